This is an optimization exercise on Yosys and OpenROAD, whose aim is small area, a short achievable clock period and few clock cycles, not a production implementation. RTL that was checked went through simulation tests only; none was proved equivalent to the original. Order is by start time. A run may have started before the one above it ended, and the first run may already hold edits. Not every run is shown, and edits may drop behaviour that the tests do not exercise. The RTL of runs 3 to 7, 9 and 11 was laid out without a check of its function. Power is estimated from default activity; no workload was simulated.

==> flow/config.mk <==
export PLATFORM = sky130hd
export DESIGN_NAME = data_mem_subsystem
export DESIGN_NICKNAME = data_mem_subsystem
export VERILOG_FILES = /design/flow/design.v
export SDC_FILE = /design/flow/constraint.sdc
export NUM_CORES = 4
export LEC_CHECK = 0
export CAP_MARGIN = 20
export CORE_MARGIN = 2
export CORE_UTILIZATION = 40
export SLEW_MARGIN = 20
export SYNTH_MEMORY_MAX_BITS = 8192
==> flow/constraint.sdc <==
create_clock -name core_clock -period 10.0 [get_ports {clk}]
set_input_delay 2.0000 -clock core_clock [delete_from_list [all_inputs] [get_ports {clk}]]
set_output_delay 2.0000 -clock core_clock [all_outputs]
set_load 0.01 [all_outputs]
==> flow/design.v <==
`timescale 1ns / 1ps
module data_mem_subsystem(
    input flush,
    input clk,
    input wr_en,
    input [15:0] addr,
    input [7:0] rdata,
    output [7:0] wdata,
    output stall,
    output cache_hit,
    output [15:0] mem_addr,
    output mem_wr_en,
    output [7:0] mem_wdata,
    input [7:0] mem_rdata
    );
wire [6:0] tag   = addr[15:9];
wire [5:0] index = addr[8:3];
reg [6:0] tag_field [0:63];
reg [63:0] valid;
reg [15:0] rd_addr;
reg        rd_valid;
wire lookup   = valid[index] & (tag_field[index] == tag);
wire rd_done  = rd_valid & (rd_addr == addr);    
wire complete = ~wr_en & rd_done;
assign stall     = ~wr_en & ~rd_done;
assign cache_hit = lookup | ~wr_en;
assign wdata     = mem_rdata;
assign mem_wr_en = wr_en;
assign mem_wdata = rdata;
assign mem_addr  = complete ? addr + 16'd1 : addr;
always @(posedge clk) begin
    rd_addr  <= mem_addr;
    rd_valid <= ~wr_en & ~flush;
    if (complete & ~flush)
        tag_field[index] <= tag;
    if (flush)
        valid <= 64'd0;
    else if (complete)
        valid[index] <= 1'b1;
end
endmodule
==> flow/run.sh <==
#!/bin/bash
# synth_recipe.tcl (not shown) runs the flow's synth.tcl, then flattens the netlist and writes it again
# the make line also repeats each setting of config.mk as NAME=value (left out here)
make -C /OpenROAD-flow-scripts/flow DESIGN_CONFIG=/design/flow/config.mk WORK_HOME=/design/flow/orfs CLKGATE_MAP_FILE= SYNTH_SCRIPT=/design/flow/synth_recipe.tcl finish
==> run summary, run 1 <==
* Die height at ~240 um
* Post-synthesis register bit count at about 530
* RSZ-0062 raised after global routing: no
* Synth area leaders: edfxtp_1 63%, dfxtp_1 7.6%, mux4_2 6.9%
* Simple-Gate Fraction of Synth Area at 7.65%
* Final WS setup at 1470 ps
* Max Cap Violations at 0
* Remaining global-route overflow at 0
* Post-Syn Nets at 1437
* First-pass GRT wire length at a little under 90000 um
* I/O Pins at 70
* Largest net degree at the start of global routing at 71
* Port buffer count at 37
* CP max FO at 64
* Routed wire per std cell at approximately 28 um
* Initial antenna violation count at 0
* Data required time of the critical path at 8000 ps
* Type of the worst min-delay path: reg2reg
* Post-synthesis adder-cell area fraction at 0.291%
* Detailed Place HPWL at 39600 um
* Die Wd at 236 um
* Fin cells at 2160
* Synth Flop Type: edfxtp_1
* Area leader, netlist: edfxtp_1
* Num CTS Buffers at 53
* Critical Path Source Type: input pin
* Synth Area in Compound Gates at 8.07%
* # fillers at ~4600
* Pwr/cell area at 190 nW/um^2
* Synth top cells by count: 448 x edfxtp_1, 135 x nor2_1, 81 x dfxtp_1, 66 x mux4_2, 59 x a21oi_1
* Setup violators final at 0
* Global Route Usage Sum at a little over a fifth
* Tcrit/Tclk final at 85.3%
* Area fraction of the dominant cell type after synthesis at a little over three fifths
* Later-pin clock latency in the skew report at 620 ps
* Final WL at about 60000 um
* GP Congestion at around 0.93
* CTS Hold Buffers Added at 0
* Main combinational cell family by area after synthesis: multiplexers
* Die area at 55600 sq um
* Setup TNS at 0 ps
* Pre-CTS WS at approximately 1700 ps
* Worst-path clk slew at 60 ps
* Worst clock skew at 35.5 ps
* Max rail drop VDD at 118 uV
* Post-synthesis mux area share at 9.07%
* Clock root cell: clkbuf_16
* Most frequent cell after synthesis: edfxtp_1
* Final layout net count at 1467
* PostCTS Resize Cnt at 0
* Initial DRC Count at 1495
* H-tree levels at 2
* Layout cell share with drive strength beyond 1 at 14.4%
* Clk sinks at 529
* TritonRoute pass-1 iters at 5
* Synth cell types at 72
* Slew @ Worst Pin at 1130 ps
* # DRC at 0
* CTS tree: built
* Total number of vias at approximately 13000
* Post-synthesis xor/xnor area fraction at 1.51%
* Rel. slew slack at between 20 and 25%
* Row count at 84
* Register area share after synthesis at a little over two thirds
* Lkg Pwr at 7.67 nW
* Register area at 15100 sq um
* Share of flip-flops with an asynchronous set or reset at 0%
* Max Slew Vio Count at 0
* Fin util at between 40 and 50%
* Vias in the first global route at 12673
* Post-CTS Setup Inserts at 0
* Area of the multi-input gates at 5730 sq um
* Tot Pwr at 4.57 mW
* Core ar. at 52900 sq um
* CP Class: in2out
* Synth Area per Inst at ~15 sq um
* Period minus WS final at 8530 ps
* Worst-case clock buffer depth at 3
* Fmax at 117 MHz
* Area grow syn2layout at 12.2%
* Area of the mapped netlist at about 21000 sq um
* Starting Density at about two fifths
* Placed instance count at 2060
* Via-to-Cell Ratio at roughly 6
* Yosys synthesis warning count at 1
* Post-DRT Antenna Nets at 0
* Crit end category: primary output
* Antenna diodes at 0
* Mapped Cells at 1397
* WP data arrival at 6530 ps
* Status: finished clean
* Endpoints failing hold at 0
* EDFF count, synth at 448
## flip-flops by register name, summed over array words and instances, names as in the netlist
signal / flops
rd_addr: 16
tag_field: 448
rd_valid: 1
valid: 64
## report_power, final
| part | total, mW | leakage [nW] | switching, mW | internal [mW] |
|---|---|---|---|---|
| Sequential | 2.39 | 4.68 | 0.00141 | 2.39 |
| Combinational | 0.271 | 2.16 | 0.186 | 0.0850 |
| Clock | 1.91 | 0.823 | 0.834 | 1.08 |
| Total | 4.57 | 7.67 | 1.02 | 3.55 |
## through the flow
step | area (sq um) | hold WS (ps)
after detailed placement | 22400 | 458
after floorplan | 21500 | 428
after CTS | 24100 | 473
final | 24100 | 473
after global placement | 22400 | 443
after global routing | 24100 | 495
## area by class of cell
type	count	share of cell area [%]
Timing Repair Buffer	74	2.59
Sequential cell	529	62.6
Tap cell	688	3.57
Inverter	41	0.639
Clock buffer	66	6.01
Clock inverter	34	0.877
Multi-Input combinational cell	728	23.8
## placed cells by master (no fill, tap or decap), drive strengths merged, types with 26 or more instances in the layout
cell type / n
clkbuf: 67
a21oi: 59
mux2i: 37
mux4: 66
edfxtp: 448
o22ai: 36
buf: 47
a22oi: 47
nor2: 135
nand3: 26
dfxtp: 81
clkdlybuf4s50: 26
clkinv: 32
inv: 40
nand2: 58
## critical path: stages
cell and delay, ps:
buf_6 460, and3b_1 630, o2bb2ai_1 280, a2111oi_0 810
nor4_1 200, or4b_1 510, a22oi_1 200, nand4_1 160
o41ai_2 560, clkdlybuf4s50_1 640
## path summary, 6_finish.rpt
check | startpoint | slack [ps] | end | cells after the start
max | addr[5] | 1470 | cache_hit | 10
min | valid[14] | 470 | valid[14] | 2
max reg2reg | rd_addr[1] | 6510 | tag_field[5][3] | 9
min reg2reg | valid[14] | 470 | valid[14] | 2
## kinds of logic after synthesis
| logic type | count (synthesis) |
|---|---|
| adder cells (fa/ha/maj) | 5 |
| multiplexers | 111 |
| AND/OR/NAND/NOR | 326 |
| buffers and inverters | 140 |
| XOR/XNOR | 37 |
| flip-flops | 529 |
| AO/OA/AOI/OAI | 249 |
## metal layers
layer | GRT usage, % | up-vias | wire length, um
li1 | - | 5522 | -
met1 | 29.6 | 6564 | 24900
met2 | 33.6 | 688 | 27700
met3 | 5.73 | 133 | 5760
met4 | 7.62 | 0 | 2130
met5 | 0 | - | 0
Testbench counts, summed over its fixed seeds: cycles 47,714.
==> run 2: changes to the inputs <==
--- a/flow/config.mk
+++ b/flow/config.mk
@@ -8,5 +8,6 @@
 export CAP_MARGIN = 20
 export CORE_MARGIN = 2
 export CORE_UTILIZATION = 40
+export SETUP_SLACK_MARGIN = 4
 export SLEW_MARGIN = 20
 export SYNTH_MEMORY_MAX_BITS = 8192
==> run summary, run 2 <==
* Area of the mapped netlist at 21500 sq um (unchanged)
* Routed wire per std cell at 29.6 um (+5.7%)
* Yosys synthesis warning count at 1 (unchanged)
* Clk sinks at 529 (unchanged)
* Initial DRC Count at 1855 (+24%)
* CP peak stage delay at 550 ps (-260 ps)
* Vias in the first global route at 13192 (+4.1%)
* Critical Path Source Type: input pin
* Endpoints failing hold at 0 (unchanged)
* Synth cell types at 72 (unchanged)
* Largest net degree at the start of global routing at 68 (-4.2%)
* Post-Syn Nets at 1437 (unchanged)
* Reg power frac at 50.9% (-1.4 points)
* Num CTS Buffers at 53 (unchanged)
* Final layout net count at 1557 (+6.1%)
* Synth Area in Compound Gates at 8.07% (unchanged)
* Data required time of the critical path at 8000 ps (about the same)
* Synth Flop Type: edfxtp_1
* Tcrit/Tclk final at 68.9% (-16 points)
* Crit path cell chain: clkbuf_16 -> and3b_2 -> buf_6 -> buf_4 -> o2bb2ai_1 -> a2111oi_2 -> nor4_2 -> or4b_1 -> a22oi_2 -> nand4_1 -> o41ai_4 -> buf_2
* Max Cap Violations at 0 (unchanged)
* Post-synthesis xor/xnor area fraction at 1.51% (unchanged)
* Worst Setup SP: addr[3]
* Remaining global-route overflow at 0 (unchanged)
* RSZ-0062 raised after global routing: yes
* Synth top cells by count: 448 x edfxtp_1, 135 x nor2_1, 81 x dfxtp_1, 66 x mux4_2, 59 x a21oi_1
* Via-to-Cell Ratio at 6.06 (+1.4%)
* Most frequent cells in the layout: 448 x edfxtp_1, 129 x nor2_1, 82 x buf_4, 81 x dfxtp_1, 66 x mux4_2
* Area leader, netlist: edfxtp_1
* Hold Path Stages at 2 (unchanged)
* CTS tree: built
* Most frequent cell after synthesis: edfxtp_1
* EDFF count, synth at 448 (unchanged)
* Status: finished clean
* Largest regs: tag_field: 448 flops, valid: 64 flops, rd_addr: 16 flops
* Post-synthesis mux area share at 9.07% (unchanged)
* Mapped Cells at 1397 (unchanged)
* Fin cells at 2248 (+4.1%)
* Die height at 236 um (unchanged)
* Die Wd at 236 um (unchanged)
* P_sw at 1.05 mW (+2.8%)
* Hold Startpoint: valid[5]
* Share of flip-flops with an asynchronous set or reset at 0% (unchanged)
* Area grow syn2layout at 19.9%
* Area fraction of the dominant cell type after synthesis at 62.6% (unchanged)
* Setup TNS at 0 ps (unchanged)
* Clk pwr share at 41.7% (about the same)
* H-tree levels at 2 (unchanged)
* Core ar. at 52900 sq um (unchanged)
* Post-synthesis adder-cell area fraction at 0.291% (unchanged)
* Period minus WS final at 6890 ps (-1640 ps)
* Combinational Power Share at 7.3% (+1.4 points)
* CP Class: in2out
* Reg-to-reg startpoint: rd_addr[1]
* Cell depth of the worst flop-to-flop path at 10 (+1)
* Layout cell share with drive strength beyond 1 at 24.4% (+10 points)
* Main combinational cell family by area after synthesis: multiplexers
* Clock root cell: clkbuf_16
* TritonRoute pass-1 iters at 5 (unchanged)
* Fin util at 48.7% (+3.1 points)
* Simple-Gate Fraction of Synth Area at 7.65% (unchanged)
* I/O Pins at 70 (unchanged)
* Sw Share at 22.3% (about the same)
* Synth Area per Inst at 15.4 sq um (unchanged)
* Worst-path clk slew at 60 ps (about the same)
* Rel. slew slack at 19.7% (-4.8 points)
* Setup violators final at 0 (unchanged)
* Global Route Usage Sum at 23.3% (+1.6 points)
* Synth area leaders: edfxtp_1 63%, dfxtp_1 7.6%, mux4_2 6.9%
* Max Slew Vio Count at 0 (unchanged)
* Initial antenna violation count at 2 (+2)
* Worst path slowest cell: or4b_1
* Int Pwr at 3.65 mW (+2.8%)
* Worst clock skew at 17.9 ps (-17.6 ps)
* # fillers at 4434 (-2.9%)
* Lkg Pwr at 8.53 nW (+11%)
* # DRC at 0 (unchanged)
* Max FFs per register at 448 (unchanged)
* Die area at 55600 sq um (unchanged)
* Register area at 15100 sq um (unchanged)
* GP Congestion at 0.931 (about the same)
* Post-synthesis register bit count at 529 (unchanged)
* Reg with most FFs: tag_field
* Crit end category: primary output
* Row count at 84 (unchanged)
* Fmax at 145 MHz (+24%)
* WP data arrival at 4890 ps (-1640 ps)
* Commonest non-fill, non-tap cell in the layout: edfxtp_1
* Area of the multi-input gates at 6130 sq um (+7.1%)
* Post-DRT Antenna Nets at 0 (unchanged)
* Antenna diodes at 0 (unchanged)
* Placed instance count at 2062 (+0.097%)
* Port buffer count at 37 (unchanged)
* Slew @ Worst Pin at 1200 ps (+68.1 ps)
* CP max FO at 6 (-91%)
* Total number of vias at 13620 (+5.5%)
* Type of the worst min-delay path: reg2reg
* Register area share after synthesis at 70.2% (unchanged)
* Final WL at 66500 um (+10%)
* Starting Density at 40.6% (unchanged)
* Max rail drop VDD at 128 uV (+8.2%)
* First-pass GRT wire length at 94000 um (+6.2%)
* Detailed Place HPWL at 38800 um (-1.9%)
* Pwr/cell area at 182 nW/um^2 (-3.9%)
* Worst-case clock buffer depth at 3 (unchanged)
* Later-pin clock latency in the skew report at 610 ps (about the same)
==> run 2: cell counts after synthesis <==
No cell type changed its count.
==> run 2: cell families (layout without fill, tap and decap cells) <==
logic type                 Yosys count  count (layout)
AOI/OAI and AO/OA                  249             249
xor gates and xnor gates            37              37
adders and majority gates            5               5
buffers and inverters              140             303
DFF                                529             529
muxes                              111             111
and+or+nand+nor                    326             326
==> run 2: power by group through the flow <==
stage	combinational, mW	sequential [mW]	clock, mW
floorplan	0.153	2.44	0
global placement	0.268	2.44	0
detailed placement	0.269	2.44	0
CTS	0.315	2.39	1.98
global route	0.356	2.39	2.06
finish	0.345	2.39	1.96
==> run 2: final timing paths <==
path,to,slack (ps)
setup / recovery,cache_hit,3110
hold / removal,valid[5],470
setup reg to reg,tag_field[26][3],6000
hold reg to reg,valid[5],470
==> run 2: critical path, delay by kind of cell <==
family                 cells  cell delay, ps
and+or+nand+nor            4            1030
buffers and inverters      4             640
AOI/OAI and AO/OA          4            1200
==> run 2: per-layer routing <==
metal / vias up / GRT usage [%] / share of wire, %
met4: 2 / 8.69 / 4.2
li1: 5723 / - / -
met1: 6883 / 32.7 / 40
met3: 176 / 5.77 / 11
met2: 836 / 35.2 / 45
met5: - / 0 / 0.020
==> run 2: area by class of cell <==
cell class	count	area share, %
clock buffers	63	5.46
inverters	41	0.632
well taps	688	3.34
repair buffers	164	7.08
flip-flops and latches	529	58.5
clock inverters	35	1.15
multi-input cells	728	23.8
==> run 2: what timing repair did <==
action	CTS	global route
hold endpoints to repair	0	0
hold buffers	0	0
pin swaps	23	33
resized for setup	176	59
setup buffers	47	24
setup endpoints to repair	18	18
gates cloned	12	5
==> run 2: metrics by stage <==
stage / power (mW) / hold WS (ps) / setup WS [ps] / instance area, sq um
3_3_place_gp: 2.71 / 452 / 1750 / 22500
5_1_grt: 4.81 / 493 / 3100 / 25800
3_5_place_dp: 2.71 / 452 / 1720 / 22500
6_report: 4.70 / 469 / 3110 / 25800
2_1_floorplan: 2.59 / 428 / 3790 / 21600
4_1_cts: 4.68 / 469 / 3090 / 25200
==> run 3: changes to the inputs <==
--- a/flow/design.v
+++ b/flow/design.v
@@ -19,7 +19,21 @@
 reg [63:0] valid;
 reg [15:0] rd_addr;
 reg        rd_valid;
-wire lookup   = valid[index] & (tag_field[index] == tag);
+wire [7:0] ent [0:63];
+genvar gi;
+generate for (gi = 0; gi < 64; gi = gi + 1) begin : g_ent
+    assign ent[gi] = {valid[gi], tag_field[gi]};
+end endgenerate
+wire [7:0] m1 [0:15];
+wire [7:0] m2 [0:3];
+generate for (gi = 0; gi < 16; gi = gi + 1) begin : g_m1
+    assign m1[gi] = ent[4*gi + addr[4:3]];
+end
+for (gi = 0; gi < 4; gi = gi + 1) begin : g_m2
+    assign m2[gi] = m1[4*gi + addr[6:5]];
+end endgenerate
+wire [7:0] sel = m2[addr[8:7]];
+wire lookup = sel[7] & (sel[6:0] == tag);
 wire rd_done  = rd_valid & (rd_addr == addr);    
 wire complete = ~wr_en & rd_done;
 assign stall     = ~wr_en & ~rd_done;
--- a/flow/config.mk
+++ b/flow/config.mk
@@ -8,6 +8,6 @@
 export CAP_MARGIN = 20
 export CORE_MARGIN = 2
 export CORE_UTILIZATION = 40
-export SETUP_SLACK_MARGIN = 4
+export SETUP_SLACK_MARGIN = 5
 export SLEW_MARGIN = 20
 export SYNTH_MEMORY_MAX_BITS = 8192
==> run summary, run 3 <==
* Most frequent cells in the layout: 448 x edfxtp_1, 173 x a22oi_1, 81 x dfxtp_1, 74 x buf_4, 70 x nand3_1
* Synth Flop Type: edfxtp_1
* Later-pin clock latency in the skew report at 610 ps (about the same)
* Tcrit/Tclk final at 71.2% (+2.3 points)
* CTS Hold Buffers Added at 0 (unchanged)
* Routed wire per std cell at 27.7 um (-6.4%)
* Remaining global-route overflow at 0 (unchanged)
* WP data arrival at 5120 ps (+230 ps)
* Synth area leaders: edfxtp_1 64%, dfxtp_1 7.7%, a22oi_1 6.2%
* Synth top cells by count: 448 x edfxtp_1, 174 x a22oi_1, 127 x nor2_1, 81 x dfxtp_1, 74 x nand3_1
* # fillers at 4391 (-0.97%)
* EDFF count, synth at 448 (unchanged)
* Int Pwr at 3.59 mW (-1.6%)
* I/O Pins at 70 (unchanged)
* Share of flip-flops with an asynchronous set or reset at 0% (unchanged)
* Post-synthesis register bit count at 529 (unchanged)
* Final WL at 63700 um (-4.3%)
* Reg with most FFs: tag_field
* P_sw at 1.07 mW (+2.1%)
* Synth cell types at 66 (-8.3%)
* Starting Density at 40.7% (about the same)
* Combinational Power Share at 7.7% (+0.4 points)
* TritonRoute pass-1 iters at 5 (unchanged)
* Final layout net count at 1618 (+3.9%)
* Area grow syn2layout at 21.3%
* CP max FO at 7 (+1)
* Mapped Cells at 1483 (+6.2%)
* CP Class: in2out
* Largest net degree at the start of global routing at 70 (+2.9%)
* Pwr/cell area at 184 nW/um^2 (+0.58%)
* Final WS setup at 2880 ps (-232 ps)
* Max rail drop VDD at 124 uV (-2.9%)
* Die Wd at 233 um (-1.2%)
* Rel. slew slack at 29.9% (+10 points)
* Clock root cell: clkbuf_16
* CTS tree: built
* Setup TNS at 0 ps (unchanged)
* Total number of vias at 14018 (+2.9%)
* Num CTS Buffers at 54 (+1.9%)
* R2r setup slk at 6300 ps (+300 ps)
* H-tree levels at 2 (unchanged)
* Most frequent cell after synthesis: edfxtp_1
* Worst-case clock buffer depth at 3 (unchanged)
* Worst clock skew at 17.0 ps (-0.968 ps)
* Post-DRT Antenna Nets at 0 (unchanged)
* Most Frequent Cell on Critical Path: buf_12
* Critical Path Source Type: input pin
* Worst-path clk slew at 60 ps (about the same)
* Sw Share at 23.0% (+0.66 points)
* Data required time of the critical path at 8000 ps (about the same)
* First-pass GRT wire length at 93300 um (-0.80%)
* Setup violators final at 0 (unchanged)
* Type of the worst min-delay path: reg2reg
* Area of the mapped netlist at 20900 sq um (-2.5%)
* Largest regs: tag_field: 448 flops, valid: 64 flops, rd_addr: 16 flops
* Max FFs per register at 448 (unchanged)
* Row count at 83 (-1.2%)
* Clk sinks at 529 (unchanged)
* Max Cap Violations at 0 (unchanged)
* Port buffer count at 37 (unchanged)
* Initial antenna violation count at 1 (-1)
* Die height at 233 um (-1.2%)
* Via-to-Cell Ratio at 6.10 (+0.68%)
* Worst path slowest cell: or4_4
* Detailed Place HPWL at 35300 um (-9.1%)
* Period minus WS final at 7120 ps (+232 ps)
* Status: finished clean
* Fmax at 140 MHz (-3.3%)
* Crit end category: primary output
* Slew @ Worst Pin at 1050 ps (-153 ps)
* Die area at 54200 sq um (-2.4%)
* Clk pwr share at 41.0% (-0.7 points)
* # DRC at 0 (unchanged)
* Reg power frac at 51.3% (+0.4 points)
* Endpoints failing hold at 0 (unchanged)
* CP peak stage delay at 530 ps (-20 ps)
* Commonest non-fill, non-tap cell in the layout: edfxtp_1
* Lkg Pwr at 8.18 nW (-4.1%)
* Area leader, netlist: edfxtp_1
* Crit path cell chain: buf_12 -> buf_12 -> ha_4 -> buf_12 -> buf_4 -> or4_4 -> o21ai_1 -> a2111oi_0 -> a222oi_1 -> nand3b_1 -> or4b_4 -> o41ai_4 -> buf_2
* Post-Syn Nets at 1525 (+6.1%)
* Synth Area per Inst at 14.1 sq um (-8.1%)
* Yosys synthesis warning count at 1 (unchanged)
* Vias in the first global route at 13860 (+5.1%)
* Area fraction of the dominant cell type after synthesis at 64.2% (+1.6 points)
* Core ar. at 51500 sq um (-2.6%)
* Register area share after synthesis at 72.0% (+1.8 points)
* Global Route Usage Sum at 23.5% (+0.18 points)
* RSZ-0062 raised after global routing: yes
* Pre-CTS WS at 1260 ps (-458 ps)
* Layout cell share with drive strength beyond 1 at 23.3% (-1.1 points)
* Initial DRC Count at 1946 (+4.9%)
* Max Slew Vio Count at 0 (unchanged)
* GP Congestion at 0.874 (-6.1%)
[run 3: kinds of logic (layout without fill, tap and decap cells)]
group / count (synthesis) / in the layout / synth area share [%]
xor+xnor: 39 / 39 / 1.63
flops: 529 / 529 / 72.0
mux: 5 / 5 / 0.424
compound gates: 388 / 388 / 13.8
fa+ha+maj: 7 / 7 / 0.418
simple gates: 357 / 358 / 8.07
buf+inv: 158 / 291 / 3.63
other cells: 0 / 1 / 0
[run 3: final cells by class]
cell class	instances	area (sq um)	area share (%)
Antenna cell	1	2.50	0.00985
Clock buffer	72	1460	5.75
Clock inverter	25	185	0.729
Inverter	37	148	0.581
Multi-Input combinational cell	797	5860	23.0
Sequential cell	529	15100	59.3
Tap cell	680	851	3.35
Timing Repair Buffer	157	1830	7.20
[run 3: routing by layer]
layer	wire length (um)	global-route usage, %	vias up
met4	2420	9.38	0
met1	25600	31.8	7076
met5	0	0	-
met3	5880	4.72	149
met2	29800	37.2	761
li1	-	-	6032
[run 3: worst max-delay path, delay by kind of cell]
family / cells / cell delay [ps]
and+or+nand+nor: 3 / 1160
buffers and inverters: 5 / 740
AOI/OAI and AO/OA: 4 / 1020
adders and majority gates: 1 / 190
[run 3: path summary, 6_finish.rpt]
| kind | to | start | depth (start not counted) |
|---|---|---|---|
| setup / recovery | cache_hit | addr[4] | 13 |
| hold / removal | valid[12] | valid[12] | 2 |
| setup reg to reg | tag_field[61][1] | rd_addr[7] | 9 |
| hold reg to reg | valid[12] | valid[12] | 2 |
[run 3: what timing repair did]
item | CTS | global route
setup endpoints to repair | 470 | 459
pin swaps | 28 | 13
buffers inserted | 63 | 15
gates cloned | 8 | 0
resized for setup | 279 | 51
[run 3: per-stage QoR]
step                      util (%)  instances  power [mW]  cell area (sq um)  hold slack, ps
after global routing          49.3       2297        4.78              25400             501
final                         49.3       2298        4.66              25400             474
after floorplan                  -       1483        2.60              21200             436
after global placement        42.6       2114        2.72              22000             447
after detailed placement      42.6       2114        2.72              22000             460
after CTS                     48.6       2282        4.67              25100             474
[run 3: power by group through the flow]
stage / registers [mW] / logic [mW] / clock network, mW
2_1_floorplan: 2.44 / 0.164 / 0
3_3_place_gp: 2.44 / 0.280 / 0
3_5_place_dp: 2.44 / 0.283 / 0
4_1_cts: 2.39 / 0.348 / 1.93
5_1_grt: 2.39 / 0.376 / 2.01
6_report: 2.39 / 0.358 / 1.91
==> run 4: changes to the inputs <==
--- a/flow/design.v
+++ b/flow/design.v
@@ -19,21 +19,16 @@
 reg [63:0] valid;
 reg [15:0] rd_addr;
 reg        rd_valid;
-wire [7:0] ent [0:63];
-genvar gi;
-generate for (gi = 0; gi < 64; gi = gi + 1) begin : g_ent
-    assign ent[gi] = {valid[gi], tag_field[gi]};
-end endgenerate
-wire [7:0] m1 [0:15];
-wire [7:0] m2 [0:3];
-generate for (gi = 0; gi < 16; gi = gi + 1) begin : g_m1
-    assign m1[gi] = ent[4*gi + addr[4:3]];
+reg [7:0] m;
+reg [7:0] cand;
+integer gj;
+always @* begin
+    for (gj = 0; gj < 8; gj = gj + 1) begin
+        cand = {valid[8*gj + addr[5:3]], tag_field[8*gj + addr[5:3]]};
+        m[gj] = cand[7] & (cand[6:0] == tag);
+    end
 end
-for (gi = 0; gi < 4; gi = gi + 1) begin : g_m2
-    assign m2[gi] = m1[4*gi + addr[6:5]];
-end endgenerate
-wire [7:0] sel = m2[addr[8:7]];
-wire lookup = sel[7] & (sel[6:0] == tag);
+wire lookup = m[addr[8:6]];
 wire rd_done  = rd_valid & (rd_addr == addr);    
 wire complete = ~wr_en & rd_done;
 assign stall     = ~wr_en & ~rd_done;
==> run summary, run 4 <==
* Status: finished clean
* Area fraction of the dominant cell type after synthesis at 62.1% (-2.2 points)
* Global Route Usage Sum at 20.6% (-2.8 points)
* Routed wire per std cell at 26.4 um (-4.6%)
* Remaining global-route overflow at 0 (unchanged)
* Max rail drop VDD at 119 uV (-4.6%)
* Max Cap Violations at 0 (unchanged)
* Largest delay contributor family on the critical path: compound AO/OA/AOI/OAI gates
* Crit path cell chain: buf_16 -> buf_16 -> mux2_4 -> a222oi_1 -> o21ai_1 -> xor2_1 -> nor4_2 -> nand4_1 -> o2111ai_2 -> a32o_2 -> buf_6
* Area grow syn2layout at 17.7%
* Layout cell share with drive strength beyond 1 at 25.0% (+1.7 points)
* Main combinational cell family by area after synthesis: multiplexers
* Crit end category: primary output
* Reg with most FFs: tag_field
* Core ar. at 53700 sq um (+4.3%)
* Detailed Place HPWL at 33100 um (-6.4%)
* Most frequent cells in the layout: 448 x edfxtp_1, 81 x dfxtp_1, 73 x mux2i_1, 71 x nor2_1, 70 x mux4_2
* Data required time of the critical path at 8000 ps (about the same)
* Area leader, netlist: edfxtp_1
* Pre-CTS WS at 1970 ps (+714 ps)
* Area of the mapped netlist at 21700 sq um (+3.5%)
* Total number of vias at 12565 (-10%)
* Post-synthesis register bit count at 529 (unchanged)
* WHS at 470 ps (-4.94 ps)
* Mapped Cells at 1375 (-7.3%)
* Worst-path clk slew at 60 ps (about the same)
* Cell depth of the worst flop-to-flop path at 8 (-1)
* Lkg Pwr at 8.28 nW (+1.2%)
* Post-Syn Nets at 1415 (-7.2%)
* R2r setup slk at 6340 ps (+40 ps)
* Register area share after synthesis at 69.6% (-2.4 points)
* First-pass GRT wire length at 84900 um (-9.0%)
* Setup TNS at 0 ps (unchanged)
* Rel. slew slack at 39.0% (+9.0 points)
* Synth Area per Inst at 15.8 sq um (+12%)
* DP Area at 22700 sq um (+3.5%)
* H-tree levels at 2 (unchanged)
* I/O Pins at 70 (unchanged)
* Worst r2r dst: tag_field[21][4]
* Worst path slowest cell: a222oi_1
* Num CTS Buffers at 55 (+1.9%)
* Slew @ Worst Pin at 912 ps (-135 ps)
* Final WL at 57600 um (-9.6%)
* TritonRoute pass-1 iters at 8 (+3)
* Max FFs per register at 448 (unchanged)
* # DRC at 0 (unchanged)
* Initial DRC Count at 1414 (-27%)
* WP buf/inv at 3 (-2)
* Clk sinks at 529 (unchanged)
* Die height at 237 um (+1.7%)
* EDFF count, synth at 448 (unchanged)
* Pwr/cell area at 180 nW/um^2 (-2.1%)
* Tot Pwr at 4.58 mW (-1.8%)
* Tcrit/Tclk final at 66.1% (-5.2 points)
* Synth cell types at 61 (-7.6%)
* CTS tree: built
* Critical Path Source Type: input pin
* Clock root cell: clkbuf_16
* Vias in the first global route at 12697 (-8.4%)
* Final layout net count at 1478 (-8.7%)
* Simple-Gate Fraction of Synth Area at 5.52% (-2.5 points)
* Antenna diodes at 0 (-1)
* Most frequent cell after synthesis: edfxtp_1
* Fmax at 151 MHz (+7.8%)
* Hold Path Stages at 2 (unchanged)
* CP max FO at 5 (-2)
* Worst-case clock buffer depth at 3 (unchanged)
* Setup violators final at 0 (unchanged)
* Synth Area in Compound Gates at 6.19% (-7.7 points)
* Synth area leaders: edfxtp_1 62%, dfxtp_1 7.5%, mux4_2 7.3%
* Share of flip-flops with an asynchronous set or reset at 0% (unchanged)
* WP data arrival at 4610 ps (-510 ps)
* Largest regs: tag_field: 448 flops, valid: 64 flops, rd_addr: 16 flops
* Die area at 56100 sq um (+3.4%)
* Reg-to-reg startpoint: rd_addr[0]
* GP Congestion at 0.830 (-5.1%)
* Post-synthesis adder-cell area fraction at 0.289% (-0.13 points)
* Type of the worst min-delay path: reg2reg
* Commonest non-fill, non-tap cell in the layout: edfxtp_1
* Starting Density at 40.4% (-0.30 points)
* Row count at 85 (+2.4%)
* CP peak stage delay at 420 ps (-110 ps)
* Post-DRT Antenna Nets at 0 (unchanged)
* Die Wd at 237 um (+1.7%)
* CP Class: in2out
* Synth Flop Type: edfxtp_1
* Hold Startpoint: valid[17]
* Endpoints failing hold at 0 (unchanged)
* Initial antenna violation count at 1 (unchanged)
* RSZ-0062 raised after global routing: yes
* Most Frequent Cell on Critical Path: buf_16
* Period minus WS final at 6610 ps (-516 ps)
* Final instance area at 25500 sq um (+0.36%)
* Final WS setup at 3390 ps (+516 ps)
* Worst clock skew at 31.6 ps (+14.6 ps)
* Later-pin clock latency in the skew report at 610 ps (about the same)
* Port buffer count at 37 (unchanged)
* Largest net degree at the start of global routing at 76 (+8.6%)
* Yosys synthesis warning count at 1 (unchanged)
* Via-to-Cell Ratio at 5.77 (-5.3%)
* Max Slew Vio Count at 0 (unchanged)
* Post-synthesis mux area share at 11.8% (+11 points)
* Synth top cells by count: 448 x edfxtp_1, 137 x nor2_1, 81 x dfxtp_1, 73 x mux2i_1, 70 x mux4_2
* Hold Path End: valid[17]
* Post-synthesis xor/xnor area fraction at 3.56% (+1.9 points)
[run 4: power breakdown]
group	internal (mW)	total (mW)	switching (mW)
Combinational	0.128	0.324	0.196
Clock	1.03	1.86	0.832
Sequential	2.39	2.39	0.00200
[run 4: layout make-up]
cell class              instances  area [sq um]
well taps                     696           871
multi-input cells             715          6550
flip-flops and latches        529         15100
clock buffers                  72          1470
inverters                      35           133
fillers                      4473         28200
clock inverters                27           139
repair buffers                102          1260
[run 4: metal layers]
metal	up-vias	GRT usage, %	share of wire, %
li1	5462	-	-
met1	6445	29.6	43
met2	553	31.8	46
met4	0	6.48	2.8
met3	105	4.13	8.1
met5	-	0	0
[run 4: worst max path at each step]
stage	to	start	cells past startpoint
floorplan	mem_addr[14]	addr[11]	8
CTS	cache_hit	addr[3]	11
global placement	cache_hit	addr[3]	11
detailed placement	cache_hit	addr[3]	11
finish	cache_hit	addr[3]	11
global route	cache_hit	addr[3]	11
[run 4: worst min-delay path, cell delays in order, from the launching register on]
cell,delay (ps)
dfxtp_1,330
a21oi_1,40
nor2_1,70
[run 4: through the flow]
step / utilization, % / instances
after floorplan: - / 1375
after global placement: 42.3 / 2043
after detailed placement: 42.3 / 2043
after CTS: 47.1 / 2175
after global routing: 47.5 / 2176
final: 47.5 / 2176
[run 4: kinds of logic (layout without fill, tap and decap cells)]
kind of cell,after synthesis,after routing
compound gates,198,198
buf+inv,131,236
mux,165,165
fa+ha+maj,5,5
simple gates,259,259
flops,529,529
xor+xnor,88,88
[run 4: what timing repair did]
item	CTS	global route
buffers inserted	22	1
gates resized for setup	170	51
gates cloned	11	0
pin swaps	17	11
hold buffers	0	0
setup endpoints to repair	467	344
==> run 5: changes to the inputs <==
==> flow/design.v (replaced) <==
`timescale 1ns / 1ps
module data_mem_subsystem(
    input flush,
    input clk,
    input wr_en,
    input [15:0] addr,
    input [7:0] rdata,
    output [7:0] wdata,
    output stall,
    output cache_hit,
    output [15:0] mem_addr,
    output mem_wr_en,
    output [7:0] mem_wdata,
    input [7:0] mem_rdata
    );
wire [6:0] tag   = addr[15:9];
wire [5:0] index = addr[8:3];
reg [6:0] tag_field [0:63];
reg [63:0] valid;
reg       second;      
reg       hit_q;       
assign stall     = ~second;
assign cache_hit = hit_q;
assign wdata     = mem_rdata;
assign mem_wr_en = wr_en;
assign mem_wdata = rdata;
assign mem_addr  = addr;
always @(posedge clk) begin
    second <= ~second & ~flush;
    hit_q  <= ~wr_en | (valid[index] & (tag_field[index] == tag));
    if (second & ~wr_en & ~flush)
        tag_field[index] <= tag;
    if (flush)
        valid <= 64'd0;
    else if (second & ~wr_en)
        valid[index] <= 1'b1;
end
endmodule
==> run summary, run 5 <==
* Initial antenna violation count at 3 (+2)
* Row count at 83 (-2.4%)
* Rel. slew slack at 25.0% (-14 points)
* Total number of vias at 12782 (+1.7%)
* CP max FO at 52 (+47)
* Post-Syn Nets at 1390 (-1.8%)
* Routed wire per std cell at 29.9 um (+13%)
* Synth cell types at 68 (+11%)
* Fin util at 46.1% (-1.4 points)
* EDFF count, synth at 448 (unchanged)
* Synth Flop Type: edfxtp_1
* Final instance area at 23700 sq um (-7.2%)
* Setup TNS at 0 ps (unchanged)
* Synth top cells by count: 448 x edfxtp_1, 151 x nor2_1, 80 x a21oi_1, 66 x dfxtp_1, 63 x a22oi_1
* Worst Setup SP: addr[4]
* Core ar. at 51300 sq um (-4.5%)
* Die area at 53700 sq um (-4.1%)
* Max FFs per register at 448 (unchanged)
* GP Congestion at 0.941 (+13%)
* Remaining global-route overflow at 0 (unchanged)
* Register area share after synthesis at 71.2% (+1.6 points)
* Type of the worst min-delay path: reg2reg
* Area of the mapped netlist at 20800 sq um (-4.2%)
* Largest net degree at the start of global routing at 68 (-11%)
* Post-synthesis register bit count at 514 (-2.8%)
* Slew @ Worst Pin at 1130 ps (+213 ps)
* Num CTS Buffers at 52 (-5.5%)
* Reg with most FFs: tag_field
* I/O Pins at 70 (unchanged)
* Area grow syn2layout at 13.9%
* Layout cell share with drive strength beyond 1 at 14.7% (-10 points)
* Max rail drop VDD at 143 uV (+20%)
* Max Slew Vio Count at 0 (unchanged)
* WHS at 412 ps (-57.7 ps)
* Endpoints failing hold at 0 (unchanged)
* Area leader, netlist: edfxtp_1
* Data required time of the critical path at 8000 ps (about the same)
* Worst-path clk slew at 60 ps (about the same)
* Max Cap Violations at 0 (unchanged)
* RSZ-0062 raised after global routing: yes
* Starting Density at 40.5% (+0.11 points)
* Mapped Cells at 1351 (-1.7%)
* CTS tree: built
* Worst clock skew at 22.0 ps (-9.63 ps)
* Post-DRT Antenna Nets at 0 (unchanged)
* Lkg Pwr at 7.68 nW (-7.3%)
* Period minus WS final at 5060 ps (-1550 ps)
* Via-to-Cell Ratio at 6.16 (+6.7%)
* Most frequent cell after synthesis: edfxtp_1
* Cell depth of the worst flop-to-flop path at 4 (-4)
* Die Wd at 232 um (-2.1%)
* Final WL at 62100 um (+7.9%)
* Later-pin clock latency in the skew report at 610 ps (about the same)
* R2r setup slk at 6850 ps (+510 ps)
* # fillers at 4474 (+0.022%)
* Area fraction of the dominant cell type after synthesis at 64.8% (+2.7 points)
* Share of flip-flops with an asynchronous set or reset at 0% (unchanged)
* Critical Path Source Type: input pin
* CP Class: in2out
* Fmax at 198 MHz (+31%)
* Pwr/cell area at 189 nW/um^2 (+5.3%)
* TritonRoute pass-1 iters at 8 (unchanged)
* Initial DRC Count at 1754 (+24%)
* Crit end category: primary output
* WP data arrival at 3060 ps (-1550 ps)
* DP Area at 21400 sq um (-5.8%)
* Yosys synthesis warning count at 1 (unchanged)
* Setup violators final at 0 (unchanged)
* Port buffer count at 31 (-16%)
* Reg-to-reg startpoint: second
* Global Route Usage Sum at 22.9% (+2.2 points)
* Detailed Place HPWL at 34500 um (+4.4%)
* Antenna diodes at 0 (unchanged)
* Synth area leaders: edfxtp_1 65%, dfxtp_1 6.4%, mux4_2 4.2%
* Most frequent cells in the layout: 448 x edfxtp_1, 151 x nor2_1, 80 x a21oi_1, 66 x dfxtp_1, 63 x a22oi_1
* Largest regs: tag_field: 448 flops, valid: 64 flops
* Worst r2r dst: tag_field[59][2]
* Tot Pwr at 4.48 mW (-2.3%)
* Final layout net count at 1394 (-5.7%)
* H-tree levels at 2 (unchanged)
* # DRC at 0 (unchanged)
* Die height at 232 um (-2.1%)
* Setup crit end: mem_addr[4]
* First-pass GRT wire length at 88500 um (+4.3%)
* Worst-case clock buffer depth at 3 (unchanged)
* Status: finished clean
* Clock root cell: clkbuf_16
* Tcrit/Tclk final at 50.6% (-15 points)
* Vias in the first global route at 12366 (-2.6%)
* Synth Area per Inst at 15.4 sq um (-2.5%)
* Clk sinks at 514 (-2.8%)
* Commonest non-fill, non-tap cell in the layout: edfxtp_1
## run 5: cell types whose count changed after synthesis, sizes merged, moves of 15 or more
cell / delta
a221oi: -23
a22oi: +42
xor2: -28
xnor2: -55
a21oi: +35
mux4: -31
clkbuf: +16
inv: -24
o22ai: -36
dfxtp: -15
## run 5: kinds of logic after synthesis
family	after synthesis	share of synthesized area, %
xor+xnor	5	0.211
flops	514	71.2
fa+ha+maj	4	0.241
buf+inv	129	3.36
mux	123	8.42
simple gates	321	8.01
compound gates	255	8.59
## run 5: area by class of cell
cell class              instances  area [sq um]  area share (%)
repair buffers                 70          1080            4.56
clock inverters                32           262            1.11
multi-input cells             708          5320            22.5
flip-flops and latches        514         14800            62.5
inverters                       9          33.8           0.143
clock buffers                  62          1340            5.66
well taps                     680           851            3.60
## run 5: per-layer routing
| layer | vias up | part of all wire (%) | global-route usage [%] |
|---|---|---|---|
| li1 | 5331 | - | - |
| met1 | 6486 | 41 | 31.4 |
| met2 | 814 | 45 | 35.3 |
| met3 | 149 | 9.9 | 5.30 |
| met4 | 2 | 4.0 | 9.01 |
| met5 | - | 0.021 | 0 |
## run 5: how the worst min path moves through the flow
stage                     startpoint     end  slack (ps)  depth (start not counted)
after detailed placement      second  second         400                          1
after global placement        second  second         400                          1
after floorplan               second  second         390                          1
after CTS                     second  second         410                          1
after global routing          second  second         440                          1
final                         second  second         410                          1
## run 5: timing repair
item / in CTS / in global routing
gates cloned: 12 / 4
hold buffers: 0 / 0
resized for setup: 51 / 4
setup buffers: 0 / 1
setup endpoints to repair: 118 / 5
## run 5: worst max-delay path: stages
cell and delay [ps]:
buf_16 230, buf_16 250, clkdlybuf4s50_1 570
## run 5: per-stage QoR
stage               std cells  setup slack [ps]
global route             2075              4900
detailed placement       1964              3880
floorplan                1351              5650
finish                   2075              4940
CTS                      2070              4900
global placement         1964              3860
## run 5: power by group
group | internal [mW] | total [mW] | switching [mW]
Clock | 1.03 | 1.86 | 0.826
Sequential | 2.33 | 2.33 | 0.00145
Combinational | 0.0999 | 0.283 | 0.183
==> run 6: changes to the inputs <==
--- a/flow/config.mk
+++ b/flow/config.mk
@@ -7,7 +7,9 @@
 export LEC_CHECK = 0
 export CAP_MARGIN = 20
 export CORE_MARGIN = 2
-export CORE_UTILIZATION = 40
+export CORE_UTILIZATION = 60
+export CTS_BUF_LIST = sky130_fd_sc_hd__clkbuf_4 sky130_fd_sc_hd__clkbuf_8
+export CTS_CLUSTER_SIZE = 30
 export SETUP_SLACK_MARGIN = 5
 export SLEW_MARGIN = 20
 export SYNTH_MEMORY_MAX_BITS = 8192
==> run summary, run 6 <==
* Final layout net count at 1411 (+1.2%)
* Global Route Usage Sum at 31.9% (+9.0 points)
* Setup TNS at 0 ps (unchanged)
* First-pass GRT wire length at 82200 um (-7.2%)
* Slew @ Worst Pin at 1020 ps (-103 ps)
* Largest regs: tag_field: 448 flops, valid: 64 flops
* WP data arrival at 5300 ps (+2240 ps)
* Simple-Gate Fraction of Synth Area at 8.01% (unchanged)
* # DRC at 0 (unchanged)
* Area fraction of the dominant cell type after synthesis at 64.8% (unchanged)
* Reg with most FFs: tag_field
* Starting Density at 60.5% (+20 points)
* Clk pwr share at 40.8% (-0.8 points)
* Yosys synthesis warning count at 1 (unchanged)
* DP Area at 21200 sq um (-1.2%)
* Area grow syn2layout at 9.94%
* Tcrit/Tclk final at 50.3% (-0.26 points)
* Type of the worst min-delay path: reg2reg
* H-tree levels at 3 (+1)
* Core ar. at 34300 sq um (-33%)
* Layout cell share with drive strength beyond 1 at 17.2% (+2.5 points)
* Post-synthesis register bit count at 514 (unchanged)
* TritonRoute pass-1 iters at 5 (-3)
* Worst Setup SP: addr[4]
* Die height at 190 um (-18%)
* Lkg Pwr at 7.45 nW (-2.9%)
* Most frequent cells in the layout: 448 x edfxtp_1, 151 x nor2_1, 84 x clkbuf_8, 80 x a21oi_1, 66 x dfxtp_1
* Initial antenna violation count at 0 (-3)
* Hold Path Stages at 1 (unchanged)
* I/O Pins at 70 (unchanged)
* Final instance area at 22800 sq um (-3.5%)
* Post-synthesis mux area share at 8.42% (unchanged)
* Later-pin clock latency in the skew report at 650 ps (+40 ps)
* Reg power frac at 53.7% (+1.6 points)
* CP Class: in2reg
* Detailed Place HPWL at 33700 um (-2.4%)
* Hold Startpoint: second
* Post-synthesis xor/xnor area fraction at 0.211% (unchanged)
* Period minus WS final at 5030 ps (-26.3 ps)
* Synth Flop Type: edfxtp_1
* R2r setup slk at 6970 ps (+120 ps)
* Vias in the first global route at 11963 (-3.3%)
* Worst r2r dst: tag_field[0][1]
* Post-CTS Setup Inserts at 0 (unchanged)
* Mapped Cells at 1351 (unchanged)
* Synth top cells by count: 448 x edfxtp_1, 151 x nor2_1, 80 x a21oi_1, 66 x dfxtp_1, 63 x a22oi_1
* Sw Share at 22.6% (about the same)
* Critical Path Source Type: input pin
* Worst-path clk slew at 60 ps (about the same)
* Share of flip-flops with an asynchronous set or reset at 0% (unchanged)
* Most frequent cell after synthesis: edfxtp_1
* Max FFs per register at 448 (unchanged)
* Antenna diodes at 0 (unchanged)
* Combinational Power Share at 5.5% (-0.8 points)
* Main combinational cell family by area after synthesis: compound AO/OA/AOI/OAI gates
* Area leader, netlist: edfxtp_1
* Row count at 68 (-18%)
* Reg-to-reg startpoint: second
* Crit end category: flop
* Synth cell types at 68 (unchanged)
* Initial DRC Count at 1475 (-16%)
* Worst clock skew at 29.8 ps (+7.81 ps)
* Commonest non-fill, non-tap cell in the layout: edfxtp_1
* Port buffer count at 31 (unchanged)
* Pwr/cell area at 190 nW/um^2 (+0.65%)
* CTS tree: built
* Post-DRT Antenna Nets at 0 (unchanged)
* Status: finished clean
* Max Cap Violations at 0 (unchanged)
* CTS Hold Buffers Added at 0 (unchanged)
* RSZ-0062 raised after global routing: no
* Die Wd at 190 um (-18%)
* Max rail drop VDD at 143 uV (about the same)
* EDFF count, synth at 448 (unchanged)
* Remaining global-route overflow at 0 (unchanged)
* Hold Path End: second
* Post-Syn Nets at 1390 (unchanged)
* Post-synthesis adder-cell area fraction at 0.241% (unchanged)
* GP Congestion at 0.886 (-5.8%)
* Routed wire per std cell at 30.2 um (+0.85%)
* Endpoints failing hold at 0 (unchanged)
* Die area at 36100 sq um (-33%)
* Area of the mapped netlist at 20800 sq um (unchanged)
* Num CTS Buffers at 81 (+56%)
* Synth area leaders: edfxtp_1 65%, dfxtp_1 6.4%, mux4_2 4.2%
* Largest net degree at the start of global routing at 70 (+2.9%)
* Final WL at 57100 um (-8.0%)
* Max Slew Vio Count at 0 (unchanged)
* Clock root cell: clkbuf_8
* Worst-case clock buffer depth at 3 (unchanged)
* Total number of vias at 12675 (-0.84%)
* CP max FO at 64 (+23%)
* # fillers at 2426 (-46%)
* Rel. slew slack at 31.3% (+6.4 points)
* Register area share after synthesis at 71.2% (unchanged)
* Fmax at 199 MHz (+0.52%)
* Int Pwr at 3.36 mW (-2.9%)
* Cell depth of the worst flop-to-flop path at 4 (unchanged)
* Synth Area in Compound Gates at 8.59% (unchanged)
* Clk sinks at 514 (unchanged)
* P_sw at 0.982 mW (-2.8%)
* Data required time of the critical path at 10270 ps (+2270 ps)
* Synth Area per Inst at 15.4 sq um (unchanged)
* Setup violators final at 0 (unchanged)
* Via-to-Cell Ratio at 6.70 (+8.8%)
==> run 6: critical path, stage by stage <==
cell     delay (ps)
buf_12          310
buf_4           530
and3b_1         890
nand2_1         750
nor2_1          720
==> run 6: kinds of logic after synthesis <==
kind of cell	count (synthesis)
DFF	514
and+or+nand+nor	321
AOI/OAI and AO/OA	255
buffers and inverters	129
muxes	123
xor gates and xnor gates	5
adders and majority gates	4
==> run 6: stage by stage <==
stage / hold slack, ps / setup slack, ps / utilization [%] / power, mW / cells
after detailed placement: 411 / 3970 / 61.7 / 2.61 / 1743
after CTS: 419 / 4780 / 66.5 / 4.36 / 1891
after global routing: 422 / 5000 / 66.6 / 4.47 / 1892
after floorplan: 393 / 5650 / - / 2.52 / 1351
final: 423 / 4970 / 66.6 / 4.35 / 1892
after global placement: 404 / 4020 / 61.7 / 2.61 / 1743
==> run 6: worst max-delay path by stage <==
stage | end | slack [ps] | depth (start not counted)
after floorplan | hit_q | 5650 | 11
after global placement | hit_q | 4020 | 9
after detailed placement | hit_q | 3970 | 9
after CTS | mem_addr[6] | 4780 | 2
after global routing | mem_addr[7] | 5000 | 3
final | tag_field[62][3] | 4970 | 5
==> run 6: timing repair <==
action	in CTS	in global routing
setup endpoints to repair	64	3
gates resized for setup	16	4
cloned	0	1
==> run 6: metal layers <==
layer / up-vias / part of all wire (%) / GRT usage, %
met5: - / 0 / 0
met4: 0 / 3.6 / 12.0
met3: 121 / 9.3 / 7.18
met2: 737 / 46 / 47.6
met1: 6460 / 41 / 46.3
li1: 5357 / - / -
==> run 6: layout make-up <==
cell class	instances	area, sq um	share of cell area (%)
clock buffers	117	1400	6.15
multi-input cells	708	5320	23.3
repair buffers	58	522	2.29
clock inverters	31	199	0.872
well taps	455	569	2.49
inverters	9	33.8	0.148
flip-flops and latches	514	14800	64.7
==> run 6: power groups by stage <==
stage	sequential [mW]	combinational, mW	clock, mW
after floorplan	2.38	0.142	0
after CTS	2.33	0.236	1.79
after detailed placement	2.38	0.234	0
after global placement	2.38	0.232	0
after global routing	2.33	0.253	1.88
final	2.33	0.241	1.77
==> run 7: changes to the inputs <==
==> flow/flow/run.sh (new file) <==
#!/bin/bash
set -euo pipefail
export SETUP_SLACK_MARGIN=6
export BUFFER_PORTS_ARGS="-buffer_cell sky130_fd_sc_hd__buf_4"
bash standard.sh > orfs_make.log 2>&1
==> flow/standard.sh (new file) <==
#!/bin/bash
# synth_recipe.tcl (not shown) runs the flow's synth.tcl, then flattens the netlist and writes it again
# the make line also repeats each setting of config.mk as NAME=value (left out here)
make -C /OpenROAD-flow-scripts/flow DESIGN_CONFIG=/design/flow/config.mk WORK_HOME=/design/flow/orfs CLKGATE_MAP_FILE= SYNTH_SCRIPT=/design/flow/synth_recipe.tcl "${@:-finish}"
==> flow/config.mk (replaced) <==
export PLATFORM = sky130hd
export DESIGN_NAME = data_mem_subsystem
export DESIGN_NICKNAME = data_mem_subsystem
export VERILOG_FILES = /design/flow/design.v
export SDC_FILE = /design/flow/constraint.sdc
export NUM_CORES = 4
export LEC_CHECK = 0
export CAP_MARGIN = 20
export CORE_MARGIN = 2
export CORE_UTILIZATION = 50
export SLEW_MARGIN = 20
export SYNTH_MEMORY_MAX_BITS = 8192
removed: flow/run.sh
==> run summary, run 7 <==
* Most frequent cells in the layout: 448 x edfxtp_1, 88 x nor2_1, 80 x a21oi_1, 66 x dfxtp_1, 63 x a22oi_1
* Data required time of the critical path at 10550 ps (+280 ps)
* Die area at 43200 sq um (+20%)
* GR Util met2 at 45.9% (-1.7 points)
* CP Class: in2reg
* CTS tree: built
* Worst-path clk slew at 60 ps (about the same)
* Vias in the first global route at 12598 (+5.3%)
* Pwr/cell area at 184 nW/um^2 (-3.5%)
* Int Pwr at 3.48 mW (+3.5%)
* R2r setup slk at 7110 ps (+140 ps)
* H-tree levels at 2 (-1)
* Largest delay contributor family on the critical path: simple AND/OR/NAND/NOR gates
* Detailed Place HPWL at 34500 um (+2.3%)
* Row count at 74 (+8.8%)
* Most frequent cell after synthesis: edfxtp_1
* Critical Path Source Type: input pin
* Max rail drop VDD at 140 uV (-1.8%)
* Fin cells at 1966 (+3.9%)
* Final instance area at 24400 sq um (+7.1%)
* Remaining global-route overflow at 0 (unchanged)
* Commonest non-fill, non-tap cell in the layout: edfxtp_1
* Num CTS Buffers at 52 (-36%)
* Synth Area per Inst at 15.4 sq um (unchanged)
* CP peak stage delay at 650 ps (-240 ps)
* Synth area leaders: edfxtp_1 65%, dfxtp_1 6.4%, mux4_2 4.2%
* Tcrit/Tclk final at 43.0% (-7.4 points)
* Max FFs per register at 448 (unchanged)
* Core ar. at 40900 sq um (+19%)
* Starting Density at 50.7% (-9.8 points)
* Synth cell types at 68 (unchanged)
* Later-pin clock latency in the skew report at 600 ps (-50 ps)
* Most Frequent Cell on Critical Path: buf_4
* Post-DRT Antenna Nets at 0 (unchanged)
* Endpoints failing hold at 0 (unchanged)
* Crit path depth at 10 (+5)
* TritonRoute pass-1 iters at 8 (+3)
* Period minus WS final at 4300 ps (-736 ps)
* Worst Setup SP: addr[5]
* Crit path cell chain: bufbuf_16 -> buf_4 -> and3b_1 -> buf_4 -> a22oi_1 -> a41oi_1 -> or4_4 -> or3_1 -> a211oi_2 -> a41o_1
* Lkg Pwr at 8.10 nW (+8.7%)
* Post-Syn Nets at 1390 (unchanged)
* CP max FO at 13 (-80%)
* Setup TNS at 0 ps (unchanged)
* Crit end category: flop
* Setup violators final at 0 (unchanged)
* Reg with most FFs: tag_field
* Mapped Cells at 1351 (unchanged)
* EDFF count, synth at 448 (unchanged)
* Type of the worst min-delay path: reg2reg
* Initial DRC Count at 1876 (+27%)
* Largest net degree at the start of global routing at 67 (-4.3%)
* Hold Startpoint: second
* Grt peak-use layer: met2
* Worst path slowest cell: or4_4
* Die height at 208 um (+9.3%)
* Final WL at 64900 um (+14%)
* First-pass GRT wire length at 92700 um (+13%)
* WP buf/inv at 3 (+1)
* Rel. slew slack at 25.2% (-6.1 points)
* RSZ-0062 raised after global routing: yes
* WP data arrival at 4850 ps (-450 ps)
* # DRC at 0 (unchanged)
* Area of the mapped netlist at 20800 sq um (unchanged)
* Reg-to-reg startpoint: second
* Fin util at 59.7% (-6.9 points)
* CTS Hold Buffers Added at 0 (unchanged)
* Final WS setup at 5700 ps (+736 ps)
* Fmax at 233 MHz (+17%)
* P_sw at 1.00 mW (+2.3%)
* Post-synthesis register bit count at 514 (unchanged)
* Area fraction of the dominant cell type after synthesis at 64.8% (unchanged)
* Worst clock skew at 25.9 ps (-3.88 ps)
* GP Congestion at 0.892 (+0.68%)
* Status: finished clean
* Die Wd at 208 um (+9.3%)
* Combinational Power Share at 7.2% (+1.7 points)
* Share of flip-flops with an asynchronous set or reset at 0% (unchanged)
* Largest regs: tag_field: 448 flops, valid: 64 flops
* Routed wire per std cell at 33.0 um (+9.4%)
* Layout cell share with drive strength beyond 1 at 23.8% (+6.6 points)
* Slew @ Worst Pin at 1120 ps (+96.4 ps)
* Register area share after synthesis at 71.2% (unchanged)
* Worst r2r dst: tag_field[41][6]
* Antenna diodes at 0 (unchanged)
* I/O Pins at 70 (unchanged)
* Synth Flop Type: edfxtp_1
* Via-to-Cell Ratio at 6.66 (-0.54%)
* Area grow syn2layout at 17.7%
* Max Slew Vio Count at 0 (unchanged)
* Pre-CTS WS at 4240 ps (+268 ps)
* Clk sinks at 514 (unchanged)
* # fillers at 3117 (+28%)
* Yosys synthesis warning count at 1 (unchanged)
* Final layout net count at 1433 (+1.6%)
* Sw Share at 22.4% (-0.21 points)
* M3 GR Usage at 6.97% (-0.20 points)
* Reg power frac at 52.0% (-1.7 points)
* DP Area at 21300 sq um (+0.46%)
* Total number of vias at 13100 (+3.4%)
* Clk pwr share at 40.8% (about the same)
* Placed instance count at 1808 (+3.7%)
* Global Route Usage Sum at 30.0% (-1.8 points)
* Synth top cells by count: 448 x edfxtp_1, 151 x nor2_1, 80 x a21oi_1, 66 x dfxtp_1, 63 x a22oi_1
* Setup crit end: hit_q
* Clock root cell: clkbuf_16
* Initial antenna violation count at 0 (unchanged)
* Cell depth of the worst flop-to-flop path at 4 (unchanged)
* Port buffer count at 31 (unchanged)
* Area leader, netlist: edfxtp_1
* Max Cap Violations at 0 (unchanged)
* Worst-case clock buffer depth at 3 (unchanged)
* Met1 Resource Use GR at 41.4% (-4.9 points)
run 7: worst min path at each step:
stage	endpoint	cells after the start
3_5_place_dp	second	1
3_3_place_gp	second	1
2_1_floorplan	second	1
4_1_cts	second	1
6_report	second	1
5_1_grt	second	1
run 7: through the flow:
stage               power [mW]  hold slack (ps)
floorplan                 2.53              393
global placement          2.61              401
detailed placement        2.61              405
finish                    4.49              410
global route              4.59              427
CTS                       4.49              413
run 7: layout make-up:
type                            count  area [sq um]  area share, %
Sequential cell                   514         14800           60.5
Multi-Input combinational cell    708          5610           23.0
Timing Repair Buffer              109          1780           7.29
Clock buffer                       66          1380           5.63
Tap cell                          532           666           2.72
Clock inverter                     28           189          0.773
Inverter                            9          37.5          0.154
run 7: timing repair:
| action | 4_1_cts | 5_1_grt |
|---|---|---|
| gates resized for setup | 116 | 15 |
| setup buffers | 33 | 5 |
| gates cloned | 26 | 0 |
| pin swaps | 0 | 1 |
| endpoints found under the setup margin | 527 | 297 |
run 7: cell families (layout without fill, tap and decap cells):
family | after synthesis | count (layout) | synth area share, %
AO/OA/AOI/OAI | 255 | 255 | 8.59
XOR/XNOR | 5 | 5 | 0.211
adder cells (fa/ha/maj) | 4 | 4 | 0.241
buffers and inverters | 129 | 212 | 3.36
flip-flops | 514 | 514 | 71.2
multiplexers | 123 | 123 | 8.42
AND/OR/NAND/NOR | 321 | 321 | 8.01
run 7: per-layer routing:
metal	wire, um	vias up
li1	-	5408
met5	0	-
met1	25900	6669
met3	6300	183
met4	3120	0
met2	29600	840
run 7: power groups by stage:
stage / Clock (mW) / Sequential [mW] / Combinational [mW]
2_1_floorplan: 0 / 2.38 / 0.151
3_3_place_gp: 0 / 2.38 / 0.233
3_5_place_dp: 0 / 2.38 / 0.235
4_1_cts: 1.85 / 2.33 / 0.314
5_1_grt: 1.93 / 2.33 / 0.333
6_report: 1.83 / 2.33 / 0.325
==> run 8: changes to the inputs <==
--- a/flow/design.v
+++ b/flow/design.v
@@ -18,21 +18,27 @@
 reg [6:0] tag_field [0:63];
 reg [63:0] valid;
 reg       second;      
-reg       hit_q;       
+reg       rd_q;        
+reg [5:0] index_q;     
+reg [6:0] tag_q;
+reg [7:0] entry_q;     
 assign stall     = ~second;
-assign cache_hit = hit_q;
+assign cache_hit = rd_q | (entry_q[7] & (entry_q[6:0] == tag_q));
 assign wdata     = mem_rdata;
 assign mem_wr_en = wr_en;
 assign mem_wdata = rdata;
 assign mem_addr  = addr;
 always @(posedge clk) begin
-    second <= ~second & ~flush;
-    hit_q  <= ~wr_en | (valid[index] & (tag_field[index] == tag));
-    if (second & ~wr_en & ~flush)
-        tag_field[index] <= tag;
+    second  <= ~second & ~flush;
+    rd_q    <= ~wr_en;
+    index_q <= index;
+    tag_q   <= tag;
+    entry_q <= {valid[index], tag_field[index]};
+    if (second & rd_q)
+        tag_field[index_q] <= tag_q;
     if (flush)
         valid <= 64'd0;
-    else if (second & ~wr_en)
-        valid[index] <= 1'b1;
+    else if (second & rd_q)
+        valid[index_q] <= 1'b1;
 end
 endmodule
==> flow/flow/run.sh (replaced) <==
#!/bin/bash
set -euo pipefail
export SETUP_SLACK_MARGIN=5.8
export BUFFER_PORTS_ARGS="-buffer_cell sky130_fd_sc_hd__buf_4"
bash standard.sh > orfs_make.log 2>&1
==> run summary, run 8 <==
* Area grow syn2layout at 13.1%
* # DRC at 0 (unchanged)
* Worst r2r dst: tag_field[5][3]
* Most frequent cell after synthesis: edfxtp_1
* Detailed Place HPWL at 28200 um (-18%)
* Synth area leaders: edfxtp_1 64%, mux4_2 14%, dfxtp_1 8.3%
* Fmax at 237 MHz (+1.8%)
* RSZ-0062 raised after global routing: yes
* Mapped Cells at 1156 (-14%)
* Worst-case clock buffer depth at 3 (unchanged)
* Remaining global-route overflow at 0 (unchanged)
* # fillers at 3170 (+1.7%)
* Hold Path Stages at 1 (unchanged)
* Post-synthesis register bit count at 535 (+4.1%)
* Critical Path Source Type: input pin
* Type of the worst min-delay path: reg2reg
* Global Route Usage Sum at 23.4% (-6.7 points)
* Status: finished clean
* DP Area at 21500 sq um (+0.97%)
* Slew @ Worst Pin at 1100 ps (-19.8 ps)
* Crit end category: primary output
* Max FFs per register at 448 (unchanged)
* CP max FO at 3 (-10)
* Starting Density at 50.3% (-0.38 points)
* Area of the mapped netlist at 21000 sq um (+1.0%)
* Layout cell share with drive strength beyond 1 at 24.1% (+0.28 points)
* CTS tree: built
* Synth top cells by count: 448 x edfxtp_1, 142 x nor2_1, 135 x mux4_2, 87 x dfxtp_1, 55 x a21oi_1
* Vias in the first global route at 10688 (-15%)
* Worst path slowest cell: buf_16
* Antenna diodes at 0 (unchanged)
* Worst-path clk slew at 60 ps (about the same)
* Worst clock skew at 27.6 ps (+1.72 ps)
* Die area at 43600 sq um (+1.0%)
* Data required time of the critical path at 8000 ps (-2550 ps)
* Rel. slew slack at 26.5% (+1.3 points)
* Final WL at 49600 um (-24%)
* Max Cap Violations at 0 (unchanged)
* CP Class: in2out
* Pre-CTS WS at 4690 ps (+448 ps)
* Clock root cell: clkbuf_16
* R2r setup slk at 6980 ps (-130 ps)
* Period minus WS final at 4220 ps (-76.3 ps)
* Die height at 209 um (+0.51%)
* Routed wire per std cell at 28.2 um (-15%)
* Largest net degree at the start of global routing at 66 (-1.5%)
* Reg-to-reg startpoint: rd_q
* Port buffer count at 31 (unchanged)
* Tot Pwr at 4.68 mW (+4.3%)
* Synth cell types at 52 (-24%)
* Largest delay contributor family on the critical path: buffers and inverters
* Via-to-Cell Ratio at 6.12 (-8.1%)
* EDFF count, synth at 448 (unchanged)
* Share of flip-flops with an asynchronous set or reset at 0% (unchanged)
* Most frequent cells in the layout: 448 x edfxtp_1, 142 x nor2_1, 135 x mux4_2, 80 x dfxtp_1, 57 x clkbuf_16
* First-pass GRT wire length at 73400 um (-21%)
* Final layout net count at 1217 (-15%)
* Synth Flop Type: edfxtp_1
* Area leader, netlist: edfxtp_1
* Row count at 75 (+1.4%)
* Crit path cell chain: buf_16 -> buf_6
* Area fraction of the dominant cell type after synthesis at 64.1% (-0.67 points)
* Reg with most FFs: tag_field
* Final instance area at 23700 sq um (-2.9%)
* Setup violators final at 0 (unchanged)
* Post-DRT Antenna Nets at 0 (unchanged)
* Post-Syn Nets at 1195 (-14%)
* Lkg Pwr at 7.65 nW (-5.6%)
* Num CTS Buffers at 54 (+3.8%)
* Max Slew Vio Count at 0 (unchanged)
* WP data arrival at 2220 ps (-2630 ps)
* TritonRoute pass-1 iters at 5 (-3)
* Initial antenna violation count at 0 (unchanged)
* Core ar. at 41700 sq um (+1.8%)
* Endpoints failing hold at 0 (unchanged)
* CP peak stage delay at 110 ps (-540 ps)
* Later-pin clock latency in the skew report at 610 ps (about the same)
* I/O Pins at 70 (unchanged)
* Hold Path End: second
* Max rail drop VDD at 119 uV (-15%)
* CTS Hold Buffers Added at 0 (unchanged)
* Total number of vias at 10779 (-18%)
* Synth Area per Inst at 18.1 sq um (+18%)
* WP buf/inv at 2 (-1)
* Final WS setup at 5780 ps (+76.3 ps)
* H-tree levels at 2 (unchanged)
* Yosys synthesis warning count at 1 (unchanged)
* Pwr/cell area at 197 nW/um^2 (+7.4%)
* Initial DRC Count at 1185 (-37%)
* Setup TNS at 0 ps (unchanged)
* Clk sinks at 535 (+4.1%)
* Hold Startpoint: second
* Cell depth of the worst flop-to-flop path at 4 (unchanged)
* Die Wd at 209 um (+0.51%)
* Commonest non-fill, non-tap cell in the layout: edfxtp_1
* GP Congestion at 0.807 (-9.5%)
* Tcrit/Tclk final at 42.2% (-0.76 points)
* Largest regs: tag_field: 448 flops, valid: 64 flops, entry_q: 8 flops
* Register area share after synthesis at 72.4% (+1.3 points)
==> run 8: worst max-delay path by stage <==
stage / start / endpoint / depth (start not counted)
after floorplan: addr[0] / mem_addr[0] / 1
after global placement: addr[3] / entry_q[0] / 7
after detailed placement: addr[3] / entry_q[0] / 7
after CTS: addr[3] / mem_addr[3] / 2
after global routing: addr[4] / mem_addr[4] / 2
final: addr[4] / mem_addr[4] / 2
==> run 8: repair_timing <==
action,4_1_cts,5_1_grt
gates cloned,6,0
gates resized for setup,49,4
buffers inserted,10,2
endpoints found under the setup margin,23,21
==> run 8: through the flow <==
stage	hold WS [ps]	utilization, %	cells
after floorplan	413	-	1156
after detailed placement	443	51.5	1643
after CTS	457	56.9	1759
after global routing	483	56.9	1761
final	454	56.9	1761
after global placement	423	51.5	1643
==> run 8: kinds of logic (layout without fill, tap and decap cells) <==
kind of cell / after synthesis / after routing / synth area share (%)
compound gates: 136 / 136 / 4.15
xor+xnor: 9 / 9 / 0.376
mux: 160 / 160 / 15.7
flops: 535 / 535 / 72.4
simple gates: 208 / 208 / 4.37
buf+inv: 104 / 170 / 2.72
fa+ha+maj: 4 / 4 / 0.239
==> run 8: final cells by class <==
class                           count  area (sq um)  share of cell area (%)
Clock buffer                       77          1530                    6.45
Clock inverter                     23           225                   0.949
Inverter                            8          30.0                   0.127
Multi-Input combinational cell    517          5210                    22.0
Sequential cell                   535         15200                    64.1
Tap cell                          539           674                    2.84
Timing Repair Buffer               62           848                    3.58
==> run 8: routing by layer <==
| layer | global-route usage [%] | up-vias | wire (um) |
|---|---|---|---|
| met1 | 34.3 | 5645 | 21300 |
| li1 | - | 4633 | - |
| met3 | 3.26 | 84 | 3180 |
| met5 | 0 | - | 0 |
| met2 | 36.2 | 417 | 23600 |
| met4 | 8.55 | 0 | 1550 |
==> run 8: where the power goes <==
| part | internal (mW) | switching, mW |
|---|---|---|
| sequential | 2.42 | 0.0110 |
| combinational | 0.101 | 0.146 |
| clock | 1.17 | 0.831 |
| total | 3.69 | 0.988 |
Testbench counts for the RTL of run 8, summed over its fixed seeds: cycles 64,000.
==> run 9: changes to the inputs <==
==> flow/design.v (replaced) <==
`timescale 1ns / 1ps
module dmc_nor2(input a, input b, output y);
assign y = ~(a | b);
endmodule
module dmc_aoi222(input a0, input b0, input a1, input b1, input a2, input b2, output y);
assign y = ~((a0 & b0) | (a1 & b1) | (a2 & b2));
endmodule
module data_mem_subsystem(
    input flush,
    input clk,
    input wr_en,
    input [15:0] addr,
    input [7:0] rdata,
    output [7:0] wdata,
    output stall,
    output cache_hit,
    output [15:0] mem_addr,
    output mem_wr_en,
    output [7:0] mem_wdata,
    input [7:0] mem_rdata
    );
wire [6:0] tag   = addr[15:9];
wire [5:0] index = addr[8:3];
reg [6:0] tag_field [0:63];
reg [63:0] valid;
reg       second;      
reg       rd_q;        
reg       valid_q;     
reg [6:0] diff_q;      
assign stall     = ~second;
assign cache_hit = rd_q | (valid_q & ~|diff_q);
assign wdata     = mem_rdata;
assign mem_wr_en = wr_en;
assign mem_wdata = rdata;
assign mem_addr  = addr;
wire [7:0] lo_n = ~(8'd1 << index[2:0]);
wire [7:0] hi_n = ~(8'd1 << index[5:3]);
wire alloc = second & rd_q;                  
wire [7:0] hi_wn = hi_n | {8{~alloc}};
wire [63:0] line;      
wire [63:0] line_we;   
genvar g, b, t;
generate
    for (g = 0; g < 64; g = g + 1) begin : g_dec
        dmc_nor2 u_sel (.a(hi_n[g/8]),  .b(lo_n[g%8]), .y(line[g]));
        dmc_nor2 u_we  (.a(hi_wn[g/8]), .b(lo_n[g%8]), .y(line_we[g]));
    end
endgenerate
wire [7:0] ent [0:63];
wire [21:0] part_n [0:7];
wire [7:0] entry;
generate
    for (g = 0; g < 64; g = g + 1) begin : g_ent
        assign ent[g] = {valid[g], tag_field[g]};
    end
    for (b = 0; b < 8; b = b + 1) begin : g_bit
        for (t = 0; t < 21; t = t + 1) begin : g_term
            dmc_aoi222 u (.a0(line[3*t]),   .b0(ent[3*t][b]),
                          .a1(line[3*t+1]), .b1(ent[3*t+1][b]),
                          .a2(line[3*t+2]), .b2(ent[3*t+2][b]),
                          .y(part_n[b][t]));
        end
        assign part_n[b][21] = ~(line[63] & ent[63][b]);
        assign entry[b] = ~&part_n[b];
    end
endgenerate
integer i;
always @(posedge clk) begin
    second  <= ~second & ~flush;
    rd_q    <= ~wr_en;
    valid_q <= entry[7];
    diff_q  <= entry[6:0] ^ tag;
    for (i = 0; i < 64; i = i + 1) begin
        if (line_we[i])
            tag_field[i] <= tag;
        valid[i] <= ~flush & (valid[i] | line_we[i]);
    end
end
endmodule
--- a/flow/config.mk
+++ b/flow/config.mk
@@ -9,4 +9,6 @@
 export CORE_MARGIN = 2
 export CORE_UTILIZATION = 50
 export SLEW_MARGIN = 20
+export SYNTH_HIERARCHICAL = 1
 export SYNTH_MEMORY_MAX_BITS = 8192
+export SYNTH_MINIMUM_KEEP_SIZE = 0
==> run summary, run 9 <==
* Status: finished clean
* Detailed Place HPWL at 28500 um (+0.92%)
* CTS Hold Buffers Added at 0 (unchanged)
* P_sw at 0.904 mW (-8.6%)
* Largest delay contributor family on the critical path: buffers and inverters
* Worst-case clock buffer depth at 3 (unchanged)
* Post-Syn Nets at 1131 (-5.4%)
* Max Slew Vio Count at 0 (unchanged)
* WP data arrival at 2250 ps (+30 ps)
* I/O Pins at 70 (unchanged)
* Clk pwr share at 43.3% (+0.6 points)
* H-tree levels at 2 (unchanged)
* Tcrit/Tclk final at 42.5% (+0.30 points)
* Crit end category: primary output
* Global Route Usage Sum at 25.6% (+2.3 points)
* CP Class: in2out
* Reg power frac at 52.9% (+0.9 points)
* Largest net degree at the start of global routing at 66 (unchanged)
* Fin cells at 1695 (-3.7%)
* EDFF count, synth at 448 (unchanged)
* RSZ-0062 raised after global routing: yes
* Clk sinks at 522 (-2.4%)
* Antenna diodes at 0 (unchanged)
* Via-to-Cell Ratio at 6.56 (+7.1%)
* Final layout net count at 1218 (+0.082%)
* Setup TNS at 0 ps (unchanged)
* Remaining global-route overflow at 0 (unchanged)
* # fillers at 2703 (-15%)
* Area fraction of the dominant cell type after synthesis at 72.5% (+8.3 points)
* Lkg Pwr at 7.03 nW (-8.1%)
* Post-DRT Antenna Nets at 0 (unchanged)
* Starting Density at 50.7% (+0.35 points)
* Num CTS Buffers at 52 (-3.7%)
* Die height at 197 um (-5.8%)
* Synth top cells by count: 448 x edfxtp_1, 260 x nor2_1, 168 x a222oi_1, 74 x dfxtp_1, 33 x buf_4
* Largest regs: tag_field: 448 flops, valid: 64 flops, diff_q: 7 flops
* Vias in the first global route at 10714 (+0.24%)
* Final WL at 49600 um (-0.10%)
* Area leader, netlist: edfxtp_1
* Rel. slew slack at 35.4% (+9.0 points)
* Row count at 70 (-6.7%)
* Int Pwr at 3.59 mW (-2.8%)
* Data required time of the critical path at 8000 ps (about the same)
* Core ar. at 36600 sq um (-12%)
* Share of flip-flops with an asynchronous set or reset at 0% (unchanged)
* CTS tree: built
* Area of the mapped netlist at 18600 sq um (-12%)
* Pwr/cell area at 206 nW/um^2 (+4.4%)
* # DRC at 0 (unchanged)
* Initial antenna violation count at 0 (unchanged)
* Slew @ Worst Pin at 965 ps (-134 ps)
* Type of the worst min-delay path: reg2reg
* Endpoints failing hold at 0 (unchanged)
* Routed wire per std cell at 29.3 um (+3.8%)
* Max Cap Violations at 0 (unchanged)
* Reg with most FFs: tag_field
* Register area share after synthesis at 80.5% (+8.0 points)
* Synth cell types at 24 (-54%)
* Commonest non-fill, non-tap cell in the layout: edfxtp_1
* WP buf/inv at 2 (unchanged)
* GP Congestion at 0.884 (+9.6%)
* Period minus WS final at 4250 ps (+30.2 ps)
* Mapped Cells at 1096 (-5.2%)
* Sw Share at 20.1% (-1.0 points)
* Max FFs per register at 448 (unchanged)
* Synth Area per Inst at 16.9 sq um (-6.7%)
* Synth area leaders: edfxtp_1 72%, a222oi_1 9.1%, dfxtp_1 8.0%
* Post-synthesis register bit count at 522 (-2.4%)
* Placed instance count at 1563 (-4.9%)
* Most frequent cell after synthesis: edfxtp_1
* Crit path cell chain: buf_16 -> buf_6
* Layout cell share with drive strength beyond 1 at 14.9% (-9.1 points)
* Port buffer count at 31 (unchanged)
* Later-pin clock latency in the skew report at 610 ps (about the same)
* Area grow syn2layout at 17.6%
* Synth Flop Type: edfxtp_1
* Yosys synthesis warning count at 9 (+8)
* Die area at 38700 sq um (-11%)
* Max rail drop VDD at 168 uV (+41%)
* First-pass GRT wire length at 71300 um (-2.8%)
* Worst-path clk slew at 60 ps (about the same)
* Fin util at 59.6% (+2.7 points)
* Fmax at 235 MHz (-0.71%)
* Initial DRC Count at 1736 (+46%)
* Combinational Power Share at 3.8% (-1.5 points)
* CP peak stage delay at 120 ps (about the same)
* Critical Path Source Type: input pin
* R2r setup slk at 7410 ps (+430 ps)
* Worst path slowest cell: buf_16
* Total number of vias at 11116 (+3.1%)
* TritonRoute pass-1 iters at 8 (+3)
* Clock root cell: clkbuf_16
* CP max FO at 2 (-1)
* Die Wd at 197 um (-5.8%)
* Most frequent cells in the layout: 448 x edfxtp_1, 250 x nor2_1, 168 x a222oi_1, 74 x dfxtp_1, 57 x clkbuf_16
* Worst clock skew at 24.9 ps (-2.74 ps)
* Setup violators final at 0 (unchanged)
## run 9: changes by cell type in the layout (fill, tap and decap cells not counted), sizes merged, moves of 23 or more
cell | before | now
nor2 | 142 | 260
a222oi | 0 | 168
nand4 | 0 | 32
a21oi | 55 | 0
mux2i | 23 | 0
mux4 | 135 | 0
## run 9: per-layer routing
layer  global-route usage, %  share of wire, %
met5                       0             0.085
met4                    10.7               4.1
met3                    4.33               9.2
met2                    41.6                48
met1                    34.8                39
## run 9: timing repair
action	4_1_cts	5_1_grt
setup endpoints to repair	22	21
gates resized for setup	68	27
setup buffers	16	6
pin swaps	14	21
gates cloned	8	4
## run 9: kinds of logic after synthesis
kind of cell	Yosys count	synth area share (%)
buffers and inverters	43	1.54
xor gates and xnor gates	7	0.330
AOI/OAI and AO/OA	177	9.71
DFF	522	80.5
and+or+nand+nor	347	7.96
## run 9: cell type report
| class | instances | area, sq um | area share (%) |
|---|---|---|---|
| Sequential cell | 522 | 14900 | 68.4 |
| Multi-Input combinational cell | 531 | 3450 | 15.8 |
| Clock buffer | 77 | 1520 | 6.95 |
| Timing Repair Buffer | 74 | 1120 | 5.13 |
| Tap cell | 468 | 586 | 2.68 |
| Clock inverter | 21 | 210 | 0.963 |
| Inverter | 2 | 7.51 | 0.0344 |
## run 9: final timing paths
| kind | startpoint | endpoint | depth (start not counted) |
|---|---|---|---|
| worst min register to register | valid[7] | valid[7] | 2 |
| worst max register to register | tag_field[18][3] | diff_q[3] | 5 |
| worst min-delay path | valid[7] | valid[7] | 2 |
| worst max-delay path | addr[12] | mem_addr[12] | 2 |
## run 9: modules after synthesis, one instance, submodules excluded
module / times used / area (sq um) / flip-flops and latches / cells inside
dmc_nor2: 128 / 3.75 / 0 / 1
data_mem_subsystem: 1 / 16400 / 522 / 800
dmc_aoi222: 168 / 10.0 / 0 / 1
## run 9: stage by stage
step | hold WS, ps | instance area, sq um | total power [mW] | setup WS [ps]
final | 466 | 21800 | 4.50 | 5750
after global routing | 480 | 21800 | 4.61 | 5710
after CTS | 468 | 21600 | 4.51 | 5750
after detailed placement | 453 | 19200 | 2.55 | 4560
after global placement | 444 | 19200 | 2.55 | 4590
after floorplan | 422 | 18600 | 2.48 | 5820
## run 9: power groups by stage
| stage | registers [mW] | clock network [mW] | logic [mW] |
|---|---|---|---|
| detailed placement | 2.42 | 0 | 0.126 |
| global route | 2.38 | 2.06 | 0.179 |
| floorplan | 2.42 | 0 | 0.0611 |
| finish | 2.38 | 1.95 | 0.172 |
| CTS | 2.38 | 1.98 | 0.159 |
| global placement | 2.42 | 0 | 0.124 |
==> run 10: changes to the inputs <==
==> flow/design.v (replaced) <==
`timescale 1ns / 1ps
module data_mem_subsystem(
    input flush,
    input clk,
    input wr_en,
    input [15:0] addr,
    input [7:0] rdata,
    output [7:0] wdata,
    output stall,
    output cache_hit,
    output [15:0] mem_addr,
    output mem_wr_en,
    output [7:0] mem_wdata,
    input [7:0] mem_rdata
    );
wire [6:0] tag   = addr[15:9];
wire [5:0] index = addr[8:3];
reg [6:0] tag_field [0:63];
reg [63:0] valid;
reg       second;      
reg       rd_q;        
reg [5:0] index_q;     
reg [6:0] tag_q;
reg [7:0] entry_q;     
assign stall     = ~second;
assign cache_hit = rd_q | (entry_q[7] & (entry_q[6:0] == tag_q));
assign wdata     = mem_rdata;
assign mem_wr_en = wr_en;
assign mem_wdata = rdata;
assign mem_addr  = addr;
always @(posedge clk) begin
    second  <= ~second & ~flush;
    rd_q    <= ~wr_en;
    index_q <= index;
    tag_q   <= tag;
    entry_q <= {valid[index], tag_field[index]};
    if (second & rd_q)
        tag_field[index_q] <= tag_q;
    if (flush)
        valid <= 64'd0;
    else if (second & rd_q)
        valid[index_q] <= 1'b1;
end
endmodule
--- a/flow/config.mk
+++ b/flow/config.mk
@@ -8,7 +8,8 @@
 export CAP_MARGIN = 20
 export CORE_MARGIN = 2
 export CORE_UTILIZATION = 50
+export CTS_BUF_LIST = sky130_fd_sc_hd__clkbuf_8 sky130_fd_sc_hd__clkbuf_16
+export CTS_CLUSTER_DIAMETER = 60
+export CTS_CLUSTER_SIZE = 20
 export SLEW_MARGIN = 20
-export SYNTH_HIERARCHICAL = 1
 export SYNTH_MEMORY_MAX_BITS = 8192
-export SYNTH_MINIMUM_KEEP_SIZE = 0
==> run summary, run 10 <==
* Status: finished clean
* Metal3 WL at 2980 um (-35%)
* Sw Share at 21.7% (+1.6 points)
* # DRC at 0 (unchanged)
* Tcrit/Tclk final at 42.2% (-0.31 points)
* Area fraction of the dominant cell type after synthesis at 64.1% (-8.3 points)
* EDFF count, synth at 448 (unchanged)
* Pwr/cell area at 181 nW/um^2 (-12%)
* CTS Hold Buffers Added at 0 (unchanged)
* Placed instance count at 1643 (+5.1%)
* Largest delay contributor family on the critical path: buffers and inverters
* WP buf/inv at 2 (unchanged)
* Commonest non-fill, non-tap cell in the layout: edfxtp_1
* Vias in the first global route at 10498 (-2.0%)
* Max FFs per register at 448 (unchanged)
* Synth Flop Type: edfxtp_1
* Area of the mapped netlist at 21000 sq um (+13%)
* CP peak stage delay at 110 ps (about the same)
* Fmax at 237 MHz (+0.74%)
* Core ar. at 41700 sq um (+14%)
* Antenna diodes at 0 (unchanged)
* Rel. slew slack at 28.3% (-7.1 points)
* Combinational Power Share at 5.9% (+2.1 points)
* Worst-case clock buffer depth at 3 (unchanged)
* Starting Density at 50.3% (-0.35 points)
* Critical Path Source Type: input pin
* First-pass GRT wire length at 72000 um (+1.0%)
* Clock root cell: clkbuf_16
* M1 WL at 21200 um (+11%)
* Crit end category: primary output
* Most frequent cells in the layout: 448 x edfxtp_1, 142 x nor2_1, 135 x mux4_2, 80 x dfxtp_1, 55 x a21oi_1
* Final instance area at 23200 sq um (+6.1%)
* Die Wd at 209 um (+6.2%)
* Synth top cells by count: 448 x edfxtp_1, 142 x nor2_1, 135 x mux4_2, 87 x dfxtp_1, 55 x a21oi_1
* CTS tree: built
* Post-DRT Antenna Nets at 0 (unchanged)
* Global Route Usage Sum at 22.9% (-2.7 points)
* Fin cells at 1728 (+1.9%)
* Wire length on met2 at 23000 um (-3.3%)
* Die area at 43600 sq um (+13%)
* Initial DRC Count at 1280 (-26%)
* Reg with most FFs: tag_field
* Lkg Pwr at 7.40 nW (+5.2%)
* Total number of vias at 10620 (-4.5%)
* CP max FO at 3 (+1)
* Layout cell share with drive strength beyond 1 at 23.0% (+8.0 points)
* Synth area leaders: edfxtp_1 64%, mux4_2 14%, dfxtp_1 8.3%
* Type of the worst min-delay path: reg2reg
* Num CTS Buffers at 37 (-29%)
* Post-synthesis register bit count at 535 (+2.5%)
* TritonRoute pass-1 iters at 5 (-3)
* Later-pin clock latency in the skew report at 570 ps (-40 ps)
* Period minus WS final at 4220 ps (-31.4 ps)
* Tot Pwr at 4.19 mW (-6.8%)
* Int Pwr at 3.28 mW (-8.8%)
* Die height at 209 um (+6.2%)
* Endpoints failing hold at 0 (unchanged)
* Post-Syn Nets at 1195 (+5.7%)
* Mapped Cells at 1156 (+5.5%)
* P_sw at 0.911 mW (+0.79%)
* I/O Pins at 70 (unchanged)
* Data required time of the critical path at 8000 ps (about the same)
* Synth Area per Inst at 18.1 sq um (+7.2%)
* CP Class: in2out
* RSZ-0062 raised after global routing: yes
* Largest regs: tag_field: 448 flops, valid: 64 flops, entry_q: 8 flops
* Area leader, netlist: edfxtp_1
* Clk pwr share at 36.0% (-7.3 points)
* Final layout net count at 1201 (-1.4%)
* Clk sinks at 535 (+2.5%)
* H-tree levels at 2 (unchanged)
* Reg power frac at 58.1% (+5.2 points)
* WP data arrival at 2220 ps (-30 ps)
* Via-to-Cell Ratio at 6.15 (-6.3%)
* Row count at 75 (+7.1%)
* DR top layer: met5
* Remaining global-route overflow at 0 (unchanged)
* Worst clock skew at 19.8 ps (-5.09 ps)
* Register area share after synthesis at 72.4% (-8.0 points)
* Port buffer count at 31 (unchanged)
* Slew @ Worst Pin at 1070 ps (+101 ps)
* Yosys synthesis warning count at 1 (-8)
* Setup violators final at 0 (unchanged)
* GP Congestion at 0.807 (-8.8%)
* Largest net degree at the start of global routing at 66 (unchanged)
* Worst path slowest cell: buf_16
* Routed wire per std cell at 28.2 um (-3.5%)
* Max Cap Violations at 0 (unchanged)
* Worst-path clk slew at 70 ps (about the same)
* Final WL at 48800 um (-1.6%)
* Setup TNS at 0 ps (unchanged)
* Area grow syn2layout at 10.4%
* Initial antenna violation count at 1 (+1)
* Synth cell types at 52 (+120%)
* Max rail drop VDD at 103 uV (-39%)
* Share of flip-flops with an asynchronous set or reset at 0% (unchanged)
* Detailed Place HPWL at 28200 um (-0.91%)
* Most frequent cell after synthesis: edfxtp_1
* Max Slew Vio Count at 0 (unchanged)
* Crit path cell chain: buf_16 -> buf_6
* DP Area at 21500 sq um (+12%)
[run 10: cell types whose count changed in the layout (fill, tap and decap cells not counted), moves of 14 or more]
cell,before,now
a222oi_1,168,0
mux4_2,0,135
nor2_1,250,142
a21oi_1,0,55
nand4_1,32,0
mux2i_1,0,23
a31oi_1,0,18
clkbuf_16,57,39
clkbuf_1,14,0
o21ai_0,0,14
[run 10: cell type report]
class	instances	area (sq um)
flip-flops and latches	535	15200
fillers	3211	18500
clock inverters	26	185
clock buffers	40	990
well taps	539	674
repair buffers	63	856
inverters	8	30.0
multi-input cells	517	5210
[run 10: per-layer routing]
metal | vias up | GRT usage, %
met3 | 87 | 3.14
met4 | 2 | 7.96
met5 | - | 0
li1 | 4591 | -
met1 | 5581 | 33.9
met2 | 359 | 35.4
[run 10: worst paths after layout]
check / endpoint / slack, ps / from / cells past startpoint
max: mem_addr[4] / 5780 / addr[4] / 2
min: second / 460 / second / 1
max reg2reg: tag_field[5][5] / 6920 / rd_q / 4
min reg2reg: second / 460 / second / 1
[run 10: timing repair]
item / in CTS / in global routing
endpoints found under the setup margin: 23 / 23
gates cloned: 6 / 0
setup buffers: 10 / 3
gates resized for setup: 49 / 4
[run 10: kinds of logic (layout without fill, tap and decap cells)]
| logic type | count (synthesis) | count (layout) | synth area share [%] |
|---|---|---|---|
| mux | 160 | 160 | 15.7 |
| compound gates | 136 | 136 | 4.15 |
| buf+inv | 104 | 137 | 2.72 |
| simple gates | 208 | 208 | 4.37 |
| fa+ha+maj | 4 | 4 | 0.239 |
| xor+xnor | 9 | 9 | 0.376 |
| flops | 535 | 535 | 72.4 |
[run 10: power groups by stage]
stage / sequential, mW / combinational (mW) / clock [mW]
after floorplan: 2.49 / 0.145 / 0
after global placement: 2.48 / 0.223 / 0
after detailed placement: 2.48 / 0.224 / 0
after CTS: 2.43 / 0.248 / 1.54
after global routing: 2.43 / 0.264 / 1.62
final: 2.43 / 0.247 / 1.51
[run 10: through the flow]
step	util [%]	hold WS, ps	worst slack (ps)
floorplan	-	413	5880
global placement	51.5	423	4670
detailed placement	51.5	443	4690
CTS	55.5	459	5780
global route	55.6	485	5780
finish	55.6	455	5780
Testbench counts for the RTL of run 10, summed over its fixed seeds: cycles 64,000.
==> run 11: changes to the inputs <==
==> flow/design.v (replaced) <==
`timescale 1ns / 1ps
module dmc_nor2(input a, input b, output y);
assign y = ~(a | b);
endmodule
module dmc_aoi222(input a0, input b0, input a1, input b1, input a2, input b2, output y);
assign y = ~((a0 & b0) | (a1 & b1) | (a2 & b2));
endmodule
module data_mem_subsystem(
    input flush,
    input clk,
    input wr_en,
    input [15:0] addr,
    input [7:0] rdata,
    output [7:0] wdata,
    output stall,
    output cache_hit,
    output [15:0] mem_addr,
    output mem_wr_en,
    output [7:0] mem_wdata,
    input [7:0] mem_rdata
    );
wire [6:0] tag   = addr[15:9];
wire [5:0] index = addr[8:3];
reg [6:0] tag_field [0:63];
reg [63:0] valid;
reg       second;      
reg       rd_q;        
reg       valid_q;     
reg [6:0] diff_q;      
assign stall     = ~second;
assign cache_hit = rd_q | (valid_q & ~|diff_q);
assign wdata     = mem_rdata;
assign mem_wr_en = wr_en;
assign mem_wdata = rdata;
assign mem_addr  = addr;
wire [7:0] lo_n = ~(8'd1 << index[2:0]);
wire [7:0] hi_n = ~(8'd1 << index[5:3]);
wire alloc = second & rd_q;                  
wire [7:0] hi_wn = hi_n | {8{~alloc}};
wire [63:0] line;      
wire [63:0] line_we;   
genvar g, b, t;
generate
    for (g = 0; g < 64; g = g + 1) begin : g_dec
        dmc_nor2 u_sel (.a(hi_n[g/8]),  .b(lo_n[g%8]), .y(line[g]));
        dmc_nor2 u_we  (.a(hi_wn[g/8]), .b(lo_n[g%8]), .y(line_we[g]));
    end
endgenerate
wire [7:0] ent [0:63];
wire [21:0] part_n [0:7];
wire [7:0] entry;
generate
    for (g = 0; g < 64; g = g + 1) begin : g_ent
        assign ent[g] = {valid[g], tag_field[g]};
    end
    for (b = 0; b < 8; b = b + 1) begin : g_bit
        for (t = 0; t < 21; t = t + 1) begin : g_term
            dmc_aoi222 u (.a0(line[3*t]),   .b0(ent[3*t][b]),
                          .a1(line[3*t+1]), .b1(ent[3*t+1][b]),
                          .a2(line[3*t+2]), .b2(ent[3*t+2][b]),
                          .y(part_n[b][t]));
        end
        assign part_n[b][21] = ~(line[63] & ent[63][b]);
        assign entry[b] = ~&part_n[b];
    end
endgenerate
integer i;
always @(posedge clk) begin
    second  <= ~second & ~flush;
    rd_q    <= ~wr_en;
    valid_q <= entry[7];
    diff_q  <= entry[6:0] ^ tag;
    for (i = 0; i < 64; i = i + 1) begin
        if (line_we[i])
            tag_field[i] <= tag;
        valid[i] <= ~flush & (valid[i] | line_we[i]);
    end
end
endmodule
--- a/flow/config.mk
+++ b/flow/config.mk
@@ -12,4 +12,6 @@
 export CTS_CLUSTER_DIAMETER = 60
 export CTS_CLUSTER_SIZE = 20
 export SLEW_MARGIN = 20
+export SYNTH_HIERARCHICAL = 1
 export SYNTH_MEMORY_MAX_BITS = 8192
+export SYNTH_MINIMUM_KEEP_SIZE = 0
==> run summary, run 11 <==
* Status: finished clean
* Yosys synthesis warning count at 9 (+8)
* Reg with most FFs: tag_field
* Pwr/cell area at 189 nW/um^2 (+4.3%)
* Area grow syn2layout at 15.4%
* Total number of vias at 11096 (+4.5%)
* R2r setup slk at 7480 ps (+560 ps)
* Remaining global-route overflow at 0 (unchanged)
* P_sw at 0.809 mW (-11%)
* Pre-CTS WS at 4560 ps (-126 ps)
* Tcrit/Tclk final at 42.5% (+0.34 points)
* Slew @ Worst Pin at 1230 ps (+163 ps)
* Critical Path Source Type: input pin
* Largest delay contributor family on the critical path: simple AND/OR/NAND/NOR gates
* Max FFs per register at 448 (unchanged)
* Crit path cell chain: bufbuf_16 -> nor2_1 -> nand2_2 -> buf_4 -> nor2_2 -> a222oi_1 -> nand4_1 -> or4_4 -> a2111oi_4 -> xnor2_1
* WP buf/inv at 2 (unchanged)
* Share of flip-flops with an asynchronous set or reset at 0% (unchanged)
* Die height at 197 um (-5.8%)
* Period minus WS final at 4250 ps (+34.3 ps)
* Final WS setup at 5750 ps (-34.3 ps)
* Synth Area per Inst at 16.9 sq um (-6.7%)
* Layout cell share with drive strength beyond 1 at 14.7% (-8.3 points)
* Num CTS Buffers at 34 (-8.1%)
* Synth Flop Type: edfxtp_1
* Most frequent cells in the layout: 448 x edfxtp_1, 238 x nor2_1, 168 x a222oi_1, 74 x dfxtp_1, 39 x clkbuf_16
* Worst-path clk slew at 70 ps (about the same)
* Clk pwr share at 36.8% (+0.8 points)
* Rel. slew slack at 17.8% (-11 points)
* Largest regs: tag_field: 448 flops, valid: 64 flops, diff_q: 7 flops
* Register area share after synthesis at 80.5% (+8.0 points)
* Synth area leaders: edfxtp_1 72%, a222oi_1 9.1%, dfxtp_1 8.0%
* Max Cap Violations at 0 (unchanged)
* Placed instance count at 1563 (-4.9%)
* Later-pin clock latency in the skew report at 540 ps (-30 ps)
* CP max FO at 8 (+5)
* Commonest non-fill, non-tap cell in the layout: edfxtp_1
* Post-synthesis register bit count at 522 (-2.4%)
* CTS Hold Buffers Added at 0 (unchanged)
* Via-to-Cell Ratio at 6.66 (+8.4%)
* Post-Syn Nets at 1131 (-5.4%)
* Final layout net count at 1206 (+0.42%)
* Max rail drop VDD at 187 uV (+82%)
* EDFF count, synth at 448 (unchanged)
* Fin util at 58.5% (+2.9 points)
* Die Wd at 197 um (-5.8%)
* Clock root cell: clkbuf_16
* Max Slew Vio Count at 0 (unchanged)
* Reg power frac at 58.7% (+0.6 points)
* Initial antenna violation count at 2 (+1)
* Area leader, netlist: edfxtp_1
* Worst path slowest cell: a222oi_1
* H-tree levels at 2 (unchanged)
* Detailed Place HPWL at 28500 um (+0.92%)
* Die area at 38700 sq um (-11%)
* Worst clock skew at 13.1 ps (-6.74 ps)
* Combinational Power Share at 4.5% (-1.4 points)
* Int Pwr at 3.23 mW (-1.5%)
* Area of the mapped netlist at 18600 sq um (-12%)
* Worst-case clock buffer depth at 3 (unchanged)
* Area fraction of the dominant cell type after synthesis at 72.5% (+8.3 points)
* GP Congestion at 0.884 (+9.6%)
* Lkg Pwr at 6.85 nW (-7.4%)
* CP Class: in2reg
* Type of the worst min-delay path: reg2reg
* Synth cell types at 24 (-54%)
* Global Route Usage Sum at 25.4% (+2.5 points)
* RSZ-0062 raised after global routing: yes
* CP peak stage delay at 620 ps (+510 ps)
* # DRC at 0 (unchanged)
* DP Area at 19200 sq um (-11%)
* Clk sinks at 522 (-2.4%)
* Starting Density at 50.7% (+0.35 points)
* Most frequent cell after synthesis: edfxtp_1
* TritonRoute pass-1 iters at 10 (+5)
* Sw Share at 20.0% (-1.7 points)
* Setup TNS at 0 ps (unchanged)
* First-pass GRT wire length at 71100 um (-1.3%)
* Synth top cells by count: 448 x edfxtp_1, 260 x nor2_1, 168 x a222oi_1, 74 x dfxtp_1, 33 x buf_4
* Fin cells at 1665 (-3.6%)
* Core ar. at 36600 sq um (-12%)
* Routed wire per std cell at 29.6 um (+4.9%)
* Mapped Cells at 1096 (-5.2%)
* Tot Pwr at 4.04 mW (-3.6%)
* Fmax at 235 MHz (-0.81%)
* Row count at 70 (-6.7%)
* CTS tree: built
* Port buffer count at 31 (unchanged)
* Vias in the first global route at 10516 (+0.17%)
* Final WL at 49300 um (+1.1%)
* WP data arrival at 4650 ps (+2430 ps)
* Antenna diodes at 0 (unchanged)
* Data required time of the critical path at 10400 ps (+2400 ps)
* Endpoints failing hold at 0 (unchanged)
* WHS at 472 ps (+16.4 ps)
* Largest net degree at the start of global routing at 66 (unchanged)
* Setup violators final at 0 (unchanged)
* Initial DRC Count at 1727 (+35%)
* Post-DRT Antenna Nets at 0 (unchanged)
* Final instance area at 21400 sq um (-7.5%)
* I/O Pins at 70 (unchanged)
* Crit end category: flop
[run 11: routing by layer]
| layer | GRT usage (%) | routed length, um |
|---|---|---|
| met3 | 4.24 | 4220 |
| met5 | 0 | 0 |
| met1 | 35.3 | 19500 |
| met4 | 8.97 | 1750 |
| met2 | 41.1 | 23900 |
[run 11: worst paths after layout]
check / start / endpoint / cells past startpoint
setup reg to reg: tag_field[18][2] / diff_q[2] / 5
hold / removal: valid[4] / valid[4] / 2
hold reg to reg: valid[4] / valid[4] / 2
setup / recovery: addr[8] / diff_q[5] / 10
[run 11: what timing repair did]
item                       4_1_cts  5_1_grt
gates resized for setup         75       42
setup buffers                   16       12
gates cloned                    10        2
pin swaps                       14       33
setup endpoints to repair       22       21
[run 11: area by class of cell]
type / count / area, sq um
flip-flops and latches: 522 / 14900
inverters: 2 / 7.51
multi-input cells: 531 / 3530
clock buffers: 38 / 940
repair buffers: 80 / 1190
fillers: 2728 / 15200
well taps: 468 / 586
clock inverters: 24 / 215
[run 11: kinds of logic after synthesis]
logic type,count (synthesis),share of synthesized area (%)
xor gates and xnor gates,7,0.330
DFF,522,80.5
buffers and inverters,43,1.54
AOI/OAI and AO/OA,177,9.71
and+or+nand+nor,347,7.96
[run 11: worst min-delay path: stages (launching register included)]
cell and delay [ps]:
dfxtp_1 310, nor2_1 80, nor2_1 40
[run 11: power groups by stage]
stage	clock network [mW]	registers (mW)	logic (mW)
finish	1.48	2.37	0.182
global route	1.58	2.37	0.190
global placement	0	2.42	0.124
CTS	1.51	2.37	0.163
detailed placement	0	2.42	0.126
floorplan	0	2.42	0.0611
[run 11: per-module statistics from Yosys (local to each module, per instance)]
module	area [sq um]	times used
data_mem_subsystem	16400	1
dmc_aoi222	10.0	168
dmc_nor2	3.75	128
==> run 12: changes to the inputs <==
--- a/flow/design.v
+++ b/flow/design.v
@@ -4,6 +4,15 @@
 endmodule
 module dmc_aoi222(input a0, input b0, input a1, input b1, input a2, input b2, output y);
 assign y = ~((a0 & b0) | (a1 & b1) | (a2 & b2));
+endmodule
+module dmc_nand4(input a, input b, input c, input d, output y);
+assign y = ~(a & b & c & d);
+endmodule
+module dmc_nand2(input a, input b, output y);
+assign y = ~(a & b);
+endmodule
+module dmc_nor3(input a, input b, input c, output y);
+assign y = ~(a | b | c);
 endmodule
 module data_mem_subsystem(
     input flush,
@@ -60,8 +69,17 @@
                           .a2(line[3*t+2]), .b2(ent[3*t+2][b]),
                           .y(part_n[b][t]));
         end
-        assign part_n[b][21] = ~(line[63] & ent[63][b]);
-        assign entry[b] = ~&part_n[b];
+        dmc_nand2 u_last (.a(line[63]), .b(ent[63][b]), .y(part_n[b][21]));
+        wire [5:0] grp;
+        wire [1:0] grp_n;
+        for (t = 0; t < 5; t = t + 1) begin : g_grp
+            dmc_nand4 u (.a(part_n[b][4*t]), .b(part_n[b][4*t+1]),
+                         .c(part_n[b][4*t+2]), .d(part_n[b][4*t+3]), .y(grp[t]));
+        end
+        dmc_nand2 u_g5 (.a(part_n[b][20]), .b(part_n[b][21]), .y(grp[5]));
+        dmc_nor3 u_n0 (.a(grp[0]), .b(grp[1]), .c(grp[2]), .y(grp_n[0]));
+        dmc_nor3 u_n1 (.a(grp[3]), .b(grp[4]), .c(grp[5]), .y(grp_n[1]));
+        dmc_nand2 u_out (.a(grp_n[0]), .b(grp_n[1]), .y(entry[b]));
     end
 endgenerate
 integer i;
==> flow/flow/run.sh (replaced) <==
#!/bin/bash
set -euo pipefail
export SETUP_SLACK_MARGIN=5.75
export BUFFER_PORTS_ARGS="-buffer_cell sky130_fd_sc_hd__buf_4"
bash standard.sh > orfs_make.log 2>&1
==> run summary, run 12 <==
* Tcrit/Tclk final at 42.5% (-0.058 points)
* Period minus WS final at 4250 ps (-5.81 ps)
* Reg power frac at 58.7% (about the same)
* Layout cell share with drive strength beyond 1 at 10.7% (-4.0 points)
* CTS tree: built
* First-pass GRT wire length at 68200 um (-4.1%)
* Port buffer count at 31 (unchanged)
* Rel. slew slack at 37.2% (+19 points)
* Max Slew Vio Count at 0 (unchanged)
* Num CTS Buffers at 35 (+2.9%)
* Mapped Cells at 1111 (+1.4%)
* Detailed Place HPWL at 26800 um (-5.8%)
* Largest delay contributor family on the critical path: buffers and inverters
* Worst-case clock buffer depth at 3 (unchanged)
* WP buf/inv at 2 (unchanged)
* Die height at 197 um (+0.21%)
* Post-Syn Nets at 1146 (+1.3%)
* Initial antenna violation count at 0 (-2)
* Starting Density at 50.8% (+0.094 points)
* Type of the worst min-delay path: reg2reg
* Setup violators final at 0 (unchanged)
* EDFF count, synth at 448 (unchanged)
* I/O Pins at 70 (unchanged)
* Area leader, netlist: edfxtp_1
* Area grow syn2layout at 12.9%
* Pwr/cell area at 192 nW/um^2 (+1.8%)
* Final layout net count at 1200 (-0.50%)
* CP peak stage delay at 120 ps (-500 ps)
* Share of flip-flops with an asynchronous set or reset at 0% (unchanged)
* Row count at 70 (unchanged)
* Reg with most FFs: tag_field
* CP Class: in2out
* Tot Pwr at 4.04 mW (about the same)
* Synth top cells by count: 448 x edfxtp_1, 259 x nor2_1, 168 x a222oi_1, 74 x dfxtp_1, 41 x nand4_1
* Fmax at 236 MHz (+0.14%)
* Post-DRT Antenna Nets at 0 (unchanged)
* P_sw at 0.815 mW (+0.70%)
* Clk pwr share at 37.6% (+0.8 points)
* CP max FO at 2 (-6)
* Commonest non-fill, non-tap cell in the layout: edfxtp_1
* Synth area leaders: edfxtp_1 72%, a222oi_1 9.0%, dfxtp_1 7.9%
* Endpoints failing hold at 0 (unchanged)
* Largest regs: tag_field: 448 flops, valid: 64 flops, diff_q: 7 flops
* Sw Share at 20.2% (+0.12 points)
* Clock root cell: clkbuf_16
* Fin util at 57.3% (-1.2 points)
* Most frequent cells in the layout: 448 x edfxtp_1, 259 x nor2_1, 168 x a222oi_1, 74 x dfxtp_1, 41 x nand4_1
* Vias in the first global route at 10386 (-1.2%)
* CTS Hold Buffers Added at 0 (unchanged)
* Clk sinks at 522 (unchanged)
* Core ar. at 36700 sq um (+0.24%)
* Combinational Power Share at 3.7% (-0.8 points)
* Max FFs per register at 448 (unchanged)
* Data required time of the critical path at 8000 ps (-2400 ps)
* Max Cap Violations at 0 (unchanged)
* Routed wire per std cell at 27.8 um (-6.0%)
* Max rail drop VDD at 158 uV (-15%)
* Global Route Usage Sum at 24.1% (-1.4 points)
* Most frequent cell after synthesis: edfxtp_1
* Worst path slowest cell: buf_12
* H-tree levels at 2 (unchanged)
* Worst clock skew at 18.5 ps (+5.46 ps)
* # DRC at 0 (unchanged)
* Post-synthesis register bit count at 522 (unchanged)
* Lkg Pwr at 6.72 nW (-1.8%)
* Synth Flop Type: edfxtp_1
* Register area share after synthesis at 80.1% (-0.34 points)
* Initial DRC Count at 1698 (-1.7%)
* Final WL at 46200 um (-6.3%)
* Setup TNS at 0 ps (unchanged)
* Worst-path clk slew at 80 ps (about the same)
* Synth Area per Inst at 16.8 sq um (-0.93%)
* Die Wd at 197 um (+0.21%)
* Crit path cell chain: buf_12 -> buf_6
* Crit end category: primary output
* Largest net degree at the start of global routing at 66 (unchanged)
* Antenna diodes at 0 (unchanged)
* Area fraction of the dominant cell type after synthesis at 72.2% (-0.31 points)
* Remaining global-route overflow at 0 (unchanged)
* Slew @ Worst Pin at 939 ps (-289 ps)
* Critical Path Source Type: input pin
* TritonRoute pass-1 iters at 9 (-1)
* Area of the mapped netlist at 18600 sq um (+0.42%)
* Synth cell types at 23 (-4.2%)
* Via-to-Cell Ratio at 6.51 (-2.3%)
* Die area at 38800 sq um (+0.42%)
* WP data arrival at 2250 ps (-2400 ps)
* Int Pwr at 3.23 mW (about the same)
* GP Congestion at 0.839 (-5.1%)
* Yosys synthesis warning count at 9 (unchanged)
* Status: finished clean
* Total number of vias at 10803 (-2.6%)
* RSZ-0062 raised after global routing: yes
* WHS at 471 ps (-0.116 ps)
* Later-pin clock latency in the skew report at 540 ps (about the same)
run 12: power groups by stage:
stage | sequential (mW) | combinational, mW | clock, mW
finish | 2.37 | 0.151 | 1.52
global route | 2.37 | 0.160 | 1.62
CTS | 2.37 | 0.149 | 1.55
detailed placement | 2.42 | 0.117 | 0
global placement | 2.42 | 0.114 | 0
floorplan | 2.42 | 0.0591 | 0
run 12: cell families after synthesis:
kind of cell	after synthesis	share of synthesized area, %
buffers and inverters	43	1.64
XOR/XNOR	7	0.329
flip-flops	522	80.1
AO/OA/AOI/OAI	169	9.06
AND/OR/NAND/NOR	370	8.83
run 12: layout make-up:
type                       instances  area (sq um)
multi-input combinational        546          3400
clock buffer                      44          1040
timing repair buffer              57           903
tap                              468           586
inverter                           3          11.3
sequential                       522         14900
fill                            2777         15700
clock inverter                    19           164
run 12: per-module statistics from Yosys (local to each module, per instance):
module              area [sq um]  flops+latches
dmc_nand2                   3.75              0
dmc_nand4                   6.26              0
data_mem_subsystem         16000            522
dmc_nor2                    3.75              0
dmc_aoi222                  10.0              0
dmc_nor3                    10.0              0
run 12: worst paths after layout:
kind | startpoint | to | slack, ps | cells after the start
worst min-delay path | valid[30] | valid[30] | 470 | 2
worst max register to register | second | tag_field[39][6] | 7910 | 3
worst max-delay path | addr[9] | mem_addr[9] | 5750 | 2
worst min register to register | valid[30] | valid[30] | 470 | 2
run 12: through the flow:
stage / setup WS, ps / instances / area [sq um]
2_1_floorplan: 5880 / 1111 / 18600
3_3_place_gp: 5170 / 1576 / 19200
3_5_place_dp: 5160 / 1576 / 19200
4_1_cts: 5720 / 1653 / 21000
5_1_grt: 5720 / 1659 / 21000
6_report: 5750 / 1659 / 21000
run 12: routing by layer:
layer / GRT usage, % / share of wire, %
met5: 0 / 0
met3: 5.17 / 9.5
met4: 6.52 / 2.1
met1: 34.5 / 41
met2: 37.8 / 47
run 12: repair_timing:
item	CTS	global route
pin swaps	0	2
gates resized for setup	45	2
setup buffers	4	6
endpoints found under the setup margin	16	8
gates cloned	10	0
Testbench counts for the RTL of run 12, summed over its fixed seeds: cycles 64,000.
==> run 13: changes to the inputs <==
--- a/flow/design.v
+++ b/flow/design.v
@@ -4,6 +4,9 @@
 endmodule
 module dmc_aoi222(input a0, input b0, input a1, input b1, input a2, input b2, output y);
 assign y = ~((a0 & b0) | (a1 & b1) | (a2 & b2));
+endmodule
+module dmc_dec3n(input [2:0] a, output [7:0] y_n);
+assign y_n = ~(8'd1 << a);
 endmodule
 module dmc_nand4(input a, input b, input c, input d, output y);
 assign y = ~(a & b & c & d);
@@ -42,17 +45,19 @@
 assign mem_wr_en = wr_en;
 assign mem_wdata = rdata;
 assign mem_addr  = addr;
-wire [7:0] lo_n = ~(8'd1 << index[2:0]);
-wire [7:0] hi_n = ~(8'd1 << index[5:3]);
+wire [7:0] lo_n, hi_n;
+dmc_dec3n u_lo (.a(index[2:0]), .y_n(lo_n));
+dmc_dec3n u_hi (.a(index[5:3]), .y_n(hi_n));
 wire alloc = second & rd_q;                  
-wire [7:0] hi_wn = hi_n | {8{~alloc}};
+wire [7:0] lo_wn = ~(8'd1 << index[2:0]);
+wire [7:0] hi_wn = ~((8'd1 << index[5:3]) & {8{alloc}});
 wire [63:0] line;      
 wire [63:0] line_we;   
 genvar g, b, t;
 generate
     for (g = 0; g < 64; g = g + 1) begin : g_dec
         dmc_nor2 u_sel (.a(hi_n[g/8]),  .b(lo_n[g%8]), .y(line[g]));
-        dmc_nor2 u_we  (.a(hi_wn[g/8]), .b(lo_n[g%8]), .y(line_we[g]));
+        dmc_nor2 u_we  (.a(hi_wn[g/8]), .b(lo_wn[g%8]), .y(line_we[g]));
     end
 endgenerate
 wire [7:0] ent [0:63];
--- a/flow/config.mk
+++ b/flow/config.mk
@@ -7,7 +7,7 @@
 export LEC_CHECK = 0
 export CAP_MARGIN = 20
 export CORE_MARGIN = 2
-export CORE_UTILIZATION = 50
+export CORE_UTILIZATION = 65
 export CTS_BUF_LIST = sky130_fd_sc_hd__clkbuf_8 sky130_fd_sc_hd__clkbuf_16
 export CTS_CLUSTER_DIAMETER = 60
 export CTS_CLUSTER_SIZE = 20
==> run summary, run 13 <==
* Max FFs per register at 448 (unchanged)
* Commonest non-fill, non-tap cell in the layout: edfxtp_1
* Synth Area per Inst at 16.8 sq um (-0.15%)
* Post-synthesis register bit count at 522 (unchanged)
* TritonRoute pass-1 iters at 8 (-1)
* Data required time of the critical path at 8000 ps (about the same)
* Tcrit/Tclk final at 42.5% (+0.051 points)
* Simple-Gate Fraction of Synth Area at 9.21% (+0.37 points)
* H-tree levels at 2 (unchanged)
* WHS at 456 ps (-15.8 ps)
* Combinational Power Share at 3.8% (about the same)
* Vias in the first global route at 10473 (+0.84%)
* Synth cell types at 21 (-8.7%)
* Main combinational cell family by area after synthesis: simple AND/OR/NAND/NOR gates
* Die Wd at 174 um (-12%)
* Via-to-Cell Ratio at 7.00 (+7.4%)
* Endpoints failing hold at 0 (unchanged)
* Synth Flop Type: edfxtp_1
* Worst clock skew at 19.5 ps (+0.937 ps)
* Total number of vias at 11011 (+1.9%)
* Mapped Cells at 1117 (+0.54%)
* Clock root cell: clkbuf_16
* Max Slew Vio Count at 0 (unchanged)
* Detailed Place HPWL at 27000 um (+0.51%)
* Layout cell share with drive strength beyond 1 at 10.3% (-0.41 points)
* Core ar. at 28500 sq um (-22%)
* Area fraction of the dominant cell type after synthesis at 71.9% (-0.28 points)
* Area of the mapped netlist at 18700 sq um (+0.39%)
* Post-Syn Nets at 1152 (+0.52%)
* Antenna diodes at 0 (unchanged)
* Sw Share at 20.3% (+0.19 points)
* WP data arrival at 2250 ps (about the same)
* Num CTS Buffers at 37 (+5.7%)
* Slew @ Worst Pin at 951 ps (+12.1 ps)
* Synth top cells by count: 448 x edfxtp_1, 259 x nor2_1, 168 x a222oi_1, 74 x dfxtp_1, 40 x nand4_1
* Fmax at 235 MHz (-0.12%)
* Setup violators final at 0 (unchanged)
* CP peak stage delay at 120 ps (about the same)
* RSZ-0062 raised after global routing: no
* Final WL at 45600 um (-1.3%)
* Starting Density at 65.5% (+15 points)
* CP Class: in2out
* Crit path cell chain: buf_8 -> buf_6
* Largest regs: tag_field: 448 flops, valid: 64 flops, diff_q: 7 flops
* First-pass GRT wire length at 66800 um (-2.0%)
* Most frequent cells in the layout: 448 x edfxtp_1, 259 x nor2_1, 168 x a222oi_1, 74 x dfxtp_1, 40 x nand4_1
* Type of the worst min-delay path: reg2reg
* Area grow syn2layout at 12.1%
* # fillers at 1821 (-34%)
* Global Route Usage Sum at 30.4% (+6.3 points)
* Reg with most FFs: tag_field
* Lkg Pwr at 6.67 nW (-0.83%)
* Die area at 30200 sq um (-22%)
* Post-synthesis adder-cell area fraction at 0% (unchanged)
* Worst path slowest cell: buf_8
* Initial DRC Count at 1886 (+11%)
* Post-synthesis xor/xnor area fraction at 0.328% (-0.0013 points)
* Crit end category: primary output
* Pwr/cell area at 193 nW/um^2 (+0.37%)
* Int Pwr at 3.22 mW (-0.17%)
* Critical Path Source Type: input pin
* Routed wire per std cell at 29.0 um (+4.1%)
* GP Congestion at 0.833 (-0.69%)
* # DRC at 0 (unchanged)
* Fin util at 73.5% (+16 points)
* Max Cap Violations at 0 (unchanged)
* Synth area leaders: edfxtp_1 72%, a222oi_1 9.0%, dfxtp_1 7.9%
* Synth Area in Compound Gates at 9.03% (-0.035 points)
* Initial antenna violation count at 1 (+1)
* Yosys synthesis warning count at 9 (unchanged)
* Setup TNS at 0 ps (unchanged)
* EDFF count, synth at 448 (unchanged)
* I/O Pins at 70 (unchanged)
* Status: finished clean
* Worst-case clock buffer depth at 3 (unchanged)
* CP max FO at 2 (unchanged)
* Clk pwr share at 37.5% (about the same)
* Largest delay contributor family on the critical path: buffers and inverters
* CTS tree: built
* Port buffer count at 31 (unchanged)
* WP buf/inv at 2 (unchanged)
* Reg power frac at 58.7% (about the same)
* Most frequent cell after synthesis: edfxtp_1
* Die height at 174 um (-12%)
* Area leader, netlist: edfxtp_1
* Remaining global-route overflow at 0 (unchanged)
* Row count at 62 (-11%)
* Final layout net count at 1200 (unchanged)
* Share of flip-flops with an asynchronous set or reset at 0% (unchanged)
* Post-DRT Antenna Nets at 0 (unchanged)
* Largest net degree at the start of global routing at 66 (unchanged)
* Max rail drop VDD at 161 uV (+1.8%)
* P_sw at 0.823 mW (+0.98%)
* Worst-path clk slew at 70 ps (about the same)
* Later-pin clock latency in the skew report at 540 ps (about the same)
* Period minus WS final at 4250 ps (+5.08 ps)
* Rel. slew slack at 36.3% (-0.89 points)
* Post-synthesis mux area share at 0% (unchanged)
* Clk sinks at 522 (unchanged)
* Register area share after synthesis at 79.8% (-0.31 points)
run 13: per-stage QoR:
stage	area, sq um	cells	setup slack (ps)	power, mW
after global routing	21000	1574	5750	4.15
after CTS	20900	1574	5750	4.06
after global placement	19100	1494	5230	2.54
final	21000	1574	5750	4.04
after floorplan	18700	1117	5880	2.48
after detailed placement	19100	1494	5200	2.54
run 13: cells by family after synthesis:
| logic type | count (synthesis) |
|---|---|
| AOI/OAI and AO/OA | 169 |
| buffers and inverters | 42 |
| xor gates and xnor gates | 7 |
| and+or+nand+nor | 377 |
| DFF | 522 |
run 13: cell type report:
class | count | area, sq um | share of cell area, %
clock buffer | 40 | 978 | 4.66
clock inverter | 24 | 231 | 1.10
inverter | 2 | 7.51 | 0.0358
multi-input combinational | 553 | 3470 | 16.6
sequential | 522 | 14900 | 71.2
tap | 384 | 480 | 2.29
timing repair buffer | 49 | 870 | 4.15
run 13: modules after synthesis (local to each module, per instance):
module | cell area, sq um | flip-flops and latches | times used | cells inside
data_mem_subsystem | 15900 | 522 | 1 | 725
dmc_nand4 | 6.26 | 0 | 40 | 1
dmc_nor3 | 10.0 | 0 | 16 | 1
dmc_nand2 | 3.75 | 0 | 24 | 1
dmc_nor2 | 3.75 | 0 | 128 | 1
dmc_aoi222 | 10.0 | 0 | 168 | 1
dmc_dec3n | 60.1 | 0 | 2 | 8
run 13: timing repair:
| item | 4_1_cts | 5_1_grt |
|---|---|---|
| setup buffers | 6 | 0 |
| hold buffers | 0 | 0 |
| gates cloned | 10 | 0 |
| gates resized for setup | 50 | 8 |
| setup endpoints to repair | 14 | 5 |
run 13: worst paths after layout:
check | slack, ps | endpoint | startpoint | cells past startpoint
min reg2reg | 460 | second | second | 1
max | 5750 | mem_addr[12] | addr[12] | 2
min | 460 | second | second | 1
max reg2reg | 7950 | tag_field[34][3] | rd_q | 3
run 13: power by group through the flow:
stage	sequential [mW]	clock (mW)	combinational, mW
after detailed placement	2.42	0	0.118
after global placement	2.42	0	0.115
after CTS	2.37	1.53	0.149
after floorplan	2.42	0	0.0599
final	2.37	1.52	0.154
after global routing	2.37	1.61	0.161
run 13: routing by layer:
layer / share of wire (%) / GRT usage, % / up-vias
met5: 0 / 0 / -
met3: 11 / 5.29 / 110
li1: - / - / 4719
met4: 3.3 / 10.6 / 0
met1: 39 / 44.1 / 5454
met2: 47 / 47.7 / 728
Testbench counts for the RTL of run 13, summed over its fixed seeds: cycles 64,000.
==> run 14: changes to the inputs <==
--- a/flow/config.mk
+++ b/flow/config.mk
@@ -7,7 +7,7 @@
 export LEC_CHECK = 0
 export CAP_MARGIN = 20
 export CORE_MARGIN = 2
-export CORE_UTILIZATION = 65
+export CORE_UTILIZATION = 75
 export CTS_BUF_LIST = sky130_fd_sc_hd__clkbuf_8 sky130_fd_sc_hd__clkbuf_16
 export CTS_CLUSTER_DIAMETER = 60
 export CTS_CLUSTER_SIZE = 20
==> run summary, run 14 <==
* Status: finished clean
* Period minus WS final at 4250 ps (-4.71 ps)
* Reg-to-reg startpoint: rd_q
* Reg with most FFs: tag_field
* Setup crit end: mem_addr[4]
* Synth top cells by count: 448 x edfxtp_1, 259 x nor2_1, 168 x a222oi_1, 74 x dfxtp_1, 40 x nand4_1
* EDFF count, synth at 448 (unchanged)
* Post-Syn Nets at 1152 (unchanged)
* GP Congestion at 0.872 (+4.7%)
* Largest delay contributor family on the critical path: buffers and inverters
* Largest regs: tag_field: 448 flops, valid: 64 flops, diff_q: 7 flops
* Worst-case clock buffer depth at 3 (unchanged)
* Final WL at 51300 um (+12%)
* Setup violators final at 0 (unchanged)
* Clk sinks at 522 (unchanged)
* First-pass GRT wire length at 74500 um (+11%)
* Slew @ Worst Pin at 1040 ps (+89.2 ps)
* Post-synthesis xor/xnor area fraction at 0.328% (unchanged)
* Post-DRT Antenna Nets at 0 (unchanged)
* Die area at 26200 sq um (-13%)
* Area fraction of the dominant cell type after synthesis at 71.9% (unchanged)
* CP Class: in2out
* Synth area leaders: edfxtp_1 72%, a222oi_1 9.0%, dfxtp_1 7.9%
* Layout cell share with drive strength beyond 1 at 11.0% (+0.71 points)
* Final layout net count at 1213 (+1.1%)
* Initial antenna violation count at 0 (-1)
* Most frequent cell after synthesis: edfxtp_1
* Max rail drop VDD at 220 uV (+36%)
* CP peak stage delay at 120 ps (about the same)
* Crit end category: primary output
* CTS Hold Buffers Added at 0 (unchanged)
* Type of the worst min-delay path: reg2reg
* Lkg Pwr at 6.80 nW (+2.0%)
* # fillers at 1023 (-44%)
* Area of the mapped netlist at 18700 sq um (unchanged)
* Total number of vias at 12048 (+9.4%)
* Area grow syn2layout at 12.7%
* Worst r2r dst: tag_field[59][6]
* Yosys synthesis warning count at 9 (unchanged)
* Vias in the first global route at 11510 (+9.9%)
* Worst Setup SP: addr[4]
* WP buf/inv at 2 (unchanged)
* Max Slew Vio Count at 0 (unchanged)
* Data required time of the critical path at 8000 ps (about the same)
* Synth cell types at 21 (unchanged)
* H-tree levels at 2 (unchanged)
* Core ar. at 24400 sq um (-15%)
* Worst clock skew at 16.2 ps (-3.22 ps)
* Mapped Cells at 1117 (unchanged)
* Critical Path Source Type: input pin
* CTS tree: built
* Register area share after synthesis at 79.8% (unchanged)
* Main combinational cell family by area after synthesis: simple AND/OR/NAND/NOR gates
* Worst path slowest cell: buf_12
* Setup TNS at 0 ps (unchanged)
* Post-synthesis register bit count at 522 (unchanged)
* Share of flip-flops with an asynchronous set or reset at 0% (unchanged)
* Synth Flop Type: edfxtp_1
* Global Route Usage Sum at 39.7% (+9.3 points)
* Largest net degree at the start of global routing at 66 (unchanged)
* Synth Area in Compound Gates at 9.03% (unchanged)
* Rel. slew slack at 30.4% (-6.0 points)
* Initial DRC Count at 2888 (+53%)
* Post-synthesis mux area share at 0% (unchanged)
* Later-pin clock latency in the skew report at 540 ps (about the same)
* Via-to-Cell Ratio at 7.88 (+13%)
* Commonest non-fill, non-tap cell in the layout: edfxtp_1
* Worst-path clk slew at 70 ps (about the same)
* Pwr/cell area at 192 nW/um^2 (-0.56%)
* Endpoints failing hold at 0 (unchanged)
* Simple-Gate Fraction of Synth Area at 9.21% (unchanged)
* I/O Pins at 70 (unchanged)
* Max FFs per register at 448 (unchanged)
* Starting Density at 76.7% (+11 points)
* TritonRoute pass-1 iters at 10 (+2)
* Die Wd at 162 um (-6.7%)
* CP max FO at 9 (+7)
* Routed wire per std cell at 33.6 um (+16%)
* RSZ-0062 raised after global routing: no
* WP data arrival at 2250 ps (about the same)
* Most frequent cells in the layout: 448 x edfxtp_1, 259 x nor2_1, 168 x a222oi_1, 74 x dfxtp_1, 40 x nand4_1
* Final WS setup at 5750 ps (+4.71 ps)
* Tot Pwr at 4.04 mW (about the same)
* Antenna diodes at 0 (unchanged)
* Clock root cell: clkbuf_16
* Synth Area per Inst at 16.8 sq um (unchanged)
* Crit path depth at 2 (unchanged)
* # DRC at 0 (unchanged)
* Tcrit/Tclk final at 42.5% (-0.047 points)
* Port buffer count at 31 (unchanged)
* Pre-CTS WS at 5180 ps (-16.3 ps)
* R2r setup slk at 7830 ps (-120 ps)
* Cell depth of the worst flop-to-flop path at 3 (unchanged)
* Fmax at 235 MHz (+0.11%)
* Post-synthesis adder-cell area fraction at 0% (unchanged)
* Remaining global-route overflow at 0 (unchanged)
* Max Cap Violations at 0 (unchanged)
* Crit path cell chain: buf_12 -> buf_8
* Num CTS Buffers at 37 (unchanged)
* Die height at 162 um (-6.7%)
* Row count at 57 (-8.1%)
* Detailed Place HPWL at 26700 um (-0.78%)
* Area leader, netlist: edfxtp_1
==> run 14: cell counts after synthesis <==
Identical to the previous run, type by type.
==> run 14: modules after synthesis, one instance, submodules excluded <==
module              cells inside  copies in the design
dmc_nand4                      1                    40
dmc_dec3n                      8                     2
dmc_nor3                       1                    16
data_mem_subsystem           725                     1
dmc_nor2                       1                   128
dmc_aoi222                     1                   168
dmc_nand2                      1                    24
==> run 14: how the worst min path moves through the flow <==
stage	from	endpoint	slack, ps	cells after the start
final	valid[4]	valid[4]	470	2
after floorplan	second	second	420	1
after global routing	valid[63]	valid[63]	490	2
after detailed placement	valid[2]	valid[2]	450	2
after global placement	second	second	430	1
after CTS	valid[23]	valid[23]	470	2
==> run 14: per-stage QoR <==
| step | instances | cell area [sq um] | utilization [%] | hold slack, ps |
|---|---|---|---|---|
| finish | 1528 | 21100 | 86.5 | 473 |
| global route | 1528 | 21100 | 86.5 | 488 |
| CTS | 1518 | 21000 | 86.1 | 473 |
| detailed placement | 1432 | 19100 | 78.1 | 454 |
| global placement | 1432 | 19100 | 78.1 | 430 |
| floorplan | 1117 | 18700 | - | 417 |
==> run 14: report_power, final <==
group          switching [mW]  leakage (nW)  internal, mW
combinational           0.106          1.58        0.0656
clock                   0.744         0.597         0.755
sequential            0.00503          4.63          2.37
total                   0.855          6.80          3.19
==> run 14: kinds of logic (layout without fill, tap and decap cells) <==
logic type             count (synthesis)  in the layout
flip-flops                           522            522
AND/OR/NAND/NOR                      377            377
AO/OA/AOI/OAI                        169            169
buffers and inverters                 42            129
XOR/XNOR                               7              7
==> run 14: timing repair <==
action                                 in CTS  in global routing
gates resized for setup                    60                  2
gates cloned                               14                  0
endpoints found under the hold margin       0                  0
setup endpoints to repair                  13                  6
setup buffers                               7                 10
==> run 14: layer usage <==
layer	global-route usage, %	wire length [um]
met5	0	0
met4	17.5	2660
met3	9.24	7700
met2	63.2	24500
met1	53.7	16500
==> run 14: layout make-up <==
| cell class | instances | area [sq um] | area share (%) |
|---|---|---|---|
| flip-flops and latches | 522 | 14900 | 70.8 |
| multi-input cells | 553 | 3470 | 16.5 |
| repair buffers | 62 | 1090 | 5.17 |
| clock buffers | 38 | 940 | 4.46 |
| well taps | 324 | 405 | 1.92 |
| clock inverters | 27 | 235 | 1.12 |
| inverters | 2 | 7.51 | 0.0356 |
==> run 15: changes to the inputs <==
--- a/flow/config.mk
+++ b/flow/config.mk
@@ -7,10 +7,10 @@
 export LEC_CHECK = 0
 export CAP_MARGIN = 20
 export CORE_MARGIN = 2
-export CORE_UTILIZATION = 75
-export CTS_BUF_LIST = sky130_fd_sc_hd__clkbuf_8 sky130_fd_sc_hd__clkbuf_16
-export CTS_CLUSTER_DIAMETER = 60
-export CTS_CLUSTER_SIZE = 20
+export CORE_UTILIZATION = 65
+export CTS_BUF_LIST = sky130_fd_sc_hd__clkbuf_8
+export CTS_CLUSTER_DIAMETER = 50
+export CTS_CLUSTER_SIZE = 16
 export SLEW_MARGIN = 20
 export SYNTH_HIERARCHICAL = 1
 export SYNTH_MEMORY_MAX_BITS = 8192
==> run summary, run 15 <==
* Status: finished clean
* Rel. slew slack at 40.7% (+10 points)
* Post-DRT Antenna Nets at 0 (unchanged)
* Post-Syn Nets at 1152 (unchanged)
* Synth Area per Inst at 16.8 sq um (unchanged)
* Synth area leaders: edfxtp_1 72%, a222oi_1 9.0%, dfxtp_1 7.9%
* Yosys synthesis warning count at 9 (unchanged)
* Area grow syn2layout at 10.5%
* Layout cell share with drive strength beyond 1 at 10.5% (-0.56 points)
* Core ar. at 28500 sq um (+17%)
* Most frequent cell after synthesis: edfxtp_1
* DP Area at 19100 sq um (+0.47%)
* Crit path cell chain: buf_8 -> buf_6
* Data required time of the critical path at 8000 ps (about the same)
* Die height at 174 um (+7.2%)
* Worst-case clock buffer depth at 3 (unchanged)
* Fin cells at 1585 (+3.7%)
* Row count at 62 (+8.8%)
* Tcrit/Tclk final at 42.5% (+0.082 points)
* Setup TNS at 0 ps (unchanged)
* Placed instance count at 1494 (+4.3%)
* CTS tree: built
* Area leader, netlist: edfxtp_1
* Largest delay contributor family on the critical path: buffers and inverters
* Vias in the first global route at 10354 (-10%)
* First-pass GRT wire length at 66200 um (-11%)
* Post-synthesis register bit count at 522 (unchanged)
* CP max FO at 17 (+8)
* Area of the mapped netlist at 18700 sq um (unchanged)
* H-tree levels at 2 (unchanged)
* Synth top cells by count: 448 x edfxtp_1, 259 x nor2_1, 168 x a222oi_1, 74 x dfxtp_1, 40 x nand4_1
* Fin util at 72.4% (-14 points)
* # fillers at 1865 (+82%)
* Setup violators final at 0 (unchanged)
* Clock root cell: clkbuf_8
* Share of flip-flops with an asynchronous set or reset at 0% (unchanged)
* RSZ-0062 raised after global routing: yes
* Worst path slowest cell: buf_8
* Pwr/cell area at 182 nW/um^2 (-5.2%)
* CTS Hold Buffers Added at 0 (unchanged)
* Num CTS Buffers at 42 (+14%)
* Final layout net count at 1205 (-0.66%)
* Tot Pwr at 3.76 mW (-7.1%)
* GP Congestion at 0.833 (-4.5%)
* CP peak stage delay at 130 ps (about the same)
* Final instance area at 20700 sq um (-2.0%)
* Register area share after synthesis at 79.8% (unchanged)
* Remaining global-route overflow at 0 (unchanged)
* Commonest non-fill, non-tap cell in the layout: edfxtp_1
* Max Slew Vio Count at 0 (unchanged)
* Pre-CTS WS at 5200 ps (+16.3 ps)
* Period minus WS final at 4250 ps (+8.25 ps)
* Worst-path clk slew at 90 ps (+20 ps)
* Lkg Pwr at 6.58 nW (-3.3%)
* Final WS setup at 5750 ps (-8.25 ps)
* Later-pin clock latency in the skew report at 590 ps (+50 ps)
* Max FFs per register at 448 (unchanged)
* WP buf/inv at 2 (unchanged)
* Largest regs: tag_field: 448 flops, valid: 64 flops, diff_q: 7 flops
* Clk sinks at 522 (unchanged)
* Global Route Usage Sum at 30.0% (-9.6 points)
* EDFF count, synth at 448 (unchanged)
* Reg with most FFs: tag_field
* TritonRoute pass-1 iters at 8 (-2)
* WHS at 458 ps (-14.4 ps)
* Final WL at 45000 um (-12%)
* Initial antenna violation count at 1 (+1)
* Initial DRC Count at 1967 (-32%)
* Worst clock skew at 31.6 ps (+15.4 ps)
* Endpoints failing hold at 0 (unchanged)
* Routed wire per std cell at 28.4 um (-15%)
* Via-to-Cell Ratio at 6.89 (-13%)
* Synth Flop Type: edfxtp_1
* WP data arrival at 2250 ps (about the same)
* Mapped Cells at 1117 (unchanged)
* Type of the worst min-delay path: reg2reg
* Die area at 30200 sq um (+15%)
* Port buffer count at 31 (unchanged)
* Starting Density at 65.5% (-11 points)
* Detailed Place HPWL at 27000 um (+0.79%)
* Most frequent cells in the layout: 448 x edfxtp_1, 259 x nor2_1, 168 x a222oi_1, 74 x dfxtp_1, 46 x clkbuf_8
* Synth cell types at 21 (unchanged)
* Slew @ Worst Pin at 886 ps (-155 ps)
* Largest net degree at the start of global routing at 66 (unchanged)
* Antenna diodes at 0 (unchanged)
* Max Cap Violations at 0 (unchanged)
* CP Class: in2out
* Max rail drop VDD at 148 uV (-33%)
* Crit end category: primary output
* Fmax at 235 MHz (-0.19%)
* Total number of vias at 10914 (-9.4%)
* Critical Path Source Type: input pin
* # DRC at 0 (unchanged)
* Area fraction of the dominant cell type after synthesis at 71.9% (unchanged)
* I/O Pins at 70 (unchanged)
* Die Wd at 174 um (+7.2%)
## run 15: cell counts after synthesis
Identical to the previous run, type by type.
## run 15: area by class of cell
cell class	count	area, sq um	share of cell area, %
Sequential cell	522	14900	72.2
Multi-Input combinational cell	553	3470	16.8
Timing Repair Buffer	49	870	4.21
Clock buffer	46	633	3.06
Tap cell	384	480	2.32
Clock inverter	29	274	1.33
Inverter	2	7.51	0.0363
## run 15: report_power, final
group	switching [mW]	internal [mW]	total [mW]
Combinational	0.0959	0.0560	0.152
Sequential	0.00393	2.37	2.37
Clock	0.671	0.563	1.23
Total	0.771	2.99	3.76
## run 15: final timing paths
check,startpoint,to,slack (ps),cells after the start
setup / recovery,addr[5],mem_addr[5],5750,2
hold / removal,second,second,460,1
setup reg to reg,second,tag_field[57][5],7950,3
hold reg to reg,second,second,460,1
## run 15: cell families after synthesis
group	Yosys count	synth area share, %
buffers and inverters	42	1.62
AND/OR/NAND/NOR	377	9.21
AO/OA/AOI/OAI	169	9.03
XOR/XNOR	7	0.328
flip-flops	522	79.8
## run 15: Yosys stat by module (local to each module, per instance)
module              copies in the design  cells inside
dmc_aoi222                           168             1
dmc_nor2                             128             1
dmc_nand2                             24             1
dmc_nor3                              16             1
data_mem_subsystem                     1           725
dmc_dec3n                              2             8
dmc_nand4                             40             1
## run 15: per-layer routing
metal	wire length [um]	up-vias	GRT usage, %
met5	13	-	0
met3	5010	100	5.70
li1	-	4732	-
met4	1340	2	9.66
met2	21200	673	47.7
met1	17400	5407	43.0
## run 15: timing repair
item	in CTS	in global routing
endpoints found under the setup margin	14	7
endpoints found under the hold margin	0	0
gates resized for setup	50	8
setup buffers	5	1
cloned	10	0
==> run 16: changes to the inputs <==
--- a/flow/design.v
+++ b/flow/design.v
@@ -4,9 +4,6 @@
 endmodule
 module dmc_aoi222(input a0, input b0, input a1, input b1, input a2, input b2, output y);
 assign y = ~((a0 & b0) | (a1 & b1) | (a2 & b2));
-endmodule
-module dmc_dec3n(input [2:0] a, output [7:0] y_n);
-assign y_n = ~(8'd1 << a);
 endmodule
 module dmc_nand4(input a, input b, input c, input d, output y);
 assign y = ~(a & b & c & d);
@@ -45,19 +42,17 @@
 assign mem_wr_en = wr_en;
 assign mem_wdata = rdata;
 assign mem_addr  = addr;
-wire [7:0] lo_n, hi_n;
-dmc_dec3n u_lo (.a(index[2:0]), .y_n(lo_n));
-dmc_dec3n u_hi (.a(index[5:3]), .y_n(hi_n));
+wire [7:0] lo_n = ~(8'd1 << index[2:0]);
+wire [7:0] hi_n = ~(8'd1 << index[5:3]);
 wire alloc = second & rd_q;                  
-wire [7:0] lo_wn = ~(8'd1 << index[2:0]);
-wire [7:0] hi_wn = ~((8'd1 << index[5:3]) & {8{alloc}});
+wire [7:0] hi_wn = hi_n | {8{~alloc}};
 wire [63:0] line;      
 wire [63:0] line_we;   
 genvar g, b, t;
 generate
     for (g = 0; g < 64; g = g + 1) begin : g_dec
         dmc_nor2 u_sel (.a(hi_n[g/8]),  .b(lo_n[g%8]), .y(line[g]));
-        dmc_nor2 u_we  (.a(hi_wn[g/8]), .b(lo_wn[g%8]), .y(line_we[g]));
+        dmc_nor2 u_we  (.a(hi_wn[g/8]), .b(lo_n[g%8]), .y(line_we[g]));
     end
 endgenerate
 wire [7:0] ent [0:63];
--- a/flow/config.mk
+++ b/flow/config.mk
@@ -8,9 +8,9 @@
 export CAP_MARGIN = 20
 export CORE_MARGIN = 2
 export CORE_UTILIZATION = 65
-export CTS_BUF_LIST = sky130_fd_sc_hd__clkbuf_8
-export CTS_CLUSTER_DIAMETER = 50
-export CTS_CLUSTER_SIZE = 16
+export CTS_BUF_LIST = sky130_fd_sc_hd__clkbuf_8 sky130_fd_sc_hd__clkbuf_16
+export CTS_CLUSTER_DIAMETER = 60
+export CTS_CLUSTER_SIZE = 20
 export SLEW_MARGIN = 20
 export SYNTH_HIERARCHICAL = 1
 export SYNTH_MEMORY_MAX_BITS = 8192
==> run summary, run 16 <==
* Port buffer count at 31 (unchanged)
* Synth Flop Type: edfxtp_1
* Starting Density at 66.5% (+1.0 points)
* Final WS setup at 5750 ps (+7.61 ps)
* Endpoints failing hold at 0 (unchanged)
* Main combinational cell family by area after synthesis: compound AO/OA/AOI/OAI gates
* Worst-case clock buffer depth at 3 (unchanged)
* Commonest non-fill, non-tap cell in the layout: edfxtp_1
* Post-synthesis xor/xnor area fraction at 0.329% (+0.0013 points)
* Synth top cells by count: 448 x edfxtp_1, 259 x nor2_1, 168 x a222oi_1, 74 x dfxtp_1, 41 x nand4_1
* EDFF count, synth at 448 (unchanged)
* Register area share after synthesis at 80.1% (+0.31 points)
* M1 WL at 17900 um (+2.9%)
* Simple-Gate Fraction of Synth Area at 8.83% (-0.37 points)
* Synth area leaders: edfxtp_1 72%, a222oi_1 9.0%, dfxtp_1 7.9%
* Antenna diodes at 0 (unchanged)
* Clk sinks at 522 (unchanged)
* GP Congestion at 0.859 (+3.1%)
* Worst clock skew at 17.9 ps (-13.7 ps)
* Crit end category: primary output
* CP Class: in2out
* Total number of vias at 11045 (+1.2%)
* Tcrit/Tclk final at 42.5% (-0.076 points)
* Synth cell types at 23 (+9.5%)
* Synth Area in Compound Gates at 9.06% (+0.035 points)
* Die Wd at 173 um (-0.19%)
* Slew @ Worst Pin at 900 ps (+14.1 ps)
* Critical Path Source Type: input pin
* Crit path cell chain: buf_6 -> buf_6
* Layout cell share with drive strength beyond 1 at 11.0% (+0.49 points)
* CTS Hold Buffers Added at 0 (unchanged)
* Max Slew Vio Count at 0 (unchanged)
* Num CTS Buffers at 36 (-14%)
* Final instance area at 20900 sq um (+1.1%)
* DP Area at 19100 sq um (-0.18%)
* Reg with most FFs: tag_field
* Remaining global-route overflow at 0 (unchanged)
* Fmax at 235 MHz (+0.18%)
* Most Frequent Cell on Critical Path: buf_6
* Setup TNS at 0 ps (unchanged)
* Most frequent cell after synthesis: edfxtp_1
* Area grow syn2layout at 12.2%
* CP peak stage delay at 120 ps (about the same)
* Later-pin clock latency in the skew report at 530 ps (-60 ps)
* Largest net degree at the start of global routing at 66 (unchanged)
* RSZ-0062 raised after global routing: no
* Pwr/cell area at 190 nW/um^2 (+4.8%)
* Row count at 61 (-1.6%)
* Yosys synthesis warning count at 9 (unchanged)
* Post-synthesis register bit count at 522 (unchanged)
* Metal3 WL at 5580 um (+11%)
* Mapped Cells at 1111 (-0.54%)
* Max Cap Violations at 0 (unchanged)
* Fin util at 74.6% (+2.2 points)
* Worst-path clk slew at 80 ps (about the same)
* Via-to-Cell Ratio at 7.03 (+2.1%)
* Worst path slowest cell: buf_6
* Vias in the first global route at 10450 (+0.93%)
* Post-synthesis adder-cell area fraction at 0% (unchanged)
* Largest delay contributor family on the critical path: buffers and inverters
* # DRC at 0 (unchanged)
* WP buf/inv at 2 (unchanged)
* CTS tree: built
* H-tree levels at 2 (unchanged)
* Global Route Usage Sum at 30.4% (+0.34 points)
* I/O Pins at 70 (unchanged)
* Wire length on met2 at 20700 um (-2.5%)
* CP max FO at 8 (-9)
* TritonRoute pass-1 iters at 9 (+1)
* Clock root cell: clkbuf_16
* Post-synthesis mux area share at 0% (unchanged)
* Detailed Place HPWL at 26200 um (-2.8%)
* Core ar. at 28000 sq um (-1.9%)
* First-pass GRT wire length at 66700 um (+0.80%)
* Most frequent cells in the layout: 448 x edfxtp_1, 259 x nor2_1, 168 x a222oi_1, 74 x dfxtp_1, 41 x nand4_1
* Synth Area per Inst at 16.8 sq um (+0.15%)
* Largest regs: tag_field: 448 flops, valid: 64 flops, diff_q: 7 flops
* Status: finished clean
* DR top layer: met5
* Period minus WS final at 4250 ps (-7.61 ps)
* Max rail drop VDD at 165 uV (+11%)
* Area of the mapped netlist at 18600 sq um (-0.39%)
* Initial DRC Count at 1916 (-2.6%)
* Setup violators final at 0 (unchanged)
* Post-Syn Nets at 1146 (-0.52%)
* Data required time of the critical path at 8000 ps (about the same)
* WP data arrival at 2250 ps (about the same)
* Area leader, netlist: edfxtp_1
* Die area at 30000 sq um (-0.38%)
* Max FFs per register at 448 (unchanged)
* Routed wire per std cell at 29.0 um (+2.3%)
* Post-DRT Antenna Nets at 0 (unchanged)
* Initial antenna violation count at 3 (+2)
* Rel. slew slack at 39.8% (-0.94 points)
* Share of flip-flops with an asynchronous set or reset at 0% (unchanged)
* Pre-CTS WS at 5140 ps (-56.3 ps)
* Type of the worst min-delay path: reg2reg
* Lkg Pwr at 6.72 nW (+2.1%)
* Die height at 173 um (-0.19%)
* Area fraction of the dominant cell type after synthesis at 72.2% (+0.28 points)
* Final layout net count at 1202 (-0.25%)
* Final WL at 45600 um (+1.4%)
[run 16: routing by layer]
| layer | global-route usage (%) | vias up |
|---|---|---|
| li1 | - | 4715 |
| met1 | 44.4 | 5501 |
| met2 | 46.1 | 725 |
| met3 | 7.41 | 102 |
| met4 | 9.46 | 2 |
| met5 | 0 | - |
[run 16: timing repair]
action                     in CTS  in global routing
pin swaps                       0                  0
hold endpoints to repair        0                  0
setup buffers                   7                  0
gates resized for setup        46                  1
setup endpoints to repair      13                  3
gates cloned                   12                  0
[run 16: kinds of logic (layout without fill, tap and decap cells)]
kind of cell	count (synthesis)	after routing
buffers and inverters	43	125
DFF	522	522
and+or+nand+nor	370	370
AOI/OAI and AO/OA	169	169
xor gates and xnor gates	7	7
[run 16: final cells by class]
| cell class | instances | area, sq um |
|---|---|---|
| fill | 1761 | 7100 |
| clock inverter | 24 | 174 |
| multi-input combinational | 546 | 3400 |
| clock buffer | 40 | 978 |
| inverter | 3 | 11.3 |
| tap | 378 | 473 |
| sequential | 522 | 14900 |
| timing repair buffer | 58 | 940 |
[run 16: final timing paths]
kind	start	endpoint	slack, ps	depth (start not counted)
hold reg to reg	valid[55]	valid[55]	470	2
setup reg to reg	second	tag_field[31][0]	7950	3
setup / recovery	addr[7]	mem_addr[7]	5750	2
hold / removal	valid[55]	valid[55]	470	2
[run 16: per-module statistics from Yosys (local to each module, per instance)]
module,times used,flops+latches
dmc_nor2,128,0
dmc_aoi222,168,0
dmc_nor3,16,0
dmc_nand4,40,0
data_mem_subsystem,1,522
dmc_nand2,24,0
[run 16: report_power, final]
| part | internal [mW] | total (mW) | switching (mW) | leakage [nW] |
|---|---|---|---|---|
| Clock | 0.745 | 1.46 | 0.710 | 0.594 |
| Combinational | 0.0573 | 0.154 | 0.0967 | 1.50 |
| Sequential | 2.37 | 2.37 | 0.00455 | 4.63 |
| Total | 3.17 | 3.98 | 0.812 | 6.72 |
[run 16: per-stage QoR]
step                std cells  hold slack (ps)  power, mW
floorplan                1111              429       2.48
detailed placement       1488              453       2.54
global placement         1488              444       2.54
global route             1571              488       4.09
finish                   1571              469       3.98
CTS                      1571              472       4.00
Testbench counts for the RTL of run 16, summed over its fixed seeds: cycles 64,000.
==> run 17: changes to the inputs <==
--- a/flow/design.v
+++ b/flow/design.v
@@ -4,6 +4,9 @@
 endmodule
 module dmc_aoi222(input a0, input b0, input a1, input b1, input a2, input b2, output y);
 assign y = ~((a0 & b0) | (a1 & b1) | (a2 & b2));
+endmodule
+module dmc_dec3n(input [2:0] a, output [7:0] y_n);
+assign y_n = ~(8'd1 << a);
 endmodule
 module dmc_nand4(input a, input b, input c, input d, output y);
 assign y = ~(a & b & c & d);
@@ -42,17 +45,19 @@
 assign mem_wr_en = wr_en;
 assign mem_wdata = rdata;
 assign mem_addr  = addr;
-wire [7:0] lo_n = ~(8'd1 << index[2:0]);
-wire [7:0] hi_n = ~(8'd1 << index[5:3]);
+wire [7:0] lo_n, hi_n;
+dmc_dec3n u_lo (.a(index[2:0]), .y_n(lo_n));
+dmc_dec3n u_hi (.a(index[5:3]), .y_n(hi_n));
 wire alloc = second & rd_q;                  
-wire [7:0] hi_wn = hi_n | {8{~alloc}};
+wire [7:0] lo_wn = ~(8'd1 << index[2:0]);
+wire [7:0] hi_wn = ~((8'd1 << index[5:3]) & {8{alloc}});
 wire [63:0] line;      
 wire [63:0] line_we;   
 genvar g, b, t;
 generate
     for (g = 0; g < 64; g = g + 1) begin : g_dec
         dmc_nor2 u_sel (.a(hi_n[g/8]),  .b(lo_n[g%8]), .y(line[g]));
-        dmc_nor2 u_we  (.a(hi_wn[g/8]), .b(lo_n[g%8]), .y(line_we[g]));
+        dmc_nor2 u_we  (.a(hi_wn[g/8]), .b(lo_wn[g%8]), .y(line_we[g]));
     end
 endgenerate
 wire [7:0] ent [0:63];
==> flow/flow/run.sh (replaced) <==
#!/bin/bash
set -euo pipefail
export SETUP_SLACK_MARGIN=5.75
export BUFFER_PORTS_ARGS="-buffer_cell sky130_fd_sc_hd__buf_4"
res=orfs/results/sky130hd/data_mem_subsystem/base
bash standard.sh "$PWD/$res/3_3_place_gp.odb" > orfs_make_place.log 2>&1
openroad -no_init -exit flow/port_feed.tcl > port_feed.log 2>&1
bash standard.sh > orfs_make.log 2>&1
==> flow/flow/port_feed.tcl (new file) <==
# Feed each output port's buffer straight from the input port when it is
# driven through that input port's buffer.
set odb orfs/results/sky130hd/data_mem_subsystem/base/3_3_place_gp.odb
read_db $odb
set block [ord::get_db_block]
set n 0
foreach bterm [$block getBTerms] {
  if {[$bterm getIoType] ne "OUTPUT"} { continue }
  set onet [$bterm getNet]
  set obuf ""
  foreach it [$onet getITerms] {
    if {[$it isOutputSignal]} { set obuf [$it getInst] }
  }
  if {$obuf eq "" || ![string match output* [$obuf getName]]} { continue }
  set a [$obuf findITerm A]
  set mnet [$a getNet]
  set ibuf ""
  foreach it [$mnet getITerms] {
    if {[$it isOutputSignal]} { set ibuf [$it getInst] }
  }
  if {$ibuf eq "" || ![string match input* [$ibuf getName]]} { continue }
  set pnet [[$ibuf findITerm A] getNet]
  set isport 0
  foreach bt [$pnet getBTerms] {
    if {[$bt getIoType] eq "INPUT"} { set isport 1 }
  }
  if {!$isport} { continue }
  $a disconnect
  $a connect $pnet
  puts "fed [$obuf getName] ([$bterm getName]) from port net [$pnet getName]"
  incr n
}
puts "reconnected $n output buffers"
write_db $odb
==> run summary, run 17 <==
* Max Slew Vio Count at 0 (unchanged)
* Post-Syn Nets at 1152 (+0.52%)
* CP Class: in2out
* Rel. slew slack at 38.7% (-1.1 points)
* Status: finished clean
* Detailed Place HPWL at 27600 um (+5.2%)
* # DRC at 0 (unchanged)
* PostCTS Resize Cnt at 0 (-100%)
* Vias in the first global route at 9936 (-4.9%)
* Remaining global-route overflow at 0 (unchanged)
* Hold Path Stages at 1 (-1)
* Data required time of the critical path at 8000 ps (about the same)
* Pwr/cell area at 196 nW/um^2 (+2.9%)
* TritonRoute pass-1 iters at 6 (-3)
* Setup violators final at 0 (unchanged)
* Synth cell types at 21 (-8.7%)
* Worst r2r dst: tag_field[35][2]
* Tcrit/Tclk final at 41.3% (-1.2 points)
* Area grow syn2layout at 8.68%
* Synth Flop Type: edfxtp_1
* Worst-path clk slew at 70 ps (about the same)
* R2r setup slk at 8000 ps (+50 ps)
* Later-pin clock latency in the skew report at 530 ps (about the same)
* Crit path cell chain: buf_4
* Clk sinks at 522 (unchanged)
* Max Cap Violations at 0 (unchanged)
* Area fraction of the dominant cell type after synthesis at 71.9% (-0.28 points)
* Register area share after synthesis at 79.8% (-0.31 points)
* EDFF count, synth at 448 (unchanged)
* Num CTS Buffers at 37 (+2.8%)
* Type of the worst min-delay path: reg2reg
* WP data arrival at 2130 ps (-120 ps)
* Largest regs: tag_field: 448 flops, valid: 64 flops, diff_q: 7 flops
* Row count at 62 (+1.6%)
* Starting Density at 65.5% (-1.0 points)
* Area of the mapped netlist at 18700 sq um (+0.39%)
* Mapped Cells at 1117 (+0.54%)
* Final layout net count at 1184 (-1.5%)
* Synth top cells by count: 448 x edfxtp_1, 259 x nor2_1, 168 x a222oi_1, 74 x dfxtp_1, 40 x nand4_1
* I/O Pins at 70 (unchanged)
* Hold Path End: second
* First-pass GRT wire length at 63200 um (-5.3%)
* Worst-case clock buffer depth at 3 (unchanged)
* Tot Pwr at 3.98 mW (about the same)
* Routed wire per std cell at 27.5 um (-5.1%)
* Area leader, netlist: edfxtp_1
* Initial DRC Count at 1909 (-0.37%)
* Core ar. at 28500 sq um (+1.9%)
* Clock root cell: clkbuf_16
* Synth Area per Inst at 16.8 sq um (-0.15%)
* Critical Path Source Type: input pin
* RSZ-0062 raised after global routing: no
* Die Wd at 174 um (+0.19%)
* H-tree levels at 2 (unchanged)
* Reg-to-reg startpoint: second
* Cell depth of the worst flop-to-flop path at 3 (unchanged)
* CTS tree: built
* Post-CTS Setup Inserts at 0 (-7)
* Via-to-Cell Ratio at 6.87 (-2.2%)
* Most frequent cells in the layout: 448 x edfxtp_1, 259 x nor2_1, 168 x a222oi_1, 74 x dfxtp_1, 40 x nand4_1
* Fin cells at 1558 (-0.83%)
* Fin util at 71.2% (-3.4 points)
* Layout cell share with drive strength beyond 1 at 9.20% (-1.8 points)
* Port buffer count at 31 (unchanged)
* WP buf/inv at 1 (-1)
* Most frequent cell after synthesis: edfxtp_1
* Initial antenna violation count at 3 (unchanged)
* Largest net degree at the start of global routing at 66 (unchanged)
* Worst clock skew at 17.0 ps (-0.912 ps)
* Placed instance count at 1494 (+0.40%)
* Slew @ Worst Pin at 916 ps (+16.5 ps)
* Post-synthesis register bit count at 522 (unchanged)
* Yosys synthesis warning count at 9 (unchanged)
* GP Congestion at 0.833 (-3.0%)
* Max FFs per register at 448 (unchanged)
* Lkg Pwr at 6.35 nW (-5.5%)
* Hold Startpoint: second
* Endpoints failing hold at 0 (unchanged)
* Reg with most FFs: tag_field
* Post-DRT Antenna Nets at 0 (unchanged)
* Setup TNS at 0 ps (unchanged)
* Period minus WS final at 4130 ps (-117 ps)
* WHS at 451 ps (-18.5 ps)
* Final WL at 42900 um (-5.9%)
* Antenna diodes at 0 (unchanged)
* Largest delay contributor family on the critical path: buffers and inverters
* Fmax at 242 MHz (+2.8%)
* Die area at 30200 sq um (+0.38%)
* Max rail drop VDD at 155 uV (-6.0%)
* Worst path slowest cell: buf_4
* CTS Hold Buffers Added at 0 (unchanged)
* Die height at 174 um (+0.19%)
* Commonest non-fill, non-tap cell in the layout: edfxtp_1
* CP peak stage delay at 120 ps (about the same)
* Global Route Usage Sum at 28.5% (-1.9 points)
* Crit end category: primary output
* CP max FO at 2 (-6)
* Synth area leaders: edfxtp_1 72%, a222oi_1 9.0%, dfxtp_1 7.9%
* Share of flip-flops with an asynchronous set or reset at 0% (unchanged)
* Total number of vias at 10709 (-3.0%)
[run 17: layout make-up]
class / instances / area, sq um
Tap cell: 384 / 480
Timing Repair Buffer: 33 / 248
Multi-Input combinational cell: 553 / 3470
Clock inverter: 26 / 240
Inverter: 2 / 7.51
Fill cell: 1895 / 8210
Sequential cell: 522 / 14900
Clock buffer: 38 / 951
[run 17: layer usage]
layer	GRT usage, %	up-vias	wire, um
li1	-	4683	-
met1	42.4	5356	17300
met2	44.9	586	20300
met3	4.87	80	4270
met4	7.42	4	989
met5	0	-	27
[run 17: per-module statistics from Yosys (local to each module, per instance)]
module / times used / cells inside / area, sq um / flip-flops and latches
dmc_nor3: 16 / 1 / 10.0 / 0
dmc_dec3n: 2 / 8 / 60.1 / 0
dmc_nand4: 40 / 1 / 6.26 / 0
dmc_nand2: 24 / 1 / 3.75 / 0
dmc_nor2: 128 / 1 / 3.75 / 0
dmc_aoi222: 168 / 1 / 10.0 / 0
data_mem_subsystem: 1 / 725 / 15900 / 522
[run 17: worst max-delay path by stage]
| stage | cells after the start | slack (ps) | startpoint | endpoint |
|---|---|---|---|---|
| 2_1_floorplan | 1 | 5880 | addr[0] | mem_addr[0] |
| 3_3_place_gp | 2 | 5230 | addr[13] | mem_addr[13] |
| 3_5_place_dp | 8 | 5430 | addr[4] | diff_q[3] |
| 4_1_cts | 1 | 5870 | addr[9] | mem_addr[9] |
| 5_1_grt | 8 | 5780 | addr[4] | diff_q[1] |
| 6_report | 1 | 5870 | addr[12] | mem_addr[12] |
[run 17: power by group]
part / internal (mW) / switching, mW / leakage [nW] / total [mW]
Combinational: 0.0286 / 0.0890 / 1.13 / 0.118
Sequential: 2.37 / 0.00379 / 4.63 / 2.37
Clock: 0.783 / 0.711 / 0.588 / 1.49
Total: 3.18 / 0.804 / 6.35 / 3.98
[run 17: logic make-up (layout without fill, tap and decap cells)]
kind of cell              after synthesis  count (layout)  synth area share (%)
buffers and inverters                  42              99                  1.62
and+or+nand+nor                       377             377                  9.21
DFF                                   522             522                  79.8
xor gates and xnor gates                7               7                 0.328
AOI/OAI and AO/OA                     169             169                  9.03
[run 17: through the flow]
step	cell area [sq um]	worst slack, ps
floorplan	18700	5880
global placement	19100	5230
detailed placement	19100	5430
CTS	20300	5870
global route	20300	5780
finish	20300	5870
Testbench counts for the RTL of run 17, summed over its fixed seeds: cycles 64,000.
==> run 18: changes to the inputs <==
==> flow/flow/run.sh (replaced) <==
#!/bin/bash
set -euo pipefail
export SETUP_SLACK_MARGIN=5.75
export BUFFER_PORTS_ARGS="-buffer_cell sky130_fd_sc_hd__buf_4"
export CTS_ARGS="-sink_clustering_enable -repair_clock_nets -sink_clustering_size 16 -sink_clustering_max_diameter 50 -buf_list sky130_fd_sc_hd__clkbuf_8 -dont_use_dummy_load"
bash standard.sh > orfs_make.log 2>&1
--- a/flow/config.mk
+++ b/flow/config.mk
@@ -8,9 +8,9 @@
 export CAP_MARGIN = 20
 export CORE_MARGIN = 2
 export CORE_UTILIZATION = 65
-export CTS_BUF_LIST = sky130_fd_sc_hd__clkbuf_8 sky130_fd_sc_hd__clkbuf_16
-export CTS_CLUSTER_DIAMETER = 60
-export CTS_CLUSTER_SIZE = 20
+export CTS_BUF_LIST = sky130_fd_sc_hd__clkbuf_8
+export CTS_CLUSTER_DIAMETER = 50
+export CTS_CLUSTER_SIZE = 16
 export SLEW_MARGIN = 20
 export SYNTH_HIERARCHICAL = 1
 export SYNTH_MEMORY_MAX_BITS = 8192
removed: flow/flow/port_feed.tcl
==> run summary, run 18 <==
* Reg with most FFs: tag_field
* Starting Density at 65.5% (unchanged)
* First-pass GRT wire length at 66100 um (+4.7%)
* Port buffer count at 31 (unchanged)
* Lkg Pwr at 6.38 nW (+0.50%)
* Slew @ Worst Pin at 930 ps (+13.9 ps)
* Num CTS Buffers at 42 (+14%)
* Post-synthesis register bit count at 522 (unchanged)
* Area leader, netlist: edfxtp_1
* Most frequent cells in the layout: 448 x edfxtp_1, 259 x nor2_1, 168 x a222oi_1, 74 x dfxtp_1, 42 x clkbuf_8
* Setup violators final at 0 (unchanged)
* Initial DRC Count at 2043 (+7.0%)
* TritonRoute pass-1 iters at 6 (unchanged)
* # fillers at 1886 (-0.47%)
* Pre-CTS WS at 5200 ps (-230 ps)
* Initial antenna violation count at 1 (-2)
* Max rail drop VDD at 127 uV (-18%)
* R2r setup slk at 7950 ps (-50 ps)
* I/O Pins at 70 (unchanged)
* Critical Path Source Type: input pin
* Max Cap Violations at 0 (unchanged)
* Worst-case clock buffer depth at 3 (unchanged)
* Area of the mapped netlist at 18700 sq um (unchanged)
* Final instance area at 20400 sq um (about the same)
* Routed wire per std cell at 29.1 um (+5.6%)
* Synth Area per Inst at 16.8 sq um (unchanged)
* Synth cell types at 21 (unchanged)
* Via-to-Cell Ratio at 7.05 (+2.6%)
* Global Route Usage Sum at 30.1% (+1.6 points)
* Register area share after synthesis at 79.8% (unchanged)
* CP Class: in2out
* Yosys synthesis warning count at 9 (unchanged)
* CTS Hold Buffers Added at 0 (unchanged)
* Share of flip-flops with an asynchronous set or reset at 0% (unchanged)
* Max Slew Vio Count at 0 (unchanged)
* Fin util at 71.3% (about the same)
* CTS tree: built
* Area fraction of the dominant cell type after synthesis at 71.9% (unchanged)
* Mapped Cells at 1117 (unchanged)
* Largest regs: tag_field: 448 flops, valid: 64 flops, diff_q: 7 flops
* Pwr/cell area at 173 nW/um^2 (-12%)
* DP Area at 19100 sq um (unchanged)
* Vias in the first global route at 10276 (+3.4%)
* Largest delay contributor family on the critical path: buffers and inverters
* Worst-path clk slew at 80 ps (about the same)
* Remaining global-route overflow at 0 (unchanged)
* Final WL at 45200 um (+5.3%)
* Largest net degree at the start of global routing at 66 (unchanged)
* CP max FO at 2 (unchanged)
* Setup TNS at 0 ps (unchanged)
* # DRC at 0 (unchanged)
* Die height at 174 um (unchanged)
* Layout cell share with drive strength beyond 1 at 9.16% (-0.038 points)
* CP peak stage delay at 120 ps (about the same)
* Area grow syn2layout at 8.77% (about the same)
* Clk sinks at 522 (unchanged)
* Total number of vias at 10951 (+2.3%)
* Post-DRT Antenna Nets at 0 (unchanged)
* Post-Syn Nets at 1152 (unchanged)
* Final layout net count at 1205 (+1.8%)
* Data required time of the critical path at 8000 ps (about the same)
* Detailed Place HPWL at 27000 um (-2.2%)
* WP buf/inv at 2 (+1)
* Period minus WS final at 4250 ps (+116 ps)
* Synth top cells by count: 448 x edfxtp_1, 259 x nor2_1, 168 x a222oi_1, 74 x dfxtp_1, 40 x nand4_1
* GP Congestion at 0.833 (unchanged)
* Worst path slowest cell: buf_12
* EDFF count, synth at 448 (unchanged)
* Crit end category: primary output
* WP data arrival at 2250 ps (+120 ps)
* Row count at 62 (unchanged)
* Final WS setup at 5750 ps (-116 ps)
* Clock root cell: clkbuf_8
* Endpoints failing hold at 0 (unchanged)
* Crit path cell chain: buf_12 -> buf_6
* Later-pin clock latency in the skew report at 590 ps (+60 ps)
* Die area at 30200 sq um (unchanged)
* Status: finished clean
* Synth area leaders: edfxtp_1 72%, a222oi_1 9.0%, dfxtp_1 7.9%
* Max FFs per register at 448 (unchanged)
* RSZ-0062 raised after global routing: no
* Rel. slew slack at 37.8% (-0.93 points)
* Core ar. at 28500 sq um (unchanged)
* Commonest non-fill, non-tap cell in the layout: edfxtp_1
* Fmax at 235 MHz (-2.7%)
* Die Wd at 174 um (unchanged)
* Most frequent cell after synthesis: edfxtp_1
* Tot Pwr at 3.52 mW (-12%)
* Synth Flop Type: edfxtp_1
* Tcrit/Tclk final at 42.5% (+1.2 points)
* H-tree levels at 2 (unchanged)
* Worst clock skew at 41.4 ps (+24.4 ps)
* Type of the worst min-delay path: reg2reg
## run 18: metal layers
metal,GRT usage [%],up-vias,wire [um]
met1,43.5,5421,17200
met2,47.2,736,21300
met4,9.03,0,1240
met5,0,-,0
li1,-,4695,-
met3,6.47,99,5410
## run 18: timing repair
item | in CTS | in global routing
setup endpoints to repair | 14 | 6
gates resized for setup | 50 | 9
buffers inserted | 6 | 0
gates cloned | 10 | 0
pin swaps | 0 | 0
## run 18: Yosys stat by module (local to each module, per instance)
module              cells inside  cell area [sq um]  flip-flops and latches  copies in the design
dmc_aoi222                     1               10.0                       0                   168
dmc_nor3                       1               10.0                       0                    16
dmc_nand4                      1               6.26                       0                    40
dmc_nor2                       1               3.75                       0                   128
data_mem_subsystem           725              15900                     522                     1
dmc_nand2                      1               3.75                       0                    24
dmc_dec3n                      8               60.1                       0                     2
## run 18: worst paths after layout
check | start | endpoint | cells past startpoint
hold / removal | second | second | 1
setup reg to reg | second | tag_field[40][2] | 3
setup / recovery | addr[12] | mem_addr[12] | 2
hold reg to reg | second | second | 1
## run 18: logic make-up after synthesis
family                    after synthesis  share of synthesized area (%)
and+or+nand+nor                       377                           9.21
xor gates and xnor gates                7                          0.328
AOI/OAI and AO/OA                     169                           9.03
buffers and inverters                  42                           1.62
DFF                                   522                           79.8
## run 18: metrics by stage
step,instances,hold slack [ps]
6_report,1553,454
5_1_grt,1552,487
4_1_cts,1552,457
3_5_place_dp,1494,439
3_3_place_gp,1494,432
2_1_floorplan,1117,417
## run 18: cell type report
cell class	instances	area [sq um]	area share, %
antenna	1	2.50	0.0123
multi-input combinational	553	3470	17.1
timing repair buffer	49	875	4.30
tap	384	480	2.36
sequential	522	14900	73.4
clock buffer	42	578	2.84
inverter	2	7.51	0.0369
## run 18: report_power, final
| part | internal [mW] | total (mW) | switching (mW) |
|---|---|---|---|
| clock network | 0.377 | 0.992 | 0.615 |
| registers | 2.37 | 2.37 | 0.00387 |
| logic | 0.0562 | 0.153 | 0.0968 |
==> run 19: changes to the inputs <==
==> flow/flow/run.sh (replaced) <==
#!/bin/bash
set -euo pipefail
export SETUP_SLACK_MARGIN=5.9
export BUFFER_PORTS_ARGS="-buffer_cell sky130_fd_sc_hd__buf_4"
res=orfs/results/sky130hd/data_mem_subsystem/base
bash standard.sh "$PWD/$res/3_3_place_gp.odb" > orfs_make_place.log 2>&1
openroad -no_init -exit flow/port_feed.tcl > port_feed.log 2>&1
bash standard.sh > orfs_make.log 2>&1
==> flow/flow/port_feed.tcl (new file) <==
# Feed each output port's buffer straight from the input port when it is
# driven through that input port's buffer.
set odb orfs/results/sky130hd/data_mem_subsystem/base/3_3_place_gp.odb
read_db $odb
set block [ord::get_db_block]
set n 0
foreach bterm [$block getBTerms] {
  if {[$bterm getIoType] ne "OUTPUT"} { continue }
  set onet [$bterm getNet]
  set obuf ""
  foreach it [$onet getITerms] {
    if {[$it isOutputSignal]} { set obuf [$it getInst] }
  }
  if {$obuf eq "" || ![string match output* [$obuf getName]]} { continue }
  set a [$obuf findITerm A]
  set mnet [$a getNet]
  set ibuf ""
  foreach it [$mnet getITerms] {
    if {[$it isOutputSignal]} { set ibuf [$it getInst] }
  }
  if {$ibuf eq "" || ![string match input* [$ibuf getName]]} { continue }
  set pnet [[$ibuf findITerm A] getNet]
  set isport 0
  foreach bt [$pnet getBTerms] {
    if {[$bt getIoType] eq "INPUT"} { set isport 1 }
  }
  if {!$isport} { continue }
  $a disconnect
  $a connect $pnet
  puts "fed [$obuf getName] ([$bterm getName]) from port net [$pnet getName]"
  incr n
}
puts "reconnected $n output buffers"
write_db $odb
==> run summary, run 19 <==
* Crit path depth at 1 (-1)
* Largest delay contributor family on the critical path: buffers and inverters
* Combinational Power Share at 3.2% (-1.2 points)
* Sw Share at 21.0% (+0.63 points)
* Num CTS Buffers at 43 (+2.4%)
* Worst-path clk slew at 80 ps (about the same)
* RSZ-0062 raised after global routing: yes
* Setup violators final at 0 (unchanged)
* Antenna diodes at 0 (-1)
* WP buf/inv at 1 (-1)
* Int Pwr at 2.92 mW (+4.2%)
* Max Slew Vio Count at 0 (unchanged)
* TritonRoute pass-1 iters at 8 (+2)
* Final WL at 42700 um (-5.5%)
* Initial DRC Count at 1777 (-13%)
* Starting Density at 65.5% (unchanged)
* Register area share after synthesis at 79.8% (unchanged)
* Fin cells at 1570 (+1.1%)
* Fin util at 70.3% (-0.99 points)
* Final layout net count at 1188 (-1.4%)
* Most frequent cells in the layout: 448 x edfxtp_1, 259 x nor2_1, 168 x a222oi_1, 74 x dfxtp_1, 46 x clkbuf_8
* Core ar. at 28500 sq um (unchanged)
* Final WS setup at 5890 ps (+134 ps)
* CP max FO at 2 (unchanged)
* Placed instance count at 1492 (-0.13%)
* Synth area leaders: edfxtp_1 72%, a222oi_1 9.0%, dfxtp_1 7.9%
* Worst clock skew at 19.9 ps (-21.5 ps)
* EDFF count, synth at 448 (unchanged)
* Clock root cell: clkbuf_8
* Die Wd at 174 um (unchanged)
* Period minus WS final at 4110 ps (-134 ps)
* Yosys synthesis warning count at 9 (unchanged)
* Post-Syn Nets at 1152 (unchanged)
* Detailed Place HPWL at 27400 um (+1.7%)
* Reg with most FFs: tag_field
* Setup crit end: mem_addr[7]
* Total number of vias at 10708 (-2.2%)
* Lkg Pwr at 6.28 nW (-1.5%)
* Fmax at 243 MHz (+3.3%)
* Vias in the first global route at 10383 (+1.0%)
* Synth cell types at 21 (unchanged)
* Reg power frac at 64.2% (-3.2 points)
* Area grow syn2layout at 7.25%
* First-pass GRT wire length at 63700 um (-3.7%)
* Pre-CTS WS at 5460 ps (+265 ps)
* GP Congestion at 0.894 (+7.4%)
* Tcrit/Tclk final at 41.1% (-1.3 points)
* Setup TNS at 0 ps (unchanged)
* Endpoints failing hold at 0 (unchanged)
* WP data arrival at 2110 ps (-140 ps)
* Worst r2r dst: tag_field[46][6]
* Largest regs: tag_field: 448 flops, valid: 64 flops, diff_q: 7 flops
* Die area at 30200 sq um (unchanged)
* Layout cell share with drive strength beyond 1 at 9.11% (-0.055 points)
* Crit path cell chain: buf_8
* Clk pwr share at 32.6% (+4.4 points)
* Post-synthesis register bit count at 522 (unchanged)
* Share of flip-flops with an asynchronous set or reset at 0% (unchanged)
* Final instance area at 20100 sq um (-1.4%)
* R2r setup slk at 7920 ps (-30 ps)
* # fillers at 1954 (+3.6%)
* Synth Area per Inst at 16.8 sq um (unchanged)
* Area of the mapped netlist at 18700 sq um (unchanged)
* Rel. slew slack at 37.0% (-0.73 points)
* CP peak stage delay at 110 ps (about the same)
* Max FFs per register at 448 (unchanged)
* Tot Pwr at 3.69 mW (+5.0%)
* Max Cap Violations at 0 (unchanged)
* Pwr/cell area at 184 nW/um^2 (+6.5%)
* Later-pin clock latency in the skew report at 580 ps (about the same)
* Row count at 62 (unchanged)
* DP Area at 19100 sq um (about the same)
* Die height at 174 um (unchanged)
* Clk sinks at 522 (unchanged)
* Max rail drop VDD at 163 uV (+28%)
* I/O Pins at 70 (unchanged)
* Synth top cells by count: 448 x edfxtp_1, 259 x nor2_1, 168 x a222oi_1, 74 x dfxtp_1, 40 x nand4_1
* Worst Setup SP: addr[7]
* H-tree levels at 2 (unchanged)
* Area leader, netlist: edfxtp_1
* # DRC at 0 (unchanged)
* Critical Path Source Type: input pin
* Slew @ Worst Pin at 941 ps (+10.9 ps)
* Data required time of the critical path at 8000 ps (about the same)
* Post-DRT Antenna Nets at 0 (unchanged)
* Most frequent cell after synthesis: edfxtp_1
* Cell depth of the worst flop-to-flop path at 3 (unchanged)
* Type of the worst min-delay path: reg2reg
* Port buffer count at 31 (unchanged)
* Largest net degree at the start of global routing at 66 (unchanged)
* Global Route Usage Sum at 28.5% (-1.6 points)
* Reg-to-reg startpoint: second
* Status: finished clean
* CTS tree: built
* Crit end category: primary output
* Worst-case clock buffer depth at 3 (unchanged)
* Remaining global-route overflow at 0 (unchanged)
* Routed wire per std cell at 27.2 um (-6.6%)
* Mapped Cells at 1117 (unchanged)
* Worst path slowest cell: buf_8
* P_sw at 0.775 mW (+8.3%)
* Commonest non-fill, non-tap cell in the layout: edfxtp_1
* Area fraction of the dominant cell type after synthesis at 71.9% (unchanged)
* Synth Flop Type: edfxtp_1
* Via-to-Cell Ratio at 6.82 (-3.3%)
* WHS at 458 ps (+4.10 ps)
* Initial antenna violation count at 0 (-1)
* Hold Path Stages at 1 (unchanged)
* CP Class: in2out
-- run 19: cell counts after synthesis --
Identical to the previous run, type by type.
-- run 19: modules after synthesis, one instance, submodules excluded --
module,cells inside,copies in the design
dmc_nand4,1,40
data_mem_subsystem,725,1
dmc_nand2,1,24
dmc_nor3,1,16
dmc_aoi222,1,168
dmc_nor2,1,128
dmc_dec3n,8,2
-- run 19: routing by layer --
layer	part of all wire (%)	GRT usage [%]	wire, um	up-vias
met5	0	0	0	-
met2	47	44.4	19900	597
met4	3.8	11.0	1610	0
met1	40	41.1	17000	5329
met3	9.8	5.09	4190	98
li1	-	-	-	4684
-- run 19: cell families after synthesis --
kind of cell | count (synthesis) | synth area share [%]
AND/OR/NAND/NOR | 377 | 9.21
buffers and inverters | 42 | 1.62
AO/OA/AOI/OAI | 169 | 9.03
XOR/XNOR | 7 | 0.328
flip-flops | 522 | 79.8
-- run 19: timing repair --
action	4_1_cts	5_1_grt
hold buffers	0	0
hold endpoints to repair	0	0
setup endpoints to repair	14	8
setup buffers	0	0
gates resized for setup	14	1
pin swaps	0	1
-- run 19: final cells by class --
class | instances | area (sq um) | area share [%]
Inverter | 2 | 7.51 | 0.0374
Sequential cell | 522 | 14900 | 74.4
Multi-Input combinational cell | 553 | 3470 | 17.3
Timing Repair Buffer | 31 | 289 | 1.44
Clock buffer | 46 | 633 | 3.16
Clock inverter | 32 | 249 | 1.24
Tap cell | 384 | 480 | 2.39
-- run 19: power by group through the flow --
stage	combinational (mW)	clock [mW]	sequential [mW]
after floorplan	0.0641	0	2.42
after global placement	0.113	0	2.42
after detailed placement	0.115	0	2.42
after CTS	0.117	1.22	2.37
after global routing	0.127	1.30	2.37
final	0.118	1.20	2.37
-- run 19: worst min-delay path by stage --
| stage | start | end | slack, ps |
|---|---|---|---|
| 3_5_place_dp | second | second | 440 |
| 4_1_cts | second | second | 460 |
| 6_report | second | second | 460 |
| 3_3_place_gp | second | second | 430 |
| 5_1_grt | valid[31] | valid[31] | 490 |
| 2_1_floorplan | second | second | 420 |
==> run 20: changes to the inputs <==
==> flow/flow/run.sh (replaced) <==
#!/bin/bash
set -euo pipefail
export SETUP_SLACK_MARGIN=5.9
export RECOVER_POWER=100
export BUFFER_PORTS_ARGS="-buffer_cell sky130_fd_sc_hd__buf_4"
export CTS_ARGS="-sink_clustering_enable -repair_clock_nets -sink_clustering_size 16 -sink_clustering_max_diameter 50 -buf_list sky130_fd_sc_hd__clkbuf_8 -dont_use_dummy_load"
res=orfs/results/sky130hd/data_mem_subsystem/base
bash standard.sh "$PWD/$res/3_3_place_gp.odb" > orfs_make_place.log 2>&1
openroad -no_init -exit flow/port_feed.tcl > port_feed.log 2>&1
bash standard.sh > orfs_make.log 2>&1
==> run summary, run 20 <==
* Status: complete, but fails checks
* Failed Checks: max-capacitance violations, max-slew violations
* Largest delay contributor family on the critical path: buffers and inverters
* Area of the multi-input gates at 3440 sq um (-1.1%)
* Crit end category: flop
* Critical Path Source Type: input pin
* Worst-case clock buffer depth at 3 (unchanged)
* Setup violators final at 0 (unchanged)
* Global Route Usage Sum at 28.4% (-0.036 points)
* Crit path depth at 2 (+1)
* CP max FO at 65 (+63)
* Lkg Pwr at 5.96 nW (-5.1%)
* WP buf/inv at 1 (unchanged)
* Placed instance count at 1492 (unchanged)
* Area fraction of the dominant cell type after synthesis at 71.9% (unchanged)
* Synth top cells by count: 448 x edfxtp_1, 259 x nor2_1, 168 x a222oi_1, 74 x dfxtp_1, 40 x nand4_1
* Vias in the first global route at 10398 (+0.14%)
* Reg with most FFs: tag_field
* WP data arrival at 4720 ps (+2610 ps)
* Port buffer count at 31 (unchanged)
* Largest regs: tag_field: 448 flops, valid: 64 flops, diff_q: 7 flops
* Row count at 62 (unchanged)
* Later-pin clock latency in the skew report at 580 ps (about the same)
* Mapped Cells at 1117 (unchanged)
* Antenna diodes at 0 (unchanged)
* CP Class: in2reg
* EDFF count, synth at 448 (unchanged)
* CP peak stage delay at 2490 ps (+2380 ps)
* Tot Pwr at 3.48 mW (-5.7%)
* Pwr/cell area at 178 nW/um^2 (-3.4%)
* Via-to-Cell Ratio at 6.91 (+1.3%)
* Area leader, netlist: edfxtp_1
* Clk sinks at 522 (unchanged)
* Setup crit end: valid[25]
* Max FFs per register at 448 (unchanged)
* Clock root cell: clkbuf_8
* Reg-to-reg startpoint: tag_field[57][6]
* CTS Hold Buffers Added at 0 (unchanged)
* Hold Path Stages at 1 (unchanged)
* Data required time of the critical path at 10300 ps (+2300 ps)
* Post-synthesis register bit count at 522 (unchanged)
* Detailed Place HPWL at 27400 um (unchanged)
* First-pass GRT wire length at 63600 um (-0.27%)
* Post-CTS Setup Inserts at 0 (unchanged)
* Int Pwr at 2.78 mW (-4.7%)
* Routed wire per std cell at 27.7 um (+2.0%)
* P_sw at 0.703 mW (-9.3%)
* Max Cap Violations at 8 (+8)
* Final WL at 42600 um (-0.29%)
* Most frequent cells in the layout: 448 x edfxtp_1, 259 x nor2_1, 168 x a222oi_1, 74 x dfxtp_1, 43 x clkbuf_8
* Endpoints failing hold at 0 (unchanged)
* Most frequent cell after synthesis: edfxtp_1
* Register area at 14900 sq um (unchanged)
* Num CTS Buffers at 43 (unchanged)
* Share of flip-flops with an asynchronous set or reset at 0% (unchanged)
* # DRC at 0 (unchanged)
* Rel. slew slack at -140% (-180 points)
* Commonest non-fill, non-tap cell in the layout: edfxtp_1
* Worst r2r dst: diff_q[6]
* Worst-path clk slew at 90 ps (about the same)
* Tcrit/Tclk final at 44.2% (+3.1 points)
* Max rail drop VDD at 157 uV (-3.7%)
* Worst Setup SP: flush
* Crit path cell chain: clkbuf_1 -> nor2_1
* Worst path slowest cell: clkbuf_1
* Clk pwr share at 28.6% (-4.0 points)
* Initial DRC Count at 1862 (+4.8%)
* Layout cell share with drive strength beyond 1 at 5.04% (-4.1 points)
* Final instance area at 19600 sq um (-2.4%)
* Synth area leaders: edfxtp_1 72%, a222oi_1 9.0%, dfxtp_1 7.9%
* Fin cells at 1535 (-2.2%)
* Synth cell types at 21 (unchanged)
* WHS at 456 ps (-2.84 ps)
* Synth Area per Inst at 16.8 sq um (unchanged)
* Register area share after synthesis at 79.8% (unchanged)
* CTS tree: built
* Post-Syn Nets at 1152 (unchanged)
* TritonRoute pass-1 iters at 6 (-2)
* Post-DRT Antenna Nets at 0 (unchanged)
* Fmax at 226 MHz (-6.9%)
* Remaining global-route overflow at 0 (unchanged)
* Type of the worst min-delay path: reg2reg
* M1 WL at 17100 um (+0.84%)
* Area of the mapped netlist at 18700 sq um (unchanged)
* Sw Share at 20.2% (-0.82 points)
* Die height at 174 um (unchanged)
* I/O Pins at 70 (unchanged)
* # fillers at 2017 (+3.2%)
* Initial antenna violation count at 1 (+1)
* Starting Density at 65.5% (unchanged)
* Combinational Power Share at 3.2% (about the same)
* Final layout net count at 1188 (unchanged)
* Reg power frac at 68.2% (+4.0 points)
* H-tree levels at 2 (unchanged)
* Synth Flop Type: edfxtp_1
* R2r setup slk at 7920 ps (about the same)
* Slew @ Worst Pin at 3610 ps (+2670 ps)
* GP Congestion at 0.894 (unchanged)
* DR top layer: met5
* Max Slew Vio Count at 528 (+528)
* DP Area at 19100 sq um (unchanged)
* Setup TNS at 0 ps (unchanged)
* Metal3 WL at 3910 um (-6.9%)
* Worst clock skew at 50.7 ps (+30.8 ps)
* Die Wd at 174 um (unchanged)
* Die area at 30200 sq um (unchanged)
* Wire length on met2 at 19900 um (about the same)
* Total number of vias at 10609 (-0.92%)
* Area grow syn2layout at 4.69%
* Cell depth of the worst flop-to-flop path at 5 (+2)
* Yosys synthesis warning count at 9 (unchanged)
* Largest net degree at the start of global routing at 66 (unchanged)
* Period minus WS final at 4420 ps (+307 ps)
* Core ar. at 28500 sq um (unchanged)
* RSZ-0062 raised after global routing: yes
==> run 20: cell count changes in the layout (fill, tap and decap cells not counted), sizes merged <==
cell,delta
clkbuf,+23
clkinv,-6
clkinvlp,-1
inv,-22
bufinv,-3
buf,-26
==> run 20: how the worst min path moves through the flow <==
stage                    from         to  slack, ps
floorplan              second     second        420
global placement       second     second        430
detailed placement     second     second        440
CTS                    second     second        460
global route        valid[39]  valid[39]        490
finish                 second     second        460
==> run 20: routing by layer <==
metal | global-route usage [%] | vias up
li1 | - | 4653
met5 | 0 | -
met1 | 40.8 | 5293
met4 | 11.1 | 4
met2 | 44.3 | 562
met3 | 5.35 | 97
==> run 20: repair_timing <==
action / in CTS / in global routing
pin swaps: 0 / 1
endpoints found under the setup margin: 14 / 8
resized for setup: 14 / 2
==> run 20: Yosys stat by module, one instance, submodules excluded <==
| module | copies in the design | cell area, sq um |
|---|---|---|
| dmc_nor2 | 128 | 3.75 |
| dmc_nand4 | 40 | 6.26 |
| dmc_nand2 | 24 | 3.75 |
| data_mem_subsystem | 1 | 15900 |
| dmc_nor3 | 16 | 10.0 |
| dmc_aoi222 | 168 | 10.0 |
| dmc_dec3n | 2 | 60.1 |
==> run 20: kinds of logic after synthesis <==
family,count (synthesis),synth area share (%)
xor+xnor,7,0.328
flops,522,79.8
buf+inv,42,1.62
compound gates,169,9.03
simple gates,377,9.21
==> run 20: power groups by stage <==
stage / Sequential, mW / Clock [mW] / Combinational, mW
finish: 2.38 / 0.997 / 0.111
CTS: 2.37 / 1.01 / 0.117
detailed placement: 2.42 / 0 / 0.115
global placement: 2.42 / 0 / 0.113
floorplan: 2.42 / 0 / 0.0641
global route: 2.38 / 1.09 / 0.119
==> run 20: area by class of cell <==
cell class / count / share of cell area (%)
sequential: 522 / 76.2
inverter: 2 / 0.0383
clock buffer: 43 / 3.02
tap: 384 / 2.45
multi-input combinational: 553 / 17.5
timing repair buffer: 31 / 0.709
==> run 20: metrics by stage <==
stage / setup WS [ps] / util, %
5_1_grt: 5350 / 68.6
2_1_floorplan: 5900 / -
4_1_cts: 5890 / 69.3
3_5_place_dp: 5460 / 67.0
3_3_place_gp: 5210 / 67.0
6_report: 5580 / 68.6
==> run 21: changes to the inputs <==
--- a/flow/flow/run.sh
+++ b/flow/flow/run.sh
@@ -1,7 +1,6 @@
 #!/bin/bash
 set -euo pipefail
 export SETUP_SLACK_MARGIN=5.9
-export RECOVER_POWER=100
 export BUFFER_PORTS_ARGS="-buffer_cell sky130_fd_sc_hd__buf_4"
 export CTS_ARGS="-sink_clustering_enable -repair_clock_nets -sink_clustering_size 16 -sink_clustering_max_diameter 50 -buf_list sky130_fd_sc_hd__clkbuf_8 -dont_use_dummy_load"
 res=orfs/results/sky130hd/data_mem_subsystem/base
==> run summary, run 21 <==
* Status: finished clean
* Global Route Usage Sum at 28.4% (unchanged)
* Routed wire per std cell at 27.8 um (+0.12%)
* Crit path cell chain: buf_8
* Max FFs per register at 448 (unchanged)
* Synth area leaders: edfxtp_1 72%, a222oi_1 9.0%, dfxtp_1 7.9%
* Die Wd at 174 um (unchanged)
* Die height at 174 um (unchanged)
* Crit end category: primary output
* TritonRoute pass-1 iters at 8 (+2)
* Post-synthesis register bit count at 522 (unchanged)
* Critical Path Source Type: input pin
* Max Cap Violations at 0 (-8)
* Largest delay contributor family on the critical path: buffers and inverters
* Worst path slowest cell: buf_8
* Max Slew Vio Count at 0 (-100%)
* Most frequent cell after synthesis: edfxtp_1
* Yosys synthesis warning count at 9 (unchanged)
* Setup TNS at 0 ps (unchanged)
* Detailed Place HPWL at 27400 um (unchanged)
* Lkg Pwr at 6.08 nW (+2.0%)
* Fmax at 243 MHz (+7.5%)
* Setup violators final at 0 (unchanged)
* Later-pin clock latency in the skew report at 590 ps (about the same)
* Endpoints failing hold at 0 (unchanged)
* Area of the mapped netlist at 18700 sq um (unchanged)
* Type of the worst min-delay path: reg2reg
* CP Class: in2out
* Antenna diodes at 0 (unchanged)
* Final layout net count at 1188 (unchanged)
* Clock root cell: clkbuf_8
* Rel. slew slack at 37.7% (+180 points)
* Largest net degree at the start of global routing at 66 (unchanged)
* Period minus WS final at 4110 ps (-309 ps)
* H-tree levels at 2 (unchanged)
* Starting Density at 65.5% (unchanged)
* Tot Pwr at 3.49 mW (about the same)
* Initial antenna violation count at 0 (-1)
* Initial DRC Count at 1707 (-8.3%)
* Worst-case clock buffer depth at 3 (unchanged)
* Die area at 30200 sq um (unchanged)
* CTS Hold Buffers Added at 0 (unchanged)
* Layout cell share with drive strength beyond 1 at 7.91% (+2.9 points)
* Post-CTS Setup Inserts at 0 (unchanged)
* Slew @ Worst Pin at 931 ps (-2670 ps)
* CTS tree: built
* Register area share after synthesis at 79.8% (unchanged)
* WP data arrival at 2110 ps (-2610 ps)
* First-pass GRT wire length at 63600 um (unchanged)
* Synth Flop Type: edfxtp_1
* Most frequent cells in the layout: 448 x edfxtp_1, 259 x nor2_1, 168 x a222oi_1, 74 x dfxtp_1, 43 x clkbuf_8
* GP Congestion at 0.894 (unchanged)
* Post-Syn Nets at 1152 (unchanged)
* Synth top cells by count: 448 x edfxtp_1, 259 x nor2_1, 168 x a222oi_1, 74 x dfxtp_1, 40 x nand4_1
* Core ar. at 28500 sq um (unchanged)
* WP buf/inv at 1 (unchanged)
* Share of flip-flops with an asynchronous set or reset at 0% (unchanged)
* Reg with most FFs: tag_field
* Commonest non-fill, non-tap cell in the layout: edfxtp_1
* Vias in the first global route at 10398 (unchanged)
* Row count at 62 (unchanged)
* EDFF count, synth at 448 (unchanged)
* Final WL at 42600 um (+0.12%)
* Port buffer count at 31 (unchanged)
* # DRC at 0 (unchanged)
* Tcrit/Tclk final at 41.1% (-3.1 points)
* Num CTS Buffers at 43 (unchanged)
* Area leader, netlist: edfxtp_1
* CP peak stage delay at 110 ps (-2380 ps)
* RSZ-0062 raised after global routing: yes
* Area grow syn2layout at 5.71%
* Mapped Cells at 1117 (unchanged)
* Clk sinks at 522 (unchanged)
* Post-DRT Antenna Nets at 0 (unchanged)
* Data required time of the critical path at 8000 ps (-2300 ps)
* Worst-path clk slew at 60 ps (-30 ps)
* Total number of vias at 10632 (+0.22%)
* I/O Pins at 70 (unchanged)
* Pwr/cell area at 176 nW/um^2 (-0.88%)
* CP max FO at 2 (-97%)
* Synth Area per Inst at 16.8 sq um (unchanged)
* Max rail drop VDD at 157 uV (+0.17%)
* Area fraction of the dominant cell type after synthesis at 71.9% (unchanged)
* Largest regs: tag_field: 448 flops, valid: 64 flops, diff_q: 7 flops
* Remaining global-route overflow at 0 (unchanged)
* Via-to-Cell Ratio at 6.93 (+0.22%)
* Synth cell types at 21 (unchanged)
* Worst clock skew at 53.4 ps (+2.74 ps)
## run 21: cell counts after synthesis
No cell type changed its count.
## run 21: power breakdown
group          switching [mW]  total (mW)  internal [mW]
Clock                   0.611       0.996          0.385
Combinational          0.0883       0.119         0.0303
Sequential            0.00340        2.37           2.37
Total                   0.703        3.49           2.78
## run 21: metrics by stage
stage                     hold slack, ps  setup WS (ps)  cell area, sq um  std cells  util, %
after floorplan                      417           5900             18800       1117        -
after global placement               429           5210             19100       1492     67.0
after detailed placement             440           5460             19100       1492     67.0
after CTS                            458           5890             19800       1535     69.3
after global routing                 487           5890             19800       1535     69.3
final                                456           5890             19800       1535     69.3
## run 21: logic make-up after synthesis
| logic type | after synthesis | share of synthesized area, % |
|---|---|---|
| DFF | 522 | 79.8 |
| and+or+nand+nor | 377 | 9.21 |
| xor gates and xnor gates | 7 | 0.328 |
| buffers and inverters | 42 | 1.62 |
| AOI/OAI and AO/OA | 169 | 9.03 |
## run 21: final timing paths
check                from          endpoint  slack (ps)  depth (start not counted)
setup reg to reg   second  tag_field[45][6]        7910                          3
hold / removal     second            second         460                          1
setup / recovery  addr[7]       mem_addr[7]        5890                          1
hold reg to reg    second            second         460                          1
## run 21: layer usage
metal / global-route usage [%] / share of wire (%) / up-vias / routed length, um
met5: 0 / 0 / - / 0
met4: 11.1 / 3.9 / 0 / 1670
met3: 5.35 / 9.9 / 100 / 4200
met2: 44.3 / 47 / 583 / 19900
met1: 40.8 / 39 / 5302 / 16800
li1: - / - / 4647 / -
## run 21: repair_timing
item                                    4_1_cts  5_1_grt
pin swaps                                     0        1
endpoints found under the setup margin       14        8
endpoints found under the hold margin         0        0
cloned                                        0        0
resized for setup                            14        2
## run 21: area by class of cell
| type | instances | area, sq um |
|---|---|---|
| flip-flops and latches | 522 | 14900 |
| well taps | 384 | 480 |
| multi-input cells | 553 | 3480 |
| clock buffers | 43 | 592 |
| fillers | 1981 | 8770 |
| inverters | 2 | 7.51 |
| repair buffers | 31 | 289 |
## run 21: modules after synthesis, one instance, submodules excluded
| module | times used | flip-flops and latches | cells |
|---|---|---|---|
| dmc_aoi222 | 168 | 0 | 1 |
| dmc_nor2 | 128 | 0 | 1 |
| dmc_nand4 | 40 | 0 | 1 |
| data_mem_subsystem | 1 | 522 | 725 |
| dmc_nor3 | 16 | 0 | 1 |
| dmc_nand2 | 24 | 0 | 1 |
| dmc_dec3n | 2 | 0 | 8 |
==> run 22: changes to the inputs <==
==> flow/flow/run.sh (replaced) <==
#!/bin/bash
set -euo pipefail
export SETUP_SLACK_MARGIN=5.9
export BUFFER_PORTS_ARGS="-buffer_cell sky130_fd_sc_hd__buf_4"
export CTS_ARGS="-sink_clustering_enable -repair_clock_nets -sink_clustering_size 20 -sink_clustering_max_diameter 60 -buf_list sky130_fd_sc_hd__clkbuf_8 -dont_use_dummy_load"
res=orfs/results/sky130hd/data_mem_subsystem/base
bash standard.sh "$PWD/$res/3_3_place_gp.odb" > orfs_make_place.log 2>&1
openroad -no_init -exit flow/port_feed.tcl > port_feed.log 2>&1
bash standard.sh > orfs_make.log 2>&1
==> run summary, run 22 <==
* Die Wd at 174 um (unchanged)
* Layout cell share with drive strength beyond 1 at 7.42% (-0.48 points)
* Hold Path End: second
* Worst path slowest cell: buf_8
* Max Cap Violations at 0 (unchanged)
* Global Route Usage Sum at 28.5% (about the same)
* Antenna diodes at 0 (unchanged)
* Post-synthesis xor/xnor area fraction at 0.328% (unchanged)
* First-pass GRT wire length at 63600 um (about the same)
* Routed wire per std cell at 27.9 um (+0.36%)
* Synth cell types at 21 (unchanged)
* Register area at 14900 sq um (unchanged)
* GP Congestion at 0.894 (unchanged)
* Most frequent cell after synthesis: edfxtp_1
* Worst r2r dst: tag_field[45][2]
* R2r setup slk at 7870 ps (-40 ps)
* Most frequent cells in the layout: 448 x edfxtp_1, 259 x nor2_1, 168 x a222oi_1, 74 x dfxtp_1, 40 x nand4_1
* Die area at 30200 sq um (unchanged)
* Core ar. at 28500 sq um (unchanged)
* Worst-path clk slew at 100 ps (+40 ps)
* CP peak stage delay at 110 ps (about the same)
* # fillers at 1992 (+0.56%)
* Post-synthesis mux area share at 0% (unchanged)
* CTS tree: built
* Status: finished clean
* Setup violators final at 0 (unchanged)
* Mapped Cells at 1117 (unchanged)
* CP max FO at 2 (unchanged)
* Num CTS Buffers at 37 (-14%)
* Crit end category: primary output
* Final layout net count at 1182 (-0.51%)
* Cell depth of the worst flop-to-flop path at 3 (unchanged)
* Initial DRC Count at 1869 (+9.5%)
* Area leader, netlist: edfxtp_1
* Clk sinks at 522 (unchanged)
* Worst-case clock buffer depth at 3 (unchanged)
* Synth top cells by count: 448 x edfxtp_1, 259 x nor2_1, 168 x a222oi_1, 74 x dfxtp_1, 40 x nand4_1
* Setup TNS at 0 ps (unchanged)
* I/O Pins at 70 (unchanged)
* WP data arrival at 2110 ps (about the same)
* Port buffer count at 31 (unchanged)
* Detailed Place HPWL at 27400 um (unchanged)
* Yosys synthesis warning count at 9 (unchanged)
* Initial antenna violation count at 0 (unchanged)
* Period minus WS final at 4110 ps (+2.96 ps)
* Remaining global-route overflow at 0 (unchanged)
* Share of flip-flops with an asynchronous set or reset at 0% (unchanged)
* TritonRoute pass-1 iters at 6 (-2)
* Type of the worst min-delay path: reg2reg
* Pwr/cell area at 174 nW/um^2 (-1.6%)
* Max Slew Vio Count at 0 (unchanged)
* Main combinational cell family by area after synthesis: simple AND/OR/NAND/NOR gates
* Max rail drop VDD at 135 uV (-14%)
* Simple-Gate Fraction of Synth Area at 9.21% (unchanged)
* Area fraction of the dominant cell type after synthesis at 71.9% (unchanged)
* Post-DRT Antenna Nets at 0 (unchanged)
* RSZ-0062 raised after global routing: yes
* Final instance area at 19700 sq um (-0.42%)
* # DRC at 0 (unchanged)
* Rel. slew slack at 38.8% (+1.1 points)
* Fin util at 69.0% (-0.29 points)
* CTS Hold Buffers Added at 0 (unchanged)
* CP Class: in2out
* Register area share after synthesis at 79.8% (unchanged)
* Slew @ Worst Pin at 915 ps (-16.3 ps)
* Largest net degree at the start of global routing at 66 (unchanged)
* Clock root cell: clkbuf_8
* Vias in the first global route at 10381 (-0.16%)
* Area grow syn2layout at 5.27%
* Max FFs per register at 448 (unchanged)
* Synth Area per Inst at 16.8 sq um (unchanged)
* Crit path cell chain: buf_8
* Final WL at 42600 um (about the same)
* Endpoints failing hold at 0 (unchanged)
* Area of the multi-input gates at 3480 sq um (unchanged)
* Lkg Pwr at 6.04 nW (-0.71%)
* Post-CTS Setup Inserts at 0 (unchanged)
* Synth Area in Compound Gates at 9.03% (unchanged)
* Fmax at 243 MHz (about the same)
* Hold Path Stages at 1 (unchanged)
* Synth area leaders: edfxtp_1 72%, a222oi_1 9.0%, dfxtp_1 7.9%
* Tcrit/Tclk final at 41.1% (about the same)
* Largest regs: tag_field: 448 flops, valid: 64 flops, diff_q: 7 flops
* Later-pin clock latency in the skew report at 560 ps (-30 ps)
* Largest delay contributor family on the critical path: buffers and inverters
* Post-synthesis register bit count at 522 (unchanged)
* Starting Density at 65.5% (unchanged)
* Post-Syn Nets at 1152 (unchanged)
* Worst clock skew at 30.7 ps (-22.7 ps)
* H-tree levels at 2 (unchanged)
* Commonest non-fill, non-tap cell in the layout: edfxtp_1
* WP buf/inv at 1 (unchanged)
* Post-synthesis adder-cell area fraction at 0% (unchanged)
* EDFF count, synth at 448 (unchanged)
* Area of the mapped netlist at 18700 sq um (unchanged)
* Row count at 62 (unchanged)
* Via-to-Cell Ratio at 6.98 (+0.72%)
* Reg with most FFs: tag_field
* DP Area at 19100 sq um (unchanged)
* Die height at 174 um (unchanged)
* Reg-to-reg startpoint: second
* Critical Path Source Type: input pin
* Data required time of the critical path at 8000 ps (about the same)
* Hold Startpoint: second
* Synth Flop Type: edfxtp_1
* Total number of vias at 10667 (+0.33%)
-- run 22: worst max-delay path by stage --
| stage | cells after the start | start | to |
|---|---|---|---|
| after floorplan | 1 | addr[0] | mem_addr[0] |
| after global placement | 2 | addr[10] | mem_addr[10] |
| after detailed placement | 8 | addr[5] | diff_q[1] |
| after CTS | 1 | addr[7] | mem_addr[7] |
| after global routing | 1 | addr[7] | mem_addr[7] |
| final | 1 | addr[7] | mem_addr[7] |
-- run 22: per-module statistics from Yosys, one instance, submodules excluded --
module	flip-flops and latches	cells	times used	cell area [sq um]
dmc_nor2	0	1	128	3.75
dmc_dec3n	0	8	2	60.1
dmc_nor3	0	1	16	10.0
dmc_nand4	0	1	40	6.26
dmc_aoi222	0	1	168	10.0
data_mem_subsystem	522	725	1	15900
dmc_nand2	0	1	24	3.75
-- run 22: layer usage --
layer  track usage [%]  part of all wire (%)
met1              41.3                    40
met2              44.5                    47
met3              5.04                   9.8
met4              10.0                   3.4
met5                 0                     0
-- run 22: area by class of cell --
cell class | count | area share [%]
repair buffers | 31 | 1.47
clock buffers | 37 | 2.59
well taps | 384 | 2.44
flip-flops and latches | 522 | 75.8
inverters | 2 | 0.0381
multi-input cells | 553 | 17.6
-- run 22: power by group --
part           internal, mW  total, mW  switching [mW]
sequential             2.37       2.37         0.00349
combinational        0.0302      0.119          0.0890
clock                 0.335      0.927           0.592
-- run 22: cells by family (layout without fill, tap and decap cells) --
logic type | Yosys count | in the layout
flip-flops | 522 | 522
AO/OA/AOI/OAI | 169 | 169
buffers and inverters | 42 | 70
AND/OR/NAND/NOR | 377 | 377
XOR/XNOR | 7 | 7
-- run 22: timing repair --
action,CTS,global route
endpoints found under the setup margin,14,8
pin swaps,0,1
hold endpoints to repair,0,0
gates resized for setup,14,2
-- run 22: stage by stage --
stage	total power [mW]	hold slack (ps)	std cells	worst slack, ps
floorplan	2.49	417	1117	5900
global placement	2.54	429	1492	5210
detailed placement	2.54	440	1492	5460
CTS	3.44	466	1529	5890
global route	3.52	490	1529	5890
finish	3.42	465	1529	5890
==> run 23: changes to the inputs <==
==> flow/flow/run.sh (replaced) <==
#!/bin/bash
set -euo pipefail
export SETUP_SLACK_MARGIN=5.9
export BUFFER_PORTS_ARGS="-buffer_cell sky130_fd_sc_hd__buf_4"
export CTS_ARGS="-sink_clustering_enable -repair_clock_nets -sink_clustering_size 10 -sink_clustering_max_diameter 40 -buf_list sky130_fd_sc_hd__clkbuf_4 -dont_use_dummy_load"
res=orfs/results/sky130hd/data_mem_subsystem/base
bash standard.sh "$PWD/$res/3_3_place_gp.odb" > orfs_make_place.log 2>&1
openroad -no_init -exit flow/port_feed.tcl > port_feed.log 2>&1
bash standard.sh > orfs_make.log 2>&1
--- a/flow/config.mk
+++ b/flow/config.mk
@@ -7,7 +7,7 @@
 export LEC_CHECK = 0
 export CAP_MARGIN = 20
 export CORE_MARGIN = 2
-export CORE_UTILIZATION = 65
+export CORE_UTILIZATION = 55
 export CTS_BUF_LIST = sky130_fd_sc_hd__clkbuf_8
 export CTS_CLUSTER_DIAMETER = 50
 export CTS_CLUSTER_SIZE = 16
==> run summary, run 23 <==
* Status: finished clean
* WP data arrival at 2110 ps (about the same)
* Area grow syn2layout at 5.86%
* Max FFs per register at 448 (unchanged)
* Hold Startpoint: valid[45]
* Synth Area per Inst at 16.8 sq um (unchanged)
* Endpoints failing hold at 0 (unchanged)
* Global Route Usage Sum at 25.7% (-2.8 points)
* WP buf/inv at 1 (unchanged)
* Die Wd at 188 um (+8.5%)
* Largest delay contributor family on the critical path: buffers and inverters
* H-tree levels at 3 (+1)
* Via-to-Cell Ratio at 6.60 (-5.4%)
* DP Area at 19200 sq um (+0.46%)
* Mapped Cells at 1117 (unchanged)
* CTS tree: built
* Fmax at 243 MHz (about the same)
* Area of the mapped netlist at 18700 sq um (unchanged)
* Clock root cell: clkbuf_4
* Worst-case clock buffer depth at 3 (unchanged)
* Max Slew Vio Count at 0 (unchanged)
* Period minus WS final at 4110 ps (-1.09 ps)
* Synth cell types at 21 (unchanged)
* CP peak stage delay at 110 ps (about the same)
* First-pass GRT wire length at 66600 um (+4.7%)
* Worst path slowest cell: buf_8
* CTS Hold Buffers Added at 0 (unchanged)
* Post-synthesis register bit count at 522 (unchanged)
* Worst clock skew at 75.1 ps (+44.4 ps)
* Synth area leaders: edfxtp_1 72%, a222oi_1 9.0%, dfxtp_1 7.9%
* CP Class: in2out
* Port buffer count at 31 (unchanged)
* Rel. slew slack at 33.9% (-4.9 points)
* Core ar. at 33500 sq um (+17%)
* TritonRoute pass-1 iters at 6 (unchanged)
* Synth top cells by count: 448 x edfxtp_1, 259 x nor2_1, 168 x a222oi_1, 74 x dfxtp_1, 40 x nand4_1
* # fillers at 2599 (+30%)
* Die area at 35500 sq um (+18%)
* Num CTS Buffers at 69 (+86%)
* Initial antenna violation count at 3 (+3)
* R2r setup slk at 7770 ps (-100 ps)
* I/O Pins at 70 (unchanged)
* Area of the multi-input gates at 3470 sq um (about the same)
* Data required time of the critical path at 8000 ps (about the same)
* Area fraction of the dominant cell type after synthesis at 71.9% (unchanged)
* Clk sinks at 522 (unchanged)
* Hold Path Stages at 2 (+1)
* Post-CTS Setup Inserts at 0 (unchanged)
* Post-Syn Nets at 1152 (unchanged)
* Area leader, netlist: edfxtp_1
* Most frequent cell after synthesis: edfxtp_1
* Slew @ Worst Pin at 988 ps (+72.8 ps)
* Largest net degree at the start of global routing at 66 (unchanged)
* Final instance area at 19800 sq um (+0.56%)
* Row count at 67 (+8.1%)
* Pwr/cell area at 174 nW/um^2 (+0.36%)
* Lkg Pwr at 6.10 nW (+0.99%)
* # DRC at 0 (unchanged)
* Later-pin clock latency in the skew report at 750 ps (+190 ps)
* Layout cell share with drive strength beyond 1 at 9.93% (+2.5 points)
* Vias in the first global route at 10605 (+2.2%)
* Yosys synthesis warning count at 9 (unchanged)
* Critical Path Source Type: input pin
* Max rail drop VDD at 108 uV (-20%)
* Synth Area in Compound Gates at 9.03% (unchanged)
* Remaining global-route overflow at 0 (unchanged)
* Share of flip-flops with an asynchronous set or reset at 0% (unchanged)
* Reg-to-reg startpoint: second
* Commonest non-fill, non-tap cell in the layout: edfxtp_1
* Reg with most FFs: tag_field
* CP max FO at 2 (unchanged)
* Max Cap Violations at 0 (unchanged)
* Main combinational cell family by area after synthesis: simple AND/OR/NAND/NOR gates
* Crit path cell chain: buf_8
* Post-DRT Antenna Nets at 0 (unchanged)
* Register area at 14900 sq um (unchanged)
* Cell depth of the worst flop-to-flop path at 3 (unchanged)
* Type of the worst min-delay path: reg2reg
* Setup TNS at 0 ps (unchanged)
* Tcrit/Tclk final at 41.1% (about the same)
* RSZ-0062 raised after global routing: yes
* Worst-path clk slew at 60 ps (-40 ps)
* Post-synthesis mux area share at 0% (unchanged)
* Hold Path End: valid[45]
* Worst r2r dst: tag_field[23][3]
* Tot Pwr at 3.45 mW (+0.92%)
* Largest regs: tag_field: 448 flops, valid: 64 flops, diff_q: 7 flops
* GP Congestion at 0.856 (-4.2%)
* Crit end category: primary output
* EDFF count, synth at 448 (unchanged)
* Final layout net count at 1215 (+2.8%)
* Most frequent cells in the layout: 448 x edfxtp_1, 259 x nor2_1, 168 x a222oi_1, 74 x dfxtp_1, 69 x clkbuf_4
* PostCTS Resize Cnt at 17 (+3)
* Die height at 188 um (+8.5%)
* Post-synthesis xor/xnor area fraction at 0.328% (unchanged)
* Synth Flop Type: edfxtp_1
* Register area share after synthesis at 79.8% (unchanged)
* Simple-Gate Fraction of Synth Area at 9.21% (unchanged)
* Detailed Place HPWL at 27900 um (+2.0%)
* Starting Density at 55.8% (-9.7 points)
* Post-synthesis adder-cell area fraction at 0% (unchanged)
* Initial DRC Count at 1560 (-17%)
* Final WL at 44800 um (+5.2%)
* Routed wire per std cell at 27.5 um (-1.2%)
* Total number of vias at 10740 (+0.68%)
* Setup violators final at 0 (unchanged)
## run 23: cell counts after synthesis
Identical to the previous run, type by type.
## run 23: cell type report
cell class                 count  area share (%)
clock buffer                  69            2.62
multi-input combinational    553            17.5
sequential                   522            75.4
timing repair buffer          32            1.55
tap                          448            2.83
inverter                       2          0.0379
antenna                        2          0.0253
## run 23: cells by family after synthesis
group | Yosys count
DFF | 522
and+or+nand+nor | 377
AOI/OAI and AO/OA | 169
buffers and inverters | 42
xor gates and xnor gates | 7
## run 23: worst max-delay path by stage
stage,startpoint,depth (start not counted),end
2_1_floorplan,addr[0],1,mem_addr[0]
3_3_place_gp,addr[9],2,mem_addr[9]
3_5_place_dp,addr[4],8,diff_q[1]
4_1_cts,addr[7],1,mem_addr[7]
5_1_grt,addr[7],1,mem_addr[7]
6_report,addr[7],1,mem_addr[7]
## run 23: report_power, final
part	internal, mW	switching [mW]
logic	0.0308	0.0885
clock network	0.319	0.639
registers	2.37	0.00389
## run 23: stage by stage
stage	hold WS, ps	std cells	setup WS [ps]	util [%]
global route	483	1628	5880	59.1
CTS	472	1626	5890	59.0
floorplan	417	1117	5900	-
detailed placement	451	1557	5480	57.3
finish	469	1628	5890	59.1
global placement	446	1557	5220	57.3
## run 23: Yosys stat by module, one instance, submodules excluded
| module | flops+latches | cells | area [sq um] |
|---|---|---|---|
| dmc_nand4 | 0 | 1 | 6.26 |
| dmc_nor3 | 0 | 1 | 10.0 |
| dmc_dec3n | 0 | 8 | 60.1 |
| dmc_nand2 | 0 | 1 | 3.75 |
| dmc_nor2 | 0 | 1 | 3.75 |
| dmc_aoi222 | 0 | 1 | 10.0 |
| data_mem_subsystem | 522 | 725 | 15900 |
## run 23: layer usage
| metal | global-route usage (%) | wire length [um] |
|---|---|---|
| met1 | 35.9 | 18500 |
| met2 | 40.1 | 21300 |
| met3 | 6.28 | 3960 |
| met4 | 8.44 | 972 |
| met5 | 0 | 19 |
==> run 24: changes to the inputs <==
==> flow/flow/run.sh (replaced) <==
#!/bin/bash
set -euo pipefail
export SETUP_SLACK_MARGIN=5.9
export BUFFER_PORTS_ARGS="-buffer_cell sky130_fd_sc_hd__buf_4"
export CTS_ARGS="-sink_clustering_enable -repair_clock_nets -sink_clustering_size 8 -sink_clustering_max_diameter 30 -buf_list {sky130_fd_sc_hd__clkbuf_2 sky130_fd_sc_hd__clkbuf_4} -dont_use_dummy_load"
res=orfs/results/sky130hd/data_mem_subsystem/base
bash standard.sh "$PWD/$res/3_3_place_gp.odb" > orfs_make_place.log 2>&1
openroad -no_init -exit flow/port_feed.tcl > port_feed.log 2>&1
bash standard.sh > orfs_make.log 2>&1
--- a/flow/config.mk
+++ b/flow/config.mk
@@ -7,7 +7,7 @@
 export LEC_CHECK = 0
 export CAP_MARGIN = 20
 export CORE_MARGIN = 2
-export CORE_UTILIZATION = 55
+export CORE_UTILIZATION = 65
 export CTS_BUF_LIST = sky130_fd_sc_hd__clkbuf_8
 export CTS_CLUSTER_DIAMETER = 50
 export CTS_CLUSTER_SIZE = 16
==> run summary, run 24 <==
* Max Cap Violations at 0 (unchanged)
* Final WS setup at 5890 ps (-1.29 ps)
* I/O Pins at 70 (unchanged)
* Global Route Usage Sum at 29.0% (+3.3 points)
* H-tree levels at 3 (unchanged)
* Final WL at 43100 um (-3.9%)
* Area of the multi-input gates at 3470 sq um (unchanged)
* Largest net degree at the start of global routing at 66 (unchanged)
* Endpoints failing hold at 0 (unchanged)
* R2r setup slk at 7870 ps (+100 ps)
* CP max FO at 2 (unchanged)
* Worst path slowest cell: buf_8
* Most frequent cell after synthesis: edfxtp_1
* Worst-case clock buffer depth at 3 (unchanged)
* RSZ-0062 raised after global routing: yes
* Register area at 14900 sq um (unchanged)
* Max FFs per register at 448 (unchanged)
* Worst clock skew at 80.8 ps (+5.67 ps)
* # DRC at 0 (unchanged)
* Mapped Cells at 1117 (unchanged)
* Register area share after synthesis at 79.8% (unchanged)
* Commonest non-fill, non-tap cell in the layout: edfxtp_1
* Area fraction of the dominant cell type after synthesis at 71.9% (unchanged)
* Later-pin clock latency in the skew report at 720 ps (-30 ps)
* Post-synthesis register bit count at 522 (unchanged)
* Rel. slew slack at 36.7% (+2.8 points)
* Initial antenna violation count at 1 (-2)
* Data required time of the critical path at 8000 ps (about the same)
* CP Class: in2out
* Layout cell share with drive strength beyond 1 at 11.8% (+1.9 points)
* Die height at 174 um (-7.8%)
* Area of the mapped netlist at 18700 sq um (unchanged)
* Synth cell types at 21 (unchanged)
* Worst r2r dst: tag_field[45][3]
* Post-Syn Nets at 1152 (unchanged)
* Via-to-Cell Ratio at 6.84 (+3.7%)
* Synth top cells by count: 448 x edfxtp_1, 259 x nor2_1, 168 x a222oi_1, 74 x dfxtp_1, 40 x nand4_1
* Routed wire per std cell at 27.1 um (-1.5%)
* Hold Startpoint: second
* Detailed Place HPWL at 27400 um (-1.9%)
* Slew @ Worst Pin at 947 ps (-41.3 ps)
* Reg-to-reg startpoint: second
* Crit end category: primary output
* Tot Pwr at 3.57 mW (+3.6%)
* Largest regs: tag_field: 448 flops, valid: 64 flops, diff_q: 7 flops
* Pre-CTS WS at 5460 ps (-15.7 ps)
* Setup TNS at 0 ps (unchanged)
* CP peak stage delay at 110 ps (about the same)
* Die area at 30200 sq um (-15%)
* Most frequent cells in the layout: 448 x edfxtp_1, 259 x nor2_1, 168 x a222oi_1, 95 x clkbuf_4, 74 x dfxtp_1
* Status: finished clean
* CTS tree: built
* Area grow syn2layout at 6.36%
* Tcrit/Tclk final at 41.1% (about the same)
* Setup violators final at 0 (unchanged)
* Reg with most FFs: tag_field
* Initial DRC Count at 1863 (+19%)
* Remaining global-route overflow at 0 (unchanged)
* Max rail drop VDD at 121 uV (+12%)
* Share of flip-flops with an asynchronous set or reset at 0% (unchanged)
* Core ar. at 28500 sq um (-15%)
* WP data arrival at 2110 ps (about the same)
* Num CTS Buffers at 95 (+38%)
* Pwr/cell area at 180 nW/um^2 (+3.1%)
* Hold Path Stages at 1 (-1)
* # fillers at 1991 (-23%)
* Max Slew Vio Count at 0 (unchanged)
* Type of the worst min-delay path: reg2reg
* Synth Area per Inst at 16.8 sq um (unchanged)
* Post-DRT Antenna Nets at 0 (unchanged)
* WP buf/inv at 1 (unchanged)
* Synth Flop Type: edfxtp_1
* Clk sinks at 522 (unchanged)
* Largest delay contributor family on the critical path: buffers and inverters
* Lkg Pwr at 6.21 nW (+1.8%)
* Critical Path Source Type: input pin
* Worst-path clk slew at 60 ps (about the same)
* TritonRoute pass-1 iters at 7 (+1)
* Vias in the first global route at 10780 (+1.7%)
* Die Wd at 174 um (-7.8%)
* Final layout net count at 1240 (+2.1%)
* Fmax at 243 MHz (about the same)
* GP Congestion at 0.894 (+4.4%)
* Row count at 62 (-7.5%)
* Hold Path End: second
* EDFF count, synth at 448 (unchanged)
* First-pass GRT wire length at 64600 um (-3.0%)
* Clock root cell: clkbuf_4
* Starting Density at 65.5% (+9.7 points)
* Crit path cell chain: buf_8
* Total number of vias at 10867 (+1.2%)
* Area leader, netlist: edfxtp_1
* Period minus WS final at 4110 ps (+1.29 ps)
* Yosys synthesis warning count at 9 (unchanged)
* Synth area leaders: edfxtp_1 72%, a222oi_1 9.0%, dfxtp_1 7.9%
* Cell depth of the worst flop-to-flop path at 3 (unchanged)
* Port buffer count at 31 (unchanged)
[run 24: what timing repair did]
action | 4_1_cts | 5_1_grt
setup endpoints to repair | 14 | 6
endpoints found under the hold margin | 0 | 0
hold buffers | 0 | 0
resized for setup | 14 | 1
setup buffers | 0 | 0
[run 24: kinds of logic after synthesis]
group | count (synthesis) | share of synthesized area, %
buffers and inverters | 42 | 1.62
AND/OR/NAND/NOR | 377 | 9.21
XOR/XNOR | 7 | 0.328
flip-flops | 522 | 79.8
AO/OA/AOI/OAI | 169 | 9.03
[run 24: worst reg2reg max path: stages, from the launching register on]
cell     delay, ps
dfxtp_1        370
and3b_1        270
nand3_1        290
nor2_1         780
[run 24: cell type report]
type	instances	share of cell area [%]
antenna	1	0.0126
tap	384	2.41
timing repair buffer	31	1.45
multi-input combinational	553	17.5
inverter	2	0.0377
clock buffer	95	3.58
sequential	522	75.0
[run 24: report_power, final]
group          switching [mW]  internal [mW]
sequential            0.00359           2.37
combinational          0.0884         0.0301
clock                   0.649          0.433
[run 24: per-module statistics from Yosys, one instance, submodules excluded]
module              copies in the design  flops+latches  cells inside  area (sq um)
dmc_aoi222                           168              0             1          10.0
dmc_nor3                              16              0             1          10.0
dmc_nand4                             40              0             1          6.26
dmc_dec3n                              2              0             8          60.1
dmc_nand2                             24              0             1          3.75
dmc_nor2                             128              0             1          3.75
data_mem_subsystem                     1            522           725         15900
[run 24: per-layer routing]
metal  global-route usage (%)  share of wire [%]  up-vias
met5                        0                  0        -
met2                     44.5                 47      602
met3                     6.51                9.6       92
li1                         -                  -     4786
met4                     12.5                3.5        0
met1                     40.9                 40     5387
[run 24: worst max-delay path by stage]
stage	from	to	slack (ps)	cells after the start
floorplan	addr[0]	mem_addr[0]	5900	1
global placement	addr[10]	mem_addr[10]	5210	2
detailed placement	addr[5]	diff_q[1]	5460	8
CTS	addr[7]	mem_addr[7]	5890	1
global route	addr[7]	mem_addr[7]	5890	1
finish	addr[7]	mem_addr[7]	5890	1
[run 24: through the flow]
stage / utilization, % / cell area, sq um / cells / hold slack [ps]
after floorplan: - / 18800 / 1117 / 417
final: 69.7 / 19900 / 1588 / 457
after global placement: 67.0 / 19100 / 1492 / 429
after detailed placement: 67.0 / 19100 / 1492 / 440
after CTS: 69.7 / 19900 / 1587 / 459
after global routing: 69.7 / 19900 / 1588 / 485
==> run 25: changes to the inputs <==
==> flow/flow/run.sh (replaced) <==
#!/bin/bash
set -euo pipefail
export SETUP_SLACK_MARGIN=5.9
export BUFFER_PORTS_ARGS="-buffer_cell sky130_fd_sc_hd__buf_4"
export CTS_ARGS="-sink_clustering_enable -repair_clock_nets -sink_clustering_size 10 -sink_clustering_max_diameter 40 -buf_list sky130_fd_sc_hd__clkbuf_4 -dont_use_dummy_load"
res=orfs/results/sky130hd/data_mem_subsystem/base
bash standard.sh "$PWD/$res/3_3_place_gp.odb" > orfs_make_place.log 2>&1
openroad -no_init -exit flow/port_feed.tcl > port_feed.log 2>&1
bash standard.sh > orfs_make.log 2>&1
--- a/flow/config.mk
+++ b/flow/config.mk
@@ -7,7 +7,7 @@
 export LEC_CHECK = 0
 export CAP_MARGIN = 20
 export CORE_MARGIN = 2
-export CORE_UTILIZATION = 65
+export CORE_UTILIZATION = 72
 export CTS_BUF_LIST = sky130_fd_sc_hd__clkbuf_8
 export CTS_CLUSTER_DIAMETER = 50
 export CTS_CLUSTER_SIZE = 16
==> run summary, run 25 <==
* Type of the worst min-delay path: reg2reg
* Total number of vias at 11052 (+1.7%)
* Initial antenna violation count at 2 (+1)
* Post-Syn Nets at 1152 (unchanged)
* WP buf/inv at 1 (unchanged)
* Register area at 14900 sq um (unchanged)
* Period minus WS final at 4110 ps (-2.69 ps)
* Hold Startpoint: second
* Post-synthesis register bit count at 522 (unchanged)
* Final layout net count at 1206 (-2.7%)
* Largest delay contributor family on the critical path: buffers and inverters
* GP Congestion at 0.877 (-1.9%)
* Status: finished clean
* CP Class: in2out
* Die height at 165 um (-4.9%)
* Slew @ Worst Pin at 893 ps (-53.7 ps)
* Die area at 27300 sq um (-9.5%)
* Rel. slew slack at 40.3% (+3.6 points)
* Later-pin clock latency in the skew report at 720 ps (about the same)
* WP data arrival at 2110 ps (about the same)
* Hold Path End: second
* Endpoints failing hold at 0 (unchanged)
* Port buffer count at 31 (unchanged)
* Lkg Pwr at 6.05 nW (-2.5%)
* Max Cap Violations at 0 (unchanged)
* Tcrit/Tclk final at 41.1% (about the same)
* Via-to-Cell Ratio at 7.34 (+7.2%)
* Routed wire per std cell at 28.7 um (+5.7%)
* Area of the multi-input gates at 3470 sq um (unchanged)
* CP max FO at 2 (unchanged)
* Synth area leaders: edfxtp_1 72%, a222oi_1 9.0%, dfxtp_1 7.9%
* Worst r2r dst: tag_field[45][3]
* I/O Pins at 70 (unchanged)
* Clk sinks at 522 (unchanged)
* CP peak stage delay at 110 ps (about the same)
* Critical Path Source Type: input pin
* Synth Area per Inst at 16.8 sq um (unchanged)
* CTS tree: built
* Post-DRT Antenna Nets at 0 (unchanged)
* Max Slew Vio Count at 0 (unchanged)
* PostCTS Resize Cnt at 16 (+2)
* Vias in the first global route at 10290 (-4.5%)
* Mapped Cells at 1117 (unchanged)
* Crit path cell chain: buf_8
* Yosys synthesis warning count at 9 (unchanged)
* RSZ-0062 raised after global routing: yes
* Worst path slowest cell: buf_8
* TritonRoute pass-1 iters at 7 (unchanged)
* Clock root cell: clkbuf_4
* Worst-case clock buffer depth at 3 (unchanged)
* Area of the mapped netlist at 18700 sq um (unchanged)
* Row count at 59 (-4.8%)
* Detailed Place HPWL at 27600 um (+0.89%)
* Max FFs per register at 448 (unchanged)
* Hold Path Stages at 1 (unchanged)
* Crit end category: primary output
* Share of flip-flops with an asynchronous set or reset at 0% (unchanged)
* # DRC at 0 (unchanged)
* Final WL at 43200 um (+0.28%)
* Data required time of the critical path at 8000 ps (about the same)
* Largest regs: tag_field: 448 flops, valid: 64 flops, diff_q: 7 flops
* EDFF count, synth at 448 (unchanged)
* Initial DRC Count at 2302 (+24%)
* R2r setup slk at 7980 ps (+110 ps)
* Most frequent cell after synthesis: edfxtp_1
* WHS at 468 ps (+10.9 ps)
* Remaining global-route overflow at 0 (unchanged)
* Synth cell types at 21 (unchanged)
* Worst clock skew at 50.9 ps (-29.9 ps)
* Area leader, netlist: edfxtp_1
* Setup violators final at 0 (unchanged)
* Num CTS Buffers at 60 (-37%)
* Area fraction of the dominant cell type after synthesis at 71.9% (unchanged)
* Starting Density at 72.6% (+7.1 points)
* Setup TNS at 0 ps (unchanged)
* CTS Hold Buffers Added at 0 (unchanged)
* Reg with most FFs: tag_field
* Worst-path clk slew at 80 ps (+20 ps)
* Max rail drop VDD at 134 uV (+11%)
* Layout cell share with drive strength beyond 1 at 9.24% (-2.6 points)
* Largest net degree at the start of global routing at 66 (unchanged)
* Commonest non-fill, non-tap cell in the layout: edfxtp_1
* Cell depth of the worst flop-to-flop path at 3 (unchanged)
* Core ar. at 25800 sq um (-9.8%)
* First-pass GRT wire length at 62500 um (-3.4%)
* Die Wd at 165 um (-4.9%)
* Post-CTS Setup Inserts at 0 (unchanged)
* H-tree levels at 2 (-1)
* Global Route Usage Sum at 31.9% (+2.9 points)
* # fillers at 1545 (-22%)
* Fin util at 76.1% (+6.3 points)
* Most frequent cells in the layout: 448 x edfxtp_1, 259 x nor2_1, 168 x a222oi_1, 74 x dfxtp_1, 60 x clkbuf_4
* Fmax at 243 MHz (about the same)
* Synth Flop Type: edfxtp_1
* Reg-to-reg startpoint: rd_q
* Synth top cells by count: 448 x edfxtp_1, 259 x nor2_1, 168 x a222oi_1, 74 x dfxtp_1, 40 x nand4_1
* Pwr/cell area at 172 nW/um^2 (-4.1%)
* Area grow syn2layout at 4.72%
* Register area share after synthesis at 79.8% (unchanged)
==> run 25: changes by cell type in the layout (fill, tap and decap cells not counted), sizes merged <==
cell	delta
diode	+1
clkbuf	-35
buf	+1
==> run 25: how the worst max path moves through the flow <==
stage                        start  cells after the start      endpoint  slack [ps]
after detailed placement   addr[4]                      8     diff_q[2]        5440
final                      addr[6]                      1   mem_addr[6]        5890
after global placement    addr[10]                      2  mem_addr[10]        5230
after global routing       addr[8]                      1   mem_addr[8]        5890
after floorplan            addr[0]                      1   mem_addr[0]        5900
after CTS                  addr[6]                      1   mem_addr[6]        5890
==> run 25: cell type report <==
class,count,share of cell area [%]
Antenna cell,2,0.0255
Clock buffer,60,2.30
Inverter,2,0.0383
Multi-Input combinational cell,553,17.7
Sequential cell,522,76.2
Tap cell,335,2.14
Timing Repair Buffer,32,1.55
==> run 25: where the power goes <==
group / total [mW] / leakage [nW] / switching, mW / internal [mW]
sequential: 2.37 / 4.63 / 0.00372 / 2.37
combinational: 0.121 / 1.15 / 0.0902 / 0.0307
clock: 0.880 / 0.276 / 0.605 / 0.274
total: 3.37 / 6.05 / 0.699 / 2.67
==> run 25: cells by family after synthesis <==
family | after synthesis | synth area share [%]
flip-flops | 522 | 79.8
AND/OR/NAND/NOR | 377 | 9.21
AO/OA/AOI/OAI | 169 | 9.03
buffers and inverters | 42 | 1.62
XOR/XNOR | 7 | 0.328
==> run 25: modules after synthesis (local to each module, per instance) <==
module              flops+latches  copies in the design  cells inside  cell area (sq um)
data_mem_subsystem            522                     1           725              15900
dmc_dec3n                       0                     2             8               60.1
dmc_aoi222                      0                   168             1               10.0
dmc_nor3                        0                    16             1               10.0
dmc_nand4                       0                    40             1               6.26
dmc_nand2                       0                    24             1               3.75
dmc_nor2                        0                   128             1               3.75
==> run 25: metal layers <==
layer / vias to the layer above / wire, um / GRT usage, %
li1: 4723 / - / -
met1: 5410 / 16300 / 46.2
met3: 110 / 5020 / 5.87
met2: 809 / 20500 / 50.2
met4: 0 / 1360 / 10.4
met5: - / 0 / 0
==> run 25: stage by stage <==
step | worst slack [ps] | power (mW) | cells | cell area [sq um]
after global routing | 5890 | 3.47 | 1505 | 19600
after detailed placement | 5440 | 2.54 | 1444 | 19100
final | 5890 | 3.37 | 1506 | 19600
after CTS | 5890 | 3.38 | 1504 | 19600
after floorplan | 5900 | 2.49 | 1117 | 18800
after global placement | 5230 | 2.54 | 1444 | 19100
==> run 25: worst register-to-register path, cell delays in order, from the launching register on <==
cell,delay (ps)
dfxtp_1,370
and3b_1,250
nand3_1,280
nor2_1,730
==> run 26: changes to the inputs <==
--- a/flow/config.mk
+++ b/flow/config.mk
@@ -7,7 +7,7 @@
 export LEC_CHECK = 0
 export CAP_MARGIN = 20
 export CORE_MARGIN = 2
-export CORE_UTILIZATION = 72
+export CORE_UTILIZATION = 65
 export CTS_BUF_LIST = sky130_fd_sc_hd__clkbuf_8
 export CTS_CLUSTER_DIAMETER = 50
 export CTS_CLUSTER_SIZE = 16
==> run summary, run 26 <==
* Post-Syn Nets at 1152 (unchanged)
* Starting Density at 65.5% (-7.1 points)
* Layout cell share with drive strength beyond 1 at 9.16% (-0.078 points)
* Crit end category: primary output
* Setup violators final at 0 (unchanged)
* Worst r2r dst: tag_field[41][2]
* Later-pin clock latency in the skew report at 720 ps (about the same)
* Area fraction of the dominant cell type after synthesis at 71.9% (unchanged)
* CP peak stage delay at 110 ps (about the same)
* Vias in the first global route at 10492 (+2.0%)
* Port buffer count at 31 (unchanged)
* Period minus WS final at 4110 ps (+0.500 ps)
* Total number of vias at 10745 (-2.8%)
* Worst Setup SP: addr[7]
* Die height at 174 um (+5.1%)
* Synth Area per Inst at 16.8 sq um (unchanged)
* Largest regs: tag_field: 448 flops, valid: 64 flops, diff_q: 7 flops
* Clock root cell: clkbuf_4
* Data required time of the critical path at 8000 ps (about the same)
* TritonRoute pass-1 iters at 6 (-1)
* Area leader, netlist: edfxtp_1
* Commonest non-fill, non-tap cell in the layout: edfxtp_1
* R2r setup slk at 7890 ps (-90 ps)
* Most frequent cells in the layout: 448 x edfxtp_1, 259 x nor2_1, 168 x a222oi_1, 74 x dfxtp_1, 60 x clkbuf_4
* Largest net degree at the start of global routing at 66 (unchanged)
* # DRC at 0 (unchanged)
* Type of the worst min-delay path: reg2reg
* Reg-to-reg startpoint: rd_q
* I/O Pins at 70 (unchanged)
* First-pass GRT wire length at 64400 um (+3.1%)
* Yosys synthesis warning count at 9 (unchanged)
* Synth top cells by count: 448 x edfxtp_1, 259 x nor2_1, 168 x a222oi_1, 74 x dfxtp_1, 40 x nand4_1
* Num CTS Buffers at 60 (unchanged)
* CP Class: in2out
* Detailed Place HPWL at 27400 um (-0.88%)
* Synth area leaders: edfxtp_1 72%, a222oi_1 9.0%, dfxtp_1 7.9%
* Pre-CTS WS at 5460 ps (+22.1 ps)
* Global Route Usage Sum at 28.7% (-3.1 points)
* Worst-case clock buffer depth at 3 (unchanged)
* Synth Flop Type: edfxtp_1
* Post-synthesis mux area share at 0% (unchanged)
* Remaining global-route overflow at 0 (unchanged)
* Hold Startpoint: second
* Cell depth of the worst flop-to-flop path at 3 (unchanged)
* Synth Area in Compound Gates at 9.03% (unchanged)
* H-tree levels at 2 (unchanged)
* Post-synthesis register bit count at 522 (unchanged)
* Die area at 30200 sq um (+10%)
* Mapped Cells at 1117 (unchanged)
* Worst clock skew at 48.4 ps (-2.48 ps)
* Worst path slowest cell: buf_8
* Synth cell types at 21 (unchanged)
* Via-to-Cell Ratio at 6.92 (-5.7%)
* Fin util at 68.8% (-7.3 points)
* Post-synthesis xor/xnor area fraction at 0.328% (unchanged)
* Simple-Gate Fraction of Synth Area at 9.21% (unchanged)
* Tcrit/Tclk final at 41.1% (about the same)
* Critical Path Source Type: input pin
* Final WL at 42900 um (-0.79%)
* Routed wire per std cell at 27.6 um (-3.8%)
* Post-synthesis adder-cell area fraction at 0% (unchanged)
* Final WS setup at 5890 ps (-0.500 ps)
* CP max FO at 2 (unchanged)
* Reg with most FFs: tag_field
* Worst-path clk slew at 100 ps (+20 ps)
* Rel. slew slack at 36.6% (-3.7 points)
* Area grow syn2layout at 4.96%
* RSZ-0062 raised after global routing: yes
* Max Slew Vio Count at 0 (unchanged)
* Crit path cell chain: buf_8
* Die Wd at 174 um (+5.1%)
* Register area share after synthesis at 79.8% (unchanged)
* Fmax at 243 MHz (about the same)
* Row count at 62 (+5.1%)
* Area of the mapped netlist at 18700 sq um (unchanged)
* Main combinational cell family by area after synthesis: simple AND/OR/NAND/NOR gates
* Largest delay contributor family on the critical path: buffers and inverters
* Max FFs per register at 448 (unchanged)
* CTS tree: built
* EDFF count, synth at 448 (unchanged)
* Core ar. at 28500 sq um (+11%)
* Endpoints failing hold at 0 (unchanged)
* Post-DRT Antenna Nets at 0 (unchanged)
* Initial antenna violation count at 1 (-1)
* Share of flip-flops with an asynchronous set or reset at 0% (unchanged)
* Hold Path End: second
* Final layout net count at 1205 (-0.083%)
* Initial DRC Count at 1788 (-22%)
* Lkg Pwr at 6.05 nW (-0.12%)
* WP buf/inv at 1 (unchanged)
* GP Congestion at 0.894 (+1.9%)
* Most frequent cell after synthesis: edfxtp_1
* Status: finished clean
* Clk sinks at 522 (unchanged)
* Max rail drop VDD at 160 uV (+20%)
* Slew @ Worst Pin at 948 ps (+55.0 ps)
* Hold Path Stages at 1 (unchanged)
* Max Cap Violations at 0 (unchanged)
* Setup TNS at 0 ps (unchanged)
* WP data arrival at 2110 ps (about the same)
* Pwr/cell area at 172 nW/um^2 (-0.24%)
[run 26: worst max-delay path by stage]
stage / endpoint / slack, ps / cells after the start
floorplan: mem_addr[0] / 5900 / 1
global placement: mem_addr[10] / 5210 / 2
finish: mem_addr[7] / 5890 / 1
CTS: mem_addr[7] / 5890 / 1
detailed placement: diff_q[1] / 5460 / 8
global route: mem_addr[7] / 5890 / 1
[run 26: where the power goes]
group	internal (mW)	total, mW	switching (mW)
clock network	0.275	0.881	0.607
registers	2.37	2.37	0.00341
logic	0.0301	0.119	0.0886
[run 26: what timing repair did]
action / 4_1_cts / 5_1_grt
setup endpoints to repair: 14 / 7
hold buffers: 0 / 0
gates resized for setup: 14 / 1
setup buffers: 0 / 0
[run 26: stage by stage]
| step | total power, mW | hold WS, ps | instances | cell area (sq um) |
|---|---|---|---|---|
| 3_5_place_dp | 2.54 | 440 | 1492 | 19100 |
| 6_report | 3.37 | 463 | 1553 | 19600 |
| 4_1_cts | 3.39 | 467 | 1552 | 19600 |
| 2_1_floorplan | 2.49 | 417 | 1117 | 18800 |
| 3_3_place_gp | 2.54 | 429 | 1492 | 19100 |
| 5_1_grt | 3.49 | 487 | 1553 | 19600 |
[run 26: routing by layer]
metal | track usage (%) | up-vias | routed length (um)
met4 | 9.49 | 0 | 1210
met3 | 5.99 | 81 | 4250
met2 | 45.0 | 569 | 20100
met5 | 0 | - | 0
met1 | 41.3 | 5385 | 17300
li1 | - | 4710 | -
[run 26: layout make-up]
| cell class | count | area [sq um] |
|---|---|---|
| Antenna cell | 1 | 2.50 |
| Clock buffer | 60 | 450 |
| Fill cell | 2009 | 8910 |
| Sequential cell | 522 | 14900 |
| Inverter | 2 | 7.51 |
| Timing Repair Buffer | 31 | 289 |
| Tap cell | 384 | 480 |
| Multi-Input combinational cell | 553 | 3470 |
[run 26: cell families after synthesis]
kind of cell | count (synthesis)
buf+inv | 42
simple gates | 377
flops | 522
xor+xnor | 7
compound gates | 169
[run 26: per-module statistics from Yosys, one instance, submodules excluded]
module,cells,flops+latches,copies in the design
data_mem_subsystem,725,522,1
dmc_dec3n,8,0,2
dmc_aoi222,1,0,168
dmc_nor3,1,0,16
dmc_nand4,1,0,40
dmc_nand2,1,0,24
dmc_nor2,1,0,128
==> run 27: changes to the inputs <==
--- a/flow/design.v
+++ b/flow/design.v
@@ -14,8 +14,8 @@
 module dmc_nand2(input a, input b, output y);
 assign y = ~(a & b);
 endmodule
-module dmc_nor3(input a, input b, input c, output y);
-assign y = ~(a | b | c);
+module dmc_nand3(input a, input b, input c, output y);
+assign y = ~(a & b & c);
 endmodule
 module data_mem_subsystem(
     input flush,
@@ -76,15 +76,16 @@
         end
         dmc_nand2 u_last (.a(line[63]), .b(ent[63][b]), .y(part_n[b][21]));
         wire [5:0] grp;
-        wire [1:0] grp_n;
+        wire [2:0] grp_n;
         for (t = 0; t < 5; t = t + 1) begin : g_grp
             dmc_nand4 u (.a(part_n[b][4*t]), .b(part_n[b][4*t+1]),
                          .c(part_n[b][4*t+2]), .d(part_n[b][4*t+3]), .y(grp[t]));
         end
         dmc_nand2 u_g5 (.a(part_n[b][20]), .b(part_n[b][21]), .y(grp[5]));
-        dmc_nor3 u_n0 (.a(grp[0]), .b(grp[1]), .c(grp[2]), .y(grp_n[0]));
-        dmc_nor3 u_n1 (.a(grp[3]), .b(grp[4]), .c(grp[5]), .y(grp_n[1]));
-        dmc_nand2 u_out (.a(grp_n[0]), .b(grp_n[1]), .y(entry[b]));
+        dmc_nor2 u_n0 (.a(grp[0]), .b(grp[1]), .y(grp_n[0]));
+        dmc_nor2 u_n1 (.a(grp[2]), .b(grp[3]), .y(grp_n[1]));
+        dmc_nor2 u_n2 (.a(grp[4]), .b(grp[5]), .y(grp_n[2]));
+        dmc_nand3 u_out (.a(grp_n[0]), .b(grp_n[1]), .c(grp_n[2]), .y(entry[b]));
     end
 endgenerate
 integer i;
==> run summary, run 27 <==
* Post-Syn Nets at 1160 (+0.69%)
* Final layout net count at 1215 (+0.83%)
* Worst-case clock buffer depth at 3 (unchanged)
* Metal3 WL at 5030 um (+18%)
* Post-synthesis register bit count at 522 (unchanged)
* Hold Path Stages at 2 (+1)
* Share of flip-flops with an asynchronous set or reset at 0% (unchanged)
* Clock root cell: clkbuf_4
* WP data arrival at 2110 ps (about the same)
* Tcrit/Tclk final at 41.1% (about the same)
* CTS tree: built
* Worst path slowest cell: buf_8
* Die height at 173 um (-0.16%)
* CP Class: in2out
* H-tree levels at 2 (unchanged)
* Layout cell share with drive strength beyond 1 at 7.89% (-1.3 points)
* Starting Density at 65.5% (about the same)
* Endpoints failing hold at 0 (unchanged)
* Register area at 14900 sq um (unchanged)
* Area of the mapped netlist at 18700 sq um (-0.32%)
* Crit path cell chain: buf_8
* Synth cell types at 20 (-4.8%)
* Yosys synthesis warning count at 9 (unchanged)
* Remaining global-route overflow at 0 (unchanged)
* Commonest non-fill, non-tap cell in the layout: edfxtp_1
* M1 WL at 17700 um (+2.6%)
* Crit end category: primary output
* Lkg Pwr at 6.04 nW (-0.10%)
* Cell depth of the worst flop-to-flop path at 3 (unchanged)
* Type of the worst min-delay path: reg2reg
* RSZ-0062 raised after global routing: yes
* Pwr/cell area at 173 nW/um^2 (+0.73%)
* Largest regs: tag_field: 448 flops, valid: 64 flops, diff_q: 7 flops
* Final WS setup at 5890 ps (+3.77 ps)
* Vias in the first global route at 10216 (-2.6%)
* Register area share after synthesis at 80.1% (+0.26 points)
* Synth Area per Inst at 16.6 sq um (-1.0%)
* Global Route Usage Sum at 29.4% (+0.71 points)
* Critical Path Source Type: input pin
* TritonRoute pass-1 iters at 7 (+1)
* Largest net degree at the start of global routing at 66 (unchanged)
* Period minus WS final at 4110 ps (-3.77 ps)
* WP buf/inv at 1 (unchanged)
* Num CTS Buffers at 61 (+1.7%)
* Routed wire per std cell at 28.3 um (+2.7%)
* Later-pin clock latency in the skew report at 740 ps (+20 ps)
* Clk sinks at 522 (unchanged)
* EDFF count, synth at 448 (unchanged)
* I/O Pins at 70 (unchanged)
* Initial antenna violation count at 2 (+1)
* Status: finished clean
* Via-to-Cell Ratio at 6.96 (+0.66%)
* Synth Flop Type: edfxtp_1
* Post-DRT Antenna Nets at 0 (unchanged)
* Setup violators final at 0 (unchanged)
* Area grow syn2layout at 5.11%
* # DRC at 0 (unchanged)
* Area leader, netlist: edfxtp_1
* Max FFs per register at 448 (unchanged)
* GP Congestion at 0.829 (-7.3%)
* Most frequent cells in the layout: 448 x edfxtp_1, 283 x nor2_1, 168 x a222oi_1, 74 x dfxtp_1, 61 x clkbuf_4
* First-pass GRT wire length at 64700 um (+0.54%)
* Max Slew Vio Count at 0 (unchanged)
* Max Cap Violations at 0 (unchanged)
* Fmax at 243 MHz (about the same)
* Core ar. at 28500 sq um (-0.27%)
* # fillers at 2001 (-0.40%)
* Row count at 62 (unchanged)
* CP max FO at 2 (unchanged)
* DR top layer: met5
* Worst clock skew at 57.7 ps (+9.32 ps)
* Wire length on met2 at 20400 um (+1.3%)
* Area fraction of the dominant cell type after synthesis at 72.1% (+0.23 points)
* Area of the multi-input gates at 3410 sq um (-1.7%)
* Synth top cells by count: 448 x edfxtp_1, 283 x nor2_1, 168 x a222oi_1, 74 x dfxtp_1, 40 x nand4_1
* Rel. slew slack at 38.8% (+2.2 points)
* Data required time of the critical path at 8000 ps (about the same)
* Largest delay contributor family on the critical path: buffers and inverters
* Setup TNS at 0 ps (unchanged)
* Post-CTS Setup Inserts at 0 (unchanged)
* Pre-CTS WS at 5470 ps (+8.33 ps)
* CP peak stage delay at 100 ps (about the same)
* Die Wd at 173 um (-0.16%)
* Reg with most FFs: tag_field
* Port buffer count at 31 (unchanged)
* Final WL at 44300 um (+3.4%)
* Crit path depth at 1 (unchanged)
* Die area at 30100 sq um (-0.31%)
* Mapped Cells at 1125 (+0.72%)
* Total number of vias at 10892 (+1.4%)
* Max rail drop VDD at 111 uV (-31%)
* Worst-path clk slew at 60 ps (-40 ps)
* Detailed Place HPWL at 28000 um (+2.3%)
* CTS Hold Buffers Added at 0 (unchanged)
* Slew @ Worst Pin at 915 ps (-33.1 ps)
* Most frequent cell after synthesis: edfxtp_1
* Initial DRC Count at 1844 (+3.1%)
* Synth area leaders: edfxtp_1 72%, a222oi_1 9.0%, dfxtp_1 7.9%
[run 27: cell type report]
type,instances,share of cell area (%)
Sequential cell,522,76.2
Multi-Input combinational cell,561,17.4
Tap cell,384,2.45
Clock buffer,61,2.34
Timing Repair Buffer,32,1.55
Inverter,2,0.0383
Antenna cell,2,0.0255
[run 27: kinds of logic after synthesis]
family          synth area share (%)
buf+inv                         1.62
xor+xnor                       0.329
simple gates                    8.92
compound gates                  9.06
flops                           80.1
[run 27: final timing paths]
path / end / from / slack (ps)
max: mem_addr[7] / addr[7] / 5890
min: valid[27] / valid[27] / 470
max reg2reg: tag_field[58][3] / second / 7800
min reg2reg: valid[27] / valid[27] / 470
[run 27: stage by stage]
stage	hold WS [ps]	util, %	instance area, sq um	cells	total power, mW
6_report	469	68.9	19600	1564	3.39
3_3_place_gp	444	67.0	19100	1501	2.53
5_1_grt	495	68.9	19600	1564	3.50
3_5_place_dp	453	67.0	19100	1501	2.54
2_1_floorplan	417	-	18800	1125	2.48
4_1_cts	473	68.8	19600	1562	3.40
[run 27: per-layer routing]
layer	global-route usage (%)	vias up
li1	-	4726
met1	44.4	5421
met2	43.7	657
met3	6.51	86
met4	9.39	2
met5	0	-
[run 27: modules after synthesis (local to each module, per instance)]
module / flip-flops and latches / cell area, sq um
dmc_nand4: 0 / 6.26
dmc_nand3: 0 / 5.00
data_mem_subsystem: 522 / 15900
dmc_nor2: 0 / 3.75
dmc_nand2: 0 / 3.75
dmc_dec3n: 0 / 60.1
dmc_aoi222: 0 / 10.0
[run 27: power by group]
part | switching [mW] | leakage [nW] | internal [mW] | total (mW)
registers | 0.00447 | 4.63 | 2.37 | 2.37
logic | 0.0892 | 1.13 | 0.0286 | 0.118
clock network | 0.621 | 0.281 | 0.279 | 0.900
[run 27: timing repair]
| item | 4_1_cts | 5_1_grt |
|---|---|---|
| gates resized for setup | 16 | 1 |
| endpoints found under the setup margin | 14 | 7 |
| gates cloned | 0 | 0 |
Testbench counts for the RTL of run 27, summed over its fixed seeds: cycles 64,000.
==> run 28: changes to the inputs <==
==> flow/flow/run.sh (replaced) <==
#!/bin/bash
set -euo pipefail
export SETUP_SLACK_MARGIN=5.75
export BUFFER_PORTS_ARGS="-buffer_cell sky130_fd_sc_hd__buf_4"
export CTS_ARGS="-sink_clustering_enable -repair_clock_nets -sink_clustering_size 10 -sink_clustering_max_diameter 40 -buf_list sky130_fd_sc_hd__clkbuf_4 -dont_use_dummy_load"
bash standard.sh > orfs_make.log 2>&1
removed: flow/flow/port_feed.tcl
==> run summary, run 28 <==
* Worst-case clock buffer depth at 3 (unchanged)
* # DRC at 0 (unchanged)
* Area of the mapped netlist at 18700 sq um (unchanged)
* Post-DRT Antenna Nets at 0 (unchanged)
* I/O Pins at 70 (unchanged)
* Placed instance count at 1501 (unchanged)
* Routed wire per std cell at 29.1 um (+2.6%)
* Max FFs per register at 448 (unchanged)
* Worst-path clk slew at 70 ps (about the same)
* Later-pin clock latency in the skew report at 720 ps (-20 ps)
* Area grow syn2layout at 9.21%
* Core ar. at 28500 sq um (unchanged)
* Final layout net count at 1243 (+2.3%)
* WP data arrival at 2270 ps (+160 ps)
* Data required time of the critical path at 8000 ps (about the same)
* Area fraction of the dominant cell type after synthesis at 72.1% (unchanged)
* Endpoints failing hold at 0 (unchanged)
* Clk sinks at 522 (unchanged)
* Crit end category: primary output
* Remaining global-route overflow at 0 (unchanged)
* Reg-to-reg startpoint: second
* CP Class: in2out
* Hold Startpoint: valid[45]
* Via-to-Cell Ratio at 7.05 (+1.2%)
* Met1 Resource Use GR at 45.7% (+1.3 points)
* Die Wd at 173 um (unchanged)
* Mapped Cells at 1125 (unchanged)
* # fillers at 1922 (-3.9%)
* Detailed Place HPWL at 26200 um (-6.5%)
* Type of the worst min-delay path: reg2reg
* Worst clock skew at 75.6 ps (+17.9 ps)
* First-pass GRT wire length at 67300 um (+3.9%)
* Fmax at 234 MHz (-3.7%)
* Starting Density at 65.5% (unchanged)
* Worst path slowest cell: buf_16
* Most frequent cells in the layout: 448 x edfxtp_1, 283 x nor2_1, 168 x a222oi_1, 74 x dfxtp_1, 66 x clkbuf_4
* GR Util met2 at 45.6% (+1.9 points)
* Tot Pwr at 3.47 mW (+2.3%)
* Tcrit/Tclk final at 42.7% (+1.6 points)
* Area leader, netlist: edfxtp_1
* Critical Path Source Type: input pin
* Final instance area at 20400 sq um (+3.9%)
* TritonRoute pass-1 iters at 6 (-1)
* Die area at 30100 sq um (unchanged)
* Share of flip-flops with an asynchronous set or reset at 0% (unchanged)
* Final WS setup at 5730 ps (-159 ps)
* Grt peak-use layer: met1
* Initial DRC Count at 2087 (+13%)
* Largest delay contributor family on the critical path: buffers and inverters
* Post-Syn Nets at 1160 (unchanged)
* Period minus WS final at 4270 ps (+159 ps)
* Max Cap Violations at 0 (unchanged)
* Setup violators final at 0 (unchanged)
* Status: finished clean
* Slew @ Worst Pin at 1020 ps (+102 ps)
* Worst Setup SP: addr[12]
* Max rail drop VDD at 119 uV (+7.0%)
* Commonest non-fill, non-tap cell in the layout: edfxtp_1
* Largest regs: tag_field: 448 flops, valid: 64 flops, diff_q: 7 flops
* Rel. slew slack at 31.9% (-6.9 points)
* Layout cell share with drive strength beyond 1 at 10.0% (+2.1 points)
* Synth Flop Type: edfxtp_1
* Lkg Pwr at 6.46 nW (+6.9%)
* CTS tree: built
* Port buffer count at 31 (unchanged)
* Total number of vias at 11209 (+2.9%)
* Pre-CTS WS at 5140 ps (-334 ps)
* Die height at 173 um (unchanged)
* Post-synthesis register bit count at 522 (unchanged)
* WP buf/inv at 2 (+1)
* DP Area at 19100 sq um (unchanged)
* Vias in the first global route at 10517 (+2.9%)
* EDFF count, synth at 448 (unchanged)
* Crit path cell chain: buf_16 -> buf_6
* Initial antenna violation count at 1 (-1)
* H-tree levels at 3 (+1)
* Synth cell types at 20 (unchanged)
* Yosys synthesis warning count at 9 (unchanged)
* Largest net degree at the start of global routing at 66 (unchanged)
* Reg with most FFs: tag_field
* Synth top cells by count: 448 x edfxtp_1, 283 x nor2_1, 168 x a222oi_1, 74 x dfxtp_1, 40 x nand4_1
* Num CTS Buffers at 66 (+8.2%)
* Global Route Usage Sum at 30.8% (+1.4 points)
* Pwr/cell area at 170 nW/um^2 (-1.6%)
* Register area share after synthesis at 80.1% (unchanged)
* Final WL at 46300 um (+4.4%)
* GP Congestion at 0.824 (-0.52%)
* CP max FO at 7 (+5)
* Max Slew Vio Count at 0 (unchanged)
* Synth area leaders: edfxtp_1 72%, a222oi_1 9.0%, dfxtp_1 7.9%
* Fin cells at 1591 (+1.7%)
* Clock root cell: clkbuf_4
* Most frequent cell after synthesis: edfxtp_1
* CP peak stage delay at 130 ps (+30 ps)
* RSZ-0062 raised after global routing: yes
* WHS at 469 ps (-0.421 ps)
* Synth Area per Inst at 16.6 sq um (unchanged)
* Setup TNS at 0 ps (unchanged)
* Fin util at 71.5% (+2.7 points)
* M3 GR Usage at 8.62% (+2.1 points)
* Row count at 62 (unchanged)
## run 28: cell counts after synthesis
Identical to the previous run, type by type.
## run 28: per-module statistics from Yosys, one instance, submodules excluded
| module | flip-flops and latches | copies in the design | area [sq um] | cells |
|---|---|---|---|---|
| dmc_nand3 | 0 | 8 | 5.00 | 1 |
| dmc_nor2 | 0 | 152 | 3.75 | 1 |
| dmc_dec3n | 0 | 2 | 60.1 | 8 |
| data_mem_subsystem | 522 | 1 | 15900 | 725 |
| dmc_nand4 | 0 | 40 | 6.26 | 1 |
| dmc_aoi222 | 0 | 168 | 10.0 | 1 |
| dmc_nand2 | 0 | 16 | 3.75 | 1 |
## run 28: path summary, 6_finish.rpt
kind	to	slack (ps)	cells past startpoint
worst min register to register	valid[45]	470	2
worst min-delay path	valid[45]	470	2
worst max-delay path	mem_addr[12]	5730	2
worst max register to register	tag_field[27][3]	7800	3
## run 28: power breakdown
group          internal, mW  switching (mW)  total [mW]  leakage [nW]
clock                 0.305           0.628       0.933         0.304
combinational        0.0614           0.100       0.162          1.53
sequential             2.37         0.00461        2.37          4.63
total                  2.73           0.733        3.47          6.46
## run 28: per-layer routing
layer	wire length [um]	vias to the layer above
met5	0	-
met4	1160	0
met3	6230	79
met2	20800	785
met1	18000	5540
li1	-	4805
## run 28: kinds of logic (layout without fill, tap and decap cells)
family                    Yosys count  in the layout  share of synthesized area (%)
AOI/OAI and AO/OA                 169            169                           9.06
xor gates and xnor gates            7              7                          0.329
buffers and inverters              42            123                           1.62
DFF                               522            522                           80.1
other                               0              1                              0
and+or+nand+nor                   385            385                           8.92
## run 28: timing repair
action / 4_1_cts / 5_1_grt
buffers inserted: 6 / 2
setup endpoints to repair: 14 / 6
hold buffers: 0 / 0
cloned: 14 / 1
resized for setup: 52 / 5
## run 28: cell type report
type	count	area [sq um]	area share (%)
repair buffers	55	1030	5.08
well taps	384	480	2.36
inverters	2	7.51	0.0369
clock buffers	66	495	2.43
flip-flops and latches	522	14900	73.3
diodes	1	2.50	0.0123
multi-input cells	561	3410	16.8
==> run 29: changes to the inputs <==
==> flow/flow/run.sh (replaced) <==
#!/bin/bash
set -euo pipefail
export SETUP_SLACK_MARGIN=6.0
export BUFFER_PORTS_ARGS="-buffer_cell sky130_fd_sc_hd__buf_4"
export CTS_ARGS="-sink_clustering_enable -repair_clock_nets -sink_clustering_size 10 -sink_clustering_max_diameter 40 -buf_list sky130_fd_sc_hd__clkbuf_4 -dont_use_dummy_load"
res=orfs/results/sky130hd/data_mem_subsystem/base
bash standard.sh "$PWD/$res/3_3_place_gp.odb" > orfs_make_place.log 2>&1
openroad -no_init -exit flow/port_feed.tcl > port_feed.log 2>&1
bash standard.sh > orfs_make.log 2>&1
==> flow/flow/port_feed.tcl (new file) <==
# Feed each output port's buffer straight from the input port when it is
# driven through that input port's buffer.
set odb orfs/results/sky130hd/data_mem_subsystem/base/3_3_place_gp.odb
read_db $odb
set block [ord::get_db_block]
set n 0
foreach bterm [$block getBTerms] {
  if {[$bterm getIoType] ne "OUTPUT"} { continue }
  set onet [$bterm getNet]
  set obuf ""
  foreach it [$onet getITerms] {
    if {[$it isOutputSignal]} { set obuf [$it getInst] }
  }
  if {$obuf eq "" || ![string match output* [$obuf getName]]} { continue }
  set a [$obuf findITerm A]
  set mnet [$a getNet]
  set ibuf ""
  foreach it [$mnet getITerms] {
    if {[$it isOutputSignal]} { set ibuf [$it getInst] }
  }
  if {$ibuf eq "" || ![string match input* [$ibuf getName]]} { continue }
  set pnet [[$ibuf findITerm A] getNet]
  set isport 0
  foreach bt [$pnet getBTerms] {
    if {[$bt getIoType] eq "INPUT"} { set isport 1 }
  }
  if {!$isport} { continue }
  $a disconnect
  $a connect $pnet
  puts "fed [$obuf getName] ([$bterm getName]) from port net [$pnet getName]"
  incr n
}
puts "reconnected $n output buffers"
write_db $odb
==> run summary, run 29 <==
* Lkg Pwr at 6.04 nW (-6.5%)
* Post-synthesis register bit count at 522 (unchanged)
* Max FFs per register at 448 (unchanged)
* Remaining global-route overflow at 0 (unchanged)
* Crit end category: primary output
* Share of flip-flops with an asynchronous set or reset at 0% (unchanged)
* Commonest non-fill, non-tap cell in the layout: edfxtp_1
* Layout cell share with drive strength beyond 1 at 7.89% (-2.1 points)
* CP max FO at 2 (-5)
* TritonRoute pass-1 iters at 7 (+1)
* Worst clock skew at 57.7 ps (-17.9 ps)
* Post-DRT Antenna Nets at 0 (unchanged)
* Initial antenna violation count at 2 (+1)
* Core ar. at 28500 sq um (unchanged)
* Rel. slew slack at 38.8% (+6.9 points)
* Register area share after synthesis at 80.1% (unchanged)
* Largest delay contributor family on the critical path: buffers and inverters
* Int Pwr at 2.68 mW (-2.2%)
* WP buf/inv at 1 (-1)
* Max Slew Vio Count at 0 (unchanged)
* Total number of vias at 10892 (-2.8%)
* Period minus WS final at 4110 ps (-159 ps)
* Simple-Gate Fraction of Synth Area at 8.92% (unchanged)
* Pwr/cell area at 173 nW/um^2 (+1.6%)
* Vias in the first global route at 10216 (-2.9%)
* Clock root cell: clkbuf_4
* Global Route Usage Sum at 29.4% (-1.4 points)
* Post-synthesis xor/xnor area fraction at 0.329% (unchanged)
* Worst-case clock buffer depth at 3 (unchanged)
* CP peak stage delay at 100 ps (-30 ps)
* Reg power frac at 70.0% (+1.6 points)
* Setup TNS at 0 ps (unchanged)
* Sw Share at 21.1% (-0.047 points)
* Data required time of the critical path at 8000 ps (about the same)
* Critical Path Source Type: input pin
* Post-CTS Setup Inserts at 0 (-6)
* PostCTS Resize Cnt at 17 (-67%)
* RSZ-0062 raised after global routing: yes
* CTS Hold Buffers Added at 0 (unchanged)
* Largest net degree at the start of global routing at 66 (unchanged)
* Area of the mapped netlist at 18700 sq um (unchanged)
* Reg with most FFs: tag_field
* EDFF count, synth at 448 (unchanged)
* Type of the worst min-delay path: reg2reg
* Post-synthesis adder-cell area fraction at 0% (unchanged)
* Crit path cell chain: buf_8
* Fmax at 243 MHz (+3.9%)
* CTS tree: built
* Die Wd at 173 um (unchanged)
* GP Congestion at 0.829 (+0.52%)
* Main combinational cell family by area after synthesis: compound AO/OA/AOI/OAI gates
* Initial DRC Count at 1844 (-12%)
* Combinational Power Share at 3.5% (-1.2 points)
* Yosys synthesis warning count at 9 (unchanged)
* Die area at 30100 sq um (unchanged)
* Die height at 173 um (unchanged)
* Row count at 62 (unchanged)
* Synth Area in Compound Gates at 9.06% (unchanged)
* Max Cap Violations at 0 (unchanged)
* P_sw at 0.715 mW (-2.4%)
* Setup violators final at 0 (unchanged)
* Largest regs: tag_field: 448 flops, valid: 64 flops, diff_q: 7 flops
* Area leader, netlist: edfxtp_1
* Routed wire per std cell at 28.3 um (-2.5%)
* Post-Syn Nets at 1160 (unchanged)
* Area fraction of the dominant cell type after synthesis at 72.1% (unchanged)
* First-pass GRT wire length at 64700 um (-3.8%)
* WP data arrival at 2110 ps (-160 ps)
* Final layout net count at 1215 (-2.3%)
* Pre-CTS WS at 5470 ps (+334 ps)
* Synth cell types at 20 (unchanged)
* Detailed Place HPWL at 28000 um (+7.0%)
* Tcrit/Tclk final at 41.1% (-1.6 points)
* # DRC at 0 (unchanged)
* I/O Pins at 70 (unchanged)
* Post-synthesis mux area share at 0% (unchanged)
* Worst path slowest cell: buf_8
* Later-pin clock latency in the skew report at 740 ps (+20 ps)
* Endpoints failing hold at 0 (unchanged)
* CP Class: in2out
* Area grow syn2layout at 5.11%
* Clk pwr share at 26.5% (-0.4 points)
* Clk sinks at 522 (unchanged)
* Final WS setup at 5890 ps (+159 ps)
* Final WL at 44300 um (-4.2%)
* Port buffer count at 31 (unchanged)
* Mapped Cells at 1125 (unchanged)
* H-tree levels at 2 (-1)
* Num CTS Buffers at 61 (-7.6%)
* Synth top cells by count: 448 x edfxtp_1, 283 x nor2_1, 168 x a222oi_1, 74 x dfxtp_1, 40 x nand4_1
* Worst-path clk slew at 60 ps (about the same)
* Via-to-Cell Ratio at 6.96 (-1.2%)
* Starting Density at 65.5% (unchanged)
* Synth Flop Type: edfxtp_1
* Synth Area per Inst at 16.6 sq um (unchanged)
* Synth area leaders: edfxtp_1 72%, a222oi_1 9.0%, dfxtp_1 7.9%
* Max rail drop VDD at 111 uV (-6.5%)
* # fillers at 2001 (+4.1%)
* Most frequent cell after synthesis: edfxtp_1
* Most frequent cells in the layout: 448 x edfxtp_1, 283 x nor2_1, 168 x a222oi_1, 74 x dfxtp_1, 61 x clkbuf_4
* Slew @ Worst Pin at 915 ps (-102 ps)
* Status: finished clean
[run 29: cell counts after synthesis]
Identical to the previous run, type by type.
[run 29: cell families after synthesis]
family	count (synthesis)
flip-flops	522
AND/OR/NAND/NOR	385
AO/OA/AOI/OAI	169
buffers and inverters	42
XOR/XNOR	7
[run 29: final cells by class]
type	instances	area [sq um]	share of cell area, %
well taps	384	480	2.45
repair buffers	32	304	1.55
multi-input cells	561	3410	17.4
clock buffers	61	458	2.34
inverters	2	7.51	0.0383
diodes	2	5.00	0.0255
flip-flops and latches	522	14900	76.2
[run 29: power groups by stage]
stage          Sequential (mW)  Clock (mW)  Combinational [mW]
6_report                  2.37       0.900               0.118
2_1_floorplan             2.42           0              0.0608
5_1_grt                   2.37        1.00               0.125
3_5_place_dp              2.42           0               0.114
3_3_place_gp              2.42           0               0.112
4_1_cts                   2.37       0.914               0.116
[run 29: Yosys stat by module, one instance, submodules excluded]
| module | cell area (sq um) | cells inside |
|---|---|---|
| dmc_dec3n | 60.1 | 8 |
| dmc_aoi222 | 10.0 | 1 |
| dmc_nand3 | 5.00 | 1 |
| dmc_nor2 | 3.75 | 1 |
| data_mem_subsystem | 15900 | 725 |
| dmc_nand2 | 3.75 | 1 |
| dmc_nand4 | 6.26 | 1 |
[run 29: worst reg2reg max path, cell delays in order, from the launching register on]
cell and delay [ps]:
dfxtp_1 470, and3_1 290, nand3_1 300, nor2_1 790
[run 29: metrics by stage]
step / std cells / utilization, % / hold slack (ps) / area [sq um] / power, mW
finish: 1564 / 68.9 / 469 / 19600 / 3.39
global route: 1564 / 68.9 / 495 / 19600 / 3.50
CTS: 1562 / 68.8 / 473 / 19600 / 3.40
detailed placement: 1501 / 67.0 / 453 / 19100 / 2.54
global placement: 1501 / 67.0 / 444 / 19100 / 2.53
floorplan: 1125 / - / 417 / 18800 / 2.48
[run 29: per-layer routing]
layer / up-vias / share of wire (%) / global-route usage [%] / wire (um)
met5: - / 0.029 / 0 / 13
met2: 657 / 46 / 43.7 / 20400
met1: 5421 / 40 / 44.4 / 17700
met3: 86 / 11 / 6.51 / 5030
li1: 4726 / - / - / -
met4: 2 / 2.6 / 9.39 / 1160
[run 29: worst paths after layout]
check | start | end | slack, ps | cells after the start
hold reg to reg | valid[27] | valid[27] | 470 | 2
hold / removal | valid[27] | valid[27] | 470 | 2
setup reg to reg | second | tag_field[58][3] | 7800 | 3
setup / recovery | addr[7] | mem_addr[7] | 5890 | 1

port drivers added, routing unchanged:
The flow's constraints put no driver on any port. The routed layouts listed below were extracted and timed again, unchanged, in two steps.
Step 1 assumes that a clkbuf_16 drives the clock port and a buf_2 every other input.
Step 2 adds t to the input delays and takes it off the output delays; t is the mean of the earliest and latest rising clock arrival at the registers after step 1. Input paths then give back, and output paths get back, about the clock's delay inside the block.
Three values: ideal, step 1, step 2; two values: the first two.
run	t, ns	setup WS [ns]	worst setup path after step 2	worst slew at a driven data input, ns
run 1	0.655	1.469 / 1.430 / 1.430	input to output	0.06
run 2	0.665	3.109 / 2.827 / 2.827	input to output	0.36
run 3	0.663	2.877 / 2.823 / 2.823	input to output	0.16
run 4	0.665	3.393 / 3.148 / 3.148	input to output	0.29
run 5	0.655	4.942 / 4.852 / 4.431	input to register	0.15
run 6	0.683	4.969 / 4.954 / 4.271	input to register	0.17
run 7	0.651	5.705 / 5.504 / 4.879	input to register	0.29
run 8	0.655	5.781 / 5.612 / 5.235	input to register	0.22
run 9	0.648	5.751 / 5.591 / 5.095	input to register	0.24
run 10	0.613	5.782 / 5.600 / 5.258	input to register	0.24
run 11	0.584	5.748 / 5.574 / 5.065	input to register	0.26
run 12	0.585	5.754 / 5.580 / 5.225	input to register	0.26
run 13	0.577	5.749 / 5.582 / 5.382	input to register	0.26
run 14	0.578	5.754 / 5.560 / 5.154	input to register	0.28
run 15	0.623	5.745 / 5.568 / 5.317	input to register	0.28
run 16	0.570	5.753 / 5.536 / 5.437	input to register	0.27
run 17	0.570	5.870 / 5.652 / 5.316	input to register	0.24
run 18	0.607	5.754 / 5.580 / 5.309	input to register	0.27
run 19	0.619	5.888 / 5.698 / 5.363	input to register	0.22
run 20	0.605	5.581 / 5.573 / 4.969	input to register	0.19
run 21	0.607	5.890 / 5.695 / 5.371	input to register	0.22
run 22	0.585	5.887 / 5.701 / 5.356	input to register	0.22
run 23	0.760	5.888 / 5.678 / 5.331	input to register	0.25
run 24	0.744	5.887 / 5.687 / 5.372	input to register	0.23
run 25	0.752	5.890 / 5.759 / 5.248	input to register	0.15
run 26	0.754	5.889 / 5.698 / 5.368	input to register	0.22
run 27	0.766	5.893 / 5.687 / 5.373	input to register	0.24
run 28	0.723	5.733 / 5.451 / 5.341	input to register	0.33
run 29	0.766	5.893 / 5.687 / 5.373	input to register	0.24
The setup slack of run 7, which loses most, moves by -0.201 ns with the drivers and by -0.826 ns with both steps.
